This design comes from an exercise in tuning for small area, a short achievable clock period and few clock cycles on the open sky130 flow, not from production work. At most, simulation tests tie the RTL to the original design; equivalence was not proved. Runs are listed by start time; runs that overlapped did not see each other's results, and the first one shown may already differ from the original design. The series may have gaps, and a smaller design here may also do less where the tests do not look. Function not checked in runs 1 to 9, 12, 14, 19, 23 and 27: the RTL went through the layout flow alone. Power and IR drop assume default switching activity.

### design.v
module div_fsm#(
    parameter   DATAWIDTH = 10'd57
)
(
    input                         clk,
    input                         rst_n,
    input                         en,
    input     [DATAWIDTH-1:0]     dividend,
    input     [DATAWIDTH-1:0]     divisor,
    output                        ready,
    output    [DATAWIDTH-1:0]     quotient,
    output    [DATAWIDTH-1:0]     remainder,
    output                        vld_out
);
localparam IDLE  = 2'b00;        
localparam SUB   = 2'b01;        
localparam SHIFT = 2'b10;        
localparam DONE  = 2'b11;        
reg [DATAWIDTH * 2'd2 - 1'b1:0] dividend_e;
reg [DATAWIDTH * 2'd2 - 1'b1:0] divisor_e;
reg [DATAWIDTH - 1'b1:0]        quotient_e;
reg [DATAWIDTH - 1'b1:0]        remainder_e;
reg [1:0]                       current_state;
reg [1:0]                       next_state;
reg [DATAWIDTH-1'b1:0]          count;
assign quotient  = quotient_e;
assign remainder = remainder_e;
assign ready = (current_state == IDLE) ? 1'b1 : 1'b0;
assign vld_out = (current_state == DONE) ? 1'b1 : 1'b0;
always@(posedge clk or negedge rst_n)begin
    if(!rst_n)
        current_state <= IDLE;
    else 
        current_state <= next_state;
end
always@(*)begin
    next_state <= 2'bx;
    case(current_state)
        IDLE: begin
            if(en)
                next_state <=  SUB;
            else
                next_state <=  IDLE;
        end
        SUB: next_state <= SHIFT;
        SHIFT: begin
            if(count<DATAWIDTH) 
                next_state <= SUB;
            else 
                next_state <= DONE;
        end
        DONE: next_state <= IDLE;
        default: next_state <= IDLE;
    endcase
end
always@(posedge clk or negedge rst_n) begin
    if(!rst_n) begin
        dividend_e  <= 1'b0;
        divisor_e   <= 1'b0;
        quotient_e  <= 1'b0;
        remainder_e <= 1'b0;
        count       <= 1'b0;
    end else begin
        case(current_state)
            IDLE:begin
                dividend_e <= {{DATAWIDTH{1'b0}}, dividend};
                divisor_e  <= {divisor, {DATAWIDTH{1'b0}}};
            end
            SUB:begin
                if(dividend_e >= divisor_e) begin
                    quotient_e <= {quotient_e[DATAWIDTH-2'd2:0], 1'b1};
                    dividend_e <= dividend_e - divisor_e;
                end else begin
                    quotient_e <= {quotient_e[DATAWIDTH-2'd2:0], 1'b0};
                    dividend_e <= dividend_e;
                end
            end
            SHIFT:begin
                if(count < DATAWIDTH) begin
                    dividend_e <= (dividend_e << 1'b1);
                    count      <= count + 1'b1;
                end else begin
                    remainder_e <= dividend_e[DATAWIDTH*2-1:DATAWIDTH];
                end
            end
            DONE:begin
                count <= 1'b0;
            end    
        endcase
    end
end
endmodule
### run.sh
#!/bin/bash
# synth_recipe.tcl (not shown) runs the flow's synth.tcl, then flattens the netlist and writes it again
# the make line also repeats each setting of config.mk as NAME=value (left out here)
make -C /OpenROAD-flow-scripts/flow DESIGN_CONFIG=/design/flow/config.mk WORK_HOME=/design/flow/orfs CLKGATE_MAP_FILE= SYNTH_SCRIPT=/design/flow/synth_recipe.tcl finish
### config.mk
export PLATFORM = sky130hd
export DESIGN_NAME = div_fsm
export DESIGN_NICKNAME = div_fsm
export VERILOG_FILES = /design/flow/design.v
export SDC_FILE = /design/flow/constraint.sdc
export NUM_CORES = 4
export LEC_CHECK = 0
export CAP_MARGIN = 20
export CORE_MARGIN = 2
export CORE_UTILIZATION = 40
export SLEW_MARGIN = 20
### constraint.sdc
create_clock -name core_clock -period 6.0 [get_ports {clk}]
set_input_delay 1.2000 -clock core_clock [delete_from_list [all_inputs] [get_ports {clk}]]
set_output_delay 1.2000 -clock core_clock [all_outputs]
set_load 0.01 [all_outputs]
==> results of run 1 <==
[worst max path at each step]
| stage | end | slack [ps] | depth (start not counted) |
|---|---|---|---|
| 2_1_floorplan | dividend_e[109]$_DFFE_PN0P_ | 2940 | 13 |
| 3_3_place_gp | dividend_e[89]$_DFFE_PN0P_ | 2110 | 10 |
| 3_5_place_dp | dividend_e[88]$_DFFE_PN0P_ | 1970 | 10 |
| 4_1_cts | dividend_e[88]$_DFFE_PN0P_ | 1940 | 10 |
| 5_1_grt | dividend_e[58]$_DFFE_PN0P_ | 1790 | 11 |
| 6_report | dividend_e[105]$_DFFE_PN0P_ | 2090 | 11 |
[stage by stage]
step	cell area [sq um]	utilization [%]	total power, mW	std cells	setup WS (ps)
2_1_floorplan	17600	-	6.82	1793	2940
3_3_place_gp	20400	47.2	8.11	2519	2110
3_5_place_dp	20400	47.2	8.19	2519	1970
4_1_cts	21700	50.2	10.7	2589	1940
5_1_grt	21700	50.3	11.5	2591	1790
6_report	21700	50.3	10.7	2591	2090
[cells by family (layout without fill, tap and decap cells)]
logic type,after synthesis,after routing,share of synthesized area (%)
AO/OA/AOI/OAI,529,529,18.7
AND/OR/NAND/NOR,500,500,13.4
flip-flops,344,344,49.0
buffers and inverters,184,397,4.09
multiplexers,119,119,7.58
adder cells (fa/ha/maj),63,63,4.53
XOR/XNOR,54,54,2.69
[worst register-to-register path: cells and delay by family (launching register included)]
kind | cells | cell delay (ps)
and+or+nand+nor | 6 | 1930
AOI/OAI and AO/OA | 3 | 770
DFF | 1 | 420
adders and majority gates | 1 | 420
buffers and inverters | 1 | 290
[metal layers]
| metal | vias up | global-route usage, % | wire length, um |
|---|---|---|---|
| met2 | 349 | 32.6 | 21600 |
| met5 | - | 0 | 24 |
| met3 | 70 | 5.29 | 3100 |
| met1 | 6831 | 29.0 | 22000 |
| li1 | 6801 | - | - |
| met4 | 4 | 5.96 | 997 |
[registers in the layout, indices dropped and copies added (netlist names)]
name / cells
count: 57
current_state: 2
dividend_e: 114
quotient_e: 57
remainder_e: 57
divisor_e: 57
[area by class of cell]
class	count	area (sq um)
Multi-Input combinational cell	1265	8280
Sequential cell	344	8610
Clock inverter	17	205
Inverter	81	304
Tap cell	585	732
Timing Repair Buffer	246	2500
Fill cell	4095	21400
Clock buffer	53	1110
[cells in the mapped netlist (all sizes together), types with 21 or more instances]
cell,number
inv,81
nand4,30
ha,62
nor2,154
nor4,33
buf,24
clkbuf,79
xnor2,30
and2,21
mux2,112
a22oi,91
nand2,169
a21oi,152
o21ai,145
dfrtp,344
a31oi,25
xor2,24
[power groups by stage]
stage                     registers, mW  clock network [mW]  logic [mW]
after floorplan                    3.23                   0        3.59
after global placement             3.32                   0        4.80
after detailed placement           3.33                   0        4.86
after CTS                          3.29                2.53        4.88
after global routing               3.36                2.62        5.51
final                              3.30                2.46        4.93
==> results.cfg, run 1 <==
[placed_design]
io_buffers = 232
gp_congestion = 0.858
hpwl_um = 33200

[logic_synthesis]
ys_seq_area_share_pct = 49.0
ys_types = 65
synthArstFlopShare_pct = 100
avgSynthCellArea_sq_um = 9.79
synthCells = 1793
ys_ff_latch = 344
synthTopCellsByArea = dfrtp_1 (49%), mux2_2 (7.2%), ha_1 (4.4%)
netlist.area_leader.share_pct = 49.0
syn-num-nets = 1973
synthFlopType = dfrtp_1
syn-cell-area_sq_um = 17600
synth_edf_count = 0
synth_warnings = 1
yosysTopAreaCell = dfrtp_1

[timing]
tns_ps = 0
worst_slew_pin_slew_ps = 920
finalCritPeriodShare_pct = 65.2
drv_slew = 0
timing.hold.ws_ps = 481
fin_crit_ps = 3910
hold_viol_final = 0
setup_viol = 0
max_freq_ghz = 0.256
skew_ps = 22.8
slew_headroom_pct = 38.7
rsz0062_at_grt = no

[power]
seqPwrFrac_pct = 30.8
pwr-share-comb_pct = 46.2
swShare_pct = 41.5
pwr-share-clk_pct = 23.0
p_sw_mw = 4.43
power_leakage_nw = 9.76
power_density_nw_per_um2 = 492
internal_power_mw = 6.25
ir_worst_vdd_mv = 0.315

[layout]
drive_gt1_share_pct = 10.5
antenna_cells = 0
syn_to_final_growth_pct = 23.8
layout_common_cells = dfrtp_1 (344), clkdlybuf4s50_1 (231), nand2_1 (169)
nNetsFinal = 2158
final_common_cell = dfrtp_1

[routing]
via_per_inst = 5.42
ant_nets = 0
drc = 0
vias = 14100
drt-wirelength-per-cell_um = 18.4
wl_um = 47700
firstDrtPassIters = 5
drtIter0Drc = 862

[floorplanning]
core_area_sq_um = 43200
io_pins = 233
row_count = 76
chipWidth_um = 213
start_util_pct = 40.7
die_area_sq_um = 45600
fp.dieH_um = 213

[min_path]
worstHoldStart = remainder_e[0]$_DFFE_PN0P_
hold_depth = 2
whs_endpoint = remainder_e[0]$_DFFE_PN0P_
hp-class = reg -> reg

[critical_path]
crit_chain = ha_1, nand4_1, or3_1, nand3b_1, or4_1, nor4_1, nor4_1, o22a_4, buf_16, a211oi_1, a211oi_1
cp-startpoint = dividend_e[98]$_DFFE_PN0P_
cp_top_family = simple AND/OR/NAND/NOR gates
worstPathArrival_ps = 4350
r2r_cells = 11
slowest_delay_ps = 500
crit_buf_inv = 1
path_max_fanout = 60
end_kind = flop
cp.required_ps = 6440
critPathSlowestCell = or4_1
r2r-start = dividend_e[98]$_DFFE_PN0P_
path_class = reg -> reg
reg2reg_to = dividend_e[105]$_DFFE_PN0P_
worst_setup_path_start_kind = flop
regToRegSetupSlack_ps = 2090

[clock_network]
clk_path_buf_depth = 3
path_clk_slew_ps = 60
cts_buffers = 40
root_buffer = clkbuf_16
cts_tree = built
h-tree-depth = 2
insertion_delay_ps = 560
cts_setup_buffers = 0
cts_resized = 0
cts.sink_count = 344
postCtsHoldBufs = 0

[global_routing]
grt_pass1_wl_um = 75600
antenna_found_initial = 2
grtUsageTotal_pct = 20.9
grt_pass1_vias = 13900
gr-total-overflow = 0
grt_max_degree = 139

[status]
outcome = finished clean

[run]
maxCapViolations = 0
==> run 2, diff against run 1 <==
==> design.v (replaced) <==
module div_fsm#(
    parameter   DATAWIDTH = 10'd57
)
(
    input                         clk,
    input                         rst_n,
    input                         en,
    input     [DATAWIDTH-1:0]     dividend,
    input     [DATAWIDTH-1:0]     divisor,
    output                        ready,
    output    [DATAWIDTH-1:0]     quotient,
    output    [DATAWIDTH-1:0]     remainder,
    output                        vld_out
);
localparam W  = DATAWIDTH;
localparam K1 = 16;              
localparam K2 = 4;               
reg  [W-1:0] r_q;                
reg  [W-1:0] r_r;                
reg  [W-1:0] r_d;                
reg  [5:0]   r_cnt;              
reg          r_busy;
reg          r_vld;
assign ready     = ~r_busy;
assign vld_out   = r_vld;
assign quotient  = r_q;
assign remainder = r_r;
wire start = en & ~r_busy;
wire [W-1:0] m;
genvar gi;
generate
    for (gi = 0; gi < W; gi = gi + 1) begin : g_m
        if (gi == W-1) begin : g_top
            assign m[gi] = 1'b1;
        end else begin : g_rest
            assign m[gi] = ~|r_d[W-1:gi+1];
        end
    end
endgenerate
wire d_nz = |r_d;
wire [W+K1-1:0] x1 = {r_r, r_q[W-1:W-K1]};
wire [W+K2-1:0] x2 = {r_r, r_q[W-1:W-K2]};
wire sk1 = d_nz & (r_cnt >= K1) & ~|x1[W+K1-1:W] & ~|(x1[W-1:0] & m);
wire sk2 = d_nz & (r_cnt >= K2) & ~|x2[W+K2-1:W] & ~|(x2[W-1:0] & m);
wire [W:0]   x0   = {r_r, r_q[W-1]};
wire [W+1:0] diff = {1'b0, x0} - {2'b00, r_d};
wire         qb   = ~diff[W+1];
always @(posedge clk or negedge rst_n) begin
    if (!rst_n) begin
        r_busy <= 1'b0;
        r_vld  <= 1'b0;
        r_cnt  <= 6'd0;
    end else begin
        r_vld <= 1'b0;
        if (start) begin
            r_busy <= 1'b1;
            r_cnt  <= W;
        end else if (r_busy) begin
            if (sk1) begin
                r_cnt <= r_cnt - K1;
                if (r_cnt == K1) begin r_busy <= 1'b0; r_vld <= 1'b1; end
            end else if (sk2) begin
                r_cnt <= r_cnt - K2;
                if (r_cnt == K2) begin r_busy <= 1'b0; r_vld <= 1'b1; end
            end else begin
                r_cnt <= r_cnt - 1'b1;
                if (r_cnt == 6'd1) begin r_busy <= 1'b0; r_vld <= 1'b1; end
            end
        end
    end
end
always @(posedge clk) begin
    if (start) begin
        r_q <= dividend;
        r_d <= divisor;
        r_r <= {W{1'b0}};
    end else if (r_busy) begin
        if (sk1) begin
            r_r <= x1[W-1:0];
            r_q <= {r_q[W-K1-1:0], {K1{1'b0}}};
        end else if (sk2) begin
            r_r <= x2[W-1:0];
            r_q <= {r_q[W-K2-1:0], {K2{1'b0}}};
        end else begin
            r_r <= qb ? diff[W-1:0] : x0[W-1:0];
            r_q <= {r_q[W-2:0], qb};
        end
    end
end
endmodule
==> run 2 against run 1 <==
Effect of this change:
- wire length is 13% higher
- sequential power is 6.1% lower
- die area is 22% lower
- still clean on timing, DRC and antenna
- final area is 22% lower
- worst hold slack better by 52 ps
- count of clock-buffer cells in the layout is 36 lower
- first-iteration DRC count is 82% higher
- clock power is 53% lower
- largest power group unchanged
==> results.cfg, run 2 <==
[critical_path]
crit_buf_inv = 1
slowest_delay_ps = 710
path_class = reg -> reg
worstPathArrival_ps = 4920
crit_chain = nor2_1, nand4_1, nor4b_4, nand3_1, o31ai_1, a2111oi_1, nand3_4, buf_12, mux2i_1, a211oi_1, a21o_1
cp.required_ps = 6220
critPathSlowestCell = nor2_1
end_kind = flop
r2r-start = r_d[39]$_DFFE_PP_
path_max_fanout = 52
cp-startpoint = r_d[39]$_DFFE_PP_
cp_top_family = simple AND/OR/NAND/NOR gates
worst_setup_path_start_kind = flop
regToRegSetupSlack_ps = 1300

[logic_synthesis]
synthTopCellsByArea = edfxtp_1 (25%), dfxtp_1 (8.3%), nand2_1 (6.4%)
ys_seq_area_share_pct = 34.8
synth_warnings = 1
syn-cell-area_sq_um = 13700
yosysTopAreaCell = edfxtp_1
avgSynthCellArea_sq_um = 8.47
synthCells = 1615
synthSimpleGateAreaFrac_pct = 17.9
synth_edf_count = 114
synthArstFlopShare_pct = 4.47
ys_types = 82
synth_compound_area_share_pct = 27.1
yosysMostFrequentCell = nand2_1
syn-num-nets = 1798
synth_common_cells = nand2_1 (234), a21oi_1 (117), edfxtp_1 (114)
synthFlopType = edfxtp_1
synth_xor_area_share_pct = 3.52
ys_ff_latch = 179
netlist.area_leader.share_pct = 25.0
synth_mux_area_share_pct = 4.83
synth_top_family_by_area = compound AO/OA/AOI/OAI gates
yosys.area_share.adder_pct = 6.09

[global_routing]
grt_pass1_vias = 13100
antenna_found_initial = 1
grt_max_degree = 99
grtUsageTotal_pct = 29.6
gr-total-overflow = 0
grt_pass1_wl_um = 80800

[floorplanning]
fp.dieH_um = 189
start_util_pct = 40.7
io_pins = 233
chipWidth_um = 189
die_area_sq_um = 35700
row_count = 67
core_area_sq_um = 33600

[placed_design]
io_buffers = 232
gp_congestion = 0.934
hpwl_um = 39000

[clock_network]
cts_setup_buffers = 0
root_buffer = clkbuf_16
cts_resized = 0
insertion_delay_ps = 460
cts_tree = built
clk_path_buf_depth = 2
cts.sink_count = 179
cts_buffers = 17
postCtsHoldBufs = 0
path_clk_slew_ps = 80
h-tree-depth = 4

[layout]
final_common_cell = nand2_1
syn_to_final_growth_pct = 23.3
antenna_cells = 0
reg_top3 = r_d: 57 flops, r_q: 57 flops, r_r: 57 flops
layout_common_cells = nand2_1 (233), clkdlybuf4s50_1 (232), a21oi_1 (117)
fillers = 3137
drive_gt1_share_pct = 4.43
nNetsFinal = 1975

[routing]
wl_um = 53800
drc = 0
firstDrtPassIters = 5
vias = 13800
ant_nets = 0
drtIter0Drc = 1565
via_per_inst = 6.14
drt-wirelength-per-cell_um = 23.9

[timing]
worst_slew_pin_slew_ps = 1050
finalCritPeriodShare_pct = 78.4
drv_slew = 0
skew_ps = 12.2
tns_ps = 0
rsz0062_at_grt = no
timing.hold.ws_ps = 533
setup_viol = 0
fin_crit_ps = 4700
slew_headroom_pct = 29.7
hold_viol_final = 0
max_freq_ghz = 0.213

[power]
power_leakage_nw = 6.96
ir_worst_vdd_mv = 0.341
power_density_nw_per_um2 = 617

[status]
outcome = finished clean

[min_path]
hp-class = reg -> reg
worstHoldStart = r_r[56]$_SDFFE_PP0P_

[run]
maxCapViolations = 0
[run 2: cell types whose count changed in the layout (fill, tap and decap cells not counted), sizes merged, moves of 64 or more]
cell | before | now
dfrtp | 344 | 8
edfxtp | 0 | 114
o211ai | 4 | 72
nor2 | 154 | 90
nand2 | 169 | 237
a22oi | 91 | 26
mux2 | 112 | 0
[run 2: path summary, 6_finish.rpt]
kind / end / depth (start not counted)
min in group asynchronous: r_cnt[0]$_DFFE_PN0P_ / 1
min reg2reg: r_r[56]$_SDFFE_PP0P_ / 2
max reg2reg: r_q[50]$_DFFE_PP_ / 11
min: r_r[56]$_SDFFE_PP0P_ / 2
max: r_q[50]$_DFFE_PP_ / 11
max in group asynchronous: r_cnt[2]$_DFFE_PN0P_ / 1
[run 2: final cells by class]
class | count | area (sq um) | area share (%)
multi-input combinational | 1254 | 8160 | 48.4
sequential | 179 | 4760 | 28.2
timing repair buffer | 247 | 2460 | 14.6
tap | 448 | 561 | 3.32
clock buffer | 17 | 425 | 2.52
inverter | 93 | 354 | 2.10
clock inverter | 15 | 144 | 0.853
[run 2: layer usage]
metal,routed length [um],vias up,global-route usage (%)
li1,-,6403,-
met1,23700,6625,42.5
met2,24100,744,46.1
met3,5090,70,5.49
met4,823,2,6.58
met5,13,-,0
[run 2: stage by stage]
stage	std cells	power (mW)	cell area, sq um	utilization (%)	setup WS (ps)
6_report	2253	10.4	16900	50.2	1300
4_1_cts	2253	10.3	16900	50.2	1360
3_3_place_gp	2221	9.11	16300	48.5	1350
5_1_grt	2253	11.1	16900	50.2	940
2_1_floorplan	1615	6.67	13700	-	2230
3_5_place_dp	2221	9.15	16300	48.5	1380
[run 2: tightest hold or removal path: cells and delay by family, from the launching register on]
family,cells,cell delay (ps)
flip-flops,1,360
AND/OR/NAND/NOR,1,70
AO/OA/AOI/OAI,1,60
[run 2: report_power, final]
| part | leakage [nW] | internal, mW | total [mW] | switching [mW] |
|---|---|---|---|---|
| registers | 1.71 | 1.98 | 3.10 | 1.13 |
| clock network | 0.282 | 0.553 | 1.15 | 0.595 |
| logic | 4.97 | 2.77 | 6.16 | 3.39 |
[run 2: logic make-up after synthesis]
group,Yosys count
compound gates,558
xor+xnor,55
fa+ha+maj,66
buf+inv,182
flops,179
mux,66
simple gates,509
==> run 3, diff against run 2 <==
--- a/config.mk
+++ b/config.mk
@@ -6,6 +6,8 @@
 export NUM_CORES = 4
 export LEC_CHECK = 0
+export ABC_CLOCK_PERIOD_IN_PS = 3000
 export CAP_MARGIN = 20
 export CORE_MARGIN = 2
 export CORE_UTILIZATION = 40
+export SETUP_SLACK_MARGIN = 2.5
 export SLEW_MARGIN = 20
==> run 3 against run 2 <==
Effect of this change:
- area after synthesis did not move
- die area unchanged
- sequential power increased by 1%
- maximum frequency up 33%
- synthesized cell count is the same
- power grew 13%
- highest routed layer unchanged
==> results.cfg, run 3 <==
[status]
outcome = finished clean

[global_routing]
grt_pass1_wl_um = 86600
gr-total-overflow = 0
grtUsageTotal_pct = 31.8
grt_max_degree = 86
grt_pass1_vias = 14000
antenna_found_initial = 3

[logic_synthesis]
yosysMostFrequentCell = nand2_1
synthTopCellsByArea = edfxtp_1 (25%), dfxtp_1 (8.3%), nand2_1 (6.4%)
synth_top_family_by_area = compound AO/OA/AOI/OAI gates
synth_common_cells = nand2_1 (234), a21oi_1 (117), edfxtp_1 (114)
synth_xor_area_share_pct = 3.52
synthCells = 1615
yosysTopAreaCell = edfxtp_1
synthSimpleGateAreaFrac_pct = 17.9
synthArstFlopShare_pct = 4.47
syn-cell-area_sq_um = 13700
netlist.area_leader.share_pct = 25.0
synth_mux_area_share_pct = 4.83
syn-num-nets = 1798
avgSynthCellArea_sq_um = 8.47
synth_edf_count = 114
synth_warnings = 1
ys_types = 82
ys_ff_latch = 179
synth_compound_area_share_pct = 27.1
yosys.area_share.adder_pct = 6.09
synthFlopType = edfxtp_1
ys_seq_area_share_pct = 34.8

[timing]
drv_slew = 0
skew_ps = 20.9
rsz0062_at_grt = yes
setup_viol = 0
fin_crit_ps = 3540
tns_ps = 0
hold_viol_final = 0
finalCritPeriodShare_pct = 59.0
max_freq_ghz = 0.282
slew_headroom_pct = 36.3
worst_slew_pin_slew_ps = 948

[layout]
seq_area_sq_um = 4800
fillers = 3080
multi_input_area_sq_um = 9120
syn_to_final_growth_pct = 39.1
drive_gt1_share_pct = 16.2
final_util_pct = 56.6
final_common_cell = clkdlybuf4s50_1
nNetsFinal = 2088
reg_top3 = r_d: 57 flops, r_q: 57 flops, r_r: 57 flops
final_area_sq_um = 19000
layout_common_cells = clkdlybuf4s50_1 (232), nand2_1 (228), edfxtp_1 (114)

[floorplanning]
die_area_sq_um = 35700
row_count = 67
chipWidth_um = 189
core_area_sq_um = 33600
fp.dieH_um = 189
io_pins = 233
start_util_pct = 40.7

[clock_network]
clk_path_buf_depth = 2
root_buffer = clkbuf_16
cts.sink_count = 179
h-tree-depth = 4
insertion_delay_ps = 470
path_clk_slew_ps = 80
cts_buffers = 17
cts_tree = built

[critical_path]
r2r-start = r_d[23]$_DFFE_PP_
end_kind = flop
critPathSlowestCell = edfxtp_1
crit_chain = or3_1, nor3_2, nor4b_4, nand3_2, o31ai_4, a2111oi_4, nand3_4, buf_16, mux2i_1, a211oi_2, a21o_1
path_max_fanout = 28
worst_setup_path_start_kind = flop
slowest_delay_ps = 520
regToRegSetupSlack_ps = 2460
reg2reg_to = r_q[49]$_DFFE_PP_
worstPathArrival_ps = 3770
cp.required_ps = 6230
path_class = reg -> reg
r2r_cells = 11

[routing]
drc = 0
vias = 15200
wl_um = 62000
ant_nets = 0
firstDrtPassIters = 6
highest_layer = met5
met1Wirelength_um = 25000
wl_met3_um = 7280
drt-wirelength-per-cell_um = 26.2
wl_met2_um = 27100
via_per_inst = 6.41
drtIter0Drc = 1810

[placed_design]
dpl-instance-area_sq_um = 16300
io_buffers = 232
hpwl_um = 39600
gp_congestion = 0.962

[power]
power_density_nw_per_um2 = 619
ir_worst_vdd_mv = 0.261
power_leakage_nw = 7.85

[min_path]
hold_depth = 2
whs_endpoint = r_r[56]$_SDFFE_PP0P_
worstHoldStart = r_r[56]$_SDFFE_PP0P_
hp-class = reg -> reg

[run]
maxCapViolations = 0
## run 3: changes by cell type in the layout (fill, tap and decap cells not counted), sizes merged
cell | previous run | this run
clkinvlp | 1 | 2
diode | 0 | 1
clkbuf | 17 | 27
nand2 | 237 | 247
inv | 101 | 97
buf | 15 | 108
nand4b | 3 | 4
nand3 | 33 | 34
clkinv | 6 | 5
bufinv | 0 | 2
## run 3: area by class of cell
class                   instances  share of cell area [%]
multi-input cells            1266                    47.9
clock inverters                13                   0.776
diodes                          1                  0.0132
well taps                     448                    2.95
repair buffers                348                    18.9
inverters                      93                    1.86
clock buffers                  19                    2.38
flip-flops and latches        179                    25.2
## run 3: report_power, final
part           switching [mW]  internal [mW]  total (mW)
clock network           0.553          0.643        1.20
logic                    4.15           3.28        7.44
registers                1.14           2.00        3.14
total                    5.84           5.93        11.8
## run 3: through the flow
step / power (mW) / hold slack (ps) / instances / setup WS, ps
after floorplan: 6.66 / 495 / 1615 / 2550
after global placement: 9.13 / 531 / 2222 / 1260
after detailed placement: 9.15 / 541 / 2222 / 1270
after CTS: 10.8 / 558 / 2289 / 2470
after global routing: 12.4 / 575 / 2367 / 2400
final: 11.8 / 557 / 2367 / 2460
## run 3: worst max-delay path by stage
stage,startpoint,to,slack [ps],cells past startpoint
after global placement,r_d[39]$_DFFE_PP_,r_q[52]$_DFFE_PP_,1260,11
after detailed placement,r_d[39]$_DFFE_PP_,r_q[49]$_DFFE_PP_,1270,11
final,r_d[23]$_DFFE_PP_,r_q[49]$_DFFE_PP_,2460,11
after CTS,r_d[52]$_DFFE_PP_,r_r[55]$_SDFFE_PP0P_,2470,15
after global routing,r_cnt[4]$_DFFE_PN0P_,r_q[33]$_DFFE_PP_,2400,14
after floorplan,r_q[56]$_DFFE_PP_,r_r[48]$_SDFFE_PP0P_,2550,14
## run 3: critical path, delay by kind of cell, from the launching register on
kind	cells	cell delay, ps
mux	1	290
compound gates	4	710
simple gates	5	1500
flops	1	520
buf+inv	1	230
## run 3: cell families after synthesis
kind of cell / count (synthesis)
AOI/OAI and AO/OA: 558
xor gates and xnor gates: 55
adders and majority gates: 66
buffers and inverters: 182
DFF: 179
muxes: 66
and+or+nand+nor: 509
## run 3: layer usage
layer / track usage [%] / vias up
met5: 0 / -
met1: 43.9 / 7266
met2: 48.7 / 1047
li1: - / 6673
met3: 7.34 / 184
met4: 11.6 / 2
## run 3: repair_timing
item,CTS,global route
cloned,7,17
setup buffers,28,60
gates resized for setup,78,132
endpoints found under the setup margin,122,121
pin swaps,21,48
hold buffers,0,0
==> run 4, diff against run 3 <==
--- a/config.mk
+++ b/config.mk
@@ -6,8 +6,8 @@
 export NUM_CORES = 4
 export LEC_CHECK = 0
-export ABC_CLOCK_PERIOD_IN_PS = 3000
+export ABC_CLOCK_PERIOD_IN_PS = 2500
 export CAP_MARGIN = 20
 export CORE_MARGIN = 2
 export CORE_UTILIZATION = 40
-export SETUP_SLACK_MARGIN = 2.5
+export SETUP_SLACK_MARGIN = 3.2
 export SLEW_MARGIN = 20
==> run 4 against run 3 <==
Effect of this change:
- count of clock-buffer cells in the layout stayed put
- critical endpoint is now r_q[28]$_DFFE_PP_
- non-clock buffer count is 99 higher
- synthesized cell count stayed put
- highest routed layer unchanged
- clock skew is 6.9 ps higher
- largest cell class unchanged
- power is 14% higher
- setup slack worse by 69 ps
- largest power group unchanged
- flip-flop and latch count stayed put
- critical path type unchanged
- combinational power is 23% higher
==> results.cfg, run 4 <==
[status]
outcome = finished clean

[logic_synthesis]
syn-num-nets = 1798
netlist.area_leader.share_pct = 25.0
synthFlopType = edfxtp_1
ys_types = 82
synth_edf_count = 114
ys_seq_area_share_pct = 34.8
yosysMostFrequentCell = nand2_1
ys_ff_latch = 179
avgSynthCellArea_sq_um = 8.47
synth_common_cells = nand2_1 (234), a21oi_1 (117), edfxtp_1 (114)
synthSimpleGateAreaFrac_pct = 17.9
synth_warnings = 1
synthCells = 1615
synth_top_family_by_area = compound AO/OA/AOI/OAI gates
yosysTopAreaCell = edfxtp_1
synth_mux_area_share_pct = 4.83
yosys.area_share.adder_pct = 6.09
syn-cell-area_sq_um = 13700
synth_compound_area_share_pct = 27.1
synth_xor_area_share_pct = 3.52
synthTopCellsByArea = edfxtp_1 (25%), dfxtp_1 (8.3%), nand2_1 (6.4%)
synthArstFlopShare_pct = 4.47

[routing]
vias = 16000
drt-wirelength-per-cell_um = 26.9
met1Wirelength_um = 26500
ant_nets = 0
drc = 0
wl_met2_um = 29200
highest_layer = met5
drtIter0Drc = 2111
wl_um = 66600
firstDrtPassIters = 9
wl_met3_um = 7530
via_per_inst = 6.48

[layout]
final_cell_count_no_fill = 2474
nNetsFinal = 2196
drive_gt1_share_pct = 25.5
final_common_cell = clkdlybuf4s50_1
syn_to_final_growth_pct = 52.9
layout_common_cells = clkdlybuf4s50_1 (220), nand2_1 (219), buf_4 (127)
reg_top3 = r_d: 57 flops, r_q: 57 flops, r_r: 57 flops
fillers = 2820
antenna_cells = 0

[timing]
setup_viol = 0
tns_ps = 0
hold_viol_final = 0
drv_slew = 0
fin_crit_ps = 3610
rsz0062_at_grt = yes
max_freq_ghz = 0.277
slew_headroom_pct = 39.2
finalCritPeriodShare_pct = 60.2
worst_slew_pin_slew_ps = 903
skew_ps = 27.8

[power]
power_mw = 13.4
power_leakage_nw = 8.77
power_density_nw_per_um2 = 639
ir_worst_vdd_mv = 0.270

[clock_network]
root_buffer = clkbuf_16
insertion_delay_ps = 490
clk_path_buf_depth = 2
cts.sink_count = 179
h-tree-depth = 4
path_clk_slew_ps = 70
cts_buffers = 17
cts_tree = built

[placed_design]
hpwl_um = 41000
dp_cells = 2231
io_buffers = 232
gp_congestion = 0.902

[critical_path]
path_class = reg -> reg
path_max_fanout = 13
cp.required_ps = 6230
worst_setup_path_start_kind = flop
worstPathArrival_ps = 3840
end_kind = flop

[global_routing]
grt_pass1_vias = 14800
gr-total-overflow = 0
grt_max_degree = 53
grtUsageTotal_pct = 35.2
antenna_found_initial = 3
grt_pass1_wl_um = 94600

[floorplanning]
io_pins = 233
core_area_sq_um = 33600
die_area_sq_um = 35700
chipWidth_um = 189
start_util_pct = 40.7
row_count = 67
fp.dieH_um = 189

[min_path]
hp-class = reg -> reg

[run]
maxCapViolations = 0
run 4: cell counts after synthesis:
Identical to the previous run, type by type.
run 4: power breakdown:
| group | switching, mW | internal, mW | leakage (nW) |
|---|---|---|---|
| Sequential | 1.02 | 2.02 | 1.71 |
| Combinational | 4.94 | 4.24 | 6.79 |
| Clock | 0.574 | 0.580 | 0.268 |
run 4: final cells by class:
type / count / area, sq um / area share [%]
clock inverters: 13 / 125 / 0.598
repair buffers: 447 / 4940 / 23.6
flip-flops and latches: 179 / 4820 / 23.1
clock buffers: 19 / 433 / 2.07
inverters: 93 / 387 / 1.85
well taps: 448 / 561 / 2.68
repair inverters: 1 / 8.76 / 0.0419
multi-input cells: 1274 / 9630 / 46.1
run 4: worst max-delay path: stages, from the launching register on:
cell,delay (ps)
edfxtp_1,470
or4_4,610
or4_4,540
nor4_4,300
nand3_1,130
nand2_1,130
a2111oi_4,100
nand3_4,230
buf_4,160
buf_12,150
mux2i_1,270
nand2_1,80
o211ai_1,90
nand2_1,80
run 4: layer usage:
metal  GRT usage (%)  up-vias
li1                -     6917
met1            47.6     7700
met2            54.3     1130
met3            7.77      278
met4            14.7        6
met5               0        -
run 4: logic make-up (layout without fill, tap and decap cells):
family,count (synthesis),after routing
AND/OR/NAND/NOR,509,529
XOR/XNOR,55,55
multiplexers,66,66
flip-flops,179,179
AO/OA/AOI/OAI,558,558
adder cells (fa/ha/maj),66,66
buffers and inverters,182,573
run 4: final timing paths:
kind	from	end	slack (ps)	cells past startpoint
min in group asynchronous	rst_n	r_vld$_DFF_PN0_	1010	1
worst min-delay path	r_r[56]$_SDFFE_PP0P_	r_r[56]$_SDFFE_PP0P_	540	2
worst min register to register	r_r[56]$_SDFFE_PP0P_	r_r[56]$_SDFFE_PP0P_	540	2
worst max register to register	r_d[29]$_DFFE_PP_	r_q[28]$_DFFE_PP_	2390	13
max in group asynchronous	rst_n	r_busy$_DFF_PN0_	4690	1
worst max-delay path	r_d[29]$_DFFE_PP_	r_q[28]$_DFFE_PP_	2390	13
run 4: per-stage QoR:
step | cell area (sq um) | hold WS, ps | setup WS [ps] | util, %
2_1_floorplan | 14000 | 495 | 2870 | -
3_3_place_gp | 16500 | 528 | 1410 | 49.1
3_5_place_dp | 16500 | 517 | 1560 | 49.1
4_1_cts | 19400 | 540 | 2530 | 57.8
5_1_grt | 20900 | 565 | 2310 | 62.2
6_report | 20900 | 539 | 2390 | 62.2
run 4: what timing repair did:
action,CTS,global route
buffers inserted,101,62
hold buffers,0,0
resized for setup,224,151
setup endpoints to repair,229,218
gates cloned,34,14
pin swaps,78,53
endpoints found under the hold margin,0,0
==> run 5, diff against run 4 <==
--- a/design.v
+++ b/design.v
@@ -17,5 +17,5 @@
 localparam K2 = 4;               
 reg  [W-1:0] r_q;                
-reg  [W-1:0] r_r;                
+reg  [W:0]   r_r;                
 reg  [W-1:0] r_d;                
 reg  [5:0]   r_cnt;              
@@ -25,6 +25,8 @@
 assign vld_out   = r_vld;
 assign quotient  = r_q;
-assign remainder = r_r;
+assign remainder = r_r[W-1:0];
 wire start = en & ~r_busy;
+wire neg   = r_r[W];
+wire corr  = (r_cnt == 6'd0);    
 wire [W-1:0] m;
 genvar gi;
@@ -39,11 +41,12 @@
 endgenerate
 wire d_nz = |r_d;
-wire [W+K1-1:0] x1 = {r_r, r_q[W-1:W-K1]};
-wire [W+K2-1:0] x2 = {r_r, r_q[W-1:W-K2]};
-wire sk1 = d_nz & (r_cnt >= K1) & ~|x1[W+K1-1:W] & ~|(x1[W-1:0] & m);
-wire sk2 = d_nz & (r_cnt >= K2) & ~|x2[W+K2-1:W] & ~|(x2[W-1:0] & m);
-wire [W:0]   x0   = {r_r, r_q[W-1]};
-wire [W+1:0] diff = {1'b0, x0} - {2'b00, r_d};
-wire         qb   = ~diff[W+1];
+wire [W+K1-1:0] x1 = {r_r[W-1:0], r_q[W-1:W-K1]};
+wire [W+K2-1:0] x2 = {r_r[W-1:0], r_q[W-1:W-K2]};
+wire sk1 = ~neg & d_nz & (r_cnt >= K1) & ~|x1[W+K1-1:W] & ~|(x1[W-1:0] & m);
+wire sk2 = ~neg & d_nz & (r_cnt >= K2) & ~|x2[W+K2-1:W] & ~|(x2[W-1:0] & m);
+wire [W+1:0] opa = corr ? {r_r[W], r_r} : {r_r, r_q[W-1]};
+wire [W+1:0] opb = neg ? {2'b00, r_d} : ~{2'b00, r_d};
+wire [W+1:0] sum = opa + opb + {{(W+1){1'b0}}, ~neg};
+wire         qb  = ~sum[W+1];
 always @(posedge clk or negedge rst_n) begin
     if (!rst_n) begin
@@ -57,5 +60,8 @@
             r_cnt  <= W;
         end else if (r_busy) begin
-            if (sk1) begin
+            if (corr) begin
+                r_busy <= 1'b0;
+                r_vld  <= 1'b1;
+            end else if (sk1) begin
                 r_cnt <= r_cnt - K1;
                 if (r_cnt == K1) begin r_busy <= 1'b0; r_vld <= 1'b1; end
@@ -65,5 +71,5 @@
             end else begin
                 r_cnt <= r_cnt - 1'b1;
-                if (r_cnt == 6'd1) begin r_busy <= 1'b0; r_vld <= 1'b1; end
+                if (r_cnt == 6'd1 && qb) begin r_busy <= 1'b0; r_vld <= 1'b1; end
             end
         end
@@ -74,14 +80,16 @@
         r_q <= dividend;
         r_d <= divisor;
-        r_r <= {W{1'b0}};
+        r_r <= {(W+1){1'b0}};
     end else if (r_busy) begin
-        if (sk1) begin
-            r_r <= x1[W-1:0];
+        if (corr) begin
+            r_r <= sum[W:0];
+        end else if (sk1) begin
+            r_r <= {1'b0, x1[W-1:0]};
             r_q <= {r_q[W-K1-1:0], {K1{1'b0}}};
         end else if (sk2) begin
-            r_r <= x2[W-1:0];
+            r_r <= {1'b0, x2[W-1:0]};
             r_q <= {r_q[W-K2-1:0], {K2{1'b0}}};
         end else begin
-            r_r <= qb ? diff[W-1:0] : x0[W-1:0];
+            r_r <= sum[W:0];
             r_q <= {r_q[W-2:0], qb};
         end
--- a/config.mk
+++ b/config.mk
@@ -6,8 +6,8 @@
 export NUM_CORES = 4
 export LEC_CHECK = 0
-export ABC_CLOCK_PERIOD_IN_PS = 2500
+export ABC_CLOCK_PERIOD_IN_PS = 3000
 export CAP_MARGIN = 20
 export CORE_MARGIN = 2
 export CORE_UTILIZATION = 40
-export SETUP_SLACK_MARGIN = 3.2
+export SETUP_SLACK_MARGIN = 3.0
 export SLEW_MARGIN = 20
==> run 5 against run 4 <==
Effect of this change:
- still clean
- wire length up 7.0%
- first-iteration DRC count down 22%
- clock skew down 5.1 ps
- worst hold slack better by 17 ps
- critical path depth up 8
- synthesized cell count up 9.4%
- area after synthesis up 5.4%
==> results.cfg, run 5 <==
[power]
power_leakage_nw = 9.06
seqPwrFrac_pct = 20.0
power_density_nw_per_um2 = 735
pwr-share-clk_pct = 7.2
internal_power_mw = 8.18
pwr-share-comb_pct = 72.7
swShare_pct = 49.3
ir_worst_vdd_mv = 0.407
p_sw_mw = 7.97

[routing]
wl_um = 71200
ant_nets = 0
drtIter0Drc = 1657
vias = 16700
via_per_inst = 6.37
drt-wirelength-per-cell_um = 27.1
drc = 0
firstDrtPassIters = 6

[min_path]
hold_depth = 2
hp-class = reg -> reg
worstHoldStart = r_r[48]$_SDFFE_PP0P_
whs_endpoint = r_r[48]$_SDFFE_PP0P_

[global_routing]
grt_max_degree = 56
grtUsageTotal_pct = 36.0
antenna_found_initial = 0
grt_pass1_wl_um = 103000
gr-total-overflow = 0
grt_pass1_vias = 16000

[critical_path]
worst_path_most_repeated_cell = buf_4
r2r_cells = 21
critPathSlowestCell = dfrtp_2
reg2reg_to = r_r[55]$_SDFFE_PP0P_
regToRegSetupSlack_ps = 2100
crit_chain = inv_2, ha_4, nand3_4, buf_12, buf_12, nand2_1, nand2_4, ha_4, a21oi_4, buf_4, buf_4, a31oi_2, nand4_1, a31oi_4, o21ai_4, a211oi_4, o211ai_1, buf_4, a31oi_2, xnor2_1, o221ai_1
path_max_fanout = 5
worstPathArrival_ps = 4260
path_class = reg -> reg
r2r-start = r_cnt[4]$_DFFE_PN0P_
cp.required_ps = 6350
cp-startpoint = r_cnt[4]$_DFFE_PN0P_
end_kind = flop
worst_setup_path_start_kind = flop
slowest_delay_ps = 440

[layout]
regMostFlops = r_r
reg_top3 = r_r: 58 flops, r_d: 57 flops, r_q: 57 flops
drive_gt1_share_pct = 25.8
fillers = 2990
largest_register_ffs = 58
syn_to_final_growth_pct = 52.3
final_area_sq_um = 22000
layout_common_cells = nand2_1 (354), clkdlybuf4s50_1 (232), buf_4 (154)
final_common_cell = nand2_1
antenna_cells = 0
nNetsFinal = 2338

[logic_synthesis]
synthFlopType = edfxtp_1
synth_edf_count = 114
avgSynthCellArea_sq_um = 8.16
synthTopCellsByArea = edfxtp_1 (24%), nand2_1 (10%), dfxtp_1 (8.1%)
ys_types = 90
syn-cell-area_sq_um = 14400
yosysMostFrequentCell = nand2_1
syn-num-nets = 1951
ys_ff_latch = 180
ys_seq_area_share_pct = 33.2
synth_common_cells = nand2_1 (392), o21ai_0 (145), edfxtp_1 (114)
synthCells = 1767
synthArstFlopShare_pct = 4.44
yosysTopAreaCell = edfxtp_1
synth_warnings = 1
netlist.area_leader.share_pct = 23.7

[placed_design]
io_buffers = 232
gp_congestion = 1.01
hpwl_um = 42800
dpl-instance-area_sq_um = 17300

[timing]
fin_crit_ps = 3900
max_freq_ghz = 0.256
tns_ps = 0
hold_viol_final = 0
finalCritPeriodShare_pct = 65.1
setup_viol = 0
drv_slew = 0
slew_headroom_pct = 38.2
worst_slew_pin_slew_ps = 923
skew_ps = 22.6
rsz0062_at_grt = yes

[floorplanning]
row_count = 69
io_pins = 233
die_area_sq_um = 37600
start_util_pct = 40.5
core_area_sq_um = 35600
chipWidth_um = 194
fp.dieH_um = 194

[clock_network]
root_buffer = clkbuf_16
cts_buffers = 17
path_clk_slew_ps = 80
clk_path_buf_depth = 2
h-tree-depth = 4
cts_tree = built
insertion_delay_ps = 480
cts.sink_count = 180

[run]
maxCapViolations = 0

[status]
outcome = finished clean
## run 5: per-layer routing
layer  up-vias  track usage [%]  wire [um]  share of wire [%]
met5         -                0          0                  0
met4         0             16.6       3710                5.2
met3       271             8.52       8210                 12
met2      1229             57.0      32100                 45
met1      7970             46.4      27200                 38
li1       7264                -          -                  -
## run 5: through the flow
| step | util [%] | instances | total power, mW | hold WS, ps | worst slack (ps) |
|---|---|---|---|---|---|
| 2_1_floorplan | - | 1767 | 8.59 | 484 | 2180 |
| 3_3_place_gp | 48.7 | 2382 | 11.6 | 506 | 1570 |
| 3_5_place_dp | 48.7 | 2382 | 11.6 | 518 | 1520 |
| 4_1_cts | 59.0 | 2575 | 14.7 | 557 | 2170 |
| 5_1_grt | 61.7 | 2628 | 16.9 | 588 | 1970 |
| 6_report | 61.7 | 2628 | 16.2 | 556 | 2100 |
## run 5: critical path: cells and delay by family, from the launching register on
kind,cells,cell delay [ps]
AOI/OAI and AO/OA,8,1320
xor gates and xnor gates,1,130
adders and majority gates,2,480
buffers and inverters,6,860
DFF,1,440
and+or+nand+nor,4,530
## run 5: kinds of logic (layout without fill, tap and decap cells)
kind of cell / Yosys count / in the layout / share of synthesized area (%)
AOI/OAI and AO/OA: 538 / 538 / 23.8
xor gates and xnor gates: 112 / 112 / 6.80
adders and majority gates: 67 / 67 / 5.86
buffers and inverters: 136 / 530 / 4.20
DFF: 180 / 180 / 33.2
muxes: 77 / 77 / 5.35
and+or+nand+nor: 657 / 663 / 20.8
## run 5: power by group through the flow
stage          Sequential [mW]  Combinational [mW]  Clock, mW
2_1_floorplan             2.70                5.89          0
3_3_place_gp              3.21                8.42          0
3_5_place_dp              3.20                8.44          0
4_1_cts                   3.14                10.4       1.17
5_1_grt                   3.22                12.4       1.22
6_report                  3.24                11.7       1.17
## run 5: repair_timing
| action | 4_1_cts | 5_1_grt |
|---|---|---|
| gates resized for setup | 330 | 124 |
| buffers inserted | 136 | 50 |
| cloned | 25 | 3 |
| hold buffers | 0 | 0 |
| setup endpoints to repair | 201 | 156 |
| pin swaps | 120 | 84 |
## run 5: how the worst max path moves through the flow
stage	cells after the start	to	slack, ps
after floorplan	21	r_r[57]$_SDFFE_PP0P_	2180
after CTS	20	r_r[55]$_SDFFE_PP0P_	2170
final	21	r_r[55]$_SDFFE_PP0P_	2100
after detailed placement	17	r_busy$_DFF_PN0_	1520
after global routing	21	r_r[55]$_SDFFE_PP0P_	1970
after global placement	17	r_busy$_DFF_PN0_	1570
## run 5: cell type report
type | count | area (sq um) | area share (%)
Clock buffer | 17 | 425 | 1.94
Tap cell | 461 | 577 | 2.63
Inverter | 40 | 184 | 0.838
Timing Repair Buffer | 456 | 4840 | 22.0
Timing Repair inverter | 2 | 16.3 | 0.0741
Multi-Input combinational cell | 1457 | 11000 | 50.0
Clock inverter | 15 | 143 | 0.650
Sequential cell | 180 | 4800 | 21.9
==> run 6, diff against run 5 <==
--- a/config.mk
+++ b/config.mk
@@ -10,4 +10,4 @@
 export CORE_MARGIN = 2
 export CORE_UTILIZATION = 40
-export SETUP_SLACK_MARGIN = 3.0
+export SETUP_SLACK_MARGIN = 2.5
 export SLEW_MARGIN = 20
==> run 6 against run 5 <==
Effect of this change:
- via count hardly changed
- count of clock-buffer cells in the layout is 1 higher
- first-iteration DRC count up 4.9%
- combinational power barely moved
- setup slack better by 2.8 ps
- synthesized cell count did not move
- global-route usage down 0.64 points
- clock skew decreased by 5.0 ps
- area after synthesis unchanged
- worst hold slack worse by 20 ps
- power shrank 0.15%
- critical endpoint is now r_r[57]$_SDFFE_PP0P_
- largest cell class unchanged
- largest power group unchanged
- highest routed layer unchanged
==> results.cfg, run 6 <==
[layout]
syn_to_final_growth_pct = 47.3
reg_top3 = r_r: 58 flops, r_d: 57 flops, r_q: 57 flops
final_common_cell = nand2_1
drive_gt1_share_pct = 23.1
antenna_cells = 0
nNetsFinal = 2310
largest_register_ffs = 58
regMostFlops = r_r
layout_common_cells = nand2_1 (360), clkdlybuf4s50_1 (232), buf_4 (137)

[power]
power_density_nw_per_um2 = 759
power_leakage_nw = 8.65
ir_worst_vdd_mv = 0.395

[clock_network]
h-tree-depth = 4
clk_path_buf_depth = 2
cts_buffers = 17
postCtsHoldBufs = 0
root_buffer = clkbuf_16
path_clk_slew_ps = 80
cts_tree = built
insertion_delay_ps = 470
cts.sink_count = 180

[logic_synthesis]
ys_types = 90
syn-num-nets = 1951
yosysTopAreaCell = edfxtp_1
ys_seq_area_share_pct = 33.2
synth_warnings = 1
yosys.area_share.adder_pct = 5.87
synth_top_family_by_area = compound AO/OA/AOI/OAI gates
netlist.area_leader.share_pct = 23.7
yosysMostFrequentCell = nand2_1
synth_edf_count = 114
ys_ff_latch = 180
synth_common_cells = nand2_1 (392), o21ai_0 (145), edfxtp_1 (114)
synth_mux_area_share_pct = 5.35
synth_xor_area_share_pct = 6.80
avgSynthCellArea_sq_um = 8.16
synthArstFlopShare_pct = 4.44
syn-cell-area_sq_um = 14400
synthTopCellsByArea = edfxtp_1 (24%), nand2_1 (10%), dfxtp_1 (8.1%)
synthSimpleGateAreaFrac_pct = 20.8
synthFlopType = edfxtp_1
synth_compound_area_share_pct = 23.8
synthCells = 1767

[routing]
wl_um = 70400
ant_nets = 0
firstDrtPassIters = 6
vias = 16700
drt-wirelength-per-cell_um = 27.1
drtIter0Drc = 1738
via_per_inst = 6.43
drc = 0

[global_routing]
grt_pass1_vias = 16100
grtUsageMet2_pct = 55.9
antenna_found_initial = 0
grt_busiest_layer = met2
use_met3_pct = 8.78
grt_pass1_wl_um = 101000
grtUsageTotal_pct = 35.3
met1_usage_pct = 45.6
gr-total-overflow = 0
grt_max_degree = 83

[floorplanning]
row_count = 69
die_area_sq_um = 37600
chipWidth_um = 194
io_pins = 233
fp.dieH_um = 194
start_util_pct = 40.5
core_area_sq_um = 35600

[critical_path]
worstPathArrival_ps = 4260
cp_top_family = compound AO/OA/AOI/OAI gates
critPathSlowestCell = dfrtp_2
worst_setup_path_start_kind = flop
crit_chain = inv_2, ha_4, buf_12, and3_4, buf_6, nand2_1, nand2_2, ha_4, nand2_4, nor2_1, and4_4, a2111oi_4, o31ai_2, buf_4, a21oi_4, a31oi_4, a31oi_4, o21bai_4, a32o_1, a21o_1
crit_buf_inv = 4
end_kind = flop
slowest_delay_ps = 420
path_max_fanout = 6
cp.required_ps = 6360
path_class = reg -> reg

[timing]
hold_viol_final = 0
skew_ps = 17.7
finalCritPeriodShare_pct = 65.0
max_freq_ghz = 0.256
fin_crit_ps = 3900
rsz0062_at_grt = yes
tns_ps = 0
worst_slew_pin_slew_ps = 1050
drv_slew = 0
setup_viol = 0
slew_headroom_pct = 29.5
final.setup.worst_slack_ps = 2100

[min_path]
hp-class = reg -> reg

[status]
outcome = finished clean

[placed_design]
hpwl_um = 43500
gp_congestion = 0.966
dp_slack_ps = 903
io_buffers = 232

[run]
maxCapViolations = 0
[run 6: path summary, 6_finish.rpt]
path | startpoint | end | slack, ps | cells past startpoint
hold / removal | r_r[56]$_SDFFE_PP0P_ | r_r[56]$_SDFFE_PP0P_ | 540 | 2
min in group asynchronous | rst_n | r_busy$_DFF_PN0_ | 1040 | 1
setup reg to reg | r_cnt[2]$_DFFE_PN0P_ | r_r[57]$_SDFFE_PP0P_ | 2100 | 20
hold reg to reg | r_r[56]$_SDFFE_PP0P_ | r_r[56]$_SDFFE_PP0P_ | 540 | 2
max in group asynchronous | rst_n | r_cnt[4]$_DFFE_PN0P_ | 4640 | 1
setup / recovery | r_cnt[2]$_DFFE_PN0P_ | r_r[57]$_SDFFE_PP0P_ | 2100 | 20
[run 6: final cells by class]
cell class,instances,area [sq um]
clock buffers,18,439
repair buffers,427,4390
multi-input cells,1460,10700
well taps,461,577
flip-flops and latches,180,4790
clock inverters,14,180
fillers,3129,14300
inverters,40,159
[run 6: cell families (layout without fill, tap and decap cells)]
family	after synthesis	count (layout)
adders and majority gates	67	67
buffers and inverters	136	499
and+or+nand+nor	657	665
xor gates and xnor gates	112	112
DFF	180	180
AOI/OAI and AO/OA	538	539
muxes	77	77
[run 6: repair_timing]
item	in CTS	in global routing
gates resized for setup	247	158
setup buffers	113	48
pin swaps	63	71
cloned	16	5
endpoints found under the setup margin	180	137
[run 6: through the flow]
| step | power, mW | hold slack [ps] | instance area (sq um) | utilization [%] | instances |
|---|---|---|---|---|---|
| after floorplan | 8.41 | 484 | 14600 | - | 1767 |
| after global placement | 11.5 | 504 | 17200 | 48.3 | 2385 |
| after detailed placement | 11.5 | 510 | 17200 | 48.3 | 2385 |
| after CTS | 14.7 | 542 | 20200 | 56.7 | 2546 |
| after global routing | 17.0 | 562 | 21200 | 59.7 | 2600 |
| final | 16.1 | 536 | 21200 | 59.7 | 2600 |
[run 6: power breakdown]
part / switching [mW] / internal (mW) / leakage, nW
Sequential: 1.24 / 2.00 / 1.71
Clock: 0.608 / 0.648 / 0.299
Combinational: 6.01 / 5.63 / 6.64
Total: 7.86 / 8.27 / 8.65
[run 6: layer usage]
metal / vias up / wire [um]
met4: 0 / 3370
met5: - / 0
met3: 260 / 8230
met2: 1213 / 31800
met1: 8032 / 27000
li1: 7221 / -
[run 6: tightest hold or removal path: cells and delay by family (launching register included)]
| kind | cells | cell delay (ps) |
|---|---|---|
| and+or+nand+nor | 1 | 70 |
| AOI/OAI and AO/OA | 1 | 50 |
| DFF | 1 | 360 |
==> run 7, diff against run 6 <==
--- a/design.v
+++ b/design.v
@@ -14,6 +14,6 @@
 );
 localparam W  = DATAWIDTH;
-localparam K1 = 16;              
-localparam K2 = 4;               
+localparam K1 = 27;              
+localparam K2 = 3;               
 reg  [W-1:0] r_q;                
 reg  [W:0]   r_r;                
@@ -22,4 +22,5 @@
 reg          r_busy;
 reg          r_vld;
+reg          r_corr;             
 assign ready     = ~r_busy;
 assign vld_out   = r_vld;
@@ -28,5 +29,5 @@
 wire start = en & ~r_busy;
 wire neg   = r_r[W];
-wire corr  = (r_cnt == 6'd0);    
+wire corr  = r_corr;
 wire [W-1:0] m;
 genvar gi;
@@ -53,7 +54,9 @@
         r_busy <= 1'b0;
         r_vld  <= 1'b0;
+        r_corr <= 1'b0;
         r_cnt  <= 6'd0;
     end else begin
-        r_vld <= 1'b0;
+        r_vld  <= 1'b0;
+        r_corr <= 1'b0;
         if (start) begin
             r_busy <= 1'b1;
@@ -71,5 +74,8 @@
             end else begin
                 r_cnt <= r_cnt - 1'b1;
-                if (r_cnt == 6'd1 && qb) begin r_busy <= 1'b0; r_vld <= 1'b1; end
+                if (r_cnt == 6'd1) begin
+                    if (qb) begin r_busy <= 1'b0; r_vld <= 1'b1; end
+                    else r_corr <= 1'b1;
+                end
             end
         end
==> run 7 against run 6 <==
Effect of this change:
- first-iteration DRC count down 2.2%
- setup slack gained 100 ps
- still clean
- power fell by 9.7%
- critical path type unchanged
==> results.cfg, run 7 <==
[status]
outcome = finished clean

[timing]
fin_crit_ps = 3800
max_freq_ghz = 0.263
slew_headroom_pct = 29.1
finalCritPeriodShare_pct = 63.3
worst_slew_pin_slew_ps = 1050
drv_slew = 0
skew_ps = 23.6
rsz0062_at_grt = yes
tns_ps = 0
hold_viol_final = 0
setup_viol = 0

[power]
power_mw = 14.6
power_density_nw_per_um2 = 693
ir_worst_vdd_mv = 0.333
power_leakage_nw = 7.95

[run]
maxCapViolations = 0

[logic_synthesis]
synth_mux_area_share_pct = 7.40
synth_warnings = 1
syn-num-nets = 1908
synthArstFlopShare_pct = 4.97
synth_compound_area_share_pct = 23.2
ys_ff_latch = 181
synth_edf_count = 114
ys_types = 88
yosys.area_share.adder_pct = 5.35
netlist.area_leader.share_pct = 23.5
synthCells = 1730
synth_xor_area_share_pct = 6.12
synth_top_family_by_area = compound AO/OA/AOI/OAI gates
synthTopCellsByArea = edfxtp_1 (23%), dfxtp_1 (8.0%), nand2_1 (5.8%)
syn-cell-area_sq_um = 14600
avgSynthCellArea_sq_um = 8.44
yosysTopAreaCell = edfxtp_1
synth_common_cells = nand2_1 (225), o21ai_0 (153), nor2_1 (126)
synthSimpleGateAreaFrac_pct = 21.1
ys_seq_area_share_pct = 33.0
yosysMostFrequentCell = nand2_1
synthFlopType = edfxtp_1

[floorplanning]
core_area_sq_um = 35700
fp.dieH_um = 195
chipWidth_um = 195
die_area_sq_um = 38000
row_count = 69
io_pins = 233
start_util_pct = 40.8

[clock_network]
cts_buffers = 17
insertion_delay_ps = 480
root_buffer = clkbuf_16
h-tree-depth = 4
path_clk_slew_ps = 80
cts.sink_count = 181
cts_tree = built
clk_path_buf_depth = 2
postCtsHoldBufs = 0

[layout]
reg_top3 = r_r: 58 flops, r_d: 57 flops, r_q: 57 flops
final_area_sq_um = 21000
layout_common_cells = clkdlybuf4s50_1 (232), nand2_1 (220), edfxtp_1 (114)
syn_to_final_growth_pct = 43.9
final_common_cell = clkdlybuf4s50_1
nNetsFinal = 2222
regMostFlops = r_r
largest_register_ffs = 58
drive_gt1_share_pct = 24.6
fillers = 3210

[critical_path]
end_kind = flop
worstPathArrival_ps = 4140
path_max_fanout = 6
path_class = reg -> reg
cp.required_ps = 6340
worst_setup_path_start_kind = flop

[min_path]
hp-class = reg -> reg

[routing]
via_per_inst = 6.37
drtIter0Drc = 1699
drt-wirelength-per-cell_um = 26.7
firstDrtPassIters = 6
wl_um = 67200
drc = 0
vias = 16100
ant_nets = 0

[placed_design]
hpwl_um = 44900
io_buffers = 232
dpl-instance-area_sq_um = 17300
gp_congestion = 0.988

[global_routing]
grt_pass1_vias = 15100
grtUsageTotal_pct = 33.1
grt_max_degree = 78
grt_pass1_wl_um = 95400
antenna_found_initial = 3
gr-total-overflow = 0
-- run 7: metrics by stage --
stage                     setup slack (ps)  instances  utilization (%)  hold WS (ps)
after detailed placement              1270       2335             48.4           508
after CTS                             2370       2439             54.2           525
final                                 2200       2519             58.8           511
after global routing                  2160       2519             58.8           541
after floorplan                       2430       1730                -           501
after global placement                1360       2335             48.4           504
-- run 7: critical path: stages, from the launching register on --
cell and delay, ps:
edfxtp_1 490, or4_4 540, or4_4 610, nor4_4 320
nand4b_4 220, buf_4 210, o2111a_1 250, and4b_2 320
a21oi_4 320, nand2_1 80, o311ai_0 150, a211oi_1 150
-- run 7: cell families (layout without fill, tap and decap cells) --
logic type,after synthesis,after routing
AO/OA/AOI/OAI,518,518
XOR/XNOR,102,102
adder cells (fa/ha/maj),62,62
buffers and inverters,137,456
flip-flops,181,181
multiplexers,101,101
other,0,1
AND/OR/NAND/NOR,629,637
-- run 7: final cells by class --
class | count | area [sq um] | area share, %
clock buffers | 20 | 447 | 2.13
inverters | 29 | 123 | 0.584
well taps | 461 | 577 | 2.75
flip-flops and latches | 181 | 4820 | 22.9
multi-input cells | 1420 | 10800 | 51.5
repair buffers | 395 | 4100 | 19.5
clock inverters | 12 | 120 | 0.572
diodes | 1 | 2.50 | 0.0119
-- run 7: power by group --
part | internal (mW) | switching [mW]
clock network | 0.590 | 0.569
logic | 4.78 | 5.39
registers | 2.00 | 1.24
-- run 7: worst paths after layout --
check,from,depth (start not counted),to,slack [ps]
max,r_d[54]$_DFFE_PP_,11,r_r[51]$_SDFFE_PP0P_,2200
min,r_r[56]$_SDFFE_PP0P_,2,r_r[56]$_SDFFE_PP0P_,510
max reg2reg,r_d[54]$_DFFE_PP_,11,r_r[51]$_SDFFE_PP0P_,2200
min reg2reg,r_r[56]$_SDFFE_PP0P_,2,r_r[56]$_SDFFE_PP0P_,510
max in group asynchronous,rst_n,1,r_corr$_DFF_PN0_,4510
min in group asynchronous,rst_n,1,r_cnt[2]$_DFFE_PN0P_,1070
-- run 7: routing by layer --
metal	up-vias	track usage, %	wire, um
li1	7133	-	-
met1	7770	42.0	26700
met2	940	53.7	30900
met3	209	8.03	6360
met4	6	14.1	3210
met5	-	0.894	78
-- run 7: what timing repair did --
item,CTS,global route
endpoints found under the setup margin,182,154
cloned,7,10
buffers inserted,65,69
pin swaps,58,81
gates resized for setup,183,234
==> run 8, diff against run 7 <==
==> flow/run.sh (new file) <==
#!/bin/bash
# The standard layout, with buf_1 as the port buffer cell instead of the
# cell buffer_ports picks by default.
set -euo pipefail
export BUFFER_PORTS_ARGS="-buffer_cell sky130_fd_sc_hd__buf_1"
bash standard.sh > standard.log 2>&1
==> standard.sh (new file) <==
#!/bin/bash
# synth_recipe.tcl (not shown) runs the flow's synth.tcl, then flattens the netlist and writes it again
# the make line also repeats each setting of config.mk as NAME=value (left out here)
make -C /OpenROAD-flow-scripts/flow DESIGN_CONFIG=/design/flow/config.mk WORK_HOME=/design/flow/orfs CLKGATE_MAP_FILE= SYNTH_SCRIPT=/design/flow/synth_recipe.tcl "${@:-finish}"
removed: run.sh
==> run 8 against run 7 <==
Effect of this change:
- sequential power about the same
- via count increased by 3.1%
- area after synthesis unchanged
- clock skew is 8.1 ps lower
- worst hold slack improved by 21 ps
- non-clock buffer count is 29 higher
- setup slack improved by 23 ps
- cell count grew 1.2%
- first-iteration DRC count rose by 27%
- final area fell by 4.6%
- wire length hardly changed
- largest power group unchanged
==> results.cfg, run 8 <==
[critical_path]
path_class = reg -> reg
worst_setup_path_start_kind = flop
worstPathArrival_ps = 4140
crit_chain = nor4_4, buf_4, nand4_1, a31oi_1, a2111oi_2, nand4_1, or4_4, buf_6, nor2_4, clkbuf_16, nor2_1, o41ai_1
worst_path_most_repeated_cell = nand4_1
critPathSlowestCell = or4_4
cp.required_ps = 6360
path_max_fanout = 9
slowest_delay_ps = 660
regToRegSetupSlack_ps = 2220
end_kind = flop

[logic_synthesis]
yosysMostFrequentCell = nand2_1
synthArstFlopShare_pct = 4.97
synth_mux_area_share_pct = 7.40
synthCells = 1730
yosys.area_share.adder_pct = 5.35
synthTopCellsByArea = edfxtp_1 (23%), dfxtp_1 (8.0%), nand2_1 (5.8%)
synth_compound_area_share_pct = 23.2
avgSynthCellArea_sq_um = 8.44
ys_types = 88
synth_edf_count = 114
syn-cell-area_sq_um = 14600
yosysTopAreaCell = edfxtp_1
ys_seq_area_share_pct = 33.0
synthFlopType = edfxtp_1
ys_ff_latch = 181
synth_common_cells = nand2_1 (225), o21ai_0 (153), nor2_1 (126)
synthSimpleGateAreaFrac_pct = 21.1
synth_xor_area_share_pct = 6.12
netlist.area_leader.share_pct = 23.5
synth_top_family_by_area = compound AO/OA/AOI/OAI gates
synth_warnings = 1
syn-num-nets = 1908

[timing]
setup_viol = 0
hold_viol_final = 0
finalCritPeriodShare_pct = 63.0
rsz0062_at_grt = yes
slew_headroom_pct = 29.2
drv_slew = 0
fin_crit_ps = 3780
skew_ps = 15.5
max_freq_ghz = 0.265
tns_ps = 0
worst_slew_pin_slew_ps = 1050

[min_path]
hp-class = reg -> reg

[placed_design]
dpl-instance-area_sq_um = 15900
dp_cells = 2337
gp_congestion = 1.02
hpwl_um = 43200
io_buffers = 232

[layout]
final_common_cell = buf_1
drive_gt1_share_pct = 26.8
antenna_cells = 0
largest_register_ffs = 58
regMostFlops = r_r
reg_top3 = r_r: 58 flops, r_d: 57 flops, r_q: 57 flops
nNetsFinal = 2253
final_cell_count_no_fill = 2549
final_area_sq_um = 20000
layout_common_cells = buf_1 (232), nand2_1 (205), buf_4 (125)
syn_to_final_growth_pct = 37.3

[routing]
vias = 16600
via_per_inst = 6.49
drc = 0
firstDrtPassIters = 6
drtIter0Drc = 2162
ant_nets = 0
drt-wirelength-per-cell_um = 26.4
wl_um = 67300

[global_routing]
antenna_found_initial = 0
grt_pass1_wl_um = 93600
grtUsageTotal_pct = 32.2
gr-total-overflow = 0
grt_pass1_vias = 15000
grt_max_degree = 67

[clock_network]
h-tree-depth = 4
root_buffer = clkbuf_16
clk_path_buf_depth = 2
cts_tree = built
cts.sink_count = 181
cts_buffers = 17
path_clk_slew_ps = 80
insertion_delay_ps = 470

[power]
power_density_nw_per_um2 = 714
power_mw = 14.3
ir_worst_vdd_mv = 0.278
power_leakage_nw = 7.58

[run]
maxCapViolations = 0

[floorplanning]
chipWidth_um = 195
die_area_sq_um = 38000
io_pins = 233
core_area_sq_um = 35700
row_count = 69
start_util_pct = 40.8
fp.dieH_um = 195

[status]
outcome = finished clean
==> run 8: cell counts after synthesis <==
Identical to the previous run, type by type.
==> run 8: critical path: cells and delay by family, from the launching register on <==
| kind | cells | cell delay (ps) |
|---|---|---|
| DFF | 1 | 540 |
| buffers and inverters | 3 | 600 |
| and+or+nand+nor | 6 | 1590 |
| AOI/OAI and AO/OA | 3 | 940 |
==> run 8: per-layer routing <==
layer / vias to the layer above / share of wire [%] / wire [um] / global-route usage [%]
met5: - / 0 / 0 / 0
met4: 0 / 5.1 / 3410 / 14.4
met3: 234 / 10 / 6960 / 7.17
met2: 1124 / 45 / 30500 / 50.9
met1: 7990 / 39 / 26400 / 42.3
li1: 7207 / - / - / -
==> run 8: area by class of cell <==
class / instances / area (sq um)
fillers: 3248 / 15700
multi-input cells: 1422 / 11000
flip-flops and latches: 181 / 4820
repair buffers: 424 / 2940
well taps: 461 / 577
clock buffers: 17 / 425
clock inverters: 15 / 189
inverters: 29 / 123
==> run 8: repair_timing <==
| action | CTS | global route |
|---|---|---|
| gates cloned | 5 | 17 |
| pin swaps | 76 | 100 |
| hold buffers | 0 | 0 |
| setup endpoints to repair | 123 | 192 |
| setup buffers | 89 | 69 |
| endpoints found under the hold margin | 0 | 0 |
| gates resized for setup | 210 | 253 |
==> run 8: power breakdown <==
| group | switching [mW] | internal (mW) | total (mW) |
|---|---|---|---|
| logic | 5.47 | 4.39 | 9.86 |
| clock network | 0.616 | 0.602 | 1.22 |
| registers | 1.24 | 2.00 | 3.24 |
==> run 8: path summary, 6_finish.rpt <==
kind	from	endpoint	cells after the start
worst min register to register	r_r[14]$_SDFFE_PP0P_	r_r[14]$_SDFFE_PP0P_	1
worst min-delay path	r_r[14]$_SDFFE_PP0P_	r_r[14]$_SDFFE_PP0P_	1
max in group asynchronous	rst_n	r_corr$_DFF_PN0_	1
worst max-delay path	r_d[34]$_DFFE_PP_	r_r[28]$_SDFFE_PP0P_	12
worst max register to register	r_d[34]$_DFFE_PP_	r_r[28]$_SDFFE_PP0P_	12
min in group asynchronous	rst_n	r_cnt[1]$_DFFE_PN0P_	1
==> run 8: cell families after synthesis <==
kind of cell    count (synthesis)
flops                         181
xor+xnor                      102
mux                           101
fa+ha+maj                      62
compound gates                518
simple gates                  629
buf+inv                       137
==> run 8: metrics by stage <==
| step | setup WS, ps | hold slack, ps | utilization (%) |
|---|---|---|---|
| 2_1_floorplan | 2430 | 501 | - |
| 4_1_cts | 2350 | 532 | 51.3 |
| 3_3_place_gp | 1390 | 500 | 44.4 |
| 5_1_grt | 2120 | 542 | 56.1 |
| 3_5_place_dp | 1270 | 508 | 44.4 |
| 6_report | 2220 | 532 | 56.1 |
==> run 9, diff against run 8 <==
--- a/design.v
+++ b/design.v
@@ -30,16 +30,20 @@
 wire neg   = r_r[W];
 wire corr  = r_corr;
+reg  [5:0]   r_wb;
+reg  [5:0]   wb_in;
+integer      wi;
+always @(*) begin
+    wb_in = 6'd0;
+    for (wi = 0; wi < W; wi = wi + 1)
+        if (divisor[wi]) wb_in = wi + 1;
+end
 wire [W-1:0] m;
 genvar gi;
 generate
     for (gi = 0; gi < W; gi = gi + 1) begin : g_m
-        if (gi == W-1) begin : g_top
-            assign m[gi] = 1'b1;
-        end else begin : g_rest
-            assign m[gi] = ~|r_d[W-1:gi+1];
-        end
+        assign m[gi] = (r_wb <= gi + 1);
     end
 endgenerate
-wire d_nz = |r_d;
+wire d_nz = (r_wb != 6'd0);
 wire [W+K1-1:0] x1 = {r_r[W-1:0], r_q[W-1:W-K1]};
 wire [W+K2-1:0] x2 = {r_r[W-1:0], r_q[W-1:W-K2]};
@@ -86,4 +90,5 @@
         r_q <= dividend;
         r_d <= divisor;
+        r_wb <= wb_in;
         r_r <= {(W+1){1'b0}};
     end else if (r_busy) begin
==> run 9 against run 8 <==
Effect of this change:
- wire length shrank 0.61%
- via count shrank 5.0%
- global-route usage shrank 1.0 points
- maximum frequency shrank 6.3%
- final area shrank 2.2%
- synthesized cell count grew 0.23%
- utilization shrank 3.8 points
- first-iteration DRC count shrank 32%
- largest cell class unchanged
==> results.cfg, run 9 <==
[critical_path]
path_class = reg -> reg
worst_path_most_repeated_cell = buf_12
cp_top_family = compound AO/OA/AOI/OAI gates
cp-startpoint = r_corr$_DFF_PN0_
end_kind = flop
worstPathArrival_ps = 4210
r2r_cells = 14
regToRegSetupSlack_ps = 1970
critPathSlowestCell = dfrtp_4
cp.required_ps = 6170
reg2reg_to = r_q[0]$_DFFE_PP_
crit_chain = buf_12, buf_16, mux2_2, ha_1, a21oi_2, a21boi_0, a31oi_2, a21oi_1, o31a_4, o31ai_4, a311o_2, a211oi_4, buf_12, o41ai_2
path_max_fanout = 9
r2r-start = r_corr$_DFF_PN0_
cp_num_cells = 14
slowest_delay_ps = 440
crit_buf_inv = 3
worst_setup_path_start_kind = flop
endpoint = r_q[0]$_DFFE_PP_

[power]
power_leakage_nw = 6.90
ir_worst_vdd_mv = 0.266
pwr-share-comb_pct = 66.4
internal_power_mw = 6.65
pwr-share-clk_pct = 8.8
p_sw_mw = 6.42
seqPwrFrac_pct = 24.8
swShare_pct = 49.1
power_density_nw_per_um2 = 667

[placed_design]
io_buffers = 232
gp_congestion = 0.971
dp_cells = 2401
dp_slack_ps = 1570
hpwl_um = 44800

[timing]
drv_slew = 0
setup_viol = 0
worst_slew_pin_slew_ps = 946
tns_ps = 0
max_freq_ghz = 0.248
skew_ps = 14.3
fin_crit_ps = 4030
finalCritPeriodShare_pct = 67.2
final.setup.worst_slack_ps = 1970
rsz0062_at_grt = yes
slew_headroom_pct = 36.9
hold_viol_final = 0

[logic_synthesis]
avgSynthCellArea_sq_um = 8.76
synthFlopType = edfxtp_1
syn-num-nets = 1912
ys_seq_area_share_pct = 32.9
synth_edf_count = 120
ys_ff_latch = 187
netlist.area_leader.share_pct = 23.7
synth_warnings = 1
yosysTopAreaCell = edfxtp_1
syn-cell-area_sq_um = 15200
synth_common_cells = nand2_1 (186), a21oi_1 (155), o21ai_0 (133)
ys_types = 100
synthCells = 1734
synthTopCellsByArea = edfxtp_1 (24%), dfxtp_1 (7.6%), mux2_2 (6.3%)
synthArstFlopShare_pct = 4.81
yosysMostFrequentCell = nand2_1

[min_path]
hp-class = reg -> reg

[global_routing]
grtUsageTotal_pct = 31.2
grt_pass1_vias = 14400
grt_pass1_wl_um = 91900
antenna_found_initial = 4
gr-total-overflow = 0
grt_max_degree = 81

[run]
maxCapViolations = 0

[routing]
wl_um = 66900
ant_nets = 0
vias = 15700
via_per_inst = 6.13
drt-wirelength-per-cell_um = 26.1
firstDrtPassIters = 6
drc = 0
drtIter0Drc = 1479

[clock_network]
path_clk_slew_ps = 80
clk_path_buf_depth = 2
cts_tree = built
insertion_delay_ps = 460
cts.sink_count = 187
root_buffer = clkbuf_16
cts_buffers = 17
h-tree-depth = 4

[layout]
nNetsFinal = 2218
final_cell_count_no_fill = 2564
layout_common_cells = buf_1 (232), nand2_1 (183), a21oi_1 (133)
drive_gt1_share_pct = 21.7
regMostFlops = r_r
syn_to_final_growth_pct = 29.1
reg_top3 = r_r: 58 flops, r_d: 57 flops, r_q: 57 flops
largest_register_ffs = 58
antenna_cells = 0
final_common_cell = buf_1

[status]
outcome = finished clean

[floorplanning]
die_area_sq_um = 39500
start_util_pct = 40.5
core_area_sq_um = 37500
io_pins = 233
fp.dieH_um = 199
row_count = 71
chipWidth_um = 199
==> run 9: changes by cell type after synthesis, sizes merged, moves of 16 or more <==
cell,before,now
mux2i,46,81
inv,28,50
nand4,36,18
nor2,127,103
o21ai,162,201
nand2,228,188
o41ai,22,2
nand3,51,35
a21oi,121,155
clkbuf,77,53
mux2,55,85
buf,31,52
a21o,51,31
nor4,44,27
==> run 9: cell families after synthesis <==
group | count (synthesis) | share of synthesized area [%]
muxes | 166 | 11.6
xor gates and xnor gates | 107 | 6.17
DFF | 187 | 32.9
and+or+nand+nor | 471 | 14.8
adders and majority gates | 62 | 5.15
buffers and inverters | 155 | 4.89
AOI/OAI and AO/OA | 586 | 24.5
==> run 9: stage by stage <==
stage	power, mW	instance area [sq um]	hold slack (ps)	utilization, %
5_1_grt	13.9	19600	564	52.3
3_5_place_dp	10.1	16500	514	44.0
2_1_floorplan	7.78	15400	478	-
6_report	13.1	19600	528	52.3
3_3_place_gp	10.0	16500	512	44.0
4_1_cts	11.9	18000	524	48.0
==> run 9: worst register-to-register path, delay by kind of cell (launching register included) <==
family / cells / cell delay (ps)
buf+inv: 3 / 500
compound gates: 9 / 2030
mux: 1 / 350
flops: 1 / 440
fa+ha+maj: 1 / 420
==> run 9: area by class of cell <==
cell class | count | area [sq um]
fill | 3576 | 17900
clock inverter | 11 | 77.6
timing repair buffer | 391 | 2690
tap | 511 | 639
multi-input combinational | 1393 | 10500
inverter | 50 | 196
clock buffer | 21 | 493
sequential | 187 | 5000
==> run 9: worst min path at each step <==
stage                            to                  from  cells past startpoint
4_1_cts        r_cnt[5]$_DFFE_PN0P_  r_cnt[5]$_DFFE_PN0P_                      1
2_1_floorplan  r_cnt[5]$_DFFE_PN0P_  r_cnt[5]$_DFFE_PN0P_                      1
5_1_grt        r_cnt[0]$_DFFE_PN0P_  r_cnt[0]$_DFFE_PN0P_                      1
3_3_place_gp   r_cnt[5]$_DFFE_PN0P_  r_cnt[5]$_DFFE_PN0P_                      1
3_5_place_dp   r_cnt[5]$_DFFE_PN0P_  r_cnt[5]$_DFFE_PN0P_                      1
6_report       r_cnt[5]$_DFFE_PN0P_  r_cnt[5]$_DFFE_PN0P_                      1
==> run 9: per-layer routing <==
metal / wire length (um) / global-route usage (%)
met3: 5200 / 3.83
met2: 30500 / 50.9
met4: 3410 / 12.5
met1: 27700 / 42.0
met5: 15 / 0
==> run 9: repair_timing <==
action / in CTS / in global routing
hold buffers: 0 / 0
setup endpoints to repair: 121 / 122
pin swaps: 31 / 65
gates cloned: 4 / 18
resized for setup: 84 / 178
setup buffers: 49 / 60
==> run 9: power by group through the flow <==
stage / clock network [mW] / registers, mW / logic (mW)
final: 1.15 / 3.24 / 8.68
after detailed placement: 0 / 3.26 / 6.84
after floorplan: 0 / 2.65 / 5.13
after CTS: 1.15 / 3.20 / 7.56
after global placement: 0 / 3.26 / 6.78
after global routing: 1.20 / 3.26 / 9.42
==> run 10, diff against run 9 <==
==> design.v (replaced) <==
module div_fsm#(
    parameter   DATAWIDTH = 10'd57
)
(
    input                         clk,
    input                         rst_n,
    input                         en,
    input     [DATAWIDTH-1:0]     dividend,
    input     [DATAWIDTH-1:0]     divisor,
    output                        ready,
    output    [DATAWIDTH-1:0]     quotient,
    output    [DATAWIDTH-1:0]     remainder,
    output                        vld_out
);
localparam W  = DATAWIDTH;
localparam K1 = 27;              
localparam K2 = 3;               
reg  [W-1:0] r_q;                
reg  [W-1:0] r_r;                
reg  [W-1:0] r_d;                
reg  [5:0]   r_cnt;              
reg          r_busy;
reg          r_vld;
assign ready     = ~r_busy;
assign vld_out   = r_vld;
assign quotient  = r_q;
assign remainder = r_r;
wire start = en & ~r_busy;
reg  [5:0]   r_wb;
reg  [5:0]   wb_in;
integer      wi;
always @(*) begin
    wb_in = 6'd0;
    for (wi = 0; wi < W; wi = wi + 1)
        if (divisor[wi]) wb_in = wi + 1;
end
wire [W-1:0] m;
genvar gi;
generate
    for (gi = 0; gi < W; gi = gi + 1) begin : g_m
        assign m[gi] = (r_wb <= gi + 1);
    end
endgenerate
wire d_nz = (r_wb != 6'd0);
wire [W+K1-1:0] x1 = {r_r, r_q[W-1:W-K1]};
wire [W+K2-1:0] x2 = {r_r, r_q[W-1:W-K2]};
wire sk1 = d_nz & (r_cnt >= K1) & ~|x1[W+K1-1:W] & ~|(x1[W-1:0] & m);
wire sk2 = d_nz & (r_cnt >= K2) & ~|x2[W+K2-1:W] & ~|(x2[W-1:0] & m);
wire [W:0]   x0   = {r_r, r_q[W-1]};
wire [W+1:0] diff = {1'b0, x0} - {2'b00, r_d};
wire         qb   = ~diff[W+1];
always @(posedge clk or negedge rst_n) begin
    if (!rst_n) begin
        r_busy <= 1'b0;
        r_vld  <= 1'b0;
        r_cnt  <= 6'd0;
    end else begin
        r_vld <= 1'b0;
        if (start) begin
            r_busy <= 1'b1;
            r_cnt  <= W;
        end else if (r_busy) begin
            if (sk1) begin
                r_cnt <= r_cnt - K1;
                if (r_cnt == K1) begin r_busy <= 1'b0; r_vld <= 1'b1; end
            end else if (sk2) begin
                r_cnt <= r_cnt - K2;
                if (r_cnt == K2) begin r_busy <= 1'b0; r_vld <= 1'b1; end
            end else begin
                r_cnt <= r_cnt - 1'b1;
                if (r_cnt == 6'd1) begin r_busy <= 1'b0; r_vld <= 1'b1; end
            end
        end
    end
end
always @(posedge clk) begin
    if (start) begin
        r_q <= dividend;
        r_d <= divisor;
        r_wb <= wb_in;
        r_r <= {W{1'b0}};
    end else if (r_busy) begin
        if (sk1) begin
            r_r <= x1[W-1:0];
            r_q <= {r_q[W-K1-1:0], {K1{1'b0}}};
        end else if (sk2) begin
            r_r <= x2[W-1:0];
            r_q <= {r_q[W-K2-1:0], {K2{1'b0}}};
        end else begin
            r_r <= qb ? diff[W-1:0] : x0[W-1:0];
            r_q <= {r_q[W-2:0], qb};
        end
    end
end
endmodule
==> run 10 against run 9 <==
Effect of this change:
- critical path depth up 1
- still clean on timing, DRC and antenna
- highest routed layer is now met4
- power down 29%
- area after synthesis down 6.1%
- first-iteration DRC count up 17%
==> results.cfg, run 10 <==
[critical_path]
path_max_fanout = 16
path_class = reg -> reg
reg2reg_to = r_cnt[3]$_DFFE_PN0P_
r2r_cells = 15
r2r-start = r_wb[2]$_SDFFCE_PP0P_
cp.required_ps = 6340
regToRegSetupSlack_ps = 2550
worstPathArrival_ps = 3790
worst_setup_path_start_kind = flop
end_kind = flop

[clock_network]
insertion_delay_ps = 460
root_buffer = clkbuf_16
postCtsHoldBufs = 0
cts.sink_count = 185
clk_path_buf_depth = 2
cts_buffers = 17
h-tree-depth = 4
cts_tree = built
path_clk_slew_ps = 80

[routing]
firstDrtPassIters = 7
vias = 15300
drc = 0
drtIter0Drc = 1727
drt-wirelength-per-cell_um = 25.2
via_per_inst = 6.29
wl_um = 61300
ant_nets = 0

[logic_synthesis]
yosysTopAreaCell = edfxtp_1
ys_ff_latch = 185
synth_edf_count = 120
yosysMostFrequentCell = a21oi_1
avgSynthCellArea_sq_um = 8.30
synth_common_cells = a21oi_1 (189), o21ai_0 (172), nand2_1 (164)
ys_types = 79
syn-num-nets = 1896
syn-cell-area_sq_um = 14300
synthFlopType = edfxtp_1
ys_seq_area_share_pct = 34.7
synth_warnings = 1
netlist.area_leader.share_pct = 25.3
synthArstFlopShare_pct = 4.32
synthTopCellsByArea = edfxtp_1 (25%), dfxtp_1 (8.0%), a21oi_1 (6.6%)
synthCells = 1718

[layout]
antenna_cells = 0
layout_common_cells = buf_1 (232), a21oi_1 (184), o21ai_0 (167)
final_cell_count_no_fill = 2439
final_common_cell = buf_1
seq_area_sq_um = 4980
syn_to_final_growth_pct = 20.3
reg_top3 = r_d: 57 flops, r_q: 57 flops, r_r: 57 flops
nNetsFinal = 2143
drive_gt1_share_pct = 10.5
fillers = 3475
multi_input_area_sq_um = 8730
final_util_pct = 48.6

[floorplanning]
start_util_pct = 40.4
chipWidth_um = 193
fp.dieH_um = 193
die_area_sq_um = 37200
row_count = 69
io_pins = 233
core_area_sq_um = 35300

[timing]
max_freq_ghz = 0.289
worst_slew_pin_slew_ps = 857
drv_slew = 0
finalCritPeriodShare_pct = 57.6
hold_viol_final = 0
rsz0062_at_grt = yes
fin_crit_ps = 3450
setup_viol = 0
tns_ps = 0
skew_ps = 17.2
slew_headroom_pct = 42.9

[min_path]
hp-class = reg -> reg
hold_depth = 1
worstHoldStart = r_cnt[0]$_DFFE_PN0P_
whs_endpoint = r_cnt[0]$_DFFE_PN0P_

[global_routing]
gr-total-overflow = 0
antenna_found_initial = 0
grt_pass1_vias = 14000
grtUsageTotal_pct = 31.6
grt_max_degree = 66
grt_pass1_wl_um = 87400

[placed_design]
io_buffers = 232
hpwl_um = 42900
gp_congestion = 0.965
dp_cells = 2358

[power]
power_density_nw_per_um2 = 540
ir_worst_vdd_mv = 0.239
power_leakage_nw = 6.45
power_mw = 9.25

[run]
maxCapViolations = 0

[status]
outcome = finished clean
==> run 10: per-layer routing <==
metal / global-route usage (%) / wire length [um] / up-vias
li1: - / - / 6937
met1: 44.3 / 26600 / 7509
met4: 11.9 / 2150 / 0
met2: 49.4 / 27600 / 768
met3: 4.38 / 4930 / 120
met5: 0 / 0 / -
==> run 10: kinds of logic after synthesis <==
family,after synthesis,synth area share (%)
AO/OA/AOI/OAI,648,28.9
AND/OR/NAND/NOR,489,16.1
buffers and inverters,201,5.89
flip-flops,185,34.7
multiplexers,85,6.03
adder cells (fa/ha/maj),63,5.55
XOR/XNOR,47,2.89
==> run 10: repair_timing <==
action	4_1_cts	5_1_grt
resized for setup	41	72
pin swaps	6	14
setup buffers	24	16
cloned	3	6
endpoints found under the setup margin	121	118
==> run 10: area by class of cell <==
type | count | area share, %
timing repair buffer | 320 | 11.1
clock buffer | 19 | 2.52
clock inverter | 13 | 0.613
tap | 461 | 3.36
multi-input combinational | 1332 | 50.9
sequential | 185 | 29.0
inverter | 109 | 2.47
==> run 10: per-stage QoR <==
step	worst slack, ps	hold slack, ps	area, sq um
3_5_place_dp	1630	574	15600
6_report	2550	580	17200
3_3_place_gp	1430	560	15600
2_1_floorplan	2620	520	14300
4_1_cts	2500	585	16600
5_1_grt	2420	597	17200
==> run 10: worst max path at each step <==
stage | start | endpoint | slack, ps
final | r_wb[2]$_SDFFCE_PP0P_ | r_cnt[3]$_DFFE_PN0P_ | 2550
after global routing | r_wb[2]$_SDFFCE_PP0P_ | r_r[0]$_SDFFE_PP0P_ | 2420
after CTS | r_wb[1]$_SDFFCE_PP0P_ | r_r[20]$_SDFFE_PP0P_ | 2500
after detailed placement | r_wb[3]$_SDFFCE_PP1P_ | r_r[0]$_SDFFE_PP0P_ | 1630
after global placement | r_wb[3]$_SDFFCE_PP1P_ | r_r[0]$_SDFFE_PP0P_ | 1430
after floorplan | r_q[56]$_DFFE_PP_ | r_r[56]$_SDFFE_PP0P_ | 2620
==> run 10: report_power, final <==
group / internal (mW) / leakage, nW / switching, mW
sequential: 1.94 / 1.76 / 1.06
combinational: 2.10 / 4.43 / 3.07
clock: 0.567 / 0.256 / 0.523
==> run 10: worst max-delay path, stage by stage, from the launching register on <==
cell	delay (ps)
edfxtp_1	520
buf_12	200
buf_4	160
a211oi_2	430
o21ai_0	140
a211oi_1	300
nor4_1	80
nand4_1	110
buf_4	150
nor3_4	50
buf_12	160
clkbuf_16	200
maj3_1	390
a21oi_1	190
xor2_1	170
a21oi_1	80
Testbench counts for the RTL of run 10, summed over its fixed seeds: cycles 33,212.
==> run 11, diff against run 10 <==
==> flow/run.sh (replaced) <==
#!/bin/bash
# The standard layout, with buf_1 as the port buffer cell instead of the
# cell buffer_ports picks by default, and sizing not held to cell footprints.
set -euo pipefail
export BUFFER_PORTS_ARGS="-buffer_cell sky130_fd_sc_hd__buf_1"
bash standard.sh MATCH_CELL_FOOTPRINT=0 finish > standard.log 2>&1
==> run 11 against run 10 <==
Effect of this change:
- largest cell class unchanged
- final area about the same
- cell count about the same
- still clean on timing, DRC and antenna
- worst hold slack got worse by 5.5 ps
- critical endpoint unchanged
==> results.cfg, run 11 <==
[status]
outcome = finished clean

[critical_path]
regToRegSetupSlack_ps = 2560
worstPathArrival_ps = 3770
r2r_cells = 15
worst_setup_path_start_kind = flop
critPathSlowestCell = a211oi_2
end_kind = flop
slowest_delay_ps = 480
path_class = reg -> reg
cp.required_ps = 6340
crit_chain = buf_12, buf_4, a211oi_2, o21ai_0, a211oi_1, nor4_1, nand4_1, buf_4, nor3_4, buf_12, buf_6, maj3_1, a21oi_1, xor2_1, a21oi_1
path_max_fanout = 16

[logic_synthesis]
syn-num-nets = 1896
synthFlopType = edfxtp_1
ys_types = 79
yosysMostFrequentCell = a21oi_1
ys_ff_latch = 185
synthSimpleGateAreaFrac_pct = 16.1
netlist.area_leader.share_pct = 25.3
synth_top_family_by_area = compound AO/OA/AOI/OAI gates
synthCells = 1718
synth_compound_area_share_pct = 28.9
yosysTopAreaCell = edfxtp_1
ys_seq_area_share_pct = 34.7
synth_edf_count = 120
syn-cell-area_sq_um = 14300
yosys.area_share.adder_pct = 5.55
synth_xor_area_share_pct = 2.89
synthTopCellsByArea = edfxtp_1 (25%), dfxtp_1 (8.0%), a21oi_1 (6.6%)
avgSynthCellArea_sq_um = 8.30
synth_mux_area_share_pct = 6.03
synthArstFlopShare_pct = 4.32
synth_common_cells = a21oi_1 (189), o21ai_0 (172), nand2_1 (164)
synth_warnings = 1

[placed_design]
hpwl_um = 42900
gp_congestion = 0.965
io_buffers = 232
dp_cells = 2358

[clock_network]
cts.sink_count = 185
insertion_delay_ps = 460
root_buffer = clkbuf_16
path_clk_slew_ps = 80
postCtsHoldBufs = 0
cts_buffers = 17
h-tree-depth = 4
cts_tree = built
clk_path_buf_depth = 2

[layout]
final_common_cell = buf_1
layout_common_cells = buf_1 (232), a21oi_1 (184), o21ai_0 (166)
final_util_pct = 48.5
syn_to_final_growth_pct = 20.2
seq_area_sq_um = 4980
nNetsFinal = 2145
final_cell_count_no_fill = 2441
antenna_cells = 0
reg_top3 = r_d: 57 flops, r_q: 57 flops, r_r: 57 flops
multi_input_area_sq_um = 8720
fillers = 3489
drive_gt1_share_pct = 10.5

[global_routing]
grt_pass1_wl_um = 87400
antenna_found_initial = 1
grtUsageMet2_pct = 49.5
grt_pass1_vias = 14000
gr-total-overflow = 0
grt_max_degree = 66
grtUsageTotal_pct = 31.6
grt_busiest_layer = met2
met1_usage_pct = 44.2
use_met3_pct = 4.64

[timing]
slew_headroom_pct = 43.3
drv_slew = 0
hold_viol_final = 0
setup_viol = 0
worst_slew_pin_slew_ps = 850
finalCritPeriodShare_pct = 57.3
fin_crit_ps = 3440
timing.hold.ws_ps = 574
max_freq_ghz = 0.291
skew_ps = 15.5
tns_ps = 0
rsz0062_at_grt = yes

[min_path]
hp-class = reg -> reg
hold_depth = 2

[routing]
drc = 0
via_per_inst = 6.24
wl_um = 61500
ant_nets = 0
vias = 15200
drt-wirelength-per-cell_um = 25.2
drtIter0Drc = 1500
firstDrtPassIters = 6

[floorplanning]
core_area_sq_um = 35300
chipWidth_um = 193
fp.dieH_um = 193
io_pins = 233
start_util_pct = 40.4
row_count = 69
die_area_sq_um = 37200

[power]
power_density_nw_per_um2 = 540
ir_worst_vdd_mv = 0.243
power_leakage_nw = 6.45

[run]
maxCapViolations = 0
-- run 11: cell counts after synthesis --
Identical to the previous run, type by type.
-- run 11: per-layer routing --
metal | wire (um) | share of wire (%)
met4 | 2220 | 3.6
met2 | 27700 | 45
met3 | 4930 | 8.0
met1 | 26600 | 43
met5 | 0 | 0
-- run 11: final timing paths --
check	end	from
worst min register to register	r_r[43]$_SDFFE_PP0P_	r_r[43]$_SDFFE_PP0P_
max in group asynchronous	r_cnt[1]$_DFFE_PN0P_	rst_n
worst max-delay path	r_cnt[3]$_DFFE_PN0P_	r_wb[3]$_SDFFCE_PP1P_
min in group asynchronous	r_cnt[2]$_DFFE_PN0P_	rst_n
worst min-delay path	r_r[43]$_SDFFE_PP0P_	r_r[43]$_SDFFE_PP0P_
worst max register to register	r_cnt[3]$_DFFE_PN0P_	r_wb[3]$_SDFFCE_PP1P_
-- run 11: critical path, delay by kind of cell, from the launching register on --
kind / cells / cell delay [ps]
adder cells (fa/ha/maj): 1 / 390
flip-flops: 1 / 440
buffers and inverters: 5 / 870
XOR/XNOR: 1 / 170
AO/OA/AOI/OAI: 5 / 1190
AND/OR/NAND/NOR: 3 / 230
-- run 11: timing repair --
action	in CTS	in global routing
hold endpoints to repair	0	0
gates cloned	3	7
resized for setup	48	64
endpoints found under the setup margin	121	118
setup buffers	24	17
pin swaps	6	18
-- run 11: power by group --
part           switching, mW  internal (mW)
combinational           3.07           2.09
clock                  0.525          0.567
sequential              1.06           1.94
total                   4.66           4.60
-- run 11: logic make-up (layout without fill, tap and decap cells) --
family                   Yosys count  count (layout)
AO/OA/AOI/OAI                    648             648
XOR/XNOR                          47              47
adder cells (fa/ha/maj)           63              63
buffers and inverters            201             463
flip-flops                       185             185
multiplexers                      85              85
AND/OR/NAND/NOR                  489             489
-- run 11: final cells by class --
type                    count  share of cell area (%)
clock inverters            13                   0.613
clock buffers              19                    2.53
multi-input cells        1332                    50.9
inverters                 109                    2.47
well taps                 461                    3.36
repair buffers            322                    11.1
flip-flops and latches    185                    29.0
-- run 11: metrics by stage --
stage | total power, mW | setup slack, ps | instance area [sq um]
floorplan | 5.71 | 2620 | 14300
global placement | 7.62 | 1430 | 15600
detailed placement | 7.65 | 1630 | 15600
CTS | 8.90 | 2500 | 16600
global route | 9.77 | 2460 | 17100
finish | 9.25 | 2560 | 17100
==> run 12, diff against run 11 <==
--- a/design.v
+++ b/design.v
@@ -47,4 +47,20 @@
 wire sk1 = d_nz & (r_cnt >= K1) & ~|x1[W+K1-1:W] & ~|(x1[W-1:0] & m);
 wire sk2 = d_nz & (r_cnt >= K2) & ~|x2[W+K2-1:W] & ~|(x2[W-1:0] & m);
+function [5:0] dec6;
+    input [5:0] a;
+    input [5:0] b;
+    reg   [6:0] bw;
+    integer     i;
+    begin
+        bw[0] = 1'b0;
+        for (i = 0; i < 6; i = i + 1) begin
+            dec6[i]  = a[i] ^ b[i] ^ bw[i];
+            bw[i+1]  = (~a[i] & b[i]) | (~a[i] & bw[i]) | (b[i] & bw[i]);
+        end
+    end
+endfunction
+wire [5:0] cnt_1  = dec6(r_cnt, 6'd1);
+wire [5:0] cnt_k1 = dec6(r_cnt, K1);
+wire [5:0] cnt_k2 = dec6(r_cnt, K2);
 wire [W:0]   x0   = {r_r, r_q[W-1]};
 wire [W+1:0] diff = {1'b0, x0} - {2'b00, r_d};
@@ -62,11 +78,11 @@
         end else if (r_busy) begin
             if (sk1) begin
-                r_cnt <= r_cnt - K1;
+                r_cnt <= cnt_k1;
                 if (r_cnt == K1) begin r_busy <= 1'b0; r_vld <= 1'b1; end
             end else if (sk2) begin
-                r_cnt <= r_cnt - K2;
+                r_cnt <= cnt_k2;
                 if (r_cnt == K2) begin r_busy <= 1'b0; r_vld <= 1'b1; end
             end else begin
-                r_cnt <= r_cnt - 1'b1;
+                r_cnt <= cnt_1;
                 if (r_cnt == 6'd1) begin r_busy <= 1'b0; r_vld <= 1'b1; end
             end
==> flow/run.sh (replaced) <==
#!/bin/bash
# The standard layout, with buf_1 as the port buffer cell instead of the
# cell buffer_ports picks by default.
set -euo pipefail
export BUFFER_PORTS_ARGS="-buffer_cell sky130_fd_sc_hd__buf_1"
bash standard.sh > standard.log 2>&1
==> run 12 against run 11 <==
Effect of this change:
- still clean on timing, DRC and antenna
- worst hold slack lost 24 ps
- first-iteration DRC count grew 23%
- register-to-register slack lost 20 ps
- cell count grew 0.70%
- count of clock-buffer cells in the layout shrank 1
- maximum frequency shrank 0.54%
- global-route usage is essentially flat
- clock power is essentially flat
- area after synthesis grew 3.0%
- critical endpoint is now r_r[49]$_SDFFE_PP0P_
- largest cell class unchanged
==> results.cfg, run 12 <==
[clock_network]
root_buffer = clkbuf_16
postCtsHoldBufs = 0
clk_path_buf_depth = 2
cts_tree = built
cts_buffers = 17
cts.sink_count = 185
path_clk_slew_ps = 80
insertion_delay_ps = 470
h-tree-depth = 4

[routing]
drt-wirelength-per-cell_um = 25.5
vias = 15700
wl_um = 62700
drc = 0
firstDrtPassIters = 6
ant_nets = 0
via_per_inst = 6.38
drtIter0Drc = 1846

[logic_synthesis]
synthArstFlopShare_pct = 4.32
ys_ff_latch = 185
synth_common_cells = nand2_1 (169), o21ai_0 (149), a21oi_1 (142)
syn-cell-area_sq_um = 14700
yosysMostFrequentCell = nand2_1
synth_edf_count = 120
netlist.area_leader.share_pct = 24.5
synthFlopType = edfxtp_1
synthTopCellsByArea = edfxtp_1 (25%), dfxtp_1 (7.8%), ha_1 (5.6%)
synth_warnings = 1
yosysTopAreaCell = edfxtp_1
avgSynthCellArea_sq_um = 8.41
syn-num-nets = 1930
synthCells = 1746
ys_types = 88
ys_seq_area_share_pct = 33.7

[status]
outcome = finished clean

[timing]
rsz0062_at_grt = yes
setup_viol = 0
finalCritPeriodShare_pct = 57.6
fin_crit_ps = 3460
tns_ps = 0
timing.hold.ws_ps = 550
max_freq_ghz = 0.289
worst_slew_pin_slew_ps = 834
drv_slew = 0
skew_ps = 15.6
slew_headroom_pct = 44.4
hold_viol_final = 0

[min_path]
worstHoldStart = r_cnt[2]$_DFFE_PN0P_
whs_endpoint = r_vld$_DFF_PN0_
hp-class = reg -> reg
hold_depth = 1

[critical_path]
slowest_delay_ps = 460
path_class = reg -> reg
end_kind = flop
critPathSlowestCell = edfxtp_1
worst_setup_path_start_kind = flop
worstPathArrival_ps = 3810
crit_chain = buf_4, inv_2, nor2_1, o21ai_0, a211oi_1, o2111ai_1, nor4b_4, buf_6, buf_16, nor2_1, buf_4, o21ai_4, nor2_1, a221o_1
worst_path_most_repeated_cell = nor2_1
cp.required_ps = 6360
path_max_fanout = 34
r2r_cells = 14
regToRegSetupSlack_ps = 2540
r2r-start = r_wb[3]$_SDFFCE_PP1P_
reg2reg_to = r_r[49]$_SDFFE_PP0P_

[power]
pwr-share-comb_pct = 54.3
power_leakage_nw = 6.42
p_sw_mw = 4.61
swShare_pct = 50.9
pwr-share-clk_pct = 12.3
power_density_nw_per_um2 = 523
power_mw = 9.06
internal_power_mw = 4.45
seqPwrFrac_pct = 33.4
ir_worst_vdd_mv = 0.243

[floorplanning]
die_area_sq_um = 38300
start_util_pct = 40.4
core_area_sq_um = 36300
chipWidth_um = 196
row_count = 70
fp.dieH_um = 196
io_pins = 233

[run]
maxCapViolations = 0

[layout]
fillers = 3663
final_common_cell = buf_1
antenna_cells = 0
reg_top3 = r_d: 57 flops, r_q: 57 flops, r_r: 57 flops
syn_to_final_growth_pct = 17.9
drive_gt1_share_pct = 11.2
layout_common_cells = buf_1 (232), nand2_1 (166), o21ai_0 (147)
nNetsFinal = 2161
final_util_pct = 47.7

[global_routing]
grt_pass1_wl_um = 91800
gr-total-overflow = 0
met1_usage_pct = 43.1
grt_pass1_vias = 14600
grtUsageMet2_pct = 50.1
antenna_found_initial = 0
use_met3_pct = 5.06
grt_max_degree = 89
grt_busiest_layer = met2
grtUsageTotal_pct = 31.7

[placed_design]
io_buffers = 232
gp_congestion = 1.04
hpwl_um = 45300
==> run 12: cell types whose count changed in the layout (fill, tap and decap cells not counted), moves of 9 or more <==
cell | before | now
a21oi_1 | 184 | 138
a22oi_1 | 20 | 30
o221ai_1 | 3 | 16
a31oi_1 | 16 | 25
a22o_1 | 33 | 18
nand3_1 | 28 | 40
a211oi_1 | 12 | 41
o21ai_0 | 166 | 147
==> run 12: cells by family (layout without fill, tap and decap cells) <==
group | count (synthesis) | after routing | synth area share (%)
fa+ha+maj | 67 | 67 | 5.76
flops | 185 | 185 | 33.7
xor+xnor | 46 | 46 | 2.74
mux | 74 | 74 | 5.08
buf+inv | 213 | 455 | 6.72
simple gates | 502 | 504 | 16.3
compound gates | 659 | 659 | 29.8
==> run 12: worst max-delay path, delay by kind of cell (launching register included) <==
kind	cells	cell delay [ps]
AO/OA/AOI/OAI	5	1100
buffers and inverters	5	970
flip-flops	1	460
AND/OR/NAND/NOR	4	770
==> run 12: routing by layer <==
metal | wire, um | share of wire, % | vias to the layer above
li1 | - | - | 7077
met1 | 26500 | 42 | 7621
met2 | 28400 | 45 | 848
met3 | 5390 | 8.6 | 146
met4 | 2350 | 3.7 | 0
met5 | 0 | 0 | -
==> run 12: area by class of cell <==
| cell class | count | area (sq um) | area share, % |
|---|---|---|---|
| clock buffers | 18 | 429 | 2.48 |
| inverters | 111 | 424 | 2.45 |
| flip-flops and latches | 185 | 4970 | 28.7 |
| repair buffers | 312 | 1640 | 9.47 |
| clock inverters | 14 | 116 | 0.672 |
| multi-input cells | 1350 | 9160 | 52.8 |
| well taps | 468 | 586 | 3.38 |
==> run 12: per-stage QoR <==
| stage | setup slack, ps | area [sq um] | cells |
|---|---|---|---|
| after detailed placement | 1530 | 15900 | 2380 |
| after global placement | 1700 | 15900 | 2380 |
| final | 2540 | 17300 | 2458 |
| after CTS | 2420 | 16900 | 2440 |
| after floorplan | 2590 | 14700 | 1746 |
| after global routing | 2410 | 17300 | 2458 |
==> run 12: worst max-delay path by stage <==
stage | startpoint | end | cells past startpoint
floorplan | r_q[56]$_DFFE_PP_ | r_r[31]$_SDFFE_PP0P_ | 14
global placement | r_q[56]$_DFFE_PP_ | r_r[17]$_SDFFE_PP0P_ | 14
detailed placement | r_q[56]$_DFFE_PP_ | r_r[30]$_SDFFE_PP0P_ | 14
CTS | r_r[29]$_SDFFE_PP0P_ | r_r[30]$_SDFFE_PP0P_ | 11
global route | r_wb[4]$_SDFFCE_PP1P_ | r_cnt[5]$_DFFE_PN0P_ | 17
finish | r_wb[3]$_SDFFCE_PP1P_ | r_r[49]$_SDFFE_PP0P_ | 14
==> run 12: power groups by stage <==
stage                     clock network (mW)  logic [mW]  registers (mW)
after global routing                    1.16        5.35            3.04
final                                   1.11        4.92            3.03
after detailed placement                   0        4.55            2.98
after CTS                               1.11        4.68            2.95
after global placement                     0        4.51            2.98
after floorplan                            0        2.92            2.64
==> run 12: timing repair <==
action                                  4_1_cts  5_1_grt
pin swaps                                     4       15
gates resized for setup                      46       69
buffers inserted                             27       15
cloned                                        1        3
endpoints found under the setup margin      120      115
==> run 13, diff against run 12 <==
--- a/design.v
+++ b/design.v
@@ -47,20 +47,4 @@
 wire sk1 = d_nz & (r_cnt >= K1) & ~|x1[W+K1-1:W] & ~|(x1[W-1:0] & m);
 wire sk2 = d_nz & (r_cnt >= K2) & ~|x2[W+K2-1:W] & ~|(x2[W-1:0] & m);
-function [5:0] dec6;
-    input [5:0] a;
-    input [5:0] b;
-    reg   [6:0] bw;
-    integer     i;
-    begin
-        bw[0] = 1'b0;
-        for (i = 0; i < 6; i = i + 1) begin
-            dec6[i]  = a[i] ^ b[i] ^ bw[i];
-            bw[i+1]  = (~a[i] & b[i]) | (~a[i] & bw[i]) | (b[i] & bw[i]);
-        end
-    end
-endfunction
-wire [5:0] cnt_1  = dec6(r_cnt, 6'd1);
-wire [5:0] cnt_k1 = dec6(r_cnt, K1);
-wire [5:0] cnt_k2 = dec6(r_cnt, K2);
 wire [W:0]   x0   = {r_r, r_q[W-1]};
 wire [W+1:0] diff = {1'b0, x0} - {2'b00, r_d};
@@ -78,11 +62,11 @@
         end else if (r_busy) begin
             if (sk1) begin
-                r_cnt <= cnt_k1;
+                r_cnt <= r_cnt - K1;
                 if (r_cnt == K1) begin r_busy <= 1'b0; r_vld <= 1'b1; end
             end else if (sk2) begin
-                r_cnt <= cnt_k2;
+                r_cnt <= r_cnt - K2;
                 if (r_cnt == K2) begin r_busy <= 1'b0; r_vld <= 1'b1; end
             end else begin
-                r_cnt <= cnt_1;
+                r_cnt <= r_cnt - 1'b1;
                 if (r_cnt == 6'd1) begin r_busy <= 1'b0; r_vld <= 1'b1; end
             end
--- a/config.mk
+++ b/config.mk
@@ -10,4 +10,4 @@
 export CORE_MARGIN = 2
 export CORE_UTILIZATION = 40
-export SETUP_SLACK_MARGIN = 2.5
+export SETUP_SLACK_MARGIN = 3.0
 export SLEW_MARGIN = 20
==> run 13 against run 12 <==
Effect of this change:
- non-clock buffer count rose by 170
- area after synthesis down 2.9%
- utilization increased by 11 points
- worst hold slack improved by 31 ps
- critical path depth increased by 4
- largest cell class unchanged
- sequential power up 3%
- cell count grew 6.0%
- global-route usage grew 4.9 points
- wire length increased by 13%
- final area is 20% higher
==> results.cfg, run 13 <==
[routing]
wl_um = 70500
drtIter0Drc = 2110
met1Wirelength_um = 27300
wl_met3_um = 8510
wl_met2_um = 30800
vias = 16800
firstDrtPassIters = 6
drc = 0
ant_nets = 0
via_per_inst = 6.46
drt-wirelength-per-cell_um = 27.1
highest_layer = met4

[layout]
antenna_cells = 0
layout_common_cells = buf_1 (228), nand2_1 (150), a21oi_1 (146)
drive_gt1_share_pct = 25.8
syn_to_final_growth_pct = 45.5
final_common_cell = buf_1
reg_top3 = r_d: 57 flops, r_q: 57 flops, r_r: 57 flops
nNetsFinal = 2310
final_cell_count_no_fill = 2606

[logic_synthesis]
synth_common_cells = a21oi_1 (189), o21ai_0 (172), nand2_1 (164)
avgSynthCellArea_sq_um = 8.30
ys_ff_latch = 185
syn-num-nets = 1896
syn-cell-area_sq_um = 14300
yosysTopAreaCell = edfxtp_1
synthTopCellsByArea = edfxtp_1 (25%), dfxtp_1 (8.0%), a21oi_1 (6.6%)
netlist.area_leader.share_pct = 25.3
yosysMostFrequentCell = a21oi_1
ys_types = 79
synthFlopType = edfxtp_1
ys_seq_area_share_pct = 34.7
synthArstFlopShare_pct = 4.32
synthCells = 1718
synth_edf_count = 120
synth_warnings = 1

[global_routing]
antenna_found_initial = 0
grt_pass1_vias = 15400
grtUsageTotal_pct = 36.6
grt_pass1_wl_um = 99500
gr-total-overflow = 0
grt_max_degree = 107

[clock_network]
insertion_delay_ps = 470
cts_buffers = 17
postCtsHoldBufs = 0
cts_tree = built
cts.sink_count = 185
h-tree-depth = 4
root_buffer = clkbuf_16
clk_path_buf_depth = 2
path_clk_slew_ps = 80

[power]
ir_worst_vdd_mv = 0.263
power_leakage_nw = 7.91
power_density_nw_per_um2 = 515

[floorplanning]
start_util_pct = 40.4
chipWidth_um = 193
fp.dieH_um = 193
row_count = 69
core_area_sq_um = 35300
die_area_sq_um = 37200
io_pins = 233

[timing]
skew_ps = 13.8
max_freq_ghz = 0.292
drv_slew = 0
setup_viol = 0
hold_viol_final = 0
fin_crit_ps = 3430
tns_ps = 0
finalCritPeriodShare_pct = 57.2
rsz0062_at_grt = yes
slew_headroom_pct = 42.1
worst_slew_pin_slew_ps = 868

[placed_design]
io_buffers = 232
dp_cells = 2357
hpwl_um = 42900
gp_congestion = 1.00

[critical_path]
r2r-start = r_wb[2]$_SDFFCE_PP0P_
critPathSlowestCell = or4_4
slowest_delay_ps = 530
path_max_fanout = 7
cp.required_ps = 6390
crit_chain = buf_12, buf_12, clkinvlp_4, buf_6, a31o_2, nand2_1, nand3_1, or4_4, nor4_4, buf_4, buf_6, and2_4, buf_12, buf_12, buf_16, a22o_1, a21oi_1, o21ai_1
worst_path_most_repeated_cell = buf_12
end_kind = flop
path_class = reg -> reg
worstPathArrival_ps = 3820
worst_setup_path_start_kind = flop
regToRegSetupSlack_ps = 2570
cp-startpoint = r_wb[2]$_SDFFCE_PP0P_

[run]
maxCapViolations = 0

[min_path]
hp-class = reg -> reg
worstHoldStart = r_cnt[0]$_DFFE_PN0P_

[status]
outcome = finished clean
[run 13: changes by cell type after synthesis, moves of 10 or more]
cell and delta:
a31oi_1 -11, nand3_1 -12, o221ai_1 -13, a22o_1 +15, buf_6 -17, o21ai_1 -10
a211oi_1 -29, o21ai_0 +23, a22oi_1 -11, a21oi_1 +47
[run 13: worst paths after layout]
path / to / cells past startpoint
min in group asynchronous: r_cnt[4]$_DFFE_PN0P_ / 1
max in group asynchronous: r_busy$_DFF_PN0_ / 1
min reg2reg: r_cnt[0]$_DFFE_PN0P_ / 1
max: r_r[15]$_SDFFE_PP0P_ / 18
max reg2reg: r_r[15]$_SDFFE_PP0P_ / 18
min: r_cnt[0]$_DFFE_PN0P_ / 1
[run 13: worst max-delay path, delay by kind of cell, from the launching register on]
kind            cells  cell delay (ps)
buf+inv             9             1180
flops               1              400
compound gates      4              500
simple gates        5             1250
[run 13: metrics by stage]
stage | area, sq um | hold slack (ps) | setup slack (ps) | power [mW] | util, %
CTS | 19700 | 568 | 2700 | 9.95 | 55.8
floorplan | 14300 | 520 | 2930 | 5.77 | -
global placement | 15600 | 549 | 1580 | 7.66 | 44.3
global route | 20700 | 632 | 2490 | 11.1 | 58.7
finish | 20700 | 581 | 2570 | 10.7 | 58.7
detailed placement | 15600 | 568 | 1500 | 7.70 | 44.3
[run 13: logic make-up after synthesis]
family          count (synthesis)  share of synthesized area, %
compound gates                648                          28.9
xor+xnor                       47                          2.89
fa+ha+maj                      63                          5.55
buf+inv                       201                          5.89
flops                         185                          34.7
mux                            85                          6.03
simple gates                  489                          16.1
[run 13: cell type report]
cell class | count | area [sq um]
Tap cell | 461 | 577
Clock buffer | 23 | 499
Fill cell | 3099 | 14600
Timing Repair inverter | 2 | 12.5
Clock inverter | 9 | 58.8
Inverter | 109 | 433
Multi-Input combinational cell | 1335 | 9910
Sequential cell | 185 | 5000
Timing Repair Buffer | 482 | 4260
[run 13: timing repair]
| item | 4_1_cts | 5_1_grt |
|---|---|---|
| setup buffers | 129 | 45 |
| pin swaps | 109 | 88 |
| resized for setup | 427 | 153 |
| setup endpoints to repair | 143 | 123 |
| gates cloned | 39 | 4 |
[run 13: power by group]
part / internal (mW) / leakage [nW] / switching [mW]
clock network: 0.591 / 0.285 / 0.539
registers: 1.95 / 1.76 / 1.17
logic: 2.83 / 5.87 / 3.61
total: 5.37 / 7.91 / 5.32
[run 13: per-layer routing]
metal / up-vias / GRT usage, %
met5: - / 0
met4: 0 / 17.3
met3: 295 / 10.3
met2: 1168 / 55.1
met1: 8063 / 48.4
li1: 7307 / -
Testbench counts for the RTL of run 13, summed over its fixed seeds: cycles 33,212.
==> run 14, diff against run 13 <==
--- a/design.v
+++ b/design.v
@@ -47,4 +47,20 @@
 wire sk1 = d_nz & (r_cnt >= K1) & ~|x1[W+K1-1:W] & ~|(x1[W-1:0] & m);
 wire sk2 = d_nz & (r_cnt >= K2) & ~|x2[W+K2-1:W] & ~|(x2[W-1:0] & m);
+function [5:0] dec6;
+    input [5:0] a;
+    input [5:0] b;
+    reg   [6:0] bw;
+    integer     i;
+    begin
+        bw[0] = 1'b0;
+        for (i = 0; i < 6; i = i + 1) begin
+            dec6[i]  = a[i] ^ b[i] ^ bw[i];
+            bw[i+1]  = (~a[i] & b[i]) | (~a[i] & bw[i]) | (b[i] & bw[i]);
+        end
+    end
+endfunction
+wire [5:0] cnt_1  = dec6(r_cnt, 6'd1);
+wire [5:0] cnt_k1 = dec6(r_cnt, K1);
+wire [5:0] cnt_k2 = dec6(r_cnt, K2);
 wire [W:0]   x0   = {r_r, r_q[W-1]};
 wire [W+1:0] diff = {1'b0, x0} - {2'b00, r_d};
@@ -62,11 +78,11 @@
         end else if (r_busy) begin
             if (sk1) begin
-                r_cnt <= r_cnt - K1;
+                r_cnt <= cnt_k1;
                 if (r_cnt == K1) begin r_busy <= 1'b0; r_vld <= 1'b1; end
             end else if (sk2) begin
-                r_cnt <= r_cnt - K2;
+                r_cnt <= cnt_k2;
                 if (r_cnt == K2) begin r_busy <= 1'b0; r_vld <= 1'b1; end
             end else begin
-                r_cnt <= r_cnt - 1'b1;
+                r_cnt <= cnt_1;
                 if (r_cnt == 6'd1) begin r_busy <= 1'b0; r_vld <= 1'b1; end
             end
==> run 14 against run 13 <==
Effect of this change:
- via count rose by 0.80%
- area after synthesis rose by 3.0%
- largest cell class unchanged
- die area is 3.0% higher
- power is 0.20% higher
- critical path depth down 7
- global-route usage shrank 1.5 points
- sequential power decreased by 3%
- register-to-register slack gained 80 ps
- worst hold slack worse by 33 ps
- utilization fell by 0.52 points
- critical path type unchanged
==> results.cfg, run 14 <==
[critical_path]
r2r_cells = 11
slowest_delay_ps = 660
critPathSlowestCell = edfxtp_1
r2r-start = r_q[40]$_DFFE_PP_
worst_setup_path_start_kind = flop
end_kind = flop
regToRegSetupSlack_ps = 2660
worstPathArrival_ps = 3710
path_max_fanout = 8
crit_chain = nor2b_1, o21ai_0, nand4_1, a2111o_1, or4_4, and4b_4, buf_6, buf_8, a221o_1, a21boi_2, a21oi_1
path_class = reg -> reg
endpoint = r_r[6]$_SDFFE_PP0P_
reg2reg_to = r_r[6]$_SDFFE_PP0P_
cp-startpoint = r_q[40]$_DFFE_PP_
cp.required_ps = 6370

[layout]
syn_to_final_growth_pct = 44.1
nNetsFinal = 2336
reg_top3 = r_d: 57 flops, r_q: 57 flops, r_r: 57 flops
layout_common_cells = buf_1 (226), nand2_1 (156), buf_4 (139)
final_util_pct = 58.2
final_common_cell = buf_1
antenna_cells = 0
drive_gt1_share_pct = 28.7

[timing]
setup_viol = 0
drv_slew = 0
skew_ps = 18.0
fin_crit_ps = 3340
tns_ps = 0
worst_slew_pin_slew_ps = 843
rsz0062_at_grt = yes
max_freq_ghz = 0.299
slew_headroom_pct = 43.8
hold_viol_final = 0
finalCritPeriodShare_pct = 55.7

[logic_synthesis]
syn-num-nets = 1930
synthCells = 1746
synthTopCellsByArea = edfxtp_1 (25%), dfxtp_1 (7.8%), ha_1 (5.6%)
synth_mux_area_share_pct = 5.08
yosysTopAreaCell = edfxtp_1
synthSimpleGateAreaFrac_pct = 16.3
avgSynthCellArea_sq_um = 8.41
synth_common_cells = nand2_1 (169), o21ai_0 (149), a21oi_1 (142)
ys_seq_area_share_pct = 33.7
netlist.area_leader.share_pct = 24.5
yosysMostFrequentCell = nand2_1
ys_ff_latch = 185
synthArstFlopShare_pct = 4.32
synth_compound_area_share_pct = 29.8
ys_types = 88
synth_top_family_by_area = compound AO/OA/AOI/OAI gates
synth_edf_count = 120
syn-cell-area_sq_um = 14700
synth_warnings = 1
synthFlopType = edfxtp_1
synth_xor_area_share_pct = 2.74
yosys.area_share.adder_pct = 5.76

[min_path]
worstHoldStart = r_cnt[0]$_DFFE_PN0P_
hp-class = reg -> reg

[floorplanning]
start_util_pct = 40.4
die_area_sq_um = 38300
row_count = 70
fp.dieH_um = 196
io_pins = 233
core_area_sq_um = 36300
chipWidth_um = 196

[placed_design]
gp_congestion = 0.988
hpwl_um = 45300
io_buffers = 232

[routing]
wl_um = 69800
firstDrtPassIters = 6
vias = 17000
via_per_inst = 6.44
drtIter0Drc = 1948
ant_nets = 0
drt-wirelength-per-cell_um = 26.5
drc = 0

[global_routing]
grt_pass1_vias = 15800
antenna_found_initial = 0
gr-total-overflow = 0
grt_max_degree = 109
grt_pass1_wl_um = 101000
grtUsageTotal_pct = 35.1

[power]
ir_worst_vdd_mv = 0.278
power_density_nw_per_um2 = 506
power_leakage_nw = 7.93

[clock_network]
cts.sink_count = 185
root_buffer = clkbuf_16
cts_buffers = 17
insertion_delay_ps = 480
cts_tree = built
clk_path_buf_depth = 2
path_clk_slew_ps = 80
h-tree-depth = 4

[status]
outcome = finished clean

[run]
maxCapViolations = 0
==> run 14: final cells by class <==
cell class              instances  area (sq um)
clock buffers                  17           425
repair buffers                483          3800
flip-flops and latches        185          5010
repair inverters                1          8.76
well taps                     468           586
clock inverters                15           153
multi-input cells            1353         10700
inverters                     111           455
fillers                      3206         15200
==> run 14: kinds of logic after synthesis <==
logic type	after synthesis
and+or+nand+nor	502
muxes	74
buffers and inverters	213
AOI/OAI and AO/OA	659
adders and majority gates	67
xor gates and xnor gates	46
DFF	185
==> run 14: critical path: cells and delay by family, from the launching register on <==
kind | cells | cell delay (ps)
buf+inv | 2 | 250
compound gates | 5 | 1030
flops | 1 | 660
simple gates | 4 | 1290
==> run 14: through the flow <==
step           hold WS, ps  cells  total power, mW  area, sq um  setup slack, ps
6_report               549   2633             10.7        21200             2660
5_1_grt                580   2633             11.2        21200             2590
4_1_cts                549   2586             9.95        19900             2720
3_5_place_dp           523   2388             7.76        16200             1570
3_3_place_gp           512   2388             7.74        16200             1500
2_1_floorplan          483   1746             5.77        15000             2810
==> run 14: per-layer routing <==
metal	global-route usage, %	wire length (um)	up-vias
met4	19.3	4090	0
met5	0	0	-
met2	55.5	31100	1082
met1	44.6	27500	8167
li1	-	-	7431
met3	7.67	7060	288
==> run 14: worst min-delay path by stage <==
stage	endpoint	slack [ps]	depth (start not counted)
after floorplan	r_vld$_DFF_PN0_	480	1
after global placement	r_vld$_DFF_PN0_	510	1
after detailed placement	r_vld$_DFF_PN0_	520	1
after CTS	r_vld$_DFF_PN0_	550	1
after global routing	r_vld$_DFF_PN0_	580	1
final	r_cnt[0]$_DFFE_PN0P_	550	1
==> run 14: power breakdown <==
part           switching [mW]  leakage (nW)  internal (mW)
combinational            3.66          5.91           2.83
clock                   0.600         0.285          0.590
sequential               1.07          1.74           1.95
total                    5.33          7.93           5.38
==> run 14: what timing repair did <==
| action | in CTS | in global routing |
|---|---|---|
| buffers inserted | 146 | 43 |
| endpoints found under the hold margin | 0 | 0 |
| endpoints found under the setup margin | 166 | 179 |
| cloned | 20 | 4 |
| pin swaps | 136 | 109 |
| hold buffers | 0 | 0 |
| gates resized for setup | 384 | 185 |
==> run 15, diff against run 14 <==
--- a/design.v
+++ b/design.v
@@ -47,20 +47,4 @@
 wire sk1 = d_nz & (r_cnt >= K1) & ~|x1[W+K1-1:W] & ~|(x1[W-1:0] & m);
 wire sk2 = d_nz & (r_cnt >= K2) & ~|x2[W+K2-1:W] & ~|(x2[W-1:0] & m);
-function [5:0] dec6;
-    input [5:0] a;
-    input [5:0] b;
-    reg   [6:0] bw;
-    integer     i;
-    begin
-        bw[0] = 1'b0;
-        for (i = 0; i < 6; i = i + 1) begin
-            dec6[i]  = a[i] ^ b[i] ^ bw[i];
-            bw[i+1]  = (~a[i] & b[i]) | (~a[i] & bw[i]) | (b[i] & bw[i]);
-        end
-    end
-endfunction
-wire [5:0] cnt_1  = dec6(r_cnt, 6'd1);
-wire [5:0] cnt_k1 = dec6(r_cnt, K1);
-wire [5:0] cnt_k2 = dec6(r_cnt, K2);
 wire [W:0]   x0   = {r_r, r_q[W-1]};
 wire [W+1:0] diff = {1'b0, x0} - {2'b00, r_d};
@@ -78,11 +62,11 @@
         end else if (r_busy) begin
             if (sk1) begin
-                r_cnt <= cnt_k1;
+                r_cnt <= r_cnt - K1;
                 if (r_cnt == K1) begin r_busy <= 1'b0; r_vld <= 1'b1; end
             end else if (sk2) begin
-                r_cnt <= cnt_k2;
+                r_cnt <= r_cnt - K2;
                 if (r_cnt == K2) begin r_busy <= 1'b0; r_vld <= 1'b1; end
             end else begin
-                r_cnt <= cnt_1;
+                r_cnt <= r_cnt - 1'b1;
                 if (r_cnt == 6'd1) begin r_busy <= 1'b0; r_vld <= 1'b1; end
             end
--- a/config.mk
+++ b/config.mk
@@ -9,5 +9,6 @@
 export CAP_MARGIN = 20
 export CORE_MARGIN = 2
-export CORE_UTILIZATION = 40
-export SETUP_SLACK_MARGIN = 3.0
+export CORE_UTILIZATION = 60
+export PLACE_DENSITY = 0.75
+export SETUP_SLACK_MARGIN = 2.5
 export SLEW_MARGIN = 20
==> run 15 against run 14 <==
Effect of this change:
- utilization increased by 14 points
- maximum frequency fell by 5.0%
- non-clock buffer count shrank 151
- area after synthesis fell by 2.9%
- largest power group unchanged
==> results.cfg, run 15 <==
[status]
outcome = finished clean

[routing]
drc = 0
vias = 15900
via_per_inst = 6.89
firstDrtPassIters = 7
ant_nets = 0
wl_um = 57200
drtIter0Drc = 2571
drt-wirelength-per-cell_um = 24.8

[critical_path]
crit_chain = buf_4, nor2_1, o21ai_0, a21o_1, a311oi_1, or4_4, nor4_4, buf_6, buf_4, a22o_1, a211o_1, a31oi_2, nor2_1
worstPathArrival_ps = 3850
path_max_fanout = 16
critPathSlowestCell = nor2_1
path_class = reg -> reg
crit_buf_inv = 3
cp_top_family = compound AO/OA/AOI/OAI gates
slowest_delay_ps = 480
end_kind = flop
cp.required_ps = 6330
worst_setup_path_start_kind = flop

[placed_design]
io_buffers = 232
hpwl_um = 39400
gp_congestion = 1.02

[timing]
worst_slew_pin_slew_ps = 920
fin_crit_ps = 3520
setup_viol = 0
hold_viol_final = 0
finalCritPeriodShare_pct = 58.7
max_freq_ghz = 0.284
skew_ps = 17.4
slew_headroom_pct = 38.6
drv_slew = 0
rsz0062_at_grt = yes
tns_ps = 0

[clock_network]
cts_tree = built
cts_buffers = 17
insertion_delay_ps = 440
clk_path_buf_depth = 2
root_buffer = clkbuf_16
path_clk_slew_ps = 80
h-tree-depth = 4
cts.sink_count = 185

[run]
maxCapViolations = 0

[logic_synthesis]
ys_seq_area_share_pct = 34.7
ys_ff_latch = 185
synthCells = 1718
avgSynthCellArea_sq_um = 8.30
synthArstFlopShare_pct = 4.32
synthFlopType = edfxtp_1
synth_common_cells = a21oi_1 (189), o21ai_0 (172), nand2_1 (164)
ys_types = 79
syn-cell-area_sq_um = 14300
synthTopCellsByArea = edfxtp_1 (25%), dfxtp_1 (8.0%), a21oi_1 (6.6%)
netlist.area_leader.share_pct = 25.3
yosysTopAreaCell = edfxtp_1
synth_edf_count = 120
yosysMostFrequentCell = a21oi_1
synth_warnings = 1
syn-num-nets = 1896

[layout]
syn_to_final_growth_pct = 19.2
drive_gt1_share_pct = 11.4
antenna_cells = 0
reg_top3 = r_d: 57 flops, r_q: 57 flops, r_r: 57 flops
final_common_cell = buf_1
layout_common_cells = buf_1 (232), a21oi_1 (183), o21ai_0 (168)
final_util_pct = 72.6
nNetsFinal = 2155

[global_routing]
grt_max_degree = 83
grtUsageTotal_pct = 43.4
grt_pass1_wl_um = 82000
grt_pass1_vias = 14300
gr-total-overflow = 0
antenna_found_initial = 0

[floorplanning]
core_area_sq_um = 23400
start_util_pct = 60.9
fp.dieH_um = 158
die_area_sq_um = 25000
io_pins = 233
row_count = 56
chipWidth_um = 158

[power]
ir_worst_vdd_mv = 0.305
power_mw = 9.44
power_leakage_nw = 6.51
power_density_nw_per_um2 = 555

[min_path]
hp-class = reg -> reg
run 15: worst reg2reg max path, delay by kind of cell (launching register included):
family / cells / cell delay (ps)
flip-flops: 1 / 440
AO/OA/AOI/OAI: 6 / 1560
AND/OR/NAND/NOR: 4 / 860
buffers and inverters: 3 / 550
run 15: layout make-up:
cell class	count	area, sq um
Clock buffer	18	429
Clock inverter	14	151
Tap cell	319	399
Multi-Input combinational cell	1332	8750
Timing Repair Buffer	332	1870
Inverter	109	422
Fill cell	1860	6400
Sequential cell	185	4980
run 15: logic make-up after synthesis:
kind of cell             after synthesis  share of synthesized area (%)
adder cells (fa/ha/maj)               63                           5.55
multiplexers                          85                           6.03
AND/OR/NAND/NOR                      489                           16.1
AO/OA/AOI/OAI                        648                           28.9
buffers and inverters                201                           5.89
flip-flops                           185                           34.7
XOR/XNOR                              47                           2.89
run 15: worst paths after layout:
path	from	end	slack (ps)	cells past startpoint
setup / recovery	r_wb[1]$_SDFFCE_PP0P_	r_r[53]$_SDFFE_PP0P_	2480	13
hold / removal	r_r[43]$_SDFFE_PP0P_	r_r[43]$_SDFFE_PP0P_	580	2
setup reg to reg	r_wb[1]$_SDFFCE_PP0P_	r_r[53]$_SDFFE_PP0P_	2480	13
hold reg to reg	r_r[43]$_SDFFE_PP0P_	r_r[43]$_SDFFE_PP0P_	580	2
max in group asynchronous	rst_n	r_cnt[5]$_DFFE_PN0P_	5020	1
min in group asynchronous	rst_n	r_cnt[3]$_DFFE_PN0P_	670	1
run 15: per-layer routing:
| metal | vias to the layer above | track usage (%) | part of all wire [%] |
|---|---|---|---|
| met2 | 1233 | 64.6 | 43 |
| met1 | 7467 | 57.2 | 38 |
| li1 | 6964 | - | - |
| met3 | 250 | 14.0 | 13 |
| met5 | - | 0 | 0 |
| met4 | 0 | 20.3 | 5.4 |
run 15: report_power, final:
part | internal (mW) | switching [mW] | total [mW]
Sequential | 1.94 | 1.21 | 3.15
Clock | 0.563 | 0.597 | 1.16
Combinational | 2.18 | 2.95 | 5.13
run 15: through the flow:
stage	std cells	setup slack, ps	hold WS (ps)	cell area, sq um
global placement	2208	1850	557	15400
global route	2309	2400	589	17000
finish	2309	2480	579	17000
detailed placement	2208	1820	572	15400
floorplan	1718	2620	520	14300
CTS	2271	2480	584	16400
run 15: repair_timing:
item / in CTS / in global routing
setup endpoints to repair: 120 / 108
hold buffers: 0 / 0
buffers inserted: 28 / 33
pin swaps: 7 / 14
resized for setup: 54 / 62
gates cloned: 3 / 5
Testbench counts for the RTL of run 15, summed over its fixed seeds: cycles 33,212.
==> run 16, diff against run 15 <==
--- a/config.mk
+++ b/config.mk
@@ -9,6 +9,6 @@
 export CAP_MARGIN = 20
 export CORE_MARGIN = 2
-export CORE_UTILIZATION = 60
-export PLACE_DENSITY = 0.75
+export CORE_UTILIZATION = 40
+export CTS_BUF_LIST = sky130_fd_sc_hd__clkbuf_4 sky130_fd_sc_hd__clkbuf_8
 export SETUP_SLACK_MARGIN = 2.5
 export SLEW_MARGIN = 20
==> run 16 against run 15 <==
Effect of this change:
- largest power group unchanged
- setup slack improved by 81 ps
- register-to-register slack improved by 80 ps
- global-route usage decreased by 12 points
- critical path type unchanged
- non-clock buffer count down 11
- first-iteration DRC count is 38% lower
- power fell by 3.2%
==> results.cfg, run 16 <==
[logic_synthesis]
ys_types = 79
syn-num-nets = 1896
synthArstFlopShare_pct = 4.32
synthFlopType = edfxtp_1
synth_warnings = 1
ys_ff_latch = 185
synth_common_cells = a21oi_1 (189), o21ai_0 (172), nand2_1 (164)
synth_edf_count = 120
synthTopCellsByArea = edfxtp_1 (25%), dfxtp_1 (8.0%), a21oi_1 (6.6%)
syn-cell-area_sq_um = 14300
ys_seq_area_share_pct = 34.7
yosysMostFrequentCell = a21oi_1
synthCells = 1718
netlist.area_leader.share_pct = 25.3
yosysTopAreaCell = edfxtp_1
avgSynthCellArea_sq_um = 8.30

[routing]
vias = 15300
drtIter0Drc = 1593
wl_met3_um = 4940
met1Wirelength_um = 26700
wl_met2_um = 27700
via_per_inst = 6.29
drc = 0
highest_layer = met4
firstDrtPassIters = 8
ant_nets = 0
drt-wirelength-per-cell_um = 25.2
wl_um = 61600

[clock_network]
postCtsHoldBufs = 0
h-tree-depth = 4
clk_path_buf_depth = 2
cts.sink_count = 185
insertion_delay_ps = 530
cts_tree = built
cts_buffers = 17
path_clk_slew_ps = 110
root_buffer = clkbuf_8

[critical_path]
worstPathArrival_ps = 3860
cp.required_ps = 6420
worst_setup_path_start_kind = flop
end_kind = flop
path_max_fanout = 6
path_class = reg -> reg

[timing]
drv_slew = 0
skew_ps = 22.5
timing.hold.ws_ps = 580
hold_viol_final = 0
worst_slew_pin_slew_ps = 837
finalCritPeriodShare_pct = 57.3
max_freq_ghz = 0.291
setup_viol = 0
rsz0062_at_grt = no
fin_crit_ps = 3440
tns_ps = 0
slew_headroom_pct = 44.2

[floorplanning]
start_util_pct = 40.4
die_area_sq_um = 37200
io_pins = 233
fp.dieH_um = 193
core_area_sq_um = 35300
chipWidth_um = 193
row_count = 69

[layout]
antenna_cells = 0
final_common_cell = buf_1
drive_gt1_share_pct = 10.7
final_util_pct = 48.2
reg_top3 = r_d: 57 flops, r_q: 57 flops, r_r: 57 flops
fillers = 3506
layout_common_cells = buf_1 (232), a21oi_1 (184), o21ai_0 (166)
syn_to_final_growth_pct = 19.3
nNetsFinal = 2144

[power]
ir_worst_vdd_mv = 0.232
power_leakage_nw = 6.39
power_density_nw_per_um2 = 537

[global_routing]
grt_max_degree = 66
gr-total-overflow = 0
grt_pass1_wl_um = 87600
antenna_found_initial = 0
grt_pass1_vias = 14000
grtUsageTotal_pct = 31.7

[run]
maxCapViolations = 0

[placed_design]
gp_congestion = 0.965
hpwl_um = 42900
io_buffers = 232

[min_path]
hp-class = in -> async

[status]
outcome = finished clean
==> run 16: cell counts after synthesis <==
No cell type changed its count.
==> run 16: timing repair <==
action,4_1_cts,5_1_grt
gates resized for setup,43,77
endpoints found under the setup margin,121,121
setup buffers,24,16
pin swaps,6,14
gates cloned,3,7
==> run 16: final cells by class <==
type	count	area, sq um	area share (%)
tap	461	577	3.39
clock buffer	19	249	1.46
multi-input combinational	1332	8750	51.4
clock inverter	13	105	0.618
timing repair buffer	321	1920	11.3
sequential	185	4980	29.3
inverter	109	423	2.49
==> run 16: path summary, 6_finish.rpt <==
path	startpoint	endpoint	slack, ps	cells past startpoint
setup reg to reg	r_r[39]$_SDFFE_PP0P_	r_r[54]$_SDFFE_PP0P_	2560	11
hold reg to reg	r_r[43]$_SDFFE_PP0P_	r_r[43]$_SDFFE_PP0P_	580	2
min in group core_clock	r_r[43]$_SDFFE_PP0P_	r_r[43]$_SDFFE_PP0P_	580	2
hold / removal	rst_n	r_cnt[2]$_DFFE_PN0P_	580	1
setup / recovery	r_r[39]$_SDFFE_PP0P_	r_r[54]$_SDFFE_PP0P_	2560	11
max in group asynchronous	rst_n	r_cnt[1]$_DFFE_PN0P_	5110	1
==> run 16: logic make-up after synthesis <==
family | synth area share (%)
buffers and inverters | 5.89
adder cells (fa/ha/maj) | 5.55
XOR/XNOR | 2.89
AND/OR/NAND/NOR | 16.1
flip-flops | 34.7
AO/OA/AOI/OAI | 28.9
multiplexers | 6.03
==> run 16: critical path: stages, from the launching register on <==
cell,delay [ps]
dfxtp_1,580
ha_1,370
a21o_1,220
a21o_1,190
a31oi_1,360
o21ai_0,220
a21oi_1,220
a31oi_1,120
o21a_1,220
or2_2,290
xor2_1,160
a221o_1,350
==> run 16: power by group <==
part           switching (mW)  internal [mW]
registers                1.07           1.94
clock network           0.493          0.332
logic                    3.14           2.17
total                    4.70           4.44
==> run 16: per-layer routing <==
layer  GRT usage (%)  up-vias
met5               0        -
met4            11.8        0
met3            4.86      137
met2            49.4      760
met1            44.2     7490
li1                -     6950
==> run 16: stage by stage <==
stage	std cells	power (mW)	area, sq um	setup WS [ps]
finish	2440	9.14	17000	2560
floorplan	1718	5.71	14300	2620
CTS	2417	8.66	16500	2510
detailed placement	2358	7.65	15600	1630
global route	2440	9.66	17000	2480
global placement	2358	7.62	15600	1430
==> run 17, diff against run 16 <==
--- a/config.mk
+++ b/config.mk
@@ -11,4 +11,4 @@
 export CORE_UTILIZATION = 40
 export CTS_BUF_LIST = sky130_fd_sc_hd__clkbuf_4 sky130_fd_sc_hd__clkbuf_8
-export SETUP_SLACK_MARGIN = 2.5
+export SETUP_SLACK_MARGIN = 2.2
 export SLEW_MARGIN = 20
==> run 17 against run 16 <==
Effect of this change:
- still clean on timing, DRC and antenna
- via count shrank 1.5%
- register-to-register slack lost 350 ps
- power shrank 4.2%
- die area is the same
- clock power is essentially flat
- global-route usage shrank 0.49 points
- critical endpoint is now r_r[1]$_SDFFE_PP0P_
==> results.cfg, run 17 <==
[status]
outcome = finished clean

[clock_network]
cts_buffers = 17
insertion_delay_ps = 530
path_clk_slew_ps = 110
clk_path_buf_depth = 2
cts.sink_count = 185
h-tree-depth = 4
root_buffer = clkbuf_8
postCtsHoldBufs = 0
cts_tree = built

[critical_path]
path_class = reg -> reg
path_max_fanout = 24
worst_setup_path_start_kind = flop
cp-startpoint = r_r[18]$_SDFFE_PP0P_
crit_buf_inv = 1
critPathSlowestCell = dfxtp_1
crit_chain = ha_1, a21oi_1, o211ai_1, a21oi_1, nand3b_1, o211ai_1, a21oi_4, buf_12, o21ai_0, o21ai_0, a21o_1
cp_num_cells = 11
cp.required_ps = 6420
reg2reg_to = r_r[1]$_SDFFE_PP0P_
cp_top_family = compound AO/OA/AOI/OAI gates
r2r-start = r_r[18]$_SDFFE_PP0P_
worstPathArrival_ps = 4210
endpoint = r_r[1]$_SDFFE_PP0P_
slowest_delay_ps = 720
end_kind = flop
regToRegSetupSlack_ps = 2210
r2r_cells = 11

[floorplanning]
io_pins = 233
core_area_sq_um = 35300
start_util_pct = 40.4
row_count = 69
die_area_sq_um = 37200
chipWidth_um = 193
fp.dieH_um = 193

[timing]
max_freq_ghz = 0.264
worst_slew_pin_slew_ps = 838
timing.hold.ws_ps = 580
skew_ps = 22.3
tns_ps = 0
finalCritPeriodShare_pct = 63.1
setup_viol = 0
fin_crit_ps = 3790
rsz0062_at_grt = yes
drv_slew = 0
hold_viol_final = 0
slew_headroom_pct = 43.3

[global_routing]
grt_pass1_vias = 13900
grt_pass1_wl_um = 86300
grt_max_degree = 71
gr-total-overflow = 0
antenna_found_initial = 0
grtUsageTotal_pct = 31.2

[logic_synthesis]
synthFlopType = edfxtp_1
synth_mux_area_share_pct = 6.03
synth_top_family_by_area = compound AO/OA/AOI/OAI gates
yosysTopAreaCell = edfxtp_1
avgSynthCellArea_sq_um = 8.30
netlist.area_leader.share_pct = 25.3
synthCells = 1718
synth_compound_area_share_pct = 28.9
synth_common_cells = a21oi_1 (189), o21ai_0 (172), nand2_1 (164)
syn-num-nets = 1896
synth_warnings = 1
synth_edf_count = 120
ys_seq_area_share_pct = 34.7
synthSimpleGateAreaFrac_pct = 16.1
yosysMostFrequentCell = a21oi_1
yosys.area_share.adder_pct = 5.55
synthTopCellsByArea = edfxtp_1 (25%), dfxtp_1 (8.0%), a21oi_1 (6.6%)
synthArstFlopShare_pct = 4.32
ys_ff_latch = 185
ys_types = 79
synth_xor_area_share_pct = 2.89
syn-cell-area_sq_um = 14300

[routing]
via_per_inst = 6.25
wl_um = 59900
drtIter0Drc = 1388
firstDrtPassIters = 5
drc = 0
drt-wirelength-per-cell_um = 24.8
vias = 15100
ant_nets = 0

[placed_design]
gp_congestion = 0.965
hpwl_um = 42900
io_buffers = 232

[layout]
syn_to_final_growth_pct = 15.3
nNetsFinal = 2122
final_common_cell = buf_1
antenna_cells = 0
fillers = 3538
layout_common_cells = buf_1 (232), a21oi_1 (187), o21ai_0 (170)
reg_top3 = r_d: 57 flops, r_q: 57 flops, r_r: 57 flops
drive_gt1_share_pct = 7.20

[run]
maxCapViolations = 0

[power]
power_mw = 8.75
ir_worst_vdd_mv = 0.271
power_density_nw_per_um2 = 532
power_leakage_nw = 6.18

[min_path]
hp-class = in -> async
run 17: cell counts after synthesis:
Identical to the previous run, type by type.
run 17: final cells by class:
cell class	instances	area [sq um]	share of cell area [%]
clock buffers	19	249	1.51
inverters	109	419	2.55
clock inverters	13	105	0.639
repair buffers	299	1580	9.59
multi-input cells	1332	8560	52.1
flip-flops and latches	185	4950	30.1
well taps	461	577	3.51
run 17: repair_timing:
item	CTS	global route
gates resized for setup	11	26
buffers inserted	18	7
setup endpoints to repair	118	113
gates cloned	1	2
pin swaps	1	5
run 17: cell families after synthesis:
| kind of cell | Yosys count |
|---|---|
| DFF | 185 |
| muxes | 85 |
| xor gates and xnor gates | 47 |
| AOI/OAI and AO/OA | 648 |
| adders and majority gates | 63 |
| and+or+nand+nor | 489 |
| buffers and inverters | 201 |
run 17: how the worst min path moves through the flow:
stage	start	to	slack, ps	cells after the start
6_report	rst_n	r_cnt[2]$_DFFE_PN0P_	580	1
2_1_floorplan	r_cnt[0]$_DFFE_PN0P_	r_cnt[0]$_DFFE_PN0P_	520	1
3_5_place_dp	r_cnt[0]$_DFFE_PN0P_	r_cnt[0]$_DFFE_PN0P_	570	1
4_1_cts	rst_n	r_busy$_DFF_PN0_	570	1
5_1_grt	rst_n	r_cnt[4]$_DFFE_PN0P_	610	1
3_3_place_gp	r_cnt[0]$_DFFE_PN0P_	r_cnt[0]$_DFFE_PN0P_	560	1
run 17: layer usage:
layer  vias up  global-route usage, %  routed length, um  part of all wire (%)
li1       6906                      -                  -                     -
met2       689                   49.0              27400                    46
met4         0                   11.1               1750                   2.9
met1      7401                   43.4              26300                    44
met3       107                   4.98               4410                   7.4
met5         -                      0                  0                     0
run 17: power by group:
part	internal, mW	total (mW)	switching (mW)
clock network	0.332	0.828	0.496
registers	1.91	2.97	1.06
logic	1.99	4.95	2.96
run 17: through the flow:
stage | util [%] | setup WS (ps) | cell area (sq um) | instances
floorplan | - | 2620 | 14300 | 1718
global placement | 44.3 | 1430 | 15600 | 2358
detailed placement | 44.3 | 1630 | 15600 | 2358
CTS | 46.0 | 2150 | 16200 | 2409
global route | 46.6 | 2130 | 16400 | 2418
finish | 46.6 | 2210 | 16400 | 2418
==> run 18, diff against run 17 <==
--- a/config.mk
+++ b/config.mk
@@ -6,9 +6,9 @@
 export NUM_CORES = 4
 export LEC_CHECK = 0
-export ABC_CLOCK_PERIOD_IN_PS = 3000
+export ABC_CLOCK_PERIOD_IN_PS = 2000
 export CAP_MARGIN = 20
 export CORE_MARGIN = 2
 export CORE_UTILIZATION = 40
 export CTS_BUF_LIST = sky130_fd_sc_hd__clkbuf_4 sky130_fd_sc_hd__clkbuf_8
-export SETUP_SLACK_MARGIN = 2.2
+export SETUP_SLACK_MARGIN = 2.5
 export SLEW_MARGIN = 20
==> run 18 against run 17 <==
Effect of this change:
- highest routed layer unchanged
- clock power barely moved
- worst hold slack got worse by 0.62 ps
- still clean on timing, DRC and antenna
- count of clock-buffer cells in the layout did not move
- critical endpoint is now r_r[54]$_SDFFE_PP0P_
==> results.cfg, run 18 <==
[critical_path]
cp.required_ps = 6420
path_max_fanout = 6
slowest_delay_ps = 580
worstPathArrival_ps = 3860
end_kind = flop
crit_buf_inv = 0
regToRegSetupSlack_ps = 2560
critPathSlowestCell = dfxtp_1
crit_chain = ha_1, a21o_1, a21o_1, a31oi_1, o21ai_0, a21oi_1, a31oi_1, o21a_1, or2_2, xor2_1, a221o_1
worst_setup_path_start_kind = flop
cp_top_family = compound AO/OA/AOI/OAI gates
path_class = reg -> reg

[timing]
setup_viol = 0
slew_headroom_pct = 44.2
drv_slew = 0
skew_ps = 22.5
timing.hold.ws_ps = 580
hold_viol_final = 0
max_freq_ghz = 0.291
finalCritPeriodShare_pct = 57.3
tns_ps = 0
rsz0062_at_grt = no
fin_crit_ps = 3440
worst_slew_pin_slew_ps = 837

[logic_synthesis]
synth_top_family_by_area = compound AO/OA/AOI/OAI gates
synth_edf_count = 120
synthFlopType = edfxtp_1
synth_common_cells = a21oi_1 (189), o21ai_0 (172), nand2_1 (164)
ys_types = 79
synth_xor_area_share_pct = 2.89
yosysTopAreaCell = edfxtp_1
syn-cell-area_sq_um = 14300
synth_compound_area_share_pct = 28.9
synthTopCellsByArea = edfxtp_1 (25%), dfxtp_1 (8.0%), a21oi_1 (6.6%)
yosysMostFrequentCell = a21oi_1
ys_ff_latch = 185
synthArstFlopShare_pct = 4.32
avgSynthCellArea_sq_um = 8.30
synth_mux_area_share_pct = 6.03
netlist.area_leader.share_pct = 25.3
synthCells = 1718
yosys.area_share.adder_pct = 5.55
synth_warnings = 1
syn-num-nets = 1896
ys_seq_area_share_pct = 34.7
synthSimpleGateAreaFrac_pct = 16.1

[layout]
reg_top3 = r_d: 57 flops, r_q: 57 flops, r_r: 57 flops
layout_common_cells = buf_1 (232), a21oi_1 (184), o21ai_0 (166)
fillers = 3506
seq_area_sq_um = 4980
nNetsFinal = 2144
antenna_cells = 0
final_common_cell = buf_1
drive_gt1_share_pct = 10.7
syn_to_final_growth_pct = 19.3
multi_input_area_sq_um = 8750

[power]
power_density_nw_per_um2 = 537
pwr-share-clk_pct = 9.0
pwr-share-comb_pct = 58.1
seqPwrFrac_pct = 32.8
power_mw = 9.14
p_sw_mw = 4.70
internal_power_mw = 4.44
swShare_pct = 51.4
ir_worst_vdd_mv = 0.232
power_leakage_nw = 6.39

[global_routing]
grt_pass1_vias = 14000
grt_pass1_wl_um = 87600
grt_max_degree = 66
grtUsageTotal_pct = 31.7
gr-total-overflow = 0
antenna_found_initial = 0

[floorplanning]
die_area_sq_um = 37200
fp.dieH_um = 193
start_util_pct = 40.4
chipWidth_um = 193
io_pins = 233
row_count = 69
core_area_sq_um = 35300

[clock_network]
clk_path_buf_depth = 2
h-tree-depth = 4
root_buffer = clkbuf_8
cts_buffers = 17
postCtsHoldBufs = 0
cts.sink_count = 185
insertion_delay_ps = 530
path_clk_slew_ps = 110
cts_tree = built

[placed_design]
hpwl_um = 42900
gp_congestion = 0.965
io_buffers = 232

[routing]
drt-wirelength-per-cell_um = 25.2
drc = 0
vias = 15300
drtIter0Drc = 1593
ant_nets = 0
via_per_inst = 6.29
wl_um = 61600
firstDrtPassIters = 8

[min_path]
hp-class = in -> async

[run]
maxCapViolations = 0

[status]
outcome = finished clean
==> run 18: cell counts after synthesis <==
Identical to the previous run, type by type.
==> run 18: layer usage <==
layer	wire (um)	up-vias	GRT usage, %	share of wire [%]
li1	-	6950	-	-
met1	26700	7490	44.2	43
met2	27700	760	49.4	45
met3	4940	137	4.86	8.0
met4	2250	0	11.8	3.7
met5	0	-	0	0
==> run 18: logic make-up (layout without fill, tap and decap cells) <==
| family | count (synthesis) | after routing |
|---|---|---|
| fa+ha+maj | 63 | 63 |
| simple gates | 489 | 489 |
| buf+inv | 201 | 462 |
| xor+xnor | 47 | 47 |
| mux | 85 | 85 |
| compound gates | 648 | 648 |
| flops | 185 | 185 |
==> run 18: path summary, 6_finish.rpt <==
path | start | endpoint | cells after the start
max | r_r[39]$_SDFFE_PP0P_ | r_r[54]$_SDFFE_PP0P_ | 11
min | rst_n | r_cnt[2]$_DFFE_PN0P_ | 1
max reg2reg | r_r[39]$_SDFFE_PP0P_ | r_r[54]$_SDFFE_PP0P_ | 11
min reg2reg | r_r[43]$_SDFFE_PP0P_ | r_r[43]$_SDFFE_PP0P_ | 2
max in group asynchronous | rst_n | r_cnt[1]$_DFFE_PN0P_ | 1
min in group core_clock | r_r[43]$_SDFFE_PP0P_ | r_r[43]$_SDFFE_PP0P_ | 2
==> run 18: power by group through the flow <==
stage	clock [mW]	sequential, mW	combinational, mW
after floorplan	0	2.63	3.08
after global placement	0	2.96	4.66
after detailed placement	0	2.95	4.70
after CTS	0.836	2.93	4.89
after global routing	0.887	3.01	5.76
final	0.825	3.00	5.31
==> run 18: timing repair <==
action                                  4_1_cts  5_1_grt
hold endpoints to repair                      0        0
cloned                                        3        7
pin swaps                                     6       14
resized for setup                            43       77
setup buffers                                24       16
endpoints found under the setup margin      121      121
==> run 18: worst register-to-register path, stage by stage (launching register included) <==
cell     delay (ps)
dfxtp_1         580
ha_1            370
a21o_1          220
a21o_1          190
a31oi_1         360
o21ai_0         230
a21oi_1         220
a31oi_1         120
o21a_1          220
or2_2           290
xor2_1          160
a221o_1         350
==> run 18: stage by stage <==
stage                     util (%)  area [sq um]  std cells  setup WS [ps]
after CTS                     46.6         16500       2417           2510
after global routing          48.2         17000       2440           2480
final                         48.2         17000       2440           2560
after detailed placement      44.3         15600       2358           1630
after floorplan                  -         14300       1718           2620
after global placement        44.3         15600       2358           1430
==> run 18: cell type report <==
cell class / count / share of cell area [%]
Sequential cell: 185 / 29.3
Clock buffer: 19 / 1.46
Clock inverter: 13 / 0.618
Tap cell: 461 / 3.39
Inverter: 109 / 2.49
Multi-Input combinational cell: 1332 / 51.4
Timing Repair Buffer: 321 / 11.3
==> run 19, diff against run 18 <==
--- a/design.v
+++ b/design.v
@@ -27,24 +27,8 @@
 assign remainder = r_r;
 wire start = en & ~r_busy;
-reg  [5:0]   r_wb;
-reg  [5:0]   wb_in;
-integer      wi;
-always @(*) begin
-    wb_in = 6'd0;
-    for (wi = 0; wi < W; wi = wi + 1)
-        if (divisor[wi]) wb_in = wi + 1;
-end
-wire [W-1:0] m;
-genvar gi;
-generate
-    for (gi = 0; gi < W; gi = gi + 1) begin : g_m
-        assign m[gi] = (r_wb <= gi + 1);
-    end
-endgenerate
-wire d_nz = (r_wb != 6'd0);
 wire [W+K1-1:0] x1 = {r_r, r_q[W-1:W-K1]};
 wire [W+K2-1:0] x2 = {r_r, r_q[W-1:W-K2]};
-wire sk1 = d_nz & (r_cnt >= K1) & ~|x1[W+K1-1:W] & ~|(x1[W-1:0] & m);
-wire sk2 = d_nz & (r_cnt >= K2) & ~|x2[W+K2-1:W] & ~|(x2[W-1:0] & m);
+wire sk1 = (r_cnt >= K1) & ~|x1[W+K1-1:W] & (x1[W-1:0] < r_d);
+wire sk2 = (r_cnt >= K2) & ~|x2[W+K2-1:W] & (x2[W-1:0] < r_d);
 wire [W:0]   x0   = {r_r, r_q[W-1]};
 wire [W+1:0] diff = {1'b0, x0} - {2'b00, r_d};
@@ -78,5 +62,4 @@
         r_q <= dividend;
         r_d <= divisor;
-        r_wb <= wb_in;
         r_r <= {W{1'b0}};
     end else if (r_busy) begin
--- a/config.mk
+++ b/config.mk
@@ -6,5 +6,5 @@
 export NUM_CORES = 4
 export LEC_CHECK = 0
-export ABC_CLOCK_PERIOD_IN_PS = 2000
+export ABC_CLOCK_PERIOD_IN_PS = 3000
 export CAP_MARGIN = 20
 export CORE_MARGIN = 2
==> run 19 against run 18 <==
Effect of this change:
- critical path depth increased by 4
- sequential power decreased by 8.7%
- flip-flop and latch count decreased by 6
- still clean
- cell count increased by 1.7%
- critical endpoint is now r_r[38]$_SDFFE_PP0P_
- power increased by 22%
- register-to-register slack got worse by 100 ps
- clock skew decreased by 6.6 ps
- setup slack got worse by 100 ps
- largest power group unchanged
- via count increased by 0.77%
- die area increased by 3.4%
- non-clock buffer count increased by 11
- synthesized cell count increased by 1.2%
==> results.cfg, run 19 <==
[status]
outcome = finished clean

[layout]
nNetsFinal = 2291
final_area_sq_um = 18100
syn_to_final_growth_pct = 22.8
fillers = 3573
final_util_pct = 49.7
drive_gt1_share_pct = 14.9
final_common_cell = buf_1
layout_common_cells = buf_1 (232), nand2_1 (187), ha_1 (166)
reg_top3 = r_d: 57 flops, r_q: 57 flops, r_r: 57 flops
antenna_cells = 0

[routing]
drtIter0Drc = 1340
ant_nets = 0
vias = 15500
drc = 0
via_per_inst = 6.23
firstDrtPassIters = 5
wl_um = 61500
drt-wirelength-per-cell_um = 24.8

[timing]
tns_ps = 0
drv_slew = 0
finalCritPeriodShare_pct = 59.1
timing.hold.ws_ps = 546
final.setup.worst_slack_ps = 2460
setup_viol = 0
hold_viol_final = 0
slew_headroom_pct = 39.8
worst_slew_pin_slew_ps = 903
skew_ps = 15.8
rsz0062_at_grt = yes
max_freq_ghz = 0.282
fin_crit_ps = 3540

[power]
ir_worst_vdd_mv = 0.268
seqPwrFrac_pct = 24.5
pwr-share-comb_pct = 67.6
p_sw_mw = 5.79
internal_power_mw = 5.39
power_density_nw_per_um2 = 617
swShare_pct = 51.8
pwr-share-clk_pct = 7.9
power_leakage_nw = 7.38

[logic_synthesis]
syn-num-nets = 2028
ys_ff_latch = 179
synthArstFlopShare_pct = 4.47
yosysMostFrequentCell = nand2_1
ys_types = 89
avgSynthCellArea_sq_um = 8.48
synthCells = 1738
syn-cell-area_sq_um = 14700
netlist.area_leader.share_pct = 23.2
ys_seq_area_share_pct = 32.3
synth_edf_count = 114
synthTopCellsByArea = edfxtp_1 (23%), ha_1 (15%), dfxtp_1 (7.7%)
yosysTopAreaCell = edfxtp_1
synth_common_cells = nand2_1 (193), o21ai_0 (178), ha_1 (172)
synth_warnings = 1
synthFlopType = edfxtp_1

[floorplanning]
fp.dieH_um = 196
chipWidth_um = 196
io_pins = 233
die_area_sq_um = 38400
core_area_sq_um = 36400
start_util_pct = 40.5
row_count = 70

[clock_network]
path_clk_slew_ps = 110
postCtsHoldBufs = 0
root_buffer = clkbuf_8
clk_path_buf_depth = 2
insertion_delay_ps = 530
cts_buffers = 17
cts.sink_count = 179
h-tree-depth = 4
cts_tree = built

[global_routing]
grtUsageTotal_pct = 30.3
grt_max_degree = 86
gr-total-overflow = 0
grt_pass1_vias = 14800
antenna_found_initial = 1
grt_pass1_wl_um = 88500

[critical_path]
path_class = reg -> reg
path_max_fanout = 12
worst_setup_path_start_kind = flop
worstPathArrival_ps = 3950
cp.required_ps = 6410
end_kind = flop

[placed_design]
dp_slack_ps = 1180
dpl-instance-area_sq_um = 16000
hpwl_um = 41500
gp_congestion = 0.967
io_buffers = 232

[min_path]
hp-class = reg -> reg

[run]
maxCapViolations = 0
-- run 19: cell types whose count changed after synthesis, moves of 15 or more --
cell / delta
nand2_1: +29
a21oi_1: -43
ha_1: +112
nor2_1: -54
nand3_1: +37
buf_2: -19
o211ai_1: +20
nand4_1: +15
mux2i_1: -40
a22o_1: -15
o21ai_1: +33
a22oi_1: +18
-- run 19: layer usage --
layer  up-vias  global-route usage, %  wire length, um
met4         2                   15.5             3310
met2       837                   49.3            28300
met5         -                      0               12
met3       189                   6.21             5220
li1       7023                      -                -
met1      7404                   38.1            24700
-- run 19: final cells by class --
| cell class | count | area, sq um | share of cell area [%] |
|---|---|---|---|
| Tap cell | 468 | 586 | 3.23 |
| Clock buffer | 18 | 241 | 1.33 |
| Sequential cell | 179 | 4800 | 26.5 |
| Inverter | 109 | 412 | 2.27 |
| Clock inverter | 14 | 140 | 0.774 |
| Multi-Input combinational cell | 1362 | 9850 | 54.4 |
| Timing Repair Buffer | 332 | 2080 | 11.5 |
-- run 19: stage by stage --
stage,cells,total power [mW]
6_report,2482,11.2
5_1_grt,2482,11.9
4_1_cts,2449,10.4
3_5_place_dp,2375,8.67
3_3_place_gp,2375,8.59
2_1_floorplan,1738,6.71
-- run 19: power groups by stage --
| stage | combinational (mW) | sequential, mW | clock [mW] |
|---|---|---|---|
| after floorplan | 4.13 | 2.58 | 0 |
| final | 7.56 | 2.74 | 0.883 |
| after global placement | 5.90 | 2.69 | 0 |
| after detailed placement | 5.97 | 2.70 | 0 |
| after global routing | 8.15 | 2.79 | 0.940 |
| after CTS | 6.78 | 2.68 | 0.900 |
-- run 19: what timing repair did --
action / CTS / global route
endpoints found under the setup margin: 121 / 120
pin swaps: 22 / 58
gates resized for setup: 84 / 172
gates cloned: 13 / 12
buffers inserted: 29 / 21
-- run 19: final timing paths --
kind	from	to	slack [ps]	cells after the start
hold reg to reg	r_r[43]$_SDFFE_PP0P_	r_r[46]$_SDFFE_PP0P_	550	2
setup / recovery	r_q[56]$_DFFE_PP_	r_r[38]$_SDFFE_PP0P_	2460	15
max in group asynchronous	rst_n	r_cnt[0]$_DFFE_PN0P_	5040	1
hold / removal	r_r[43]$_SDFFE_PP0P_	r_r[46]$_SDFFE_PP0P_	550	2
min in group asynchronous	rst_n	r_vld$_DFF_PN0_	590	1
setup reg to reg	r_q[56]$_DFFE_PP_	r_r[38]$_SDFFE_PP0P_	2460	15
-- run 19: logic make-up after synthesis --
logic type,synth area share [%]
muxes,2.66
DFF,32.3
and+or+nand+nor,15.4
AOI/OAI and AO/OA,25.9
buffers and inverters,5.87
xor gates and xnor gates,3.09
adders and majority gates,14.8
-- run 19: critical path, cell delays in order, from the launching register on --
cell and delay (ps):
edfxtp_1 450, inv_2 110, ha_4 140, inv_2 30
fa_2 330, a21o_1 190, a311o_1 370, a21oi_4 200
o21ai_4 70, o211ai_1 290, a31o_2 340, o31a_4 280
bufbuf_16 330, nor2_1 60, a21oi_1 140, o21ai_1 80
==> run 20, diff against run 19 <==
--- a/design.v
+++ b/design.v
@@ -27,8 +27,24 @@
 assign remainder = r_r;
 wire start = en & ~r_busy;
+reg  [5:0]   r_wb;
+reg  [5:0]   wb_in;
+integer      wi;
+always @(*) begin
+    wb_in = 6'd0;
+    for (wi = 0; wi < W; wi = wi + 1)
+        if (divisor[wi]) wb_in = wi + 1;
+end
+wire [W-1:0] m;
+genvar gi;
+generate
+    for (gi = 0; gi < W; gi = gi + 1) begin : g_m
+        assign m[gi] = (r_wb <= gi + 1);
+    end
+endgenerate
+wire d_nz = (r_wb != 6'd0);
 wire [W+K1-1:0] x1 = {r_r, r_q[W-1:W-K1]};
 wire [W+K2-1:0] x2 = {r_r, r_q[W-1:W-K2]};
-wire sk1 = (r_cnt >= K1) & ~|x1[W+K1-1:W] & (x1[W-1:0] < r_d);
-wire sk2 = (r_cnt >= K2) & ~|x2[W+K2-1:W] & (x2[W-1:0] < r_d);
+wire sk1 = d_nz & (r_cnt >= K1) & ~|x1[W+K1-1:W] & ~|(x1[W-1:0] & m);
+wire sk2 = d_nz & (r_cnt >= K2) & ~|x2[W+K2-1:W] & ~|(x2[W-1:0] & m);
 wire [W:0]   x0   = {r_r, r_q[W-1]};
 wire [W+1:0] diff = {1'b0, x0} - {2'b00, r_d};
@@ -62,4 +78,5 @@
         r_q <= dividend;
         r_d <= divisor;
+        r_wb <= wb_in;
         r_r <= {W{1'b0}};
     end else if (r_busy) begin
==> flow/run.sh (replaced) <==
#!/bin/bash
# The standard layout, with buf_1 as the port buffer cell instead of the
# cell buffer_ports picks by default, and power recovery after global route.
set -euo pipefail
export BUFFER_PORTS_ARGS="-buffer_cell sky130_fd_sc_hd__buf_1"
bash standard.sh RECOVER_POWER=100 finish > standard.log 2>&1
==> run 20 against run 19 <==
Effect of this change:
- clock skew increased by 8.8 ps
- the layout now fails its checks (max-capacitance violations, max-slew violations)
- sequential share of layout area increased by 3.0 points
- worst hold slack improved by 34 ps
- combinational power decreased by 32%
- first-iteration DRC count increased by 12%
- critical endpoint is now r_r[48]$_SDFFE_PP0P_
==> results.cfg, run 20 <==
[logic_synthesis]
syn-num-nets = 1896
synth_warnings = 1
syn-cell-area_sq_um = 14300
synthTopCellsByArea = edfxtp_1 (25%), dfxtp_1 (8.0%), a21oi_1 (6.6%)
ys_seq_area_share_pct = 34.7
yosysMostFrequentCell = a21oi_1
synth_edf_count = 120
yosysTopAreaCell = edfxtp_1
avgSynthCellArea_sq_um = 8.30
ys_types = 79
netlist.area_leader.share_pct = 25.3
synth_common_cells = a21oi_1 (189), o21ai_0 (172), nand2_1 (164)
synthFlopType = edfxtp_1
synthArstFlopShare_pct = 4.32
ys_ff_latch = 185
synthCells = 1718

[clock_network]
root_buffer = clkbuf_8
clk_path_buf_depth = 2
path_clk_slew_ps = 110
h-tree-depth = 4
cts_tree = built
postCtsHoldBufs = 0
cts_buffers = 17
insertion_delay_ps = 530
cts.sink_count = 185

[floorplanning]
io_pins = 233
die_area_sq_um = 37200
start_util_pct = 40.4
row_count = 69
core_area_sq_um = 35300
fp.dieH_um = 193
chipWidth_um = 193

[status]
so_faults = max-capacitance violations, max-slew violations
outcome = complete, but fails checks

[routing]
via_per_inst = 6.29
wl_um = 61700
vias = 15300
drc = 0
drt-wirelength-per-cell_um = 25.3
firstDrtPassIters = 6
ant_nets = 0
drtIter0Drc = 1502

[power]
ir_worst_vdd_mv = 0.222
pwr-share-clk_pct = 9.2
power_mw = 8.94
p_sw_mw = 4.67
internal_power_mw = 4.27
swShare_pct = 52.2
power_density_nw_per_um2 = 534
pwr-share-comb_pct = 57.5
power_leakage_nw = 6.24
seqPwrFrac_pct = 33.3

[global_routing]
grt_pass1_wl_um = 87600
grt_max_degree = 66
grtUsageMet2_pct = 49.4
grtUsageTotal_pct = 31.7
antenna_found_initial = 0
met1_usage_pct = 44.2
gr-total-overflow = 0
grt_pass1_vias = 14000
use_met3_pct = 4.86
grt_busiest_layer = met2

[layout]
reg_top3 = r_d: 57 flops, r_q: 57 flops, r_r: 57 flops
final_cell_count_no_fill = 2440
antenna_cells = 0
layout_common_cells = buf_1 (226), a21oi_1 (185), o21ai_0 (167)
fillers = 3550
final_area_sq_um = 16800
nNetsFinal = 2144
drive_gt1_share_pct = 7.83
syn_to_final_growth_pct = 17.5
final_common_cell = buf_1

[timing]
timing.hold.ws_ps = 580
skew_ps = 24.6
drv_slew = 71
rsz0062_at_grt = no
fin_crit_ps = 4570
finalCritPeriodShare_pct = 76.2
setup_viol = 0
hold_viol_final = 0
max_freq_ghz = 0.219
worst_slew_pin_slew_ps = 1990
tns_ps = 0
slew_headroom_pct = -33.0

[run]
maxCapViolations = 2

[critical_path]
crit_buf_inv = 5
cp_num_cells = 14
worst_path_most_repeated_cell = clkbuf_1
slowest_delay_ps = 630
worst_setup_path_start_kind = flop
path_max_fanout = 9
crit_chain = clkbuf_1, ha_1, nand4_1, or4_1, a211oi_1, clkbuf_1, o211ai_1, clkbuf_1, a21oi_1, clkbuf_1, buf_4, nor2_1, a222oi_1, o31ai_1
critPathSlowestCell = clkbuf_1
worstPathArrival_ps = 4970
reg2reg_to = r_r[48]$_SDFFE_PP0P_
cp.required_ps = 6400
cp_top_family = buffers and inverters
path_class = reg -> reg
end_kind = flop
r2r_cells = 14
regToRegSetupSlack_ps = 1430
r2r-start = r_r[19]$_SDFFE_PP0P_

[placed_design]
io_buffers = 232
gp_congestion = 0.965
dp_cells = 2358
dpl-instance-area_sq_um = 15600
hpwl_um = 42900

[min_path]
hp-class = in -> async
run 20: cell count changes after synthesis, sizes merged, moves of 37 or more:
cell | before | now
a21oi | 150 | 189
ha | 172 | 60
mux2i | 38 | 78
nand3 | 65 | 28
nor2 | 85 | 138
o21ai | 213 | 173
run 20: final cells by class:
| cell class | count | area [sq um] | area share, % |
|---|---|---|---|
| Multi-Input combinational cell | 1332 | 8710 | 52.0 |
| Clock inverter | 13 | 105 | 0.627 |
| Tap cell | 461 | 577 | 3.44 |
| Timing Repair Buffer | 321 | 1750 | 10.4 |
| Sequential cell | 185 | 4940 | 29.5 |
| Inverter | 109 | 423 | 2.52 |
| Clock buffer | 19 | 249 | 1.49 |
run 20: routing by layer:
metal	wire length [um]	part of all wire [%]	vias to the layer above
met5	0	0	-
met4	2280	3.7	0
met3	4770	7.7	130
met2	27800	45	741
met1	26800	43	7522
li1	-	-	6950
run 20: power groups by stage:
stage | combinational [mW] | clock, mW | sequential (mW)
3_3_place_gp | 4.66 | 0 | 2.96
4_1_cts | 4.89 | 0.836 | 2.93
6_report | 5.14 | 0.824 | 2.98
2_1_floorplan | 3.08 | 0 | 2.63
5_1_grt | 5.59 | 0.887 | 2.99
3_5_place_dp | 4.70 | 0 | 2.95
run 20: worst register-to-register path, stage by stage (launching register included):
cell and delay, ps:
dfxtp_1 320, clkbuf_1 630, ha_1 370, nand4_1 130, or4_1 420, a211oi_1 170, clkbuf_1 360, o211ai_1 160
clkbuf_1 150, a21oi_1 380, clkbuf_1 590, buf_4 220, nor2_1 160, a222oi_1 270, o31ai_1 130
run 20: what timing repair did:
action	4_1_cts	5_1_grt
pin swaps	6	14
cloned	3	7
setup endpoints to repair	121	121
buffers inserted	24	16
gates resized for setup	43	77
run 20: worst max-delay path by stage:
stage / to / from
floorplan: r_r[56]$_SDFFE_PP0P_ / r_q[56]$_DFFE_PP_
global placement: r_r[0]$_SDFFE_PP0P_ / r_wb[3]$_SDFFCE_PP1P_
detailed placement: r_r[0]$_SDFFE_PP0P_ / r_wb[3]$_SDFFCE_PP1P_
CTS: r_r[4]$_SDFFE_PP0P_ / r_q[56]$_DFFE_PP_
global route: r_q[41]$_DFFE_PP_ / r_r[11]$_SDFFE_PP0P_
finish: r_r[48]$_SDFFE_PP0P_ / r_r[19]$_SDFFE_PP0P_
run 20: cell families after synthesis:
kind of cell             Yosys count  synth area share, %
flip-flops                       185                 34.7
adder cells (fa/ha/maj)           63                 5.55
multiplexers                      85                 6.03
AO/OA/AOI/OAI                    648                 28.9
AND/OR/NAND/NOR                  489                 16.1
buffers and inverters            201                 5.89
XOR/XNOR                          47                 2.89
run 20: through the flow:
stage / setup WS, ps / utilization, %
4_1_cts: 2510 / 46.6
3_3_place_gp: 1430 / 44.3
6_report: 1430 / 47.4
5_1_grt: 1290 / 47.4
2_1_floorplan: 2620 / -
3_5_place_dp: 1630 / 44.3
Testbench counts for the RTL of run 20, summed over its fixed seeds: cycles 33,212.
==> run 21, diff against run 20 <==
==> flow/run.sh (replaced) <==
#!/bin/bash
# The standard layout, with buf_1 as the port buffer cell instead of the
# cell buffer_ports picks by default.
set -euo pipefail
export BUFFER_PORTS_ARGS="-buffer_cell sky130_fd_sc_hd__buf_1"
bash standard.sh > standard.log 2>&1
--- a/config.mk
+++ b/config.mk
@@ -11,4 +11,4 @@
 export CORE_UTILIZATION = 40
 export CTS_BUF_LIST = sky130_fd_sc_hd__clkbuf_4 sky130_fd_sc_hd__clkbuf_8
-export SETUP_SLACK_MARGIN = 2.5
+export SETUP_SLACK_MARGIN = 2.7
 export SLEW_MARGIN = 20
==> run 21 against run 20 <==
Effect of this change:
- the run now finishes clean
- global-route usage increased by 0.98 points
- combinational power increased by 9.9%
- cell count increased by 3.5%
- clock skew about the same
- area after synthesis unchanged
- synthesized cell count unchanged
- utilization increased by 5.4 points
- sequential power increased by 4%
- count of clock-buffer cells in the layout decreased by 1
- clock power about the same
- sequential share of layout area decreased by 2.8 points
- register-to-register slack improved by 1200 ps
==> results.cfg, run 21 <==
[global_routing]
grt_pass1_vias = 14500
antenna_found_initial = 0
grtUsageTotal_pct = 32.7
grt_pass1_wl_um = 89900
grt_max_degree = 110
gr-total-overflow = 0

[logic_synthesis]
netlist.area_leader.share_pct = 25.3
avgSynthCellArea_sq_um = 8.30
ys_types = 79
synth_mux_area_share_pct = 6.03
yosysTopAreaCell = edfxtp_1
syn-cell-area_sq_um = 14300
synth_compound_area_share_pct = 28.9
synthArstFlopShare_pct = 4.32
synthCells = 1718
synth_common_cells = a21oi_1 (189), o21ai_0 (172), nand2_1 (164)
yosysMostFrequentCell = a21oi_1
synth_edf_count = 120
synth_xor_area_share_pct = 2.89
syn-num-nets = 1896
synthFlopType = edfxtp_1
ys_ff_latch = 185
synthSimpleGateAreaFrac_pct = 16.1
yosys.area_share.adder_pct = 5.55
ys_seq_area_share_pct = 34.7
synth_top_family_by_area = compound AO/OA/AOI/OAI gates
synthTopCellsByArea = edfxtp_1 (25%), dfxtp_1 (8.0%), a21oi_1 (6.6%)
synth_warnings = 1

[min_path]
whs_endpoint = r_cnt[0]$_DFFE_PN0P_
hold_depth = 1
hp-class = reg -> reg
worstHoldStart = r_cnt[0]$_DFFE_PN0P_

[critical_path]
regToRegSetupSlack_ps = 2580
cp.required_ps = 6370
r2r-start = r_wb[4]$_SDFFCE_PP1P_
path_class = reg -> reg
worstPathArrival_ps = 3800
reg2reg_to = r_r[20]$_SDFFE_PP0P_
worst_setup_path_start_kind = flop
end_kind = flop
r2r_cells = 14
path_max_fanout = 9

[layout]
drive_gt1_share_pct = 19.3
nNetsFinal = 2230
reg_top3 = r_d: 57 flops, r_q: 57 flops, r_r: 57 flops
syn_to_final_growth_pct = 30.9
seq_area_sq_um = 4990
final_cell_count_no_fill = 2526
multi_input_area_sq_um = 9380
final_common_cell = buf_1
fillers = 3428
final_area_sq_um = 18700
layout_common_cells = buf_1 (232), a21oi_1 (163), nand2_1 (152)
antenna_cells = 0

[power]
power_leakage_nw = 7.07
power_density_nw_per_um2 = 514
power_mw = 9.59
ir_worst_vdd_mv = 0.245

[timing]
skew_ps = 24.6
slew_headroom_pct = 36.8
fin_crit_ps = 3420
tns_ps = 0
setup_viol = 0
drv_slew = 0
hold_viol_final = 0
rsz0062_at_grt = yes
max_freq_ghz = 0.292
finalCritPeriodShare_pct = 57.1
worst_slew_pin_slew_ps = 940

[placed_design]
dp_cells = 2361
io_buffers = 232
dpl-instance-area_sq_um = 15700
gp_congestion = 0.971
hpwl_um = 43200

[clock_network]
root_buffer = clkbuf_8
clk_path_buf_depth = 2
cts_tree = built
h-tree-depth = 4
cts_buffers = 17
postCtsHoldBufs = 0
path_clk_slew_ps = 110
cts.sink_count = 185
insertion_delay_ps = 520

[routing]
drc = 0
ant_nets = 0
vias = 15900
drtIter0Drc = 1994
firstDrtPassIters = 6
via_per_inst = 6.31
drt-wirelength-per-cell_um = 25.4
wl_um = 64300

[floorplanning]
row_count = 69
fp.dieH_um = 193
start_util_pct = 40.4
chipWidth_um = 193
core_area_sq_um = 35300
die_area_sq_um = 37200
io_pins = 233

[run]
maxCapViolations = 0

[status]
outcome = finished clean
## run 21: cell counts after synthesis
Identical to the previous run, type by type.
## run 21: what timing repair did
| item | CTS | global route |
|---|---|---|
| pin swaps | 34 | 84 |
| resized for setup | 160 | 187 |
| cloned | 12 | 8 |
| endpoints found under the setup margin | 122 | 119 |
| setup buffers | 76 | 36 |
| endpoints found under the hold margin | 0 | 0 |
## run 21: routing by layer
layer	up-vias	global-route usage, %	routed length (um)
li1	7134	-	-
met2	917	49.6	28700
met5	-	0	0
met4	0	13.7	2500
met3	150	6.95	6130
met1	7742	45.0	26900
## run 21: cells by family (layout without fill, tap and decap cells)
family                   after synthesis  count (layout)
flip-flops                           185             185
buffers and inverters                201             547
multiplexers                          85              85
AO/OA/AOI/OAI                        648             649
AND/OR/NAND/NOR                      489             489
adder cells (fa/ha/maj)               63              63
XOR/XNOR                              47              47
## run 21: power by group
group / switching (mW) / internal [mW] / leakage (nW)
Combinational: 3.21 / 2.45 / 5.13
Sequential: 1.17 / 1.94 / 1.76
Clock: 0.500 / 0.326 / 0.173
Total: 4.88 / 4.71 / 7.07
## run 21: critical path, stage by stage, from the launching register on
cell and delay [ps]:
edfxtp_1 470, buf_6 160, clkinvlp_4 100, buf_6 140, o311a_4 390, nand2_4 80, nand3_2 80, or4_4 520
nor4_4 410, buf_6 180, nor2b_4 70, buf_12 150, a22o_1 220, a21oi_2 180, o21ai_1 120
## run 21: worst max path at each step
stage | startpoint | end
3_3_place_gp | r_wb[4]$_SDFFCE_PP1P_ | r_q[15]$_DFFE_PP_
3_5_place_dp | r_wb[3]$_SDFFCE_PP1P_ | r_q[15]$_DFFE_PP_
2_1_floorplan | r_q[56]$_DFFE_PP_ | r_r[44]$_SDFFE_PP0P_
6_report | r_wb[4]$_SDFFCE_PP1P_ | r_r[20]$_SDFFE_PP0P_
5_1_grt | r_wb[4]$_SDFFCE_PP1P_ | r_r[32]$_SDFFE_PP0P_
4_1_cts | r_wb[4]$_SDFFCE_PP1P_ | r_q[29]$_DFFE_PP_
## run 21: per-stage QoR
stage | setup WS, ps | util [%] | hold WS (ps)
after global routing | 2510 | 52.8 | 606
after floorplan | 2740 | - | 520
after global placement | 1510 | 44.4 | 559
after CTS | 2650 | 49.7 | 577
final | 2580 | 52.8 | 586
after detailed placement | 1640 | 44.4 | 567
## run 21: final cells by class
| class | count | area share, % |
|---|---|---|
| repair buffers | 406 | 15.7 |
| flip-flops and latches | 185 | 26.8 |
| clock buffers | 18 | 1.29 |
| multi-input cells | 1333 | 50.3 |
| inverters | 109 | 2.32 |
| clock inverters | 14 | 0.570 |
| well taps | 461 | 3.09 |
==> run 22, diff against run 21 <==
--- a/config.mk
+++ b/config.mk
@@ -11,4 +11,4 @@
 export CORE_UTILIZATION = 40
 export CTS_BUF_LIST = sky130_fd_sc_hd__clkbuf_4 sky130_fd_sc_hd__clkbuf_8
-export SETUP_SLACK_MARGIN = 2.7
+export SETUP_SLACK_MARGIN = 2.4
 export SLEW_MARGIN = 20
==> run 22 against run 21 <==
Effect of this change:
- flip-flop and latch count did not move
- power fell by 6.5%
- critical path type unchanged
- sequential share of layout area rose by 2.8 points
- largest cell class unchanged
- still clean on timing, DRC and antenna
- clock power barely moved
- clock skew fell by 0.99 ps
- sequential power fell by 4%
- count of clock-buffer cells in the layout rose by 1
- highest routed layer unchanged
- critical endpoint is now r_r[54]$_SDFFE_PP0P_
==> results.cfg, run 22 <==
[critical_path]
worst_setup_path_start_kind = flop
r2r_cells = 11
end_kind = flop
reg2reg_to = r_r[54]$_SDFFE_PP0P_
cp.required_ps = 6430
path_class = reg -> reg
r2r-start = r_r[18]$_SDFFE_PP0P_
regToRegSetupSlack_ps = 2460
path_max_fanout = 7
worstPathArrival_ps = 3960

[logic_synthesis]
synthCells = 1718
yosysMostFrequentCell = a21oi_1
synth_edf_count = 120
synthArstFlopShare_pct = 4.32
avgSynthCellArea_sq_um = 8.30
ys_types = 79
yosysTopAreaCell = edfxtp_1
ys_ff_latch = 185
syn-cell-area_sq_um = 14300
ys_seq_area_share_pct = 34.7
synth_warnings = 1
syn-num-nets = 1896
synthFlopType = edfxtp_1
netlist.area_leader.share_pct = 25.3
synthTopCellsByArea = edfxtp_1 (25%), dfxtp_1 (8.0%), a21oi_1 (6.6%)
synth_common_cells = a21oi_1 (189), o21ai_0 (172), nand2_1 (164)

[clock_network]
cts_buffers = 17
root_buffer = clkbuf_8
path_clk_slew_ps = 110
cts_tree = built
cts.sink_count = 185
postCtsHoldBufs = 0
h-tree-depth = 4
insertion_delay_ps = 540
clk_path_buf_depth = 2

[floorplanning]
chipWidth_um = 193
fp.dieH_um = 193
die_area_sq_um = 37200
core_area_sq_um = 35300
io_pins = 233
row_count = 69
start_util_pct = 40.4

[timing]
rsz0062_at_grt = yes
skew_ps = 23.6
setup_viol = 0
slew_headroom_pct = 44.0
hold_viol_final = 0
finalCritPeriodShare_pct = 58.9
worst_slew_pin_slew_ps = 841
max_freq_ghz = 0.283
tns_ps = 0
drv_slew = 0
fin_crit_ps = 3540

[placed_design]
gp_congestion = 0.965
io_buffers = 232
hpwl_um = 42900

[routing]
vias = 15200
via_per_inst = 6.26
met1Wirelength_um = 26700
wl_met3_um = 4700
firstDrtPassIters = 7
ant_nets = 0
wl_met2_um = 27500
highest_layer = met4
drc = 0
drtIter0Drc = 1585
drt-wirelength-per-cell_um = 25.1
wl_um = 61000

[layout]
layout_common_cells = buf_1 (232), a21oi_1 (186), o21ai_0 (168)
reg_top3 = r_d: 57 flops, r_q: 57 flops, r_r: 57 flops
antenna_cells = 0
fillers = 3529
drive_gt1_share_pct = 9.53
final_common_cell = buf_1
syn_to_final_growth_pct = 17.7
nNetsFinal = 2137

[global_routing]
grt_pass1_vias = 14000
grt_max_degree = 66
grtUsageTotal_pct = 31.7
antenna_found_initial = 0
gr-total-overflow = 0
grt_pass1_wl_um = 87500

[power]
power_leakage_nw = 6.31
power_density_nw_per_um2 = 535
power_mw = 8.97
ir_worst_vdd_mv = 0.238

[min_path]
hp-class = in -> async

[run]
maxCapViolations = 0

[status]
outcome = finished clean
-- run 22: cell counts after synthesis --
Identical to the previous run, type by type.
-- run 22: critical path: stages, from the launching register on --
cell      delay, ps
dfxtp_2         560
ha_1            370
a21oi_1         250
o211ai_1        120
a21oi_1         330
nand3b_1        260
o211ai_1        380
a31oi_1         150
o21a_1          230
or2_2           290
xor2_1          160
a221o_1         340
-- run 22: per-layer routing --
| metal | GRT usage [%] | up-vias |
|---|---|---|
| met5 | 0 | - |
| met4 | 11.7 | 0 |
| met3 | 5.00 | 128 |
| met2 | 49.6 | 705 |
| met1 | 44.1 | 7471 |
| li1 | - | 6937 |
-- run 22: kinds of logic after synthesis --
group / synth area share, %
AO/OA/AOI/OAI: 28.9
AND/OR/NAND/NOR: 16.1
buffers and inverters: 5.89
flip-flops: 34.7
multiplexers: 6.03
adder cells (fa/ha/maj): 5.55
XOR/XNOR: 2.89
-- run 22: power by group --
| part | total [mW] | leakage (nW) | switching, mW | internal (mW) |
|---|---|---|---|---|
| clock network | 0.829 | 0.175 | 0.497 | 0.332 |
| registers | 2.99 | 1.76 | 1.06 | 1.93 |
| logic | 5.15 | 4.38 | 3.07 | 2.08 |
| total | 8.97 | 6.31 | 4.63 | 4.34 |
-- run 22: final cells by class --
cell class	instances	area (sq um)	area share, %
Sequential cell	185	4970	29.6
Inverter	109	423	2.52
Clock inverter	13	105	0.626
Multi-Input combinational cell	1332	8680	51.7
Timing Repair Buffer	314	1780	10.6
Tap cell	461	577	3.44
Clock buffer	19	249	1.48
-- run 22: how the worst max path moves through the flow --
stage | slack [ps] | end | cells past startpoint | from
after floorplan | 2620 | r_r[56]$_SDFFE_PP0P_ | 14 | r_q[56]$_DFFE_PP_
after global placement | 1430 | r_r[0]$_SDFFE_PP0P_ | 11 | r_wb[3]$_SDFFCE_PP1P_
after detailed placement | 1630 | r_r[0]$_SDFFE_PP0P_ | 11 | r_wb[3]$_SDFFCE_PP1P_
after CTS | 2400 | r_r[54]$_SDFFE_PP0P_ | 12 | r_r[10]$_SDFFE_PP0P_
after global routing | 2340 | r_r[4]$_SDFFE_PP0P_ | 15 | r_q[56]$_DFFE_PP_
final | 2460 | r_r[54]$_SDFFE_PP0P_ | 11 | r_r[18]$_SDFFE_PP0P_
-- run 22: through the flow --
step | util [%] | setup slack [ps] | instances | hold slack [ps] | cell area [sq um]
4_1_cts | 46.5 | 2400 | 2416 | 572 | 16400
3_5_place_dp | 44.3 | 1630 | 2358 | 574 | 15600
5_1_grt | 47.5 | 2340 | 2433 | 602 | 16800
2_1_floorplan | - | 2620 | 1718 | 520 | 14300
6_report | 47.5 | 2460 | 2433 | 575 | 16800
3_3_place_gp | 44.3 | 1430 | 2358 | 560 | 15600
-- run 22: timing repair --
item | 4_1_cts | 5_1_grt
gates cloned | 3 | 3
setup endpoints to repair | 121 | 117
gates resized for setup | 30 | 56
buffers inserted | 23 | 14
pin swaps | 4 | 8
==> run 23, diff against run 22 <==
--- a/design.v
+++ b/design.v
@@ -27,20 +27,16 @@
 assign remainder = r_r;
 wire start = en & ~r_busy;
-reg  [5:0]   r_wb;
-reg  [5:0]   wb_in;
-integer      wi;
-always @(*) begin
-    wb_in = 6'd0;
-    for (wi = 0; wi < W; wi = wi + 1)
-        if (divisor[wi]) wb_in = wi + 1;
-end
 wire [W-1:0] m;
 genvar gi;
 generate
     for (gi = 0; gi < W; gi = gi + 1) begin : g_m
-        assign m[gi] = (r_wb <= gi + 1);
+        if (gi == W-1) begin : g_top
+            assign m[gi] = 1'b1;
+        end else begin : g_rest
+            assign m[gi] = ~|r_d[W-1:gi+1];
+        end
     end
 endgenerate
-wire d_nz = (r_wb != 6'd0);
+wire d_nz = |r_d;
 wire [W+K1-1:0] x1 = {r_r, r_q[W-1:W-K1]};
 wire [W+K2-1:0] x2 = {r_r, r_q[W-1:W-K2]};
@@ -78,5 +74,4 @@
         r_q <= dividend;
         r_d <= divisor;
-        r_wb <= wb_in;
         r_r <= {W{1'b0}};
     end else if (r_busy) begin
--- a/config.mk
+++ b/config.mk
@@ -11,4 +11,4 @@
 export CORE_UTILIZATION = 40
 export CTS_BUF_LIST = sky130_fd_sc_hd__clkbuf_4 sky130_fd_sc_hd__clkbuf_8
-export SETUP_SLACK_MARGIN = 2.4
+export SETUP_SLACK_MARGIN = 2.5
 export SLEW_MARGIN = 20
==> run 23 against run 22 <==
Effect of this change:
- still clean
- global-route usage increased by 0.49 points
- power increased by 11%
- wire length decreased by 1.5%
- count of clock-buffer cells in the layout increased by 1
- maximum frequency increased by 0.39%
- critical endpoint is now r_r[55]$_SDFFE_PP0P_
- largest power group unchanged
==> results.cfg, run 23 <==
[status]
outcome = finished clean

[routing]
vias = 15200
drc = 0
firstDrtPassIters = 8
ant_nets = 0
drtIter0Drc = 1877
via_per_inst = 6.29
drt-wirelength-per-cell_um = 24.8
wl_um = 60100

[logic_synthesis]
synth_warnings = 1
synthArstFlopShare_pct = 4.47
synth_edf_count = 114
synthCells = 1673
synthFlopType = edfxtp_1
yosysTopAreaCell = edfxtp_1
ys_types = 86
ys_seq_area_share_pct = 34.5
netlist.area_leader.share_pct = 24.8
syn-cell-area_sq_um = 13800
yosysMostFrequentCell = nand2_1
avgSynthCellArea_sq_um = 8.26
syn-num-nets = 1851
synthTopCellsByArea = edfxtp_1 (25%), dfxtp_1 (8.3%), a21oi_1 (6.4%)
synth_common_cells = nand2_1 (188), a21oi_1 (178), edfxtp_1 (114)
ys_ff_latch = 179

[clock_network]
postCtsHoldBufs = 0
h-tree-depth = 4
cts_buffers = 17
insertion_delay_ps = 520
root_buffer = clkbuf_8
clk_path_buf_depth = 2
cts.sink_count = 179
cts_tree = built
path_clk_slew_ps = 110

[placed_design]
hpwl_um = 42800
dpl-instance-area_sq_um = 15100
dp_cells = 2295
gp_congestion = 1.00
io_buffers = 232
dp_slack_ps = 1250

[critical_path]
r2r_cells = 13
worst_setup_path_start_kind = flop
regToRegSetupSlack_ps = 2480
end_kind = flop
worstPathArrival_ps = 3940
cp.required_ps = 6420
r2r-start = r_r[28]$_SDFFE_PP0P_
endpoint = r_r[55]$_SDFFE_PP0P_
path_max_fanout = 7
path_class = reg -> reg
reg2reg_to = r_r[55]$_SDFFE_PP0P_
cp-startpoint = r_r[28]$_SDFFE_PP0P_

[floorplanning]
die_area_sq_um = 36000
fp.dieH_um = 190
start_util_pct = 40.3
io_pins = 233
row_count = 68
chipWidth_um = 190
core_area_sq_um = 34300

[layout]
final_cell_count_no_fill = 2422
layout_common_cells = buf_1 (232), nand2_1 (182), a21oi_1 (170)
multi_input_area_sq_um = 8980
syn_to_final_growth_pct = 22.5
antenna_cells = 0
final_util_pct = 49.4
final_area_sq_um = 16900
nNetsFinal = 2132
reg_top3 = r_d: 57 flops, r_q: 57 flops, r_r: 57 flops
fillers = 3435
seq_area_sq_um = 4780
drive_gt1_share_pct = 15.5
final_common_cell = buf_1

[power]
pwr-share-comb_pct = 62.2
internal_power_mw = 4.76
power_mw = 9.97
seqPwrFrac_pct = 29.6
p_sw_mw = 5.21
power_density_nw_per_um2 = 589
pwr-share-clk_pct = 8.3
ir_worst_vdd_mv = 0.230
swShare_pct = 52.2
power_leakage_nw = 6.34

[global_routing]
grt_pass1_vias = 14200
gr-total-overflow = 0
grt_max_degree = 63
antenna_found_initial = 0
grt_pass1_wl_um = 87800
grtUsageTotal_pct = 32.2

[timing]
slew_headroom_pct = 31.7
fin_crit_ps = 3520
rsz0062_at_grt = yes
hold_viol_final = 0
tns_ps = 0
final.setup.worst_slack_ps = 2480
drv_slew = 0
skew_ps = 24.8
worst_slew_pin_slew_ps = 1020
timing.hold.ws_ps = 581
setup_viol = 0
max_freq_ghz = 0.284
finalCritPeriodShare_pct = 58.7

[run]
maxCapViolations = 0

[min_path]
hold_depth = 1
hp-class = reg -> reg
-- run 23: changes by cell type after synthesis, moves of 20 or more --
cell	previous run	this run
inv_1	107	85
buf_2	35	11
nand3_1	28	55
clkbuf_1	46	66
and2_1	4	24
nor2_1	138	109
mux2i_1	78	36
o21ai_1	1	62
a22o_1	33	4
nand2_1	164	188
o21ai_0	172	96
-- run 23: worst max-delay path: stages (launching register included) --
cell       delay [ps]
dfxtp_1           530
ha_2              390
nand4_1           160
buf_4             160
inv_1              40
o2bb2ai_1         130
a2111o_1          430
o211ai_1          200
buf_4             160
nand2_1           150
a32o_2            340
o21a_1            180
o311a_1           320
o31ai_1           230
-- run 23: cells by family after synthesis --
kind of cell,after synthesis,share of synthesized area (%)
AOI/OAI and AO/OA,605,28.3
and+or+nand+nor,558,20.1
buffers and inverters,181,5.59
DFF,179,34.5
adders and majority gates,62,5.65
xor gates and xnor gates,49,3.11
muxes,39,2.85
-- run 23: final cells by class --
type                       instances  share of cell area, %
multi-input combinational       1319                   53.1
sequential                       179                   28.3
timing repair buffer             352                   11.3
tap                              455                   3.36
inverter                          85                   1.88
clock buffer                      20                   1.52
clock inverter                    12                  0.591
-- run 23: worst min path at each step --
stage / from / to / slack (ps)
after floorplan: r_r[32]$_SDFFE_PP0P_ / r_r[32]$_SDFFE_PP0P_ / 530
after global placement: r_busy$_DFF_PN0_ / r_cnt[0]$_DFFE_PN0P_ / 550
after detailed placement: r_busy$_DFF_PN0_ / r_cnt[0]$_DFFE_PN0P_ / 550
after CTS: r_busy$_DFF_PN0_ / r_cnt[0]$_DFFE_PN0P_ / 590
after global routing: r_cnt[0]$_DFFE_PN0P_ / r_cnt[0]$_DFFE_PN0P_ / 610
final: r_cnt[0]$_DFFE_PN0P_ / r_cnt[0]$_DFFE_PN0P_ / 580
-- run 23: per-layer routing --
layer	up-vias	share of wire [%]	global-route usage (%)
met2	939	45	51.3
met5	-	0	0
met4	0	4.4	13.7
met1	7266	40	42.8
met3	159	10	6.14
li1	6878	-	-
-- run 23: timing repair --
action | in CTS | in global routing
gates resized for setup | 80 | 86
cloned | 6 | 2
buffers inserted | 32 | 54
pin swaps | 18 | 28
setup endpoints to repair | 121 | 118
-- run 23: power by group through the flow --
stage	combinational, mW	clock, mW	sequential [mW]
CTS	5.79	0.837	2.89
detailed placement	5.51	0	2.90
floorplan	3.67	0	2.70
global route	6.72	0.876	2.97
global placement	5.47	0	2.90
finish	6.20	0.823	2.95
==> run 24, diff against run 23 <==
--- a/design.v
+++ b/design.v
@@ -27,16 +27,20 @@
 assign remainder = r_r;
 wire start = en & ~r_busy;
+reg  [5:0]   r_wb;
+reg  [5:0]   wb_in;
+integer      wi;
+always @(*) begin
+    wb_in = 6'd0;
+    for (wi = 0; wi < W; wi = wi + 1)
+        if (divisor[wi]) wb_in = wi + 1;
+end
 wire [W-1:0] m;
 genvar gi;
 generate
     for (gi = 0; gi < W; gi = gi + 1) begin : g_m
-        if (gi == W-1) begin : g_top
-            assign m[gi] = 1'b1;
-        end else begin : g_rest
-            assign m[gi] = ~|r_d[W-1:gi+1];
-        end
+        assign m[gi] = (r_wb <= gi + 1);
     end
 endgenerate
-wire d_nz = |r_d;
+wire d_nz = (r_wb != 6'd0);
 wire [W+K1-1:0] x1 = {r_r, r_q[W-1:W-K1]};
 wire [W+K2-1:0] x2 = {r_r, r_q[W-1:W-K2]};
@@ -74,4 +78,5 @@
         r_q <= dividend;
         r_d <= divisor;
+        r_wb <= wb_in;
         r_r <= {W{1'b0}};
     end else if (r_busy) begin
--- a/config.mk
+++ b/config.mk
@@ -11,4 +11,5 @@
 export CORE_UTILIZATION = 40
 export CTS_BUF_LIST = sky130_fd_sc_hd__clkbuf_4 sky130_fd_sc_hd__clkbuf_8
+export PLACE_DENSITY = 0.5
 export SETUP_SLACK_MARGIN = 2.5
 export SLEW_MARGIN = 20
==> run 24 against run 23 <==
Effect of this change:
- via count increased by 1.1%
- global-route usage increased by 0.50 points
- wire length increased by 7.0%
- worst hold slack got worse by 8.7 ps
- cell count increased by 2.6%
- power decreased by 6.6%
- first-iteration DRC count decreased by 21%
- synthesized cell count increased by 2.7%
- still clean
- die area increased by 3.1%
- clock skew decreased by 0.61 ps
- count of clock-buffer cells in the layout decreased by 3
- utilization increased by 0.60 points
==> results.cfg, run 24 <==
[logic_synthesis]
avgSynthCellArea_sq_um = 8.30
synth_edf_count = 120
ys_seq_area_share_pct = 34.7
ys_types = 79
ys_ff_latch = 185
netlist.area_leader.share_pct = 25.3
synth_warnings = 1
syn-cell-area_sq_um = 14300
yosysMostFrequentCell = a21oi_1
synthArstFlopShare_pct = 4.32
synthTopCellsByArea = edfxtp_1 (25%), dfxtp_1 (8.0%), a21oi_1 (6.6%)
syn-num-nets = 1896
yosysTopAreaCell = edfxtp_1
synth_common_cells = a21oi_1 (189), o21ai_0 (172), nand2_1 (164)
synthFlopType = edfxtp_1
synthCells = 1718

[clock_network]
cts.sink_count = 185
path_clk_slew_ps = 120
h-tree-depth = 4
insertion_delay_ps = 530
clk_path_buf_depth = 2
root_buffer = clkbuf_8
cts_tree = built
cts_buffers = 17

[floorplanning]
start_util_pct = 40.4
chipWidth_um = 193
io_pins = 233
core_area_sq_um = 35300
die_area_sq_um = 37200
fp.dieH_um = 193
row_count = 69

[timing]
fin_crit_ps = 3520
skew_ps = 24.2
max_freq_ghz = 0.284
timing.hold.ws_ps = 572
drv_slew = 0
final.setup.worst_slack_ps = 2480
finalCritPeriodShare_pct = 58.6
rsz0062_at_grt = yes
setup_viol = 0
worst_slew_pin_slew_ps = 892
hold_viol_final = 0
slew_headroom_pct = 40.5
tns_ps = 0

[critical_path]
cp.required_ps = 6450
r2r-start = r_wb[5]$_SDFFCE_PP1P_
worst_path_most_repeated_cell = buf_4
reg2reg_to = r_r[9]$_SDFFE_PP0P_
path_class = reg -> reg
end_kind = flop
slowest_delay_ps = 470
path_max_fanout = 26
cp-startpoint = r_wb[5]$_SDFFCE_PP1P_
r2r_cells = 14
worstPathArrival_ps = 3970
crit_chain = buf_12, inv_1, buf_6, or3_1, a32oi_1, o2111ai_2, buf_4, nor4_2, buf_4, nor2b_4, clkbuf_16, a22o_1, a21oi_1, o21ai_0
critPathSlowestCell = edfxtp_1
worst_setup_path_start_kind = flop
regToRegSetupSlack_ps = 2480

[global_routing]
gr-total-overflow = 0
grt_pass1_wl_um = 89200
grt_max_degree = 71
grt_pass1_vias = 13800
antenna_found_initial = 1
grtUsageTotal_pct = 32.7

[layout]
nNetsFinal = 2190
final_common_cell = buf_1
syn_to_final_growth_pct = 23.8
fillers = 3543
seq_area_sq_um = 4980
antenna_cells = 0
final_util_pct = 50.0
drive_gt1_share_pct = 13.8
multi_input_area_sq_um = 8890
reg_top3 = r_d: 57 flops, r_q: 57 flops, r_r: 57 flops
layout_common_cells = buf_1 (232), a21oi_1 (184), nand2_1 (161)

[status]
outcome = finished clean

[placed_design]
dp_slack_ps = 1520
io_buffers = 232
gp_congestion = 0.961
hpwl_um = 44400

[power]
power_leakage_nw = 6.70
ir_worst_vdd_mv = 0.284
power_mw = 9.31
power_density_nw_per_um2 = 528

[routing]
via_per_inst = 6.20
drtIter0Drc = 1489
drc = 0
firstDrtPassIters = 13
wl_um = 64300
vias = 15400
drt-wirelength-per-cell_um = 25.9
ant_nets = 0

[run]
maxCapViolations = 0

[min_path]
hp-class = in -> async
## run 24: cell count changes after synthesis, moves of 12 or more
| cell | previous run | this run |
|---|---|---|
| buf_2 | 11 | 35 |
| o21ai_1 | 62 | 1 |
| nor2_1 | 109 | 138 |
| nand2_1 | 188 | 164 |
| a22o_1 | 4 | 33 |
| and2_1 | 24 | 4 |
| a221oi_2 | 12 | 0 |
| o21ai_0 | 96 | 172 |
| inv_1 | 85 | 107 |
| nand3_1 | 55 | 28 |
| mux2i_1 | 36 | 78 |
| clkbuf_1 | 66 | 46 |
## run 24: final cells by class
| class | count | share of cell area (%) |
|---|---|---|
| clock buffers | 17 | 1.33 |
| clock inverters | 15 | 0.787 |
| flip-flops and latches | 185 | 28.2 |
| multi-input cells | 1333 | 50.4 |
| repair buffers | 366 | 13.6 |
| inverters | 109 | 2.40 |
| well taps | 461 | 3.27 |
## run 24: routing by layer
layer  track usage, %  up-vias  wire (um)
met5                0        -          0
met4             12.3        0       2200
met3             5.49      119       4960
met2             49.7      742      28600
met1             46.2     7511      28600
li1                 -     7031          -
## run 24: how the worst max path moves through the flow
stage	endpoint
floorplan	r_r[56]$_SDFFE_PP0P_
global placement	r_r[31]$_SDFFE_PP0P_
detailed placement	r_r[14]$_SDFFE_PP0P_
CTS	r_r[0]$_SDFFE_PP0P_
global route	r_r[9]$_SDFFE_PP0P_
finish	r_r[9]$_SDFFE_PP0P_
## run 24: cell families (layout without fill, tap and decap cells)
logic type                 count (synthesis)  in the layout  synth area share, %
AOI/OAI and AO/OA                        648            649                 28.9
and+or+nand+nor                          489            489                 16.1
buffers and inverters                    201            507                 5.89
DFF                                      185            185                 34.7
muxes                                     85             85                 6.03
adders and majority gates                 63             63                 5.55
xor gates and xnor gates                  47             47                 2.89
## run 24: repair_timing
action / 4_1_cts / 5_1_grt
setup endpoints to repair: 119 / 115
cloned: 4 / 12
resized for setup: 59 / 98
hold buffers: 0 / 0
buffers inserted: 39 / 38
pin swaps: 10 / 24
## run 24: critical path, delay by kind of cell, from the launching register on
family          cells  cell delay, ps
buf+inv             6            1150
simple gates        3             980
flops               1             470
compound gates      5             810
## run 24: power breakdown
group | switching, mW | internal (mW) | total [mW]
clock network | 0.535 | 0.337 | 0.873
registers | 1.14 | 1.93 | 3.07
logic | 3.14 | 2.22 | 5.37
## run 24: stage by stage
| step | cell area, sq um | std cells |
|---|---|---|
| 3_3_place_gp | 15700 | 2361 |
| 2_1_floorplan | 14300 | 1718 |
| 6_report | 17600 | 2486 |
| 5_1_grt | 17600 | 2486 |
| 4_1_cts | 16700 | 2436 |
| 3_5_place_dp | 15700 | 2361 |
Testbench counts for the RTL of run 24, summed over its fixed seeds: cycles 33,212.
==> run 25, diff against run 24 <==
--- a/design.v
+++ b/design.v
@@ -74,22 +74,27 @@
     end
 end
+wire s_k1  = r_busy & sk1;
+wire s_k2  = r_busy & ~sk1 & sk2;
+wire s_st  = r_busy & ~sk1 & ~sk2;
+wire s_sub = s_st & qb;
+wire s_sh  = s_st & ~qb;
+wire s_hd  = ~r_busy & ~en;
+wire [W-1:0] r_nx = ({W{s_sub}} & diff[W-1:0])
+                  | ({W{s_sh}}  & x0[W-1:0])
+                  | ({W{s_k1}}  & x1[W-1:0])
+                  | ({W{s_k2}}  & x2[W-1:0])
+                  | ({W{s_hd}}  & r_r);
+wire [W-1:0] q_nx = ({W{start}} & dividend)
+                  | ({W{s_k1}}  & {r_q[W-K1-1:0], {K1{1'b0}}})
+                  | ({W{s_k2}}  & {r_q[W-K2-1:0], {K2{1'b0}}})
+                  | ({W{s_st}}  & {r_q[W-2:0], qb})
+                  | ({W{s_hd}}  & r_q);
 always @(posedge clk) begin
     if (start) begin
-        r_q <= dividend;
-        r_d <= divisor;
+        r_d  <= divisor;
         r_wb <= wb_in;
-        r_r <= {W{1'b0}};
-    end else if (r_busy) begin
-        if (sk1) begin
-            r_r <= x1[W-1:0];
-            r_q <= {r_q[W-K1-1:0], {K1{1'b0}}};
-        end else if (sk2) begin
-            r_r <= x2[W-1:0];
-            r_q <= {r_q[W-K2-1:0], {K2{1'b0}}};
-        end else begin
-            r_r <= qb ? diff[W-1:0] : x0[W-1:0];
-            r_q <= {r_q[W-2:0], qb};
-        end
     end
+    r_r <= r_nx;
+    r_q <= q_nx;
 end
 endmodule
--- a/config.mk
+++ b/config.mk
@@ -11,5 +11,4 @@
 export CORE_UTILIZATION = 40
 export CTS_BUF_LIST = sky130_fd_sc_hd__clkbuf_4 sky130_fd_sc_hd__clkbuf_8
-export PLACE_DENSITY = 0.5
-export SETUP_SLACK_MARGIN = 2.5
+export SETUP_SLACK_MARGIN = 2.7
 export SLEW_MARGIN = 20
==> run 25 against run 24 <==
Effect of this change:
- cell count is 7.6% lower
- combinational power decreased by 1%
- clock power shrank 4.1%
- largest power group unchanged
- power decreased by 2.4%
- flip-flop and latch count is the same
- largest cell class unchanged
- count of clock-buffer cells in the layout increased by 9
==> results.cfg, run 25 <==
[critical_path]
path_max_fanout = 22
r2r-start = r_d[0]$_DFFE_PP_
r2r_cells = 14
path_class = reg -> reg
worstPathArrival_ps = 3820
reg2reg_to = r_r[9]$_DFF_P_
cp.required_ps = 6440
end_kind = flop
regToRegSetupSlack_ps = 2620
worst_setup_path_start_kind = flop

[clock_network]
insertion_delay_ps = 510
h-tree-depth = 4
cts_buffers = 17
cts_tree = built
path_clk_slew_ps = 100
root_buffer = clkbuf_8
cts.sink_count = 185
clk_path_buf_depth = 2

[placed_design]
gp_congestion = 0.947
hpwl_um = 37600
dp_slack_ps = 1610
io_buffers = 232

[timing]
finalCritPeriodShare_pct = 56.3
drv_slew = 0
tns_ps = 0
max_freq_ghz = 0.296
final.setup.worst_slack_ps = 2620
timing.hold.ws_ps = 541
slew_headroom_pct = 33.1
worst_slew_pin_slew_ps = 1000
skew_ps = 19.6
hold_viol_final = 0
rsz0062_at_grt = yes
fin_crit_ps = 3380
setup_viol = 0

[logic_synthesis]
synthCells = 1607
synthArstFlopShare_pct = 4.32
yosysMostFrequentCell = a21oi_1
synthTopCellsByArea = dfxtp_1 (17%), edfxtp_1 (14%), a21oi_1 (7.9%)
yosysTopAreaCell = dfxtp_1
avgSynthCellArea_sq_um = 8.28
syn-num-nets = 1785
synth_edf_count = 63
ys_types = 80
ys_ff_latch = 185
synthFlopType = dfxtp_1
synth_warnings = 1
netlist.area_leader.share_pct = 17.1
ys_seq_area_share_pct = 32.9
syn-cell-area_sq_um = 13300
synth_common_cells = a21oi_1 (210), o21ai_0 (139), dfxtp_1 (114)

[min_path]
worstHoldStart = r_cnt[5]$_DFFE_PN0P_
hp-class = reg -> reg
hold_depth = 1
whs_endpoint = r_cnt[5]$_DFFE_PN0P_

[power]
ir_worst_vdd_mv = 0.210
power_leakage_nw = 6.31
power_density_nw_per_um2 = 559

[global_routing]
antenna_found_initial = 0
gr-total-overflow = 0
grt_pass1_vias = 13500
grtUsageTotal_pct = 30.4
grt_pass1_wl_um = 82400
grt_max_degree = 76

[routing]
drtIter0Drc = 1320
ant_nets = 0
drc = 0
via_per_inst = 6.25
wl_um = 55200
firstDrtPassIters = 5
vias = 14300
drt-wirelength-per-cell_um = 24.0

[floorplanning]
die_area_sq_um = 34800
chipWidth_um = 186
row_count = 66
fp.dieH_um = 186
io_pins = 233
core_area_sq_um = 32600
start_util_pct = 40.8

[layout]
final_common_cell = buf_1
nNetsFinal = 2019
syn_to_final_growth_pct = 22.2
reg_top3 = r_d: 57 flops, r_q: 57 flops, r_r: 57 flops
drive_gt1_share_pct = 15.2
antenna_cells = 0
layout_common_cells = buf_1 (231), a21oi_1 (190), o21ai_0 (114)

[run]
maxCapViolations = 0

[status]
outcome = finished clean
-- run 25: cell count changes after synthesis, moves of 30 or more --
cell	previous run	this run
edfxtp_1	120	63
a221oi_1	10	40
o21ai_0	172	139
nand2_1	164	85
dfxtp_1	57	114
nor2_1	138	101
-- run 25: how the worst max path moves through the flow --
stage                                startpoint              end  slack (ps)  depth (start not counted)
final                          r_d[0]$_DFFE_PP_   r_r[9]$_DFF_P_        2620                         14
after global routing             r_r[3]$_DFF_P_  r_r[55]$_DFF_P_        2500                         13
after CTS                      r_d[0]$_DFFE_PP_  r_r[55]$_DFF_P_        2560                         14
after detailed placement  r_wb[1]$_SDFFCE_PP0P_  r_r[24]$_DFF_P_        1610                         11
after global placement    r_wb[1]$_SDFFCE_PP0P_  r_r[28]$_DFF_P_        1500                         11
after floorplan                 r_q[56]$_DFF_P_  r_r[33]$_DFF_P_        2720                         18
-- run 25: where the power goes --
part           internal (mW)  leakage (nW)  total, mW  switching, mW
Clock                  0.359         0.193      0.837          0.477
Combinational           2.28          4.50       5.31           3.04
Sequential              1.83          1.62       2.94           1.12
-- run 25: cell type report --
class | instances | area [sq um]
clock buffers | 26 | 333
clock inverters | 6 | 38.8
fillers | 3198 | 16300
well taps | 442 | 553
multi-input cells | 1218 | 8680
inverters | 96 | 375
repair buffers | 323 | 1860
flip-flops and latches | 185 | 4430
-- run 25: what timing repair did --
item                                   CTS  global route
endpoints found under the hold margin    0             0
setup endpoints to repair              121           117
gates resized for setup                144            85
pin swaps                               31            24
cloned                                   7             4
hold buffers                             0             0
buffers inserted                        28            20
-- run 25: per-layer routing --
layer  GRT usage, %  share of wire (%)
met1           41.7                 44
met2           46.9                 44
met3           5.49                8.3
met4           13.0                3.7
met5              0                  0
-- run 25: critical path: stages (launching register included) --
cell and delay (ps):
edfxtp_1 460, ha_2 230, inv_2 70, fa_2 210
a211oi_2 80, o21ai_2 200, nand2_2 140, a221oi_4 370
nand4_2 180, a211oi_4 360, o21bai_4 110, a31o_4 290
buf_12 180, o31a_1 310, o21ai_1 110
-- run 25: logic make-up after synthesis --
family	share of synthesized area, %
AND/OR/NAND/NOR	13.7
multiplexers	4.96
XOR/XNOR	3.49
flip-flops	32.9
adder cells (fa/ha/maj)	6.02
buffers and inverters	6.51
AO/OA/AOI/OAI	32.5
-- run 25: through the flow --
step	power [mW]	cells	instance area, sq um	util, %
6_report	9.09	2296	16300	49.9
5_1_grt	9.61	2296	16300	49.9
4_1_cts	8.73	2272	15800	48.3
3_5_place_dp	7.21	2205	14500	44.5
3_3_place_gp	7.17	2205	14500	44.5
2_1_floorplan	5.53	1607	13300	-
Testbench counts for the RTL of run 25, summed over its fixed seeds: cycles 33,212.
==> run 26, diff against run 25 <==
--- a/config.mk
+++ b/config.mk
@@ -11,4 +11,4 @@
 export CORE_UTILIZATION = 40
 export CTS_BUF_LIST = sky130_fd_sc_hd__clkbuf_4 sky130_fd_sc_hd__clkbuf_8
-export SETUP_SLACK_MARGIN = 2.7
+export SETUP_SLACK_MARGIN = 2.5
 export SLEW_MARGIN = 20
==> run 26 against run 25 <==
Effect of this change:
- still clean
- die area stayed put
- setup slack worse by 87 ps
- wire length decreased by 0.26%
- combinational power down 9.8%
- clock skew shrank 0.84 ps
- count of clock-buffer cells in the layout up 1
- final area decreased by 3.1%
- sequential share of layout area rose by 0.79 points
- sequential power increased by 3%
- via count fell by 0.48%
- critical path depth down 1
- largest power group unchanged
==> results.cfg, run 26 <==
[critical_path]
cp.required_ps = 6400
reg2reg_to = r_r[21]$_DFF_P_
path_class = reg -> reg
crit_buf_inv = 2
worstPathArrival_ps = 3860
cp_num_cells = 13
endpoint = r_r[21]$_DFF_P_
regToRegSetupSlack_ps = 2540
slowest_delay_ps = 650
r2r_cells = 13
critPathSlowestCell = dfxtp_1
path_max_fanout = 8
crit_chain = ha_1, a21oi_1, a21oi_1, nor2b_1, o21ai_0, a221oi_2, buf_4, a211oi_4, o21bai_4, a31o_4, clkbuf_16, mux2i_1, o21ai_0
worst_setup_path_start_kind = flop
cp_top_family = compound AO/OA/AOI/OAI gates
r2r-start = r_r[21]$_DFF_P_
cp-startpoint = r_r[21]$_DFF_P_
end_kind = flop

[power]
ir_worst_vdd_mv = 0.217
power_leakage_nw = 6.14
power_density_nw_per_um2 = 555

[layout]
reg_top3 = r_d: 57 flops, r_q: 57 flops, r_r: 57 flops
syn_to_final_growth_pct = 18.4
nNetsFinal = 2006
final_util_pct = 48.3
antenna_cells = 0
drive_gt1_share_pct = 11.5
layout_common_cells = buf_1 (231), a21oi_1 (207), o21ai_0 (135)
final_common_cell = buf_1

[floorplanning]
die_area_sq_um = 34800
row_count = 66
io_pins = 233
fp.dieH_um = 186
start_util_pct = 40.8
core_area_sq_um = 32600
chipWidth_um = 186

[logic_synthesis]
synthArstFlopShare_pct = 4.32
ys_seq_area_share_pct = 32.9
ys_types = 80
yosysTopAreaCell = dfxtp_1
syn-num-nets = 1785
avgSynthCellArea_sq_um = 8.28
synth_edf_count = 63
synthFlopType = dfxtp_1
synth_warnings = 1
syn-cell-area_sq_um = 13300
synthCells = 1607
synth_common_cells = a21oi_1 (210), o21ai_0 (139), dfxtp_1 (114)
synthTopCellsByArea = dfxtp_1 (17%), edfxtp_1 (14%), a21oi_1 (7.9%)
yosysMostFrequentCell = a21oi_1
netlist.area_leader.share_pct = 17.1
ys_ff_latch = 185

[clock_network]
path_clk_slew_ps = 100
postCtsHoldBufs = 0
cts_buffers = 17
cts.sink_count = 185
h-tree-depth = 4
clk_path_buf_depth = 2
insertion_delay_ps = 520
root_buffer = clkbuf_8
cts_tree = built

[global_routing]
grt_pass1_vias = 13300
antenna_found_initial = 2
grt_max_degree = 77
grt_pass1_wl_um = 81800
gr-total-overflow = 0
grtUsageTotal_pct = 30.2

[timing]
slew_headroom_pct = 37.5
drv_slew = 0
skew_ps = 18.7
tns_ps = 0
setup_viol = 0
worst_slew_pin_slew_ps = 938
max_freq_ghz = 0.289
rsz0062_at_grt = yes
finalCritPeriodShare_pct = 57.7
timing.hold.ws_ps = 540
fin_crit_ps = 3460
hold_viol_final = 0

[routing]
wl_um = 55100
drtIter0Drc = 1448
drt-wirelength-per-cell_um = 24.1
firstDrtPassIters = 7
vias = 14300
ant_nets = 0
drc = 0
via_per_inst = 6.25

[placed_design]
hpwl_um = 38900
gp_congestion = 1.01
io_buffers = 232

[status]
outcome = finished clean

[run]
maxCapViolations = 0

[min_path]
hp-class = reg -> reg
## run 26: timing repair
action                     4_1_cts  5_1_grt
gates cloned                     1        5
pin swaps                        8       17
setup buffers                   22       20
resized for setup               44       63
setup endpoints to repair      120      104
## run 26: layout make-up
cell class / count / area, sq um
Tap cell: 442 / 553
Clock buffer: 27 / 347
Timing Repair Buffer: 310 / 1620
Clock inverter: 5 / 83.8
Inverter: 96 / 368
Multi-Input combinational cell: 1218 / 8380
Fill cell: 3249 / 16900
Sequential cell: 185 / 4410
## run 26: power by group
part	switching, mW	leakage (nW)	total (mW)	internal (mW)
clock	0.475	0.216	0.932	0.457
sequential	1.22	1.62	3.03	1.82
combinational	2.75	4.31	4.79	2.04
total	4.44	6.14	8.76	4.31
## run 26: routing by layer
metal | global-route usage, % | wire length (um) | share of wire (%) | vias to the layer above
li1 | - | - | - | 6537
met2 | 47.1 | 24300 | 44 | 845
met5 | 0 | 61 | 0.11 | -
met3 | 5.77 | 4930 | 8.9 | 168
met1 | 40.6 | 23300 | 42 | 6725
met4 | 13.5 | 2510 | 4.6 | 4
## run 26: worst min-delay path by stage
stage                                       to  cells after the start                  from
final                     r_cnt[5]$_DFFE_PN0P_                      1  r_cnt[5]$_DFFE_PN0P_
after detailed placement  r_cnt[5]$_DFFE_PN0P_                      1  r_cnt[5]$_DFFE_PN0P_
after CTS                 r_cnt[5]$_DFFE_PN0P_                      1  r_cnt[5]$_DFFE_PN0P_
after floorplan                r_vld$_DFF_PN0_                      1  r_cnt[5]$_DFFE_PN0P_
after global placement    r_cnt[5]$_DFFE_PN0P_                      1  r_cnt[5]$_DFFE_PN0P_
after global routing      r_cnt[5]$_DFFE_PN0P_                      1  r_cnt[5]$_DFFE_PN0P_
## run 26: logic make-up after synthesis
family / share of synthesized area [%]
simple gates: 13.7
mux: 4.96
fa+ha+maj: 6.02
compound gates: 32.5
xor+xnor: 3.49
buf+inv: 6.51
flops: 32.9
## run 26: metrics by stage
step           area (sq um)  total power, mW  instances  worst slack [ps]
2_1_floorplan         13300             5.52       1607              2510
3_3_place_gp          14500             7.20       2203              1540
3_5_place_dp          14500             7.22       2203              1630
4_1_cts               15300             8.28       2258              2470
5_1_grt               15800             9.28       2283              2450
6_report              15800             8.76       2283              2540
==> run 27, diff against run 26 <==
--- a/design.v
+++ b/design.v
@@ -27,20 +27,16 @@
 assign remainder = r_r;
 wire start = en & ~r_busy;
-reg  [5:0]   r_wb;
-reg  [5:0]   wb_in;
-integer      wi;
-always @(*) begin
-    wb_in = 6'd0;
-    for (wi = 0; wi < W; wi = wi + 1)
-        if (divisor[wi]) wb_in = wi + 1;
-end
 wire [W-1:0] m;
 genvar gi;
 generate
     for (gi = 0; gi < W; gi = gi + 1) begin : g_m
-        assign m[gi] = (r_wb <= gi + 1);
+        if (gi == W-1) begin : g_top
+            assign m[gi] = 1'b1;
+        end else begin : g_rest
+            assign m[gi] = ~|r_d[W-1:gi+1];
+        end
     end
 endgenerate
-wire d_nz = (r_wb != 6'd0);
+wire d_nz = |r_d;
 wire [W+K1-1:0] x1 = {r_r, r_q[W-1:W-K1]};
 wire [W+K2-1:0] x2 = {r_r, r_q[W-1:W-K2]};
@@ -93,5 +89,4 @@
     if (start) begin
         r_d  <= divisor;
-        r_wb <= wb_in;
     end
     r_r <= r_nx;
==> run 27 against run 26 <==
Effect of this change:
- sequential power down 14%
- final area is 10% higher
- via count is 8.4% higher
- flip-flop and latch count fell by 6
- cell count is 0.74% higher
- still clean on timing, DRC and antenna
- critical path type unchanged
- first-iteration DRC count rose by 43%
==> results.cfg, run 27 <==
[critical_path]
path_max_fanout = 7
end_kind = flop
path_class = reg -> reg
worstPathArrival_ps = 4040
cp-startpoint = r_d[37]$_DFFE_PP_
worst_setup_path_start_kind = flop
cp.required_ps = 6370
r2r-start = r_d[37]$_DFFE_PP_

[power]
power_mw = 9.71
power_leakage_nw = 6.78
power_density_nw_per_um2 = 560
ir_worst_vdd_mv = 0.299

[layout]
antenna_cells = 0
drive_gt1_share_pct = 20.3
nNetsFinal = 2063
final_common_cell = buf_1
layout_common_cells = buf_1 (231), buf_4 (135), a21oi_1 (113)
syn_to_final_growth_pct = 33.6
reg_top3 = r_d: 57 flops, r_q: 57 flops, r_r: 57 flops
fillers = 2944

[global_routing]
grt_max_degree = 58
grt_pass1_wl_um = 87100
gr-total-overflow = 0
grtUsageTotal_pct = 34.2
antenna_found_initial = 1
grt_pass1_vias = 14000

[logic_synthesis]
synthArstFlopShare_pct = 4.47
synth_warnings = 1
syn-cell-area_sq_um = 13000
ys_types = 80
netlist.area_leader.share_pct = 17.6
synthTopCellsByArea = dfxtp_1 (18%), edfxtp_1 (13%), ha_1 (5.8%)
avgSynthCellArea_sq_um = 8.50
yosysTopAreaCell = dfxtp_1
synth_edf_count = 57
synthFlopType = dfxtp_1
syn-num-nets = 1705
yosysMostFrequentCell = a21oi_1
ys_seq_area_share_pct = 32.3
synthCells = 1527
ys_ff_latch = 179
synth_common_cells = a21oi_1 (125), dfxtp_1 (114), o21ai_0 (107)

[routing]
firstDrtPassIters = 12
drc = 0
drt-wirelength-per-cell_um = 27.2
drtIter0Drc = 2070
via_per_inst = 6.73
vias = 15500
ant_nets = 0
wl_um = 62500

[floorplanning]
die_area_sq_um = 33900
core_area_sq_um = 31700
chipWidth_um = 184
start_util_pct = 40.9
io_pins = 233
row_count = 65
fp.dieH_um = 184

[timing]
slew_headroom_pct = 39.8
max_freq_ghz = 0.273
finalCritPeriodShare_pct = 61.1
hold_viol_final = 0
fin_crit_ps = 3670
setup_viol = 0
tns_ps = 0
rsz0062_at_grt = yes
drv_slew = 0
worst_slew_pin_slew_ps = 903
skew_ps = 27.0

[placed_design]
gp_congestion = 1.02
hpwl_um = 42400
io_buffers = 232

[clock_network]
cts_tree = built
root_buffer = clkbuf_8
clk_path_buf_depth = 2
insertion_delay_ps = 530
cts.sink_count = 179
cts_buffers = 17
path_clk_slew_ps = 110
h-tree-depth = 4

[run]
maxCapViolations = 0

[min_path]
hp-class = reg -> reg
worstHoldStart = r_cnt[0]$_DFFE_PN0P_

[status]
outcome = finished clean
## run 27: layer usage
layer  wire, um  vias to the layer above  global-route usage [%]
li1           -                     6752                       -
met1      24100                     7381                    43.8
met2      27800                     1085                    54.2
met3       7010                      254                    7.19
met4       3550                        2                    18.4
met5         13                        -                       0
## run 27: logic make-up after synthesis
logic type      Yosys count  share of synthesized area [%]
compound gates          534                           28.9
simple gates            463                           18.8
xor+xnor                 50                           3.37
buf+inv                 169                           5.24
fa+ha+maj                62                           6.03
flops                   179                           32.3
mux                      70                           5.41
## run 27: what timing repair did
action                     in CTS  in global routing
setup endpoints to repair     121                122
buffers inserted               74                 59
pin swaps                      48                 71
gates resized for setup       141                143
hold endpoints to repair        0                  0
hold buffers                    0                  0
cloned                          7                  9
## run 27: worst max-delay path: stages (launching register included)
cell	delay (ps)
edfxtp_1	520
buf_4	200
or4_4	540
or3_4	470
nor4_4	260
and4bb_1	210
nand4_1	150
or2_4	200
nor3_4	50
buf_6	170
buf_6	140
a222oi_1	420
o21ai_1	170
## run 27: worst paths after layout
kind                       slack, ps                   end  cells after the start
min in group asynchronous        580       r_vld$_DFF_PN0_                      1
max reg2reg                     2330       r_r[17]$_DFF_P_                     12
min reg2reg                      560  r_cnt[0]$_DFFE_PN0P_                      1
min                              560  r_cnt[0]$_DFFE_PN0P_                      1
max in group asynchronous       5090  r_cnt[0]$_DFFE_PN0P_                      1
max                             2330       r_r[17]$_DFF_P_                     12
## run 27: where the power goes
part | switching (mW) | internal, mW | leakage (nW)
Sequential | 0.905 | 1.71 | 1.56
Clock | 0.562 | 0.356 | 0.213
Combinational | 3.48 | 2.70 | 5.00
## run 27: cell type report
class                   count  area [sq um]  area share (%)
multi-input cells        1181          9090            52.4
flip-flops and latches    179          4220            24.4
repair buffers            419          2770            16.0
well taps                 402           503            2.90
inverters                  87           329            1.90
clock buffers              17           234            1.35
clock inverters            15           185            1.07
## run 27: through the flow
step                      cells  hold WS [ps]  setup slack, ps  util, %  cell area [sq um]
after floorplan            1527           526             2590        -              13000
after global placement     2118           490             1360     45.2              14300
after detailed placement   2119           505             1340     45.3              14400
after CTS                  2232           531             2390     50.8              16100
after global routing       2300           581             2240     54.7              17300
final                      2300           564             2330     54.7              17300
==> run 28, diff against run 27 <==
--- a/design.v
+++ b/design.v
@@ -27,16 +27,20 @@
 assign remainder = r_r;
 wire start = en & ~r_busy;
+reg  [5:0]   r_wb;
+reg  [5:0]   wb_in;
+integer      wi;
+always @(*) begin
+    wb_in = 6'd0;
+    for (wi = 0; wi < W; wi = wi + 1)
+        if (divisor[wi]) wb_in = wi + 1;
+end
 wire [W-1:0] m;
 genvar gi;
 generate
     for (gi = 0; gi < W; gi = gi + 1) begin : g_m
-        if (gi == W-1) begin : g_top
-            assign m[gi] = 1'b1;
-        end else begin : g_rest
-            assign m[gi] = ~|r_d[W-1:gi+1];
-        end
+        assign m[gi] = (r_wb <= gi + 1);
     end
 endgenerate
-wire d_nz = |r_d;
+wire d_nz = (r_wb != 6'd0);
 wire [W+K1-1:0] x1 = {r_r, r_q[W-1:W-K1]};
 wire [W+K2-1:0] x2 = {r_r, r_q[W-1:W-K2]};
@@ -89,4 +93,5 @@
     if (start) begin
         r_d  <= divisor;
+        r_wb <= wb_in;
     end
     r_r <= r_nx;
--- a/config.mk
+++ b/config.mk
@@ -11,4 +11,5 @@
 export CORE_UTILIZATION = 40
 export CTS_BUF_LIST = sky130_fd_sc_hd__clkbuf_4 sky130_fd_sc_hd__clkbuf_8
+export GPL_ROUTABILITY_DRIVEN = 0
 export SETUP_SLACK_MARGIN = 2.5
 export SLEW_MARGIN = 20
==> run 28 against run 27 <==
Effect of this change:
- setup slack improved by 190 ps
- synthesized cell count increased by 5.2%
- clock power increased by 1%
- flip-flop and latch count increased by 6
- final area decreased by 9.5%
- utilization decreased by 6.6 points
- combinational power decreased by 23%
- largest cell class unchanged
==> results.cfg, run 28 <==
[layout]
final_common_cell = buf_1
reg_top3 = r_d: 57 flops, r_q: 57 flops, r_r: 57 flops
final_util_pct = 48.1
nNetsFinal = 2000
antenna_cells = 0
layout_common_cells = buf_1 (231), a21oi_1 (207), o21ai_0 (132)
final_cell_count_no_fill = 2277
syn_to_final_growth_pct = 17.9
drive_gt1_share_pct = 11.1

[timing]
rsz0062_at_grt = yes
slew_headroom_pct = 43.5
drv_slew = 0
worst_slew_pin_slew_ps = 848
setup_viol = 0
max_freq_ghz = 0.288
fin_crit_ps = 3470
skew_ps = 15.7
hold_viol_final = 0
finalCritPeriodShare_pct = 57.9
tns_ps = 0

[routing]
drc = 0
drt-wirelength-per-cell_um = 23.3
firstDrtPassIters = 19
vias = 14400
ant_nets = 0
via_per_inst = 6.32
wl_um = 53000
drtIter0Drc = 2180

[floorplanning]
io_pins = 233
die_area_sq_um = 34800
core_area_sq_um = 32600
row_count = 66
chipWidth_um = 186
fp.dieH_um = 186
start_util_pct = 40.8

[logic_synthesis]
yosysMostFrequentCell = a21oi_1
ys_types = 80
synthCells = 1607
yosysTopAreaCell = dfxtp_1
synth_edf_count = 63
ys_ff_latch = 185
syn-cell-area_sq_um = 13300
synthFlopType = dfxtp_1
synthArstFlopShare_pct = 4.32
syn-num-nets = 1785
ys_seq_area_share_pct = 32.9
synth_warnings = 1
netlist.area_leader.share_pct = 17.1
synthTopCellsByArea = dfxtp_1 (17%), edfxtp_1 (14%), a21oi_1 (7.9%)
synth_common_cells = a21oi_1 (210), o21ai_0 (139), dfxtp_1 (114)
avgSynthCellArea_sq_um = 8.28

[clock_network]
path_clk_slew_ps = 110
cts.sink_count = 185
insertion_delay_ps = 510
h-tree-depth = 4
root_buffer = clkbuf_8
cts_tree = built
cts_buffers = 17
postCtsHoldBufs = 0
clk_path_buf_depth = 2

[critical_path]
worstPathArrival_ps = 3870
crit_chain = or4_1, nor3_2, nand4_1, a22oi_1, nand4_1, or3_1, buf_6, and2_1, buf_6, and2_4, a221oi_2, o21ai_1
cp.required_ps = 6400
r2r-start = r_r[47]$_DFF_P_
r2r_cells = 12
path_max_fanout = 35
path_class = reg -> reg
worst_setup_path_start_kind = flop
end_kind = flop
slowest_delay_ps = 560
reg2reg_to = r_r[53]$_DFF_P_
regToRegSetupSlack_ps = 2530
crit_buf_inv = 2
cp-startpoint = r_r[47]$_DFF_P_
cp_top_family = simple AND/OR/NAND/NOR gates
critPathSlowestCell = or4_1

[run]
maxCapViolations = 0

[power]
power_density_nw_per_um2 = 558
ir_worst_vdd_mv = 0.213
power_leakage_nw = 6.10
power_mw = 8.76

[min_path]
whs_endpoint = r_cnt[5]$_DFFE_PN0P_
hold_depth = 1
worstHoldStart = r_cnt[5]$_DFFE_PN0P_
hp-class = reg -> reg

[global_routing]
gr-total-overflow = 0
grt_pass1_wl_um = 78200
grtUsageTotal_pct = 28.6
grt_pass1_vias = 13300
grt_max_degree = 77
antenna_found_initial = 0

[status]
outcome = finished clean

[placed_design]
hpwl_um = 36400
dp_cells = 2196
io_buffers = 232
-- run 28: cell types whose count changed in the layout (fill, tap and decap cells not counted), moves of 21 or more --
| cell | before | now |
|---|---|---|
| o21ai_0 | 77 | 132 |
| a22o_1 | 0 | 57 |
| buf_4 | 135 | 60 |
| a21oi_1 | 113 | 207 |
| a222oi_1 | 56 | 0 |
| nor2_1 | 78 | 99 |
-- run 28: cell type report --
class / instances / area, sq um
clock inverters: 13 / 164
inverters: 96 / 373
repair buffers: 303 / 1500
multi-input cells: 1219 / 8430
fillers: 3309 / 16900
well taps: 442 / 553
clock buffers: 19 / 255
flip-flops and latches: 185 / 4410
-- run 28: per-layer routing --
metal  wire [um]  vias to the layer above  global-route usage [%]
met4        2040                        0                    10.6
met2       22800                      926                    43.9
li1            -                     6535                       -
met1       22200                     6732                    38.8
met5           0                        -                   0.275
met3        5870                      200                    7.05
-- run 28: repair_timing --
| item | in CTS | in global routing |
|---|---|---|
| resized for setup | 38 | 71 |
| setup endpoints to repair | 119 | 119 |
| cloned | 1 | 6 |
| buffers inserted | 18 | 24 |
| endpoints found under the hold margin | 0 | 0 |
| pin swaps | 5 | 20 |
-- run 28: how the worst max path moves through the flow --
stage	end	depth (start not counted)	slack [ps]
5_1_grt	r_r[3]$_DFF_P_	13	2420
6_report	r_r[53]$_DFF_P_	12	2530
3_3_place_gp	r_q[0]$_DFF_P_	11	1800
2_1_floorplan	r_r[33]$_DFF_P_	18	2510
4_1_cts	r_r[24]$_DFF_P_	14	2460
3_5_place_dp	r_q[0]$_DFF_P_	11	1720
-- run 28: cell families (layout without fill, tap and decap cells) --
group                      Yosys count  count (layout)  synth area share, %
AOI/OAI and AO/OA                  658             660                 32.5
xor gates and xnor gates            53              53                 3.49
adders and majority gates           64              64                 6.02
buffers and inverters              207             431                 6.51
DFF                                185             185                 32.9
muxes                               66              66                 4.96
and+or+nand+nor                    374             376                 13.7
-- run 28: stage by stage --
step	hold slack, ps	instance area [sq um]	setup WS (ps)
floorplan	488	13300	2510
global placement	527	14500	1800
detailed placement	531	14500	1720
CTS	550	15200	2460
global route	585	15700	2420
finish	549	15700	2530
-- run 28: worst reg2reg max path, stage by stage (launching register included) --
cell	delay, ps
dfxtp_1	480
or4_1	560
nor3_2	240
nand4_1	200
a22oi_1	180
nand4_1	130
or3_1	400
buf_6	210
and2_1	210
buf_6	210
and2_4	220
a221oi_2	240
o21ai_1	100
-- run 28: where the power goes --
part	switching [mW]	leakage [nW]	internal, mW	total (mW)
clock network	0.496	0.220	0.432	0.928
logic	2.74	4.26	2.03	4.77
registers	1.24	1.62	1.82	3.06
total	4.48	6.10	4.28	8.76
Testbench counts for the RTL of run 28, summed over its fixed seeds: cycles 33,212.
==> run 29, diff against run 28 <==
--- a/config.mk
+++ b/config.mk
@@ -6,4 +6,5 @@
 export NUM_CORES = 4
 export LEC_CHECK = 0
+export ABC_AREA = 1
 export ABC_CLOCK_PERIOD_IN_PS = 3000
 export CAP_MARGIN = 20
@@ -11,5 +12,4 @@
 export CORE_UTILIZATION = 40
 export CTS_BUF_LIST = sky130_fd_sc_hd__clkbuf_4 sky130_fd_sc_hd__clkbuf_8
-export GPL_ROUTABILITY_DRIVEN = 0
 export SETUP_SLACK_MARGIN = 2.5
 export SLEW_MARGIN = 20
==> run 29 against run 28 <==
Effect of this change:
- still clean
- sequential power shrank 13%
- count of clock-buffer cells in the layout is 1 higher
- utilization rose by 5.4 points
- combinational power up 13%
- clock skew up 7.0 ps
- setup slack got worse by 710 ps
- critical path depth is 20 higher
- maximum frequency shrank 17%
- first-iteration DRC count shrank 47%
- largest cell class unchanged
==> results.cfg, run 29 <==
[floorplanning]
core_area_sq_um = 32500
die_area_sq_um = 34300
fp.dieH_um = 185
start_util_pct = 40.5
chipWidth_um = 185
io_pins = 233
row_count = 66

[critical_path]
worstPathArrival_ps = 4570
cp_top_family = compound AO/OA/AOI/OAI gates
path_max_fanout = 6
slowest_delay_ps = 370
end_kind = flop
path_class = reg -> reg
cp.required_ps = 6380
worst_setup_path_start_kind = flop
worst_path_most_repeated_cell = nand2_2
critPathSlowestCell = dfxtp_4
crit_buf_inv = 6

[power]
power_density_nw_per_um2 = 518
power_leakage_nw = 7.24
internal_power_mw = 4.32
pwr-share-comb_pct = 60.2
swShare_pct = 52.0
pwr-share-clk_pct = 10.1
ir_worst_vdd_mv = 0.183
p_sw_mw = 4.68
seqPwrFrac_pct = 29.7

[logic_synthesis]
yosysMostFrequentCell = nand2_1
synthTopCellsByArea = dfxtp_1 (17%), edfxtp_1 (14%), nand2_1 (11%)
synth_common_cells = nand2_1 (372), inv_1 (280), a21oi_1 (140)
avgSynthCellArea_sq_um = 7.37
netlist.area_leader.share_pct = 17.4
synthFlopType = dfxtp_1
ys_seq_area_share_pct = 33.3
synthCells = 1781
ys_ff_latch = 185
synth_edf_count = 63
synth_warnings = 1
yosysTopAreaCell = dfxtp_1
syn-num-nets = 1959
ys_types = 62
syn-cell-area_sq_um = 13100
synthArstFlopShare_pct = 4.32

[layout]
final_area_sq_um = 17400
antenna_cells = 0
nNetsFinal = 2284
drive_gt1_share_pct = 21.4
syn_to_final_growth_pct = 32.3
final_common_cell = nand2_1
final_util_pct = 53.5
reg_top3 = r_d: 57 flops, r_q: 57 flops, r_r: 57 flops
layout_common_cells = nand2_1 (343), inv_1 (263), buf_1 (231)

[clock_network]
path_clk_slew_ps = 110
insertion_delay_ps = 530
h-tree-depth = 4
cts.sink_count = 185
cts_tree = built
root_buffer = clkbuf_8
postCtsHoldBufs = 0
clk_path_buf_depth = 2
cts_buffers = 17

[timing]
rsz0062_at_grt = yes
max_freq_ghz = 0.239
hold_viol_final = 0
slew_headroom_pct = 34.0
finalCritPeriodShare_pct = 69.7
worst_slew_pin_slew_ps = 982
skew_ps = 22.8
fin_crit_ps = 4180
drv_slew = 0
setup_viol = 0
tns_ps = 0

[global_routing]
grt_pass1_vias = 14000
gr-total-overflow = 0
grt_max_degree = 56
grtUsageTotal_pct = 34.1
grt_pass1_wl_um = 86600
antenna_found_initial = 0

[min_path]
hp-class = reg -> reg

[placed_design]
gp_congestion = 1.04
dpl-instance-area_sq_um = 14500
hpwl_um = 43700
io_buffers = 232

[run]
maxCapViolations = 0

[routing]
drt-wirelength-per-cell_um = 23.7
ant_nets = 0
drtIter0Drc = 1161
wl_um = 60600
vias = 14800
drc = 0
via_per_inst = 5.79
firstDrtPassIters = 5

[status]
outcome = finished clean
[run 29: cell types whose count changed after synthesis, moves of 31 or more]
cell and delta:
nand2_1 +287, a21oi_1 -70, mux2i_1 -66, a221o_1 -31, o22ai_1 +52, a22o_1 -57
o21ai_0 -31, inv_1 +187
[run 29: what timing repair did]
action | 4_1_cts | 5_1_grt
gates resized for setup | 184 | 145
pin swaps | 44 | 48
cloned | 9 | 7
setup endpoints to repair | 122 | 120
hold endpoints to repair | 0 | 0
setup buffers | 73 | 22
[run 29: area by class of cell]
| cell class | count | area (sq um) |
|---|---|---|
| Clock buffer | 20 | 256 |
| Clock inverter | 12 | 144 |
| Fill cell | 3214 | 15100 |
| Tap cell | 442 | 553 |
| Multi-Input combinational cell | 1252 | 8530 |
| Inverter | 289 | 1120 |
| Timing Repair Buffer | 361 | 2370 |
| Sequential cell | 185 | 4390 |
[run 29: cells by family (layout without fill, tap and decap cells)]
logic type | count (synthesis) | after routing | share of synthesized area, %
AOI/OAI and AO/OA | 522 | 522 | 27.2
xor gates and xnor gates | 51 | 51 | 3.40
adders and majority gates | 61 | 61 | 5.87
buffers and inverters | 348 | 682 | 10.6
DFF | 185 | 185 | 33.3
and+or+nand+nor | 614 | 618 | 19.6
[run 29: per-layer routing]
metal  up-vias  global-route usage (%)  wire [um]
met1      7037                    44.3      25700
met3       170                    6.72       4720
met2       761                    53.5      27200
met4         0                    17.9       2990
li1       6865                       -          -
met5         -                       0          0
[run 29: power by group through the flow]
stage	combinational, mW	clock (mW)	sequential [mW]
final	5.41	0.912	2.67
after global routing	5.78	0.963	2.71
after CTS	4.96	0.923	2.60
after detailed placement	4.18	0	2.58
after global placement	4.12	0	2.59
after floorplan	2.78	0	2.41
[run 29: worst register-to-register path: cells and delay by family, from the launching register on]
kind | cells | cell delay [ps]
AOI/OAI and AO/OA | 13 | 1740
and+or+nand+nor | 11 | 890
buffers and inverters | 6 | 550
adders and majority gates | 2 | 490
DFF | 1 | 370
[run 29: stage by stage]
step                hold WS (ps)  instances  setup slack [ps]  power, mW
finish                       519       2561              1820       9.00
global route                 560       2561              1390       9.45
CTS                          517       2532              1860       8.48
detailed placement           496       2418              1210       6.76
global placement             490       2418              1350       6.70
floorplan                    461       1781              2260       5.19
[run 29: final timing paths]
| kind | slack [ps] | start | end | depth (start not counted) |
|---|---|---|---|---|
| worst max register to register | 1820 | r_q[56]$_DFF_P_ | r_r[8]$_DFF_P_ | 32 |
| min in group asynchronous | 610 | rst_n | r_cnt[1]$_DFFE_PN0P_ | 1 |
| worst min register to register | 520 | r_cnt[2]$_DFFE_PN0P_ | r_cnt[2]$_DFFE_PN0P_ | 1 |
| max in group asynchronous | 5060 | rst_n | r_vld$_DFF_PN0_ | 1 |
| worst max-delay path | 1820 | r_q[56]$_DFF_P_ | r_r[8]$_DFF_P_ | 32 |
| worst min-delay path | 520 | r_cnt[2]$_DFFE_PN0P_ | r_cnt[2]$_DFFE_PN0P_ | 1 |
==> run 30, diff against run 29 <==
--- a/config.mk
+++ b/config.mk
@@ -6,5 +6,4 @@
 export NUM_CORES = 4
 export LEC_CHECK = 0
-export ABC_AREA = 1
 export ABC_CLOCK_PERIOD_IN_PS = 3000
 export CAP_MARGIN = 20
@@ -12,4 +11,5 @@
 export CORE_UTILIZATION = 40
 export CTS_BUF_LIST = sky130_fd_sc_hd__clkbuf_4 sky130_fd_sc_hd__clkbuf_8
-export SETUP_SLACK_MARGIN = 2.5
+export SETUP_SLACK_MARGIN = 2.6
 export SLEW_MARGIN = 20
+export TNS_END_PERCENT = 30
==> run 30 against run 29 <==
Effect of this change:
- maximum frequency grew 19%
- cell count shrank 10%
- wire length shrank 6.5%
- critical path depth shrank 20
- combinational power is essentially flat
- critical endpoint is now r_r[55]$_DFF_P_
- via count shrank 1.7%
- still clean on timing, DRC and antenna
- global-route usage shrank 3.5 points
- sequential power grew 17%
- power grew 4.2%
- non-clock buffer count shrank 37
- largest cell class unchanged
- final area shrank 6.7%
==> results.cfg, run 30 <==
[power]
seqPwrFrac_pct = 33.3
ir_worst_vdd_mv = 0.225
power_leakage_nw = 6.30
swShare_pct = 51.5
pwr-share-clk_pct = 8.8
internal_power_mw = 4.55
p_sw_mw = 4.83
pwr-share-comb_pct = 58.0
power_density_nw_per_um2 = 579

[timing]
finalCritPeriodShare_pct = 58.5
fin_crit_ps = 3510
rsz0062_at_grt = yes
hold_viol_final = 0
drv_slew = 0
worst_slew_pin_slew_ps = 915
setup_viol = 0
slew_headroom_pct = 39.0
skew_ps = 17.2
max_freq_ghz = 0.285
tns_ps = 0

[logic_synthesis]
synthFlopType = dfxtp_1
yosysMostFrequentCell = a21oi_1
syn-num-nets = 1785
synthCells = 1607
synthArstFlopShare_pct = 4.32
netlist.area_leader.share_pct = 17.1
ys_seq_area_share_pct = 32.9
yosysTopAreaCell = dfxtp_1
avgSynthCellArea_sq_um = 8.28
synth_edf_count = 63
synth_common_cells = a21oi_1 (210), o21ai_0 (139), dfxtp_1 (114)
synth_warnings = 1
ys_ff_latch = 185
ys_types = 80
synthTopCellsByArea = dfxtp_1 (17%), edfxtp_1 (14%), a21oi_1 (7.9%)
syn-cell-area_sq_um = 13300

[global_routing]
antenna_found_initial = 0
grt_pass1_vias = 13500
gr-total-overflow = 0
grtUsageTotal_pct = 30.5
grt_max_degree = 77
grt_pass1_wl_um = 82500

[run]
maxCapViolations = 0

[floorplanning]
die_area_sq_um = 34800
chipWidth_um = 186
io_pins = 233
core_area_sq_um = 32600
start_util_pct = 40.8
fp.dieH_um = 186
row_count = 66

[routing]
via_per_inst = 6.35
highest_layer = met4
wl_met3_um = 5350
drt-wirelength-per-cell_um = 24.7
drtIter0Drc = 1534
firstDrtPassIters = 8
wl_um = 56600
vias = 14600
ant_nets = 0
drc = 0
wl_met2_um = 24800
met1Wirelength_um = 24000

[min_path]
hp-class = reg -> reg

[layout]
nNetsFinal = 2019
drive_gt1_share_pct = 14.2
final_common_cell = buf_1
antenna_cells = 0
final_cell_count_no_fill = 2296
reg_top3 = r_d: 57 flops, r_q: 57 flops, r_r: 57 flops
layout_common_cells = buf_1 (231), a21oi_1 (200), o21ai_0 (118)
syn_to_final_growth_pct = 21.7

[status]
outcome = finished clean

[critical_path]
worst_setup_path_start_kind = flop
worstPathArrival_ps = 3910
path_class = reg -> reg
end_kind = flop
path_max_fanout = 9
cp.required_ps = 6410

[clock_network]
cts_buffers = 17
cts_tree = built
h-tree-depth = 4
clk_path_buf_depth = 2
insertion_delay_ps = 520
postCtsHoldBufs = 0
cts.sink_count = 185
root_buffer = clkbuf_8
path_clk_slew_ps = 100

[placed_design]
gp_congestion = 1.02
io_buffers = 232
dp_cells = 2198
hpwl_um = 37600
[run 30: changes by cell type in the layout (fill, tap and decap cells not counted), sizes merged, moves of 31 or more]
cell / previous run / this run
nor2: 134 / 101
a21oi: 154 / 210
mux2i: 0 / 66
buf: 353 / 315
a22o: 0 / 57
inv: 287 / 95
o22ai: 57 / 5
a221o: 0 / 31
nand2: 384 / 85
[run 30: power groups by stage]
stage / combinational (mW) / sequential, mW / clock (mW)
2_1_floorplan: 2.99 / 2.54 / 0
3_3_place_gp: 4.14 / 3.04 / 0
3_5_place_dp: 4.18 / 3.03 / 0
4_1_cts: 4.63 / 3.02 / 0.830
5_1_grt: 5.83 / 3.14 / 0.867
6_report: 5.44 / 3.12 / 0.824
[run 30: cell families after synthesis]
group | synth area share (%)
AOI/OAI and AO/OA | 32.5
and+or+nand+nor | 13.7
buffers and inverters | 6.51
DFF | 32.9
muxes | 4.96
adders and majority gates | 6.02
xor gates and xnor gates | 3.49
[run 30: worst paths after layout]
kind	end	start	depth (start not counted)	slack (ps)
worst max-delay path	r_r[55]$_DFF_P_	r_r[0]$_DFF_P_	12	2490
worst min-delay path	r_cnt[5]$_DFFE_PN0P_	r_cnt[5]$_DFFE_PN0P_	1	540
worst max register to register	r_r[55]$_DFF_P_	r_r[0]$_DFF_P_	12	2490
worst min register to register	r_cnt[5]$_DFFE_PN0P_	r_cnt[5]$_DFFE_PN0P_	1	540
max in group asynchronous	r_busy$_DFF_PN0_	rst_n	1	5070
min in group asynchronous	r_vld$_DFF_PN0_	rst_n	1	590
[run 30: metal layers]
layer  global-route usage, %  vias up
met5                       0        -
met3                    5.12      179
met1                    41.7     6894
met4                    12.6        0
met2                    47.9      942
li1                        -     6564
[run 30: worst max-delay path, stage by stage, from the launching register on]
cell	delay [ps]
dfxtp_2	480
ha_1	270
nor2b_1	140
o31a_1	320
o41ai_4	500
a21oi_2	180
o21ai_2	200
nand2_1	100
a31o_2	280
or3_1	370
a311o_1	330
xnor2_1	150
o21ai_1	80
[run 30: metrics by stage]
stage / area, sq um / power (mW) / setup slack (ps) / util [%] / hold WS [ps]
after global placement: 14500 / 7.18 / 1340 / 44.4 / 525
after global routing: 16200 / 9.84 / 2450 / 49.7 / 592
after detailed placement: 14500 / 7.21 / 1470 / 44.4 / 526
after floorplan: 13300 / 5.53 / 2610 / - / 488
final: 16200 / 9.38 / 2490 / 49.7 / 544
after CTS: 15500 / 8.48 / 2550 / 47.5 / 544
[run 30: layout make-up]
| cell class | count | area (sq um) |
|---|---|---|
| Fill cell | 3290 | 16400 |
| Multi-Input combinational cell | 1217 | 8570 |
| Sequential cell | 185 | 4420 |
| Timing Repair Buffer | 324 | 1930 |
| Tap cell | 442 | 553 |
| Inverter | 96 | 365 |
| Clock buffer | 22 | 290 |
| Clock inverter | 10 | 70.1 |
[run 30: timing repair]
item	4_1_cts	5_1_grt
gates resized for setup	75	108
buffers inserted	30	20
gates cloned	5	11
setup endpoints to repair	121	115
pin swaps	15	35
==> run 31, diff against run 30 <==
--- a/config.mk
+++ b/config.mk
@@ -11,5 +11,6 @@
 export CORE_UTILIZATION = 40
 export CTS_BUF_LIST = sky130_fd_sc_hd__clkbuf_4 sky130_fd_sc_hd__clkbuf_8
-export SETUP_SLACK_MARGIN = 2.6
+export CTS_CLUSTER_DIAMETER = 60
+export CTS_CLUSTER_SIZE = 20
+export SETUP_SLACK_MARGIN = 2.5
 export SLEW_MARGIN = 20
-export TNS_END_PERCENT = 30
==> run 31 against run 30 <==
Effect of this change:
- flip-flop and latch count unchanged
- sequential power down 3%
- combinational power fell by 12%
- final area shrank 2.7%
- power shrank 6.7%
- sequential share of layout area rose by 0.69 points
- die area unchanged
- cell count fell by 0.57%
- critical path depth increased by 1
- largest cell class unchanged
- highest routed layer is now met5
==> results.cfg, run 31 <==
[layout]
final_common_cell = buf_1
layout_common_cells = buf_1 (231), a21oi_1 (207), o21ai_0 (135)
antenna_cells = 0
syn_to_final_growth_pct = 18.4
final_cell_count_no_fill = 2283
seq_area_sq_um = 4410
fillers = 3249
reg_top3 = r_d: 57 flops, r_q: 57 flops, r_r: 57 flops
nNetsFinal = 2006
multi_input_area_sq_um = 8380
drive_gt1_share_pct = 11.5

[critical_path]
end_kind = flop
worstPathArrival_ps = 3860
worst_setup_path_start_kind = flop
regToRegSetupSlack_ps = 2540
r2r_cells = 13
path_class = reg -> reg
cp.required_ps = 6400
reg2reg_to = r_r[21]$_DFF_P_
path_max_fanout = 8
r2r-start = r_r[21]$_DFF_P_

[timing]
rsz0062_at_grt = yes
slew_headroom_pct = 37.5
fin_crit_ps = 3460
setup_viol = 0
max_freq_ghz = 0.289
skew_ps = 18.7
worst_slew_pin_slew_ps = 938
timing.hold.ws_ps = 540
drv_slew = 0
tns_ps = 0
hold_viol_final = 0
finalCritPeriodShare_pct = 57.7
final.setup.worst_slack_ps = 2540

[placed_design]
io_buffers = 232
hpwl_um = 38900
dp_slack_ps = 1630
gp_congestion = 1.01
dp_cells = 2203

[global_routing]
grt_pass1_vias = 13300
gr-total-overflow = 0
grtUsageTotal_pct = 30.2
grt_pass1_wl_um = 81800
grt_max_degree = 77
antenna_found_initial = 2

[clock_network]
cts.sink_count = 185
h-tree-depth = 4
clk_path_buf_depth = 2
cts_tree = built
path_clk_slew_ps = 100
cts_buffers = 17
insertion_delay_ps = 520
root_buffer = clkbuf_8

[logic_synthesis]
yosysMostFrequentCell = a21oi_1
ys_seq_area_share_pct = 32.9
avgSynthCellArea_sq_um = 8.28
synth_warnings = 1
syn-num-nets = 1785
yosysTopAreaCell = dfxtp_1
synthFlopType = dfxtp_1
synth_edf_count = 63
synthArstFlopShare_pct = 4.32
ys_ff_latch = 185
synth_common_cells = a21oi_1 (210), o21ai_0 (139), dfxtp_1 (114)
ys_types = 80
synthTopCellsByArea = dfxtp_1 (17%), edfxtp_1 (14%), a21oi_1 (7.9%)
syn-cell-area_sq_um = 13300
netlist.area_leader.share_pct = 17.1
synthCells = 1607

[power]
power_mw = 8.76
ir_worst_vdd_mv = 0.217
power_density_nw_per_um2 = 555
power_leakage_nw = 6.14

[floorplanning]
fp.dieH_um = 186
io_pins = 233
row_count = 66
start_util_pct = 40.8
die_area_sq_um = 34800
chipWidth_um = 186
core_area_sq_um = 32600

[min_path]
hold_depth = 1
whs_endpoint = r_cnt[5]$_DFFE_PN0P_
worstHoldStart = r_cnt[5]$_DFFE_PN0P_
hp-class = reg -> reg

[routing]
drt-wirelength-per-cell_um = 24.1
ant_nets = 0
vias = 14300
drtIter0Drc = 1448
drc = 0
wl_um = 55100
via_per_inst = 6.25
firstDrtPassIters = 7

[status]
outcome = finished clean

[run]
maxCapViolations = 0
-- run 31: cell counts after synthesis --
No cell type changed its count.
-- run 31: what timing repair did --
action | 4_1_cts | 5_1_grt
gates cloned | 1 | 5
hold buffers | 0 | 0
endpoints found under the setup margin | 120 | 104
resized for setup | 44 | 63
endpoints found under the hold margin | 0 | 0
buffers inserted | 22 | 20
pin swaps | 8 | 17
-- run 31: layer usage --
layer	wire length (um)	GRT usage [%]	part of all wire (%)
met1	23300	40.6	42
met2	24300	47.1	44
met3	4930	5.77	8.9
met4	2510	13.5	4.6
met5	61	0	0.11
-- run 31: cells by family (layout without fill, tap and decap cells) --
logic type,Yosys count,count (layout),share of synthesized area [%]
AO/OA/AOI/OAI,658,660,32.5
AND/OR/NAND/NOR,374,375,13.7
buffers and inverters,207,438,6.51
flip-flops,185,185,32.9
multiplexers,66,66,4.96
adder cells (fa/ha/maj),64,64,6.02
XOR/XNOR,53,53,3.49
-- run 31: through the flow --
step	util (%)	area [sq um]
floorplan	-	13300
global placement	44.5	14500
detailed placement	44.5	14500
CTS	46.8	15300
global route	48.3	15800
finish	48.3	15800
-- run 31: worst max-delay path by stage --
| stage | to | start | cells after the start | slack (ps) |
|---|---|---|---|---|
| after CTS | r_r[24]$_DFF_P_ | r_q[56]$_DFF_P_ | 15 | 2470 |
| after global routing | r_r[21]$_DFF_P_ | r_r[28]$_DFF_P_ | 13 | 2450 |
| after global placement | r_q[23]$_DFF_P_ | r_wb[2]$_SDFFCE_PP0P_ | 11 | 1540 |
| after floorplan | r_r[33]$_DFF_P_ | r_q[56]$_DFF_P_ | 18 | 2510 |
| after detailed placement | r_q[20]$_DFF_P_ | r_wb[2]$_SDFFCE_PP0P_ | 11 | 1630 |
| final | r_r[21]$_DFF_P_ | r_r[21]$_DFF_P_ | 13 | 2540 |
-- run 31: critical path, stage by stage (launching register included) --
cell and delay (ps):
dfxtp_1 650, ha_1 400, a21oi_1 240, a21oi_1 100, nor2b_1 190, o21ai_0 180, a221oi_2 270, buf_4 170
a211oi_4 80, o21bai_4 180, a31o_4 330, clkbuf_16 210, mux2i_1 220, o21ai_0 110
-- run 31: layout make-up --
type	count	share of cell area, %
clock buffers	27	2.20
clock inverters	5	0.532
inverters	96	2.33
multi-input cells	1218	53.2
flip-flops and latches	185	28.0
well taps	442	3.51
repair buffers	310	10.3
-- run 31: report_power, final --
group | switching (mW) | total, mW | internal [mW]
Sequential | 1.22 | 3.03 | 1.82
Clock | 0.475 | 0.932 | 0.457
Combinational | 2.75 | 4.79 | 2.04
==> run 32, diff against run 31 <==
--- a/config.mk
+++ b/config.mk
@@ -9,8 +9,7 @@
 export CAP_MARGIN = 20
 export CORE_MARGIN = 2
-export CORE_UTILIZATION = 40
+export CORE_UTILIZATION = 50
 export CTS_BUF_LIST = sky130_fd_sc_hd__clkbuf_4 sky130_fd_sc_hd__clkbuf_8
-export CTS_CLUSTER_DIAMETER = 60
-export CTS_CLUSTER_SIZE = 20
+export PLACE_DENSITY = 0.65
 export SETUP_SLACK_MARGIN = 2.5
 export SLEW_MARGIN = 20
==> run 32 against run 31 <==
Effect of this change:
- global-route usage increased by 5.1 points
- highest routed layer is now met4
- largest cell class unchanged
- critical path type unchanged
- wire length decreased by 5.5%
- first-iteration DRC count grew 16%
- sequential share of layout area up 0.13 points
- sequential power about the same
- non-clock buffer count is 7 lower
- still clean
- die area fell by 20%
==> results.cfg, run 32 <==
[routing]
drc = 0
highest_layer = met4
vias = 14100
ant_nets = 0
wl_met2_um = 22900
drt-wirelength-per-cell_um = 24.0
wl_um = 52000
wl_met3_um = 5310
drtIter0Drc = 1674
firstDrtPassIters = 25
via_per_inst = 6.53
met1Wirelength_um = 22300

[logic_synthesis]
ys_types = 80
synth_common_cells = a21oi_1 (210), o21ai_0 (139), dfxtp_1 (114)
netlist.area_leader.share_pct = 17.1
synthCells = 1607
synth_edf_count = 63
ys_ff_latch = 185
yosysTopAreaCell = dfxtp_1
syn-cell-area_sq_um = 13300
synth_warnings = 1
ys_seq_area_share_pct = 32.9
avgSynthCellArea_sq_um = 8.28
synthTopCellsByArea = dfxtp_1 (17%), edfxtp_1 (14%), a21oi_1 (7.9%)
synthFlopType = dfxtp_1
synthArstFlopShare_pct = 4.32
syn-num-nets = 1785
yosysMostFrequentCell = a21oi_1

[timing]
tns_ps = 0
slew_headroom_pct = 38.9
drv_slew = 0
final.setup.worst_slack_ps = 2450
worst_slew_pin_slew_ps = 917
hold_viol_final = 0
setup_viol = 0
finalCritPeriodShare_pct = 59.1
rsz0062_at_grt = yes
max_freq_ghz = 0.282
fin_crit_ps = 3550
skew_ps = 30.5

[clock_network]
cts.sink_count = 185
cts_tree = built
clk_path_buf_depth = 2
insertion_delay_ps = 490
root_buffer = clkbuf_8
path_clk_slew_ps = 110
cts_buffers = 17
h-tree-depth = 4

[layout]
reg_top3 = r_d: 57 flops, r_q: 57 flops, r_r: 57 flops
fillers = 2444
final_common_cell = buf_1
layout_common_cells = buf_1 (231), a21oi_1 (203), o21ai_0 (119)
nNetsFinal = 1997
syn_to_final_growth_pct = 18.1
antenna_cells = 0
drive_gt1_share_pct = 11.8
multi_input_area_sq_um = 8460
seq_area_sq_um = 4420

[status]
outcome = finished clean

[floorplanning]
die_area_sq_um = 27900
chipWidth_um = 167
start_util_pct = 50.9
io_pins = 233
row_count = 59
fp.dieH_um = 167
core_area_sq_um = 26100

[placed_design]
dp_slack_ps = 1610
gp_congestion = 1.02
hpwl_um = 36000
io_buffers = 232

[min_path]
hp-class = reg -> reg
hold_depth = 2

[critical_path]
path_class = reg -> reg
path_max_fanout = 9
worstPathArrival_ps = 3900
cp.required_ps = 6360
r2r_cells = 13
worst_setup_path_start_kind = flop
end_kind = flop

[power]
pwr-share-clk_pct = 10.4
power_density_nw_per_um2 = 568
ir_worst_vdd_mv = 0.226
pwr-share-comb_pct = 55.9
internal_power_mw = 4.36
p_sw_mw = 4.57
power_leakage_nw = 6.16
swShare_pct = 51.2
seqPwrFrac_pct = 33.7

[global_routing]
gr-total-overflow = 0
grt_max_degree = 77
grt_pass1_vias = 12900
grtUsageTotal_pct = 35.3
antenna_found_initial = 1
grt_pass1_wl_um = 77400

[run]
maxCapViolations = 0
run 32: changes by cell type in the layout (fill, tap and decap cells not counted), sizes merged:
cell | previous run | this run
a31o | 5 | 3
bufbuf | 0 | 1
inv | 94 | 102
clkinvlp | 3 | 1
clkinv | 2 | 6
buf | 306 | 298
clkbuf | 31 | 21
run 32: layout make-up:
type | count | share of cell area (%)
multi-input combinational | 1216 | 53.8
sequential | 185 | 28.1
timing repair buffer | 303 | 10.5
tap | 335 | 2.67
inverter | 96 | 2.31
clock buffer | 17 | 1.49
clock inverter | 15 | 1.16
run 32: cells by family after synthesis:
family | count (synthesis) | synth area share (%)
AO/OA/AOI/OAI | 658 | 32.5
XOR/XNOR | 53 | 3.49
adder cells (fa/ha/maj) | 64 | 6.02
buffers and inverters | 207 | 6.51
flip-flops | 185 | 32.9
multiplexers | 66 | 4.96
AND/OR/NAND/NOR | 374 | 13.7
run 32: worst paths after layout:
path	startpoint	to	slack (ps)
max	r_r[6]$_DFF_P_	r_r[55]$_DFF_P_	2450
max in group asynchronous	rst_n	r_busy$_DFF_PN0_	5090
min	r_q[1]$_DFF_P_	r_q[2]$_DFF_P_	590
min in group asynchronous	rst_n	r_cnt[1]$_DFFE_PN0P_	600
max reg2reg	r_r[6]$_DFF_P_	r_r[55]$_DFF_P_	2450
min reg2reg	r_q[1]$_DFF_P_	r_q[2]$_DFF_P_	590
run 32: timing repair:
item                                    CTS  global route
cloned                                    4             3
hold buffers                              0             0
setup buffers                            22            12
pin swaps                                 7            22
resized for setup                        49            87
endpoints found under the setup margin  121           116
run 32: metal layers:
layer	global-route usage, %	vias up
li1	-	6522
met1	50.6	6671
met2	54.4	836
met3	6.26	112
met4	10.8	0
met5	0	-
run 32: metrics by stage:
stage	util [%]	instances	area [sq um]	hold WS (ps)	power (mW)
floorplan	-	1607	13300	488	5.52
finish	60.2	2167	15700	588	8.93
global placement	55.0	2094	14400	556	7.09
CTS	58.4	2152	15300	588	8.38
global route	60.2	2167	15700	619	9.41
detailed placement	55.0	2094	14400	570	7.12
run 32: worst max-delay path, stage by stage, from the launching register on:
cell and delay [ps]:
dfxtp_2 590, ha_4 220, nand2_1 90, a211oi_2 260, nand2_2 120, a221oi_4 410, nand4_4 170, a211oi_4 410
o21bai_4 140, a31o_4 300, buf_12 140, and2_4 190, a221oi_2 240, o21ai_1 100
run 32: power groups by stage:
stage	registers (mW)	logic [mW]	clock network [mW]
finish	3.01	5.00	0.928
global route	3.03	5.40	0.982
CTS	2.91	4.53	0.944
detailed placement	2.92	4.20	0
global placement	2.94	4.15	0
floorplan	2.54	2.98	0

static timing again, ports no longer ideal:
The flow's constraints put no driver on any port. The routed layouts listed below were extracted and timed again, unchanged, in two steps.
Step 1 (the two cells are an assumption about what drives the block):
set clk [get_ports {clk}]
set_driving_cell -lib_cell sky130_fd_sc_hd__clkbuf_16 $clk
set_driving_cell -lib_cell sky130_fd_sc_hd__buf_2 [delete_from_list [all_inputs] $clk]
Step 2, shift: input delay + t, output delay - t, t = (earliest + latest rising clock arrival at the registers) / 2. This alone moves slack from input paths to output paths.
a / b / c = ideal ports / drivers / drivers and shift; a / b = the first two.
run	t, ns	setup WS [ns]	hold slack, ns	worst register clock-pin slew, ns
run 1	0.611	2.087 / 2.087 / 2.087	0.481 / 0.481 / 0.481	0.06 / 0.06
run 2	0.506	1.299 / 1.299 / 1.299	0.533 / 0.533 / 0.533	0.08 / 0.08
run 3	0.512	2.458 / 2.458 / 2.347	0.557 / 0.557 / 0.557	0.08 / 0.08
run 4	0.534	2.389 / 2.389 / 2.389	0.539 / 0.539 / 0.539	0.09 / 0.09
run 5	0.528	2.096 / 2.096 / 2.096	0.556 / 0.556 / 0.556	0.09 / 0.09
run 6	0.522	2.098 / 2.098 / 2.098	0.536 / 0.536 / 0.536	0.09 / 0.09
run 7	0.528	2.200 / 2.200 / 1.848	0.511 / 0.511 / 0.511	0.09 / 0.09
run 8	0.524	2.223 / 2.223 / 2.040	0.532 / 0.532 / 0.532	0.09 / 0.09
run 9	0.506	1.969 / 1.969 / 1.969	0.528 / 0.528 / 0.528	0.08 / 0.08
run 10	0.510	2.545 / 2.545 / 2.281	0.580 / 0.580 / 0.580	0.08 / 0.08
run 11	0.502	2.563 / 2.563 / 2.246	0.574 / 0.574 / 0.574	0.08 / 0.08
run 12	0.512	2.545 / 2.545 / 2.284	0.550 / 0.550 / 0.550	0.08 / 0.08
run 13	0.512	2.571 / 2.571 / 2.509	0.581 / 0.581 / 0.581	0.08 / 0.08
run 14	0.529	2.655 / 2.655 / 2.460	0.549 / 0.549 / 0.549	0.08 / 0.08
run 15	0.490	2.479 / 2.479 / 2.226	0.579 / 0.579 / 0.579	0.08 / 0.08
run 16	0.569	2.560 / 2.560 / 2.163	0.580 / 0.555 / 0.581	0.11 / 0.11
run 17	0.571	2.213 / 2.213 / 2.032	0.580 / 0.556 / 0.588	0.11 / 0.11
run 18	0.569	2.560 / 2.560 / 2.163	0.580 / 0.555 / 0.581	0.11 / 0.11
run 19	0.576	2.456 / 2.456 / 2.456	0.546 / 0.546 / 0.546	0.11 / 0.11
run 20	0.570	1.425 / 1.425 / 1.051	0.580 / 0.554 / 0.592	0.11 / 0.11
run 21	0.551	2.576 / 2.576 / 2.351	0.586 / 0.582 / 0.586	0.11 / 0.11
run 22	0.575	2.465 / 2.465 / 2.088	0.575 / 0.550 / 0.581	0.11 / 0.11
run 23	0.553	2.478 / 2.478 / 2.478	0.581 / 0.572 / 0.581	0.11 / 0.11
run 24	0.573	2.484 / 2.484 / 2.031	0.572 / 0.543 / 0.585	0.12 / 0.12
run 25	0.550	2.624 / 2.624 / 2.268	0.541 / 0.541 / 0.541	0.10 / 0.10
run 26	0.560	2.537 / 2.537 / 2.170	0.540 / 0.540 / 0.540	0.10 / 0.10
run 27	0.567	2.333 / 2.333 / 2.333	0.564 / 0.550 / 0.564	0.12 / 0.12
run 28	0.544	2.527 / 2.527 / 2.015	0.549 / 0.549 / 0.549	0.11 / 0.11
run 29	0.568	1.816 / 1.816 / 1.635	0.519 / 0.519 / 0.519	0.11 / 0.11
run 30	0.562	2.491 / 2.491 / 2.137	0.544 / 0.544 / 0.544	0.11 / 0.11
run 31	0.560	2.537 / 2.537 / 2.170	0.540 / 0.540 / 0.540	0.10 / 0.10
run 32	0.524	2.454 / 2.454 / 2.237	0.588 / 0.577 / 0.588	0.12 / 0.12
The setup slack of run 28, which loses most, moves by 0.000 ns with the drivers and by -0.512 ns with both steps.
